From an optimization exercise on the open Yosys and OpenROAD flow, aimed at small area, a short achievable clock period and few clock cycles per item; shortcuts taken in it are not production practice.
At most, simulation tests tie the RTL to the original design; equivalence was not proved.
The runs stand in the order in which they began. Some may have run side by side, so a run need not build on the results above it, and the first need not be the original design.
The series may have gaps, and a smaller design here may also do less where the tests do not look.
The RTL of runs 1, 4, 6, 9, 17 and 18 was laid out without a check of its function.
No activity file was given, so power comes from the tool's default toggle rates.

==> flow/design.v <==
module top(
    input clk,
    input rst_n,
    input start,
    input Clr,
    output [191:0] C,
    output done,
    output [31:0] mem_address,
    output mem_read,
    input [63:0] mem_readdata,
    input mem_readdatavalid,
    input mem_waitrequest
);
    logic       run;        
    logic       rd_q;       
    logic [3:0] addr;       
    logic       have_b;     
    logic       done_q;
    logic       l_full;     
    logic       r_busy;     
    logic [2:0] r_cnt;      
    logic [2:0] rotcnt;     
    logic       a_v, a_last;   
    wire accept = rd_q & ~mem_waitrequest;
    wire row_v  = mem_readdatavalid & have_b;
    wire b_v    = mem_readdatavalid & ~have_b;
    wire r_end  = r_busy & (r_cnt == 3'd7);
    wire r_take_l  = r_end & l_full;
    wire r_take_rd = row_v & (~r_busy | (r_end & ~l_full));
    wire l_load    = row_v & ~r_take_rd;
    wire rot    = a_v & a_last;
    logic [3:0] addr_n;
    logic       l_full_n;
    always_comb begin
        addr_n = accept ? addr + 4'd1 : addr;
        l_full_n = l_load | (l_full & ~r_take_l);
    end
    always_ff @(posedge clk, negedge rst_n) begin
        if (!rst_n) begin
            run <= 1'b0;
            rd_q <= 1'b0;
            addr <= 4'd0;
            have_b <= 1'b0;
            done_q <= 1'b1;
            l_full <= 1'b0;
            r_busy <= 1'b0;
            r_cnt <= 3'd0;
            rotcnt <= 3'd0;
            a_v <= 1'b0;
            a_last <= 1'b0;
        end else begin
            if (start) begin
                run <= 1'b1;
                rd_q <= 1'b1;
                addr <= 4'd0;
                have_b <= 1'b0;
                done_q <= 1'b0;
                rotcnt <= 3'd0;
            end else begin
                addr <= addr_n;
                rd_q <= run & (addr_n != 4'd9) & ~l_full_n;
                if (b_v) have_b <= 1'b1;
                if (rot) begin
                    rotcnt <= rotcnt + 3'd1;
                    if (rotcnt == 3'd7) begin
                        done_q <= 1'b1;
                        run <= 1'b0;
                    end
                end
            end
            l_full <= l_full_n;
            if (r_take_rd | r_take_l) begin
                r_busy <= 1'b1;
                r_cnt <= 3'd0;
            end else if (r_busy) begin
                r_cnt <= r_cnt + 3'd1;
                if (r_cnt == 3'd7) r_busy <= 1'b0;
            end
            a_v <= r_busy;
            a_last <= r_end;
        end
    end
    assign mem_read = rd_q;
    assign mem_address = {28'd0, addr};
    assign done = done_q;
    logic [63:0] L, R, bv;
    logic [15:0] P;
    always_ff @(posedge clk) begin
        if (l_load) L <= mem_readdata;
        if (r_take_rd) R <= mem_readdata;
        else if (r_take_l) R <= L;
        else R <= {8'd0, R[63:8]};
        if (b_v) bv <= mem_readdata;
        else if (r_busy) bv <= {bv[7:0], bv[63:8]};
        P <= R[7:0] * bv[7:0];
    end
    logic [23:0] acc [0:7];
    wire clr = Clr | ~rst_n;
    wire [23:0] sum = acc[0] + {8'd0, P};
    always_ff @(posedge clk) begin
        if (clr) begin
            for (int i = 0; i < 8; i++) acc[i] <= 24'd0;
        end else if (rot) begin
            for (int i = 0; i < 7; i++) acc[i] <= acc[i+1];
            acc[7] <= sum;
        end else if (a_v) begin
            acc[0] <= sum;
        end
    end
    genvar gi;
    generate
        for (gi = 0; gi < 8; gi = gi + 1) begin : g_c
            assign C[24*gi +: 24] = acc[gi];
        end
    endgenerate
endmodule
==> flow/run.sh <==
#!/bin/bash
# synth_recipe.tcl (not shown) runs the flow's synth.tcl, then flattens the netlist and writes it again
# the make line also repeats each setting of config.mk as NAME=value (left out here)
make -C /OpenROAD-flow-scripts/flow DESIGN_CONFIG=/design/flow/config.mk WORK_HOME=/design/flow/orfs CLKGATE_MAP_FILE= SYNTH_SCRIPT=/design/flow/synth_recipe.tcl finish
==> flow/config.mk <==
export PLATFORM = sky130hd
export DESIGN_NAME = top
export DESIGN_NICKNAME = top
export VERILOG_FILES = /design/flow/design.v
export SDC_FILE = /design/flow/constraint.sdc
export NUM_CORES = 4
export LEC_CHECK = 0
export CAP_MARGIN = 20
export CORE_MARGIN = 2
export CORE_UTILIZATION = 40
export SLEW_MARGIN = 20
==> flow/constraint.sdc <==
create_clock -name core_clock -period 6.0 [get_ports {clk}]
set_input_delay 1.2000 -clock core_clock [delete_from_list [all_inputs] [get_ports {clk}]]
set_output_delay 1.2000 -clock core_clock [all_outputs]
set_load 0.01 [all_outputs]
==> out/qor.csv, run 1 <==
stage,metric,value,unit
floorplanning,CORE AREA,45300,um^2
layout,"most common cell after layout, fill and taps aside",nand2_1,
grt,initial antenna violation count,1,
clock_network,root buf cell,clkbuf_16,
critical_path,cell family with most CP delay,adder cells,
detailed_routing,vias per inst,5.09,
layout,final-layout fill cell count,4178,
timing,RSZ-0062 raised after global routing,false,
yosys,YS warnings,2,
timing,setup TNS,0,ps
clock_network,"Clk pin slew, worst setup/hold paths",60,ps
clock_network,Hold Buf Count CTS,0,
timing,Tcrit/Tclk final,75.6,%
floorplanning,I/O pins,296,
critical_path,Worst Path Required,6460,ps
clock_network,Bufs on Longest Clock Path,3,
timing,Setup Viol. Count Final,0,
layout,fraction of layout instances using a drive strength above 1,7.72,%
layout,area delta synth->final,24.8,%
floorplanning,Rows,78,
critical_path,critical path type,reg -> reg,
layout,fin nets,2225,
detailed_routing,wire length per cell,18.6,um
timing,Tightest Pin Transition,1090,ps
pwr,Cell Pwr Density,430,nW/um^2
floorplanning,die span in y,218,um
floorplanning,die area,47600,um^2
critical_path,Critical-path top delay cell,fa_1,
yosys,share of flip-flops with an asynchronous set or reset,4.31,%
yosys,Syn Area/Cell,9.99,um^2
placed_design,I/O Buffers,267,
timing,Fmax achieved,220,MHz
run_status,outcome,"complete, no violations",
detailed_routing,initial drt markers,1023,
layout,Storage cell area,9740,um^2
clock_network,Max H-tree Level,2,
critical_path,critical path's largest stage delay,570,ps
yosys,"EDFF count, synth",128,
placed_design,placed cells,2613,
layout,n_diodes,0,
detailed_routing,Final Routed Wirelength,50300,um
yosys,Syn Inst Count,1836,
layout,most frequent cells in the layout,"423 x nand2_1, 272 x dfxtp_1, 267 x clkdlybuf4s50_1",
clock_network,CTS sink cnt,418,
run,number of max-cap violations,0,
critical_path,worst-path maximum fanout,9,
critical_path,critical path data arrival time,4990,ps
layout,area of the multi-input gates,7920,um^2
grt,first-pass GRT wire length,76600,um
detailed_routing,"antenna viol nets, final",0,
yosys,library cells used by synthesis,61,
critical_path,critical path cell sequence,and2_1 -> fa_1 -> fa_1 -> fa_1 -> inv_1 -> fa_1 -> inv_1 -> ha_1 -> or3_1 -> o21ai_0 -> a21oi_1 -> a211oi_1 -> a21oi_1 -> xnor2_1,
pwr,worst vdd ir,355,uV
yosys,sequential-to-total area share from yosys stat,53.1,%
critical_path,kind of end point of the critical path,register,
timing,final hold viol count,0,
timing,Final Max Slew Viols,0,
placed_design,hpwl dp,36000,um
grt,largest net degree at the start of global routing,108,
timing,Slew HR,27.5,%
placed_design,GP Congestion,0.869,
grt,vias in the first global route,13092,
critical_path,Worst path most repeated cell,fa_1,
timing,hold slack,456,ps
timing,minimum clock period,4540,ps
worst_hold_path,Hold Crit Class,reg -> reg,
detailed_routing,1st-pass router iterations,5,
clock_network,post_cts resized,0,
grt,GRT Overall Usage,20.7,%
layout,Post-Layout Cell Count,2698,
timing,Final Skew,12.0,ps
grt,GR Overflow Total,0,
floorplanning,Starting Density,40.5,%
critical_path,startpoint types,register,
critical_path,WP buf/inv,2,
detailed_routing,DRC Markers,0,
detailed_routing,DR vias,13728,
floorplanning,Die Span X,218,um
yosys,mapped cell area,18300,um^2
pwr,LEAKAGE,8.21,nW
clock_network,Clock Latency Late Sink,570,ps
yosys,"Primary FF master, synth",dfxtp_1,
clock_network,Setup Buffers After CTS,0,
yosys,#FFs+latches synth,418,
clock_network,number of CTS-inserted buffers,45,
clock_network,CTS tree,built,
==> through the flow <==
stage          cell area [um^2]  setup WS (ps)  total power, mW  util (%)
5_1_grt                   22900           1260             10.6      50.6
2_1_floorplan             18400           1410             6.29         -
6_report                  22900           1460             9.84      50.6
4_1_cts                   22900           1430             9.96      50.5
3_3_place_gp              21400           1490             7.17      47.3
3_5_place_dp              21400           1460             7.23      47.3
==> final timing paths <==
check | endpoint | cells after the start | slack (ps) | startpoint
setup reg to reg | P[15] | 14 | 1460 | bv[4]
setup / recovery | P[15] | 14 | 1460 | bv[4]
min in group asynchronous | addr[3] | 2 | 980 | rst_n
hold / removal | R[61] | 1 | 460 | L[61]
max in group asynchronous | done_q | 2 | 4740 | rst_n
hold reg to reg | R[61] | 1 | 460 | L[61]
==> power breakdown <==
part | total [mW] | leakage [nW] | switching, mW | internal [mW]
logic | 3.31 | 3.82 | 1.87 | 1.44
clock network | 2.69 | 0.706 | 1.15 | 1.55
registers | 3.84 | 3.68 | 0.317 | 3.52
total | 9.84 | 8.21 | 3.34 | 6.51
==> cells in the mapped netlist (all sizes together), types with 3 or more instances <==
library cell,count,area (um^2)
a21oi,200,1000
nor2b,10,62.6
nor2,40,150
a21o,8,60.1
a21boi,4,30.0
clkbuf,90,338
mux2,65,732
and3,10,68.8
nand3,11,55.1
nand4,3,18.8
mux2i,64,641
o211ai,8,60.1
ha,57,713
buf,42,268
o311a,3,30.0
o31ai,4,30.0
fa,37,741
edfxtp,128,3840
dfrtp,17,425
a211oi,7,52.6
o21ai,91,455
nand2b,9,56.3
and2,60,375
nand2,424,1590
xor2,9,78.8
a22o,8,70.1
inv,61,229
o21a,8,60.1
a31oi,12,75.1
or3,8,50.1
xnor2,23,201
nor3,13,65.1
dfxtp,272,5450
==> registers in the layout, indices dropped and copies added, names as in the netlist, 3 cells and up <==
| name | flops |
|---|---|
| L | 64 |
| P | 16 |
| R | 64 |
| acc | 192 |
| addr | 4 |
| bv | 64 |
| r_cnt | 3 |
| rotcnt | 3 |
==> layer usage <==
metal / track usage [%] / wire [um]
met4: 5.26 / 1070
met1: 28.1 / 22600
met2: 34.2 / 23800
met5: 0 / 0
met3: 3.59 / 2880
==> area by class of cell <==
cell class                      count  area share, %
Clock buffer                       63           5.43
Clock inverter                     21          0.809
Sequential cell                   418           42.5
Inverter                           61           1.00
Multi-Input combinational cell   1252           34.6
Tap cell                          600           3.28
Timing Repair Buffer              283           12.3
==> logic make-up (layout without fill, tap and decap cells) <==
group	count (synthesis)	count (layout)	share of synthesized area (%)
AO/OA/AOI/OAI	373	373	11.5
other	1	28	0.0204
AND/OR/NAND/NOR	596	596	13.9
flip-flops	418	418	53.1
multiplexers	129	129	7.48
buffers and inverters	193	428	4.55
adder cells (fa/ha/maj)	94	94	7.93
XOR/XNOR	32	32	1.53
==> run 2: changes to the inputs <==
--- a/flow/design.v
+++ b/flow/design.v
@@ -84,7 +84,8 @@
     assign mem_address = {28'd0, addr};
     assign done = done_q;
     logic [63:0] L, R, bv;
-    logic [15:0] P;
+    logic [9:0]  t3;            
+    logic [15:0] ps, pc;        
     always_ff @(posedge clk) begin
         if (l_load) L <= mem_readdata;
         if (r_take_rd) R <= mem_readdata;
@@ -92,11 +93,37 @@
         else R <= {8'd0, R[63:8]};
         if (b_v) bv <= mem_readdata;
         else if (r_busy) bv <= {bv[7:0], bv[63:8]};
-        P <= R[7:0] * bv[7:0];
     end
-    logic [23:0] acc [0:7];
+    wire [7:0] b_next = r_busy ? bv[15:8] : bv[7:0];
+    always_ff @(posedge clk) t3 <= {2'b00, b_next} + {1'b0, b_next, 1'b0};
+    wire [7:0] a = R[7:0];
+    wire [7:0] b = bv[7:0];
+    function automatic [9:0] pick(input [1:0] d, input [7:0] bb, input [9:0] bb3);
+        case (d)
+            2'd0: pick = 10'd0;
+            2'd1: pick = {2'b00, bb};
+            2'd2: pick = {1'b0, bb, 1'b0};
+            default: pick = bb3;
+        endcase
+    endfunction
+    wire [15:0] pr0 = {6'd0, pick(a[1:0], b, t3)};
+    wire [15:0] pr1 = {4'd0, pick(a[3:2], b, t3), 2'd0};
+    wire [15:0] pr2 = {2'd0, pick(a[5:4], b, t3), 4'd0};
+    wire [15:0] pr3 = {pick(a[7:6], b, t3), 6'd0};
+    wire [15:0] s1 = pr0 ^ pr1 ^ pr2;
+    wire [15:0] c1 = {(pr0[14:0] & pr1[14:0]) | (pr0[14:0] & pr2[14:0]) | (pr1[14:0] & pr2[14:0]), 1'b0};
+    wire [15:0] s2 = s1 ^ c1 ^ pr3;
+    wire [15:0] c2 = {(s1[14:0] & c1[14:0]) | (s1[14:0] & pr3[14:0]) | (c1[14:0] & pr3[14:0]), 1'b0};
+    always_ff @(posedge clk) begin
+        ps <= s2;
+        pc <= c2;
+    end
+    logic [7:0][23:0] acc;
     wire clr = Clr | ~rst_n;
-    wire [23:0] sum = acc[0] + {8'd0, P};
+    wire [23:0] hd  = acc[0];
+    wire [23:0] xs = hd ^ {8'd0, ps} ^ {8'd0, pc};
+    wire [23:0] yc = {(hd[22:0] & {7'd0, ps}) | (hd[22:0] & {7'd0, pc}) | ({7'd0, ps} & {7'd0, pc}), 1'b0};
+    wire [23:0] sum = xs + yc;
     always_ff @(posedge clk) begin
         if (clr) begin
             for (int i = 0; i < 8; i++) acc[i] <= 24'd0;
@@ -107,10 +134,5 @@
             acc[0] <= sum;
         end
     end
-    genvar gi;
-    generate
-        for (gi = 0; gi < 8; gi = gi + 1) begin : g_c
-            assign C[24*gi +: 24] = acc[gi];
-        end
-    endgenerate
+    assign C = acc;
 endmodule
==> run 2 against run 1 <==
  * Still clean
  * Total power grew 2.5%
  * Worst setup slack improved by 1400 ps
  * Sequential power up about 10%
  * Critical endpoint is now acc[178]
==> out/qor.csv, run 2 <==
stage,metric,value,unit,change
critical_path,R2R Path Start,acc[5],,
floorplanning,Starting Density,40.4,%,-0.078 points
detailed_routing,wire length per cell,19.9,um,+6.6%
floorplanning,CORE AREA,46400,um^2,+2.4%
worst_hold_path,Hold Crit Class,reg -> reg,,
placed_design,dpl ws,2510,ps,+1060 ps
worst_hold_path,worst hold path stage count,1,,unchanged
worst_hold_path,worst hold endpoint,R[56],,
critical_path,critical path type,reg -> reg,,
yosys,#FFs+latches synth,439,,+5.0%
critical_path,Worst Path Required,6520,ps,+60 ps
timing,Slew HR,25.7,%,-1.8 points
grt,vias in the first global route,13036,,-0.43%
timing,Final Max Slew Viols,0,,unchanged
run,number of max-cap violations,0,,unchanged
detailed_routing,"antenna viol nets, final",0,,unchanged
clock_network,number of CTS-inserted buffers,47,,+4.4%
yosys,Post-synth top cells,"409 x nand2_1, 293 x dfxtp_1, 186 x a21oi_1",,
yosys,Synth top area share,31.3,%,+1.6 points
clock_network,root buf cell,clkbuf_16,,
layout,max reg flops,192,,unchanged
yosys,YS warnings,1,,-1
critical_path,critical path's largest stage delay,920,ps,+350 ps
detailed_routing,DRC Markers,0,,unchanged
layout,final instance area,23100,um^2,+0.98%
floorplanning,die area,48600,um^2,+2.1%
clock_network,Bufs on Longest Clock Path,3,,unchanged
layout,fin nets,2144,,-3.6%
clock_network,Setup Buffers After CTS,0,,unchanged
timing,Fmax achieved,316,MHz,+43%
critical_path,cell family with most CP delay,compound AO/OA/AOI/OAI gates,,
timing,setup TNS,0,ps,unchanged
timing,Tcrit/Tclk final,52.7,%,-23 points
yosys,"EDFF count, synth",128,,unchanged
layout,area delta synth->final,23.4,%,
critical_path,RR Endpoint,acc[178],,
placed_design,GP Congestion,0.872,,+0.30%
yosys,"Primary FF master, synth",dfxtp_1,,
yosys,share of flip-flops with an asynchronous set or reset,4.10,%,-0.21 points
clock_network,post_cts resized,0,,unchanged
detailed_routing,DR vias,13705,,-0.17%
critical_path,r2r setup slk,2840,ps,+1380 ps
yosys,mapped cell area,18700,um^2,+2.2%
floorplanning,I/O pins,296,,unchanged
layout,fraction of layout instances using a drive strength above 1,10.3,%,+2.6 points
critical_path,critical path cell sequence,fa_1 -> ha_1 -> a21o_1 -> a31o_2 -> o211a_1 -> a2111oi_0 -> a21oi_1 -> nor2_1,,
placed_design,DP Area,21700,um^2,+1.1%
grt,first-pass GRT wire length,79100,um,+3.2%
pwr,Cell Pwr Density,437,nW/um^2,+1.5%
critical_path,Critical-path top delay cell,a2111oi_0,,
worst_hold_path,Hold Startpoint,L[56],,
clock_network,Clock Latency Late Sink,590,ps,+20 ps
critical_path,R2R depth,8,,-6
detailed_routing,Final Routed Wirelength,52700,um,+4.7%
pwr,worst vdd ir,244,uV,-31%
timing,Tightest Pin Transition,1090,ps,-1.04 ps
run_status,outcome,"complete, no violations",,
timing,RSZ-0062 raised after global routing,false,,
layout,fin util,49.9,%,-0.69 points
critical_path,WP buf/inv,0,,-2
detailed_routing,vias per inst,5.17,,+1.6%
yosys,"count leader, synth",nand2_1,,
yosys,leading post-synthesis cells by cell area,"dfxtp_1 31%, edfxtp_1 21%, nand2_1 8.2%",,
grt,GRT Overall Usage,21.4,%,+0.69 points
timing,setup slack after layout,2840,ps,+1380 ps
yosys,Syn Inst Count,1797,,-2.1%
clock_network,CTS tree,built,,
yosys,"area leader, netlist",dfxtp_1,,
grt,GR Overflow Total,0,,unchanged
layout,most frequent cells in the layout,"408 x nand2_1, 293 x dfxtp_1, 267 x clkdlybuf4s50_1",,
detailed_routing,initial drt markers,852,,-17%
yosys,library cells used by synthesis,75,,+23%
grt,initial antenna violation count,0,,-1
layout,"most common cell after layout, fill and taps aside",nand2_1,,
layout,final-layout fill cell count,4365,,+4.5%
timing,final hold viol count,0,,unchanged
yosys,Syn Area/Cell,10.4,um^2,+4.4%
critical_path,kind of end point of the critical path,register,,
floorplanning,Die Span X,220,um,+1.1%
floorplanning,die span in y,220,um,+1.1%
critical_path,startpoint types,register,,
layout,Storage cell area,10200,um^2,+4.3%
layout,area of the multi-input gates,7860,um^2,-0.76%
placed_design,I/O Buffers,267,,unchanged
critical_path,critical path data arrival time,3680,ps,-1310 ps
timing,minimum clock period,3160,ps,-1380 ps
layout,"Most flops, register",acc,,
critical_path,worst-path maximum fanout,6,,-3
placed_design,hpwl dp,38100,um,+5.8%
pwr,LEAKAGE,8.15,nW,-0.74%
grt,largest net degree at the start of global routing,124,,+15%
detailed_routing,1st-pass router iterations,5,,unchanged
clock_network,"Clk pin slew, worst setup/hold paths",60,ps,about the same
clock_network,Hold Buf Count CTS,0,,unchanged
clock_network,CTS sink cnt,439,,+5.0%
yosys,sequential-to-total area share from yosys stat,54.2,%,+1.1 points
timing,Setup Viol. Count Final,0,,unchanged
clock_network,Max H-tree Level,2,,unchanged
floorplanning,Rows,79,,+1.3%
timing,Final Skew,11.4,ps,-0.504 ps
==> run 2: final cells by class <==
type	instances	area share (%)
Antenna cell	1	0.0108
Clock buffer	70	5.72
Clock inverter	16	0.552
Inverter	24	0.390
Multi-Input combinational cell	1210	34.0
Sequential cell	439	43.9
Tap cell	607	3.28
Timing Repair Buffer	283	12.1
==> run 2: power by group <==
group / total (mW) / switching [mW] / leakage [nW] / internal [mW]
Combinational: 3.11 / 1.75 / 3.58 / 1.36
Clock: 2.75 / 1.21 / 0.707 / 1.54
Sequential: 4.23 / 0.514 / 3.86 / 3.72
==> run 2: worst max-delay path by stage <==
stage          cells after the start  endpoint               from
2_1_floorplan                      4      rd_q  mem_readdatavalid
3_3_place_gp                       7    acc[8]              rst_n
3_5_place_dp                       4    bv[15]  mem_readdatavalid
4_1_cts                            8  acc[178]             acc[5]
5_1_grt                            6  acc[187]             a_last
6_report                           8  acc[178]             acc[5]
==> run 2: per-stage QoR <==
step	power (mW)	instances	hold slack, ps
3_3_place_gp	7.37	2563	440
3_5_place_dp	7.41	2563	443
6_report	10.1	2650	460
4_1_cts	10.2	2649	457
5_1_grt	10.7	2649	477
2_1_floorplan	6.42	1824	436
==> run 2: kinds of logic after synthesis <==
logic type	count (synthesis)	synth area share [%]
AOI/OAI and AO/OA	385	12.6
buffers and inverters	175	4.64
adders and majority gates	69	5.65
other	1	0.0200
muxes	175	10.0
xor gates and xnor gates	24	1.12
and+or+nand+nor	529	11.7
DFF	439	54.2
==> run 2: per-layer routing <==
metal | global-route usage [%] | part of all wire (%)
met1 | 27.1 | 42
met2 | 35.9 | 48
met3 | 3.59 | 6.3
met4 | 9.40 | 4.1
met5 | 0 | 0
Testbench counts for the RTL of run 2, summed over its fixed seeds: cycles 14,956, items 192.
==> run 3: changes to the inputs <==
--- a/flow/config.mk
+++ b/flow/config.mk
@@ -8,4 +8,5 @@
 export CAP_MARGIN = 20
 export CORE_MARGIN = 2
 export CORE_UTILIZATION = 40
+export SETUP_SLACK_MARGIN = 3.5
 export SLEW_MARGIN = 20
==> run 3 against run 2 <==
  * Count of clock-buffer cells in the layout rose by 3
  * Cell area rose by 6.3%
  * Worst hold slack worse by 6.7 ps
  * Sequential cell count unchanged
  * Global-route usage is 1.4 points higher
  * Worst setup slack gained 520 ps
  * Wire length rose by 7.4%
  * Register-to-register slack improved by 520 ps
  * Area after synthesis did not move
==> out/qor.csv, run 3 <==
stage,metric,value,unit,change
run_status,outcome,"complete, no violations",,
yosys,#FFs+latches synth,439,,unchanged
pwr,final total power,11.4,mW,+13%
layout,max reg flops,192,,unchanged
floorplanning,die area,48600,um^2,unchanged
critical_path,critical path type,reg -> reg,,
layout,"most common cell after layout, fill and taps aside",nand2_1,,
detailed_routing,DR WL met3,3750,um,+13%
critical_path,Critical-path top delay cell,fa_1,,
clock_network,number of CTS-inserted buffers,48,,+2.1%
timing,Tightest Pin Transition,852,ps,-235 ps
clock_network,root buf cell,clkbuf_16,,
yosys,Syn Inst Count,1797,,unchanged
layout,area delta synth->final,31.2,%,
pwr,Int Power,7.45,mW,+13%
grt,initial antenna violation count,0,,unchanged
layout,fin util,53.0,%,+3.2 points
clock_network,"Clk pin slew, worst setup/hold paths",60,ps,about the same
clock_network,Bufs on Longest Clock Path,3,,unchanged
placed_design,hpwl dp,38700,um,+1.5%
floorplanning,I/O pins,296,,unchanged
yosys,Post-synth top cells,"409 x nand2_1, 293 x dfxtp_1, 186 x a21oi_1",,
timing,Final Max Slew Viols,0,,unchanged
pwr,clock share of power,26.2,%,-1.0 points
placed_design,placed cells,2561,,-0.078%
worst_hold_path,worst hold path stage count,1,,unchanged
floorplanning,Starting Density,40.4,%,unchanged
pwr,worst vdd ir,259,uV,+6.2%
grt,GR Overflow Total,0,,unchanged
pwr,LEAKAGE,9.24,nW,+13%
timing,final hold viol count,0,,unchanged
timing,Slew HR,43.2,%,+18 points
detailed_routing,top sig layer,met4,,
critical_path,R2R depth,9,,+1
floorplanning,CORE AREA,46400,um^2,unchanged
layout,Post-Layout Cell Count,2724,,+2.8%
timing,RSZ-0062 raised after global routing,true,,
layout,fraction of layout instances using a drive strength above 1,23.0,%,+13 points
clock_network,Hold Buf Count CTS,0,,unchanged
detailed_routing,initial drt markers,1144,,+34%
yosys,YS warnings,1,,unchanged
detailed_routing,"antenna viol nets, final",0,,unchanged
grt,GRT Overall Usage,22.8,%,+1.4 points
pwr,Seq pwr share,37.3,%,-4.6 points
yosys,"EDFF count, synth",128,,unchanged
pwr,Cell Pwr Density,462,nW/um^2,+5.8%
clock_network,CTS sink cnt,439,,unchanged
yosys,"count leader, synth",nand2_1,,
yosys,share of flip-flops with an asynchronous set or reset,4.10,%,unchanged
critical_path,worst-path maximum fanout,5,,-1
yosys,library cells used by synthesis,75,,unchanged
grt,vias in the first global route,13938,,+6.9%
yosys,leading post-synthesis cells by cell area,"dfxtp_1 31%, edfxtp_1 21%, nand2_1 8.2%",,
yosys,mapped cell area,18700,um^2,unchanged
timing,hold slack,454,ps,-6.70 ps
yosys,Syn Area/Cell,10.4,um^2,unchanged
critical_path,startpoint types,register,,
grt,largest net degree at the start of global routing,99,,-20%
worst_hold_path,Hold Crit Class,reg -> reg,,
critical_path,WP buf/inv,1,,+1
critical_path,critical path data arrival time,3100,ps,-580 ps
yosys,sequential-to-total area share from yosys stat,54.2,%,unchanged
critical_path,Worst Path Required,6460,ps,-60 ps
layout,final-layout fill cell count,4106,,-5.9%
critical_path,cell family with most CP delay,adder cells,,
critical_path,critical path cell sequence,fa_1 -> ha_4 -> and4_4 -> nand3_4 -> o22ai_4 -> buf_6 -> and2b_1 -> o211ai_1 -> a21oi_1,,
pwr,switching power share of the total,34.4,%,-0.074 points
yosys,Synth top area share,31.3,%,unchanged
layout,Storage cell area,10300,um^2,+1.5%
floorplanning,die span in y,220,um,unchanged
floorplanning,Die Span X,220,um,unchanged
detailed_routing,WL met1,22900,um,+4.6%
detailed_routing,1st-pass router iterations,5,,unchanged
layout,"Most flops, register",acc,,
layout,fin nets,2216,,+3.4%
critical_path,critical path's largest stage delay,500,ps,-420 ps
clock_network,Clock Latency Late Sink,600,ps,about the same
timing,Final Skew,17.3,ps,+5.85 ps
yosys,"Primary FF master, synth",dfxtp_1,,
floorplanning,Rows,79,,unchanged
placed_design,GP Congestion,0.884,,+1.4%
detailed_routing,Final Routed Wirelength,56500,um,+7.4%
yosys,"area leader, netlist",dfxtp_1,,
timing,Setup Viol. Count Final,0,,unchanged
detailed_routing,wire length per cell,20.8,um,+4.4%
run,number of max-cap violations,0,,unchanged
clock_network,CTS tree,built,,
detailed_routing,vias per inst,5.25,,+1.5%
layout,most frequent cells in the layout,"404 x nand2_1, 207 x dfxtp_1, 174 x a21oi_1",,
pwr,Net Switching,3.90,mW,+12%
critical_path,Worst path depth,9,,+1
detailed_routing,metal2 WL,27400,um,+8.3%
detailed_routing,DR vias,14294,,+4.3%
grt,first-pass GRT wire length,83900,um,+6.1%
clock_network,Max H-tree Level,2,,unchanged
critical_path,kind of end point of the critical path,register,,
timing,minimum clock period,2640,ps,-517 ps
timing,setup TNS,0,ps,unchanged
detailed_routing,DRC Markers,0,,unchanged
timing,Fmax achieved,378,MHz,+20%
layout,area of the multi-input gates,8600,um^2,+9.4%
timing,Tcrit/Tclk final,44.1,%,-8.6 points
placed_design,I/O Buffers,267,,unchanged
pwr,Comb pwr share,36.6,%,+5.8 points
[run 3: cell counts after synthesis]
No cell type changed its count.
[run 3: logic make-up (layout without fill, tap and decap cells)]
group	count (synthesis)	in the layout	synth area share (%)
simple gates	529	538	11.7
flops	439	439	54.2
compound gates	385	385	12.6
mux	175	175	10.0
buf+inv	175	458	4.64
fa+ha+maj	69	69	5.65
xor+xnor	24	24	1.12
other cells	1	29	0.0200
[run 3: metal layers]
metal / GRT usage, % / up-vias
met4: 10.6 / 0
met3: 4.51 / 99
met1: 27.8 / 6973
li1: - / 6765
met5: 0 / -
met2: 38.9 / 457
[run 3: layout make-up]
| class | count | share of cell area [%] |
|---|---|---|
| clock buffer | 73 | 5.59 |
| inverter | 24 | 0.382 |
| sequential | 439 | 42.0 |
| tap | 607 | 3.09 |
| antenna | 1 | 0.0102 |
| timing repair buffer | 345 | 13.1 |
| clock inverter | 16 | 0.881 |
| multi-input combinational | 1219 | 35.0 |
[run 3: worst register-to-register path, stage by stage (launching register included)]
cell and delay [ps]:
dfxtp_4 370, fa_1 510, ha_4 320, and4_4 240, nand3_4 90, o22ai_4 200, buf_6 140, and2b_1 180
o211ai_1 350, a21oi_1 110
[run 3: power groups by stage]
stage | sequential (mW) | clock (mW) | combinational, mW
2_1_floorplan | 3.97 | 0 | 2.46
6_report | 4.23 | 2.97 | 4.15
3_5_place_dp | 4.32 | 0 | 3.14
4_1_cts | 4.25 | 3.03 | 3.90
3_3_place_gp | 4.31 | 0 | 3.09
5_1_grt | 4.29 | 3.15 | 4.54
[run 3: timing repair]
action / 4_1_cts / 5_1_grt
resized for setup: 475 / 113
setup buffers: 45 / 19
pin swaps: 61 / 38
setup endpoints to repair: 656 / 254
cloned: 9 / 0
[run 3: final timing paths]
| path | from | end | slack, ps |
|---|---|---|---|
| worst max register to register | acc[8] | acc[183] | 3360 |
| worst min register to register | L[58] | R[58] | 450 |
| worst max-delay path | acc[8] | acc[183] | 3360 |
| worst min-delay path | L[58] | R[58] | 450 |
| max in group asynchronous | rst_n | done_q | 4740 |
| min in group asynchronous | rst_n | have_b | 990 |
[run 3: through the flow]
step / setup WS [ps] / instance area, um^2
2_1_floorplan: 3350 / 18900
3_3_place_gp: 2180 / 21700
3_5_place_dp: 2140 / 21700
4_1_cts: 3300 / 24200
5_1_grt: 3280 / 24600
6_report: 3360 / 24600
==> run 4: changes to the inputs <==
--- a/flow/design.v
+++ b/flow/design.v
@@ -18,13 +18,13 @@
     logic       done_q;
     logic       l_full;     
     logic       r_busy;     
-    logic [2:0] r_cnt;      
+    logic [1:0] r_cnt;      
     logic [2:0] rotcnt;     
     logic       a_v, a_last;   
     wire accept = rd_q & ~mem_waitrequest;
     wire row_v  = mem_readdatavalid & have_b;
     wire b_v    = mem_readdatavalid & ~have_b;
-    wire r_end  = r_busy & (r_cnt == 3'd7);
+    wire r_end  = r_busy & (r_cnt == 2'd3);
     wire r_take_l  = r_end & l_full;
     wire r_take_rd = row_v & (~r_busy | (r_end & ~l_full));
     wire l_load    = row_v & ~r_take_rd;
@@ -44,7 +44,7 @@
             done_q <= 1'b1;
             l_full <= 1'b0;
             r_busy <= 1'b0;
-            r_cnt <= 3'd0;
+            r_cnt <= 2'd0;
             rotcnt <= 3'd0;
             a_v <= 1'b0;
             a_last <= 1'b0;
@@ -71,10 +71,10 @@
             l_full <= l_full_n;
             if (r_take_rd | r_take_l) begin
                 r_busy <= 1'b1;
-                r_cnt <= 3'd0;
+                r_cnt <= 2'd0;
             end else if (r_busy) begin
-                r_cnt <= r_cnt + 3'd1;
-                if (r_cnt == 3'd7) r_busy <= 1'b0;
+                r_cnt <= r_cnt + 2'd1;
+                if (r_cnt == 2'd3) r_busy <= 1'b0;
             end
             a_v <= r_busy;
             a_last <= r_end;
@@ -84,20 +84,21 @@
     assign mem_address = {28'd0, addr};
     assign done = done_q;
     logic [63:0] L, R, bv;
-    logic [9:0]  t3;            
-    logic [15:0] ps, pc;        
+    logic [9:0]  t3a, t3b;      
+    logic [16:0] ps, pc;        
     always_ff @(posedge clk) begin
         if (l_load) L <= mem_readdata;
         if (r_take_rd) R <= mem_readdata;
         else if (r_take_l) R <= L;
-        else R <= {8'd0, R[63:8]};
+        else R <= {16'd0, R[63:16]};
         if (b_v) bv <= mem_readdata;
-        else if (r_busy) bv <= {bv[7:0], bv[63:8]};
+        else if (r_busy) bv <= {bv[15:0], bv[63:16]};
     end
-    wire [7:0] b_next = r_busy ? bv[15:8] : bv[7:0];
-    always_ff @(posedge clk) t3 <= {2'b00, b_next} + {1'b0, b_next, 1'b0};
-    wire [7:0] a = R[7:0];
-    wire [7:0] b = bv[7:0];
+    wire [15:0] b_next = r_busy ? bv[31:16] : bv[15:0];
+    always_ff @(posedge clk) begin
+        t3a <= {2'b00, b_next[7:0]} + {1'b0, b_next[7:0], 1'b0};
+        t3b <= {2'b00, b_next[15:8]} + {1'b0, b_next[15:8], 1'b0};
+    end
     function automatic [9:0] pick(input [1:0] d, input [7:0] bb, input [9:0] bb3);
         case (d)
             2'd0: pick = 10'd0;
@@ -106,23 +107,33 @@
             default: pick = bb3;
         endcase
     endfunction
-    wire [15:0] pr0 = {6'd0, pick(a[1:0], b, t3)};
-    wire [15:0] pr1 = {4'd0, pick(a[3:2], b, t3), 2'd0};
-    wire [15:0] pr2 = {2'd0, pick(a[5:4], b, t3), 4'd0};
-    wire [15:0] pr3 = {pick(a[7:6], b, t3), 6'd0};
-    wire [15:0] s1 = pr0 ^ pr1 ^ pr2;
-    wire [15:0] c1 = {(pr0[14:0] & pr1[14:0]) | (pr0[14:0] & pr2[14:0]) | (pr1[14:0] & pr2[14:0]), 1'b0};
-    wire [15:0] s2 = s1 ^ c1 ^ pr3;
-    wire [15:0] c2 = {(s1[14:0] & c1[14:0]) | (s1[14:0] & pr3[14:0]) | (c1[14:0] & pr3[14:0]), 1'b0};
+    wire [16:0] r0 = {7'd0, pick(R[1:0],   bv[7:0],  t3a)};
+    wire [16:0] r1 = {5'd0, pick(R[3:2],   bv[7:0],  t3a), 2'd0};
+    wire [16:0] r2 = {3'd0, pick(R[5:4],   bv[7:0],  t3a), 4'd0};
+    wire [16:0] r3 = {1'd0, pick(R[7:6],   bv[7:0],  t3a), 6'd0};
+    wire [16:0] r4 = {7'd0, pick(R[9:8],   bv[15:8], t3b)};
+    wire [16:0] r5 = {5'd0, pick(R[11:10], bv[15:8], t3b), 2'd0};
+    wire [16:0] r6 = {3'd0, pick(R[13:12], bv[15:8], t3b), 4'd0};
+    wire [16:0] r7 = {1'd0, pick(R[15:14], bv[15:8], t3b), 6'd0};
+    function automatic [33:0] csa(input [16:0] x, input [16:0] y, input [16:0] z);
+        csa = {x ^ y ^ z, (x[15:0] & y[15:0]) | (x[15:0] & z[15:0]) | (y[15:0] & z[15:0]), 1'b0};
+    endfunction
+    wire [16:0] s1, c1, s2, c2, s3, c3, s4, c4, s5, c5, s6, c6;
+    assign {s1, c1} = csa(r0, r1, r2);
+    assign {s2, c2} = csa(r4, r5, r6);
+    assign {s3, c3} = csa(s1, c1, s2);
+    assign {s4, c4} = csa(c2, r3, r7);
+    assign {s5, c5} = csa(s3, c3, s4);
+    assign {s6, c6} = csa(s5, c5, c4);
     always_ff @(posedge clk) begin
-        ps <= s2;
-        pc <= c2;
+        ps <= s6;
+        pc <= c6;
     end
     logic [7:0][23:0] acc;
     wire clr = Clr | ~rst_n;
     wire [23:0] hd  = acc[0];
-    wire [23:0] xs = hd ^ {8'd0, ps} ^ {8'd0, pc};
-    wire [23:0] yc = {(hd[22:0] & {7'd0, ps}) | (hd[22:0] & {7'd0, pc}) | ({7'd0, ps} & {7'd0, pc}), 1'b0};
+    wire [23:0] xs = hd ^ {7'd0, ps} ^ {7'd0, pc};
+    wire [23:0] yc = {(hd[22:0] & {6'd0, ps}) | (hd[22:0] & {6'd0, pc}) | ({6'd0, ps} & {6'd0, pc}), 1'b0};
     wire [23:0] sum = xs + yc;
     always_ff @(posedge clk) begin
         if (clr) begin
==> run 4 against run 3 <==
  * Still clean on timing, DRC and antenna
  * Total power grew 20%
  * Sequential cell count rose by 13
  * Synthesized cell count is 12% higher
  * Worst setup slack got worse by 520 ps
  * Combinational power rose by about 50%
  * Core utilization increased by 0.44 points
  * Register-to-register slack worse by 520 ps
  * Largest cell class is now multi-input combinational cells
  * Highest routed layer unchanged
==> out/qor.csv, run 4 <==
stage,metric,value,unit,change
run_status,outcome,"complete, no violations",,
yosys,"EDFF count, synth",128,,unchanged
detailed_routing,DRC Markers,0,,unchanged
timing,Setup Viol. Count Final,0,,unchanged
placed_design,GP Congestion,0.922,,+4.3%
detailed_routing,DR vias,15981,,+12%
run,number of max-cap violations,0,,unchanged
pwr,final total power,13.6,mW,+20%
yosys,largest family of logic cells by synthesized area,compound AO/OA/AOI/OAI gates,,
detailed_routing,wire length per cell,19.9,um,-4.2%
layout,final-layout fill cell count,4591,,+12%
yosys,Syn Inst Count,2020,,+12%
timing,Fmax achieved,316,MHz,-16%
floorplanning,die span in y,233,um,+5.5%
critical_path,Critical-path top delay cell,fa_1,,
layout,fin nets,2530,,+14%
yosys,sequential-to-total area share from yosys stat,49.8,%,-4.4 points
yosys,Syn Area/Cell,10.3,um^2,-0.75%
clock_network,CTS sink cnt,452,,+3.0%
critical_path,critical path cell sequence,mux2_4 -> a22o_1 -> fa_1 -> inv_1 -> fa_1 -> fa_1 -> inv_1 -> fa_2,,
grt,initial antenna violation count,0,,unchanged
yosys,Post-synth top cells,"414 x nand2_1, 307 x dfxtp_1, 183 x a21oi_1",,
grt,GRT Overall Usage,21.4,%,-1.4 points
yosys,Post-Synth Simple-Gate Area,10.4,%,-1.3 points
grt,vias in the first global route,15478,,+11%
critical_path,critical path data arrival time,3700,ps,+600 ps
layout,Post-Layout Cell Count,3047,,+12%
critical_path,WP buf/inv,2,,+1
placed_design,DP Area,24300,um^2,+12%
critical_path,cell family with most CP delay,adder cells,,
timing,minimum clock period,3160,ps,+518 ps
worst_hold_path,Hold Crit Class,reg -> reg,,
yosys,library cells used by synthesis,61,,-19%
layout,area delta synth->final,31.7,%,
clock_network,Max H-tree Level,2,,unchanged
yosys,"count leader, synth",nand2_1,,
yosys,fraction of the mapped netlist area in compound gates,12.5,%,-0.16 points
layout,"Most flops, register",acc,,
layout,n_diodes,0,,-1
timing,Tcrit/Tclk final,52.7,%,+8.6 points
clock_network,number of CTS-inserted buffers,48,,unchanged
detailed_routing,1st-pass router iterations,6,,+1
clock_network,Bufs on Longest Clock Path,3,,unchanged
detailed_routing,vias per inst,5.24,,about the same
placed_design,I/O Buffers,267,,unchanged
timing,hold slack,454,ps,+0.788 ps
layout,Storage cell area,10600,um^2,+2.7%
critical_path,Worst Path Required,6530,ps,+70 ps
timing,Final Skew,28.2,ps,+10.9 ps
yosys,YS warnings,1,,unchanged
pwr,LEAKAGE,10.8,nW,+16%
floorplanning,CORE AREA,51500,um^2,+11%
layout,area of the multi-input gates,10600,um^2,+24%
pwr,worst vdd ir,277,uV,+6.9%
detailed_routing,Final Routed Wirelength,60600,um,+7.2%
timing,Tightest Pin Transition,830,ps,-21.4 ps
pwr,Cell Pwr Density,494,nW/um^2,+6.9%
critical_path,Critical path origin,bv[5],,
grt,GR Overflow Total,0,,unchanged
yosys,leading post-synthesis cells by cell area,"dfxtp_1 29%, edfxtp_1 18%, nand2_1 7.4%",,
timing,RSZ-0062 raised after global routing,true,,
critical_path,startpoint types,register,,
yosys,Synth Area in Adders,10.2,%,+4.6 points
clock_network,root buf cell,clkbuf_16,,
layout,final instance area,27500,um^2,+12%
floorplanning,Rows,83,,+5.1%
floorplanning,Die Span X,233,um,+5.5%
floorplanning,Starting Density,40.6,%,+0.16 points
critical_path,Worst path most repeated cell,fa_1,,
yosys,#FFs+latches synth,452,,+3.0%
layout,max reg flops,192,,unchanged
detailed_routing,"antenna viol nets, final",0,,unchanged
timing,Final Max Slew Viols,0,,unchanged
floorplanning,die area,54100,um^2,+11%
clock_network,Clock Latency Late Sink,600,ps,about the same
timing,setup TNS,0,ps,unchanged
yosys,"Primary FF master, synth",dfxtp_1,,
clock_network,CTS tree,built,,
yosys,mux cell area share after synthesis,10.7,%,+0.65 points
yosys,"area leader, netlist",dfxtp_1,,
timing,Slew HR,44.6,%,+1.4 points
clock_network,"Clk pin slew, worst setup/hold paths",60,ps,about the same
placed_design,hpwl dp,41000,um,+6.1%
yosys,mapped cell area,20900,um^2,+12%
layout,most frequent cells in the layout,"408 x nand2_1, 205 x dfxtp_1, 167 x a21oi_1",,
yosys,share of flip-flops with an asynchronous set or reset,3.76,%,-0.34 points
grt,largest net degree at the start of global routing,97,,-2.0%
placed_design,placed cells,2839,,+11%
yosys,Synth top area share,29.4,%,-1.9 points
detailed_routing,initial drt markers,1296,,+13%
timing,final hold viol count,0,,unchanged
critical_path,kind of end point of the critical path,register,,
grt,first-pass GRT wire length,89600,um,+6.8%
critical_path,R2R Path Start,bv[5],,
worst_hold_path,Hold Startpoint,L[62],,
floorplanning,I/O pins,296,,unchanged
critical_path,critical path's largest stage delay,500,ps,about the same
clock_network,Hold Buf Count CTS,0,,unchanged
critical_path,critical path type,reg -> reg,,
critical_path,worst-path maximum fanout,3,,-2
layout,"most common cell after layout, fill and taps aside",nand2_1,,
layout,fraction of layout instances using a drive strength above 1,27.2,%,+4.3 points
yosys,XOR/XNOR Fraction of Synth Area,1.38,%,+0.26 points
[run 4: path summary, 6_finish.rpt]
path / end / slack, ps / cells after the start
worst max-delay path: ps[8] / 2840 / 8
worst min-delay path: R[62] / 450 / 1
worst max register to register: ps[8] / 2840 / 8
worst min register to register: R[62] / 450 / 1
max in group asynchronous: done_q / 4670 / 2
min in group asynchronous: a_last / 1020 / 2
[run 4: final cells by class]
cell class / count / area share (%)
timing repair buffer: 396 / 13.2
inverter: 82 / 1.12
clock buffer: 73 / 5.00
sequential: 452 / 38.5
multi-input combinational: 1349 / 38.6
tap: 680 / 3.09
clock inverter: 15 / 0.577
[run 4: repair_timing]
| action | CTS | global route |
|---|---|---|
| gates cloned | 3 | 5 |
| pin swaps | 62 | 54 |
| endpoints found under the setup margin | 583 | 329 |
| resized for setup | 512 | 138 |
| setup buffers | 69 | 43 |
[run 4: logic make-up after synthesis]
group,count (synthesis)
AND/OR/NAND/NOR,526
flip-flops,452
AO/OA/AOI/OAI,420
buffers and inverters,251
multiplexers,206
adder cells (fa/ha/maj),131
XOR/XNOR,33
other,1
[run 4: worst register-to-register path: stages (launching register included)]
cell and delay (ps):
edfxtp_1 490, mux2_4 320, a22o_1 200, fa_1 500
inv_1 60, fa_1 490, fa_1 490, inv_1 50
fa_2 510
[run 4: metal layers]
metal	vias up	global-route usage, %	wire, um	share of wire, %
met3	130	2.97	3150	5.2
met5	-	0	0	0
met4	0	10.8	2910	4.8
met2	497	36.4	29500	49
met1	7835	26.6	25000	41
li1	7519	-	-	-
[run 4: per-stage QoR]
stage	util [%]	worst slack [ps]
CTS	52.2	2870
finish	53.5	2840
global route	53.5	2770
floorplan	-	2920
detailed placement	47.1	2170
global placement	47.1	2270
[run 4: report_power, final]
| group | total (mW) | internal [mW] | switching [mW] | leakage, nW |
|---|---|---|---|---|
| combinational | 6.24 | 3.00 | 3.24 | 6.01 |
| clock | 2.90 | 1.68 | 1.22 | 0.751 |
| sequential | 4.45 | 3.90 | 0.550 | 3.99 |
==> run 5: changes to the inputs <==
==> flow/design.v: back to that of run 2 <==
==> flow/flow/run.sh (new file) <==
#!/bin/bash
# The standard layout (standard.sh), with sky130_fd_sc_hd__buf_1 as
# the buffer that buffer_ports puts on every input and output port.
set -o pipefail
export BUFFER_PORTS_ARGS="-buffer_cell sky130_fd_sc_hd__buf_1"
bash standard.sh 2>&1 | tee standard.log
==> flow/standard.sh (new file) <==
#!/bin/bash
# synth_recipe.tcl (not shown) runs the flow's synth.tcl, then flattens the netlist and writes it again
# the make line also repeats each setting of config.mk as NAME=value (left out here)
make -C /OpenROAD-flow-scripts/flow DESIGN_CONFIG=/design/flow/config.mk WORK_HOME=/design/flow/orfs CLKGATE_MAP_FILE= SYNTH_SCRIPT=/design/flow/synth_recipe.tcl "${@:-finish}"
--- a/flow/config.mk
+++ b/flow/config.mk
@@ -8,5 +8,6 @@
 export CAP_MARGIN = 20
 export CORE_MARGIN = 2
 export CORE_UTILIZATION = 40
+export CTS_BUF_LIST = sky130_fd_sc_hd__clkbuf_4
 export SETUP_SLACK_MARGIN = 3.5
 export SLEW_MARGIN = 20
removed: flow/run.sh
==> run 5 against run 4 <==
  * Worst setup slack better by 400 ps
  * Wire length grew 4.1%
  * Sequential cell count is 13 lower
  * Sequential share of layout area grew 1.9 points
  * Clock power is 8.3% lower
  * Via count decreased by 0.68%
  * Register-to-register slack gained 460 ps
  * Largest power group is now registers
==> out/qor.csv, run 5 <==
stage,metric,value,unit,change
clock_network,Max H-tree Level,3,,+1
run,number of max-cap violations,0,,unchanged
detailed_routing,vias per inst,5.24,,-0.18%
timing,setup TNS,0,ps,unchanged
critical_path,Worst path depth,1,,-7
grt,vias in the first global route,15422,,-0.36%
detailed_routing,wire length per cell,20.8,um,+4.6%
detailed_routing,1st-pass router iterations,5,,-1
critical_path,kind of end point of the critical path,output port,,
clock_network,root buf cell,clkbuf_4,,
floorplanning,Rows,79,,-4.8%
layout,"Most flops, register",acc,,
timing,Setup Viol. Count Final,0,,unchanged
placed_design,GP Congestion,0.872,,-5.4%
yosys,mapped cell area,18700,um^2,-10%
placed_design,I/O Buffers,267,,unchanged
detailed_routing,DRC Markers,0,,unchanged
yosys,"count leader, synth",nand2_1,,
worst_hold_path,Hold Crit Class,in -> async,,
critical_path,critical path cell sequence,buf_6,,
timing,minimum clock period,2770,ps,-397 ps
floorplanning,CORE AREA,46400,um^2,-10%
critical_path,Critical-path top delay cell,dfstp_2,,
critical_path,cell family with most CP delay,flip-flops,,
layout,most frequent cells in the layout,"404 x nand2_1, 257 x buf_4, 210 x buf_6",,
timing,Tcrit/Tclk final,46.1,%,-6.6 points
clock_network,Bufs on Longest Clock Path,3,,unchanged
floorplanning,I/O pins,296,,unchanged
critical_path,worst-path maximum fanout,2,,-1
clock_network,CTS sink cnt,439,,-2.9%
timing,Final Skew,79.2,ps,+50.9 ps
yosys,Syn Area/Cell,10.4,um^2,+0.76%
clock_network,CTS tree,built,,
layout,area of the multi-input gates,8560,um^2,-19%
detailed_routing,"antenna viol nets, final",0,,unchanged
yosys,Synth top area share,31.3,%,+1.9 points
pwr,LEAKAGE,10.3,nW,-4.5%
layout,max reg flops,192,,unchanged
floorplanning,Die Span X,220,um,-5.2%
detailed_routing,initial drt markers,1295,,-0.077%
yosys,"EDFF count, synth",128,,unchanged
pwr,Cell Pwr Density,427,nW/um^2,-13%
clock_network,Clock Latency Late Sink,900,ps,+300 ps
floorplanning,die span in y,220,um,-5.2%
timing,Tightest Pin Transition,992,ps,+162 ps
pwr,worst vdd ir,258,uV,-7.1%
timing,Fmax achieved,362,MHz,+14%
detailed_routing,DR vias,15873,,-0.68%
yosys,share of flip-flops with an asynchronous set or reset,4.10,%,+0.34 points
critical_path,critical path's largest stage delay,590,ps,+90 ps
layout,Storage cell area,10600,um^2,-0.26%
clock_network,"Clk pin slew, worst setup/hold paths",70,ps,about the same
critical_path,R2R depth,9,,+1
timing,Final Max Slew Viols,0,,unchanged
critical_path,Worst Path Required,4800,ps,-1730 ps
placed_design,hpwl dp,37700,um,-8.0%
layout,final-layout fill cell count,3798,,-17%
critical_path,WP buf/inv,1,,-1
yosys,"Primary FF master, synth",dfxtp_1,,
timing,Slew HR,33.8,%,-11 points
yosys,Syn Inst Count,1797,,-11%
yosys,leading post-synthesis cells by cell area,"dfxtp_1 31%, edfxtp_1 21%, nand2_1 8.2%",,
pwr,final total power,11.2,mW,-18%
detailed_routing,Final Routed Wirelength,63100,um,+4.1%
yosys,"area leader, netlist",dfxtp_1,,
layout,area delta synth->final,39.6,%,
timing,RSZ-0062 raised after global routing,true,,
yosys,YS warnings,1,,unchanged
timing,final hold viol count,0,,unchanged
layout,"most common cell after layout, fill and taps aside",nand2_1,,
critical_path,critical path type,reg -> out,,
grt,initial antenna violation count,10,,+10
yosys,library cells used by synthesis,75,,+23%
yosys,Post-synth top cells,"409 x nand2_1, 293 x dfxtp_1, 186 x a21oi_1",,
clock_network,number of CTS-inserted buffers,112,,+130%
critical_path,critical path data arrival time,1570,ps,-2130 ps
run_status,outcome,"complete, no violations",,
grt,first-pass GRT wire length,89800,um,+0.27%
grt,GR Overflow Total,0,,unchanged
layout,fraction of layout instances using a drive strength above 1,43.9,%,+17 points
yosys,sequential-to-total area share from yosys stat,54.2,%,+4.4 points
grt,largest net degree at the start of global routing,116,,+20%
floorplanning,Starting Density,40.4,%,-0.16 points
grt,GRT Overall Usage,24.7,%,+3.2 points
critical_path,startpoint types,register,,
floorplanning,die area,48600,um^2,-10%
layout,fin nets,2471,,-2.3%
yosys,#FFs+latches synth,439,,-2.9%
run 5: worst paths after layout:
kind	from	end	slack (ps)
max in group asynchronous	rst_n	done_q	5340
worst max-delay path	done_q	done	3230
worst min-delay path	rst_n	addr[3]	340
worst max register to register	acc[5]	acc[191]	3300
worst min register to register	L[56]	R[56]	430
min in group core_clock	L[56]	R[56]	430
run 5: logic make-up (layout without fill, tap and decap cells):
group,after synthesis,in the layout,share of synthesized area [%]
and+or+nand+nor,529,531,11.7
muxes,175,175,10.0
adders and majority gates,69,69,5.65
DFF,439,439,54.2
buffers and inverters,175,768,4.64
xor gates and xnor gates,24,24,1.12
AOI/OAI and AO/OA,385,385,12.6
other,1,34,0.0200
run 5: layout make-up:
| cell class | instances | share of cell area [%] |
|---|---|---|
| Inverter | 24 | 0.349 |
| Multi-Input combinational cell | 1212 | 32.7 |
| Timing Repair Buffer | 543 | 17.9 |
| Antenna cell | 6 | 0.0574 |
| Sequential cell | 439 | 40.4 |
| Clock buffer | 168 | 4.82 |
| Clock inverter | 33 | 0.856 |
| Tap cell | 607 | 2.90 |
run 5: routing by layer:
metal / vias to the layer above / GRT usage (%) / part of all wire [%]
met3: 191 / 7.62 / 8.3
met2: 684 / 43.1 / 49
met4: 12 / 14.5 / 5.7
met1: 7633 / 26.3 / 37
met5: - / 0 / 0.13
li1: 7353 / - / -
run 5: through the flow:
step	instance area [um^2]	cells	utilization (%)	hold WS, ps	worst slack [ps]
after global placement	20000	2561	43.2	443	2620
after CTS	25500	2970	54.9	268	3110
after detailed placement	20000	2561	43.2	447	2580
after global routing	26200	3029	56.4	274	3120
after floorplan	18900	1824	-	436	3350
final	26200	3032	56.4	343	3230
run 5: worst register-to-register path: cells and delay by family, from the launching register on:
family	cells	cell delay [ps]
adders and majority gates	2	740
AOI/OAI and AO/OA	5	1070
buffers and inverters	1	160
xor gates and xnor gates	1	220
DFF	1	360
run 5: what timing repair did:
item	in CTS	in global routing
gates resized for setup	771	52
hold buffers	0	0
gates cloned	2	1
setup buffers	206	55
setup endpoints to repair	478	247
pin swaps	54	42
run 5: report_power, final:
| part | switching (mW) | leakage [nW] | internal (mW) |
|---|---|---|---|
| registers | 0.539 | 3.97 | 3.73 |
| clock network | 1.25 | 0.885 | 1.41 |
| logic | 2.18 | 5.42 | 2.07 |
| total | 3.97 | 10.3 | 7.20 |
Testbench counts for the RTL of run 5, summed over its fixed seeds: cycles 14,956, items 192.
==> run 6: changes to the inputs <==
==> flow/design.v (replaced) <==
module top(
    input clk,
    input rst_n,
    input start,
    input Clr,
    output [191:0] C,
    output done,
    output [31:0] mem_address,
    output mem_read,
    input [63:0] mem_readdata,
    input mem_readdatavalid,
    input mem_waitrequest
);
    logic       run;        
    logic       rd_q;       
    logic [3:0] addr;       
    logic       have_b;     
    logic       done_q;
    logic       l_full;     
    logic       r_busy;     
    logic [1:0] r_cnt;      
    logic [2:0] rotcnt;     
    logic       a_v, a_first, a_last;   
    logic       b_last;     
    wire accept = rd_q & ~mem_waitrequest;
    wire row_v  = mem_readdatavalid & have_b;
    wire b_v    = mem_readdatavalid & ~have_b;
    wire r_end  = r_busy & (r_cnt == 2'd3);
    wire r_take_l  = r_end & l_full;
    wire r_take_rd = row_v & (~r_busy | (r_end & ~l_full));
    wire l_load    = row_v & ~r_take_rd;
    wire rot    = b_last;
    logic [3:0] addr_n;
    logic       l_full_n;
    always_comb begin
        addr_n = accept ? addr + 4'd1 : addr;
        l_full_n = l_load | (l_full & ~r_take_l);
    end
    always_ff @(posedge clk, negedge rst_n) begin
        if (!rst_n) begin
            run <= 1'b0;
            rd_q <= 1'b0;
            addr <= 4'd0;
            have_b <= 1'b0;
            done_q <= 1'b1;
            l_full <= 1'b0;
            r_busy <= 1'b0;
            r_cnt <= 2'd0;
            rotcnt <= 3'd0;
            a_v <= 1'b0;
            a_first <= 1'b0;
            a_last <= 1'b0;
            b_last <= 1'b0;
        end else begin
            if (start) begin
                run <= 1'b1;
                rd_q <= 1'b1;
                addr <= 4'd0;
                have_b <= 1'b0;
                done_q <= 1'b0;
                rotcnt <= 3'd0;
            end else begin
                addr <= addr_n;
                rd_q <= run & (addr_n != 4'd9) & ~l_full_n;
                if (b_v) have_b <= 1'b1;
                if (rot) begin
                    rotcnt <= rotcnt + 3'd1;
                    if (rotcnt == 3'd7) begin
                        done_q <= 1'b1;
                        run <= 1'b0;
                    end
                end
            end
            l_full <= l_full_n;
            if (r_take_rd | r_take_l) begin
                r_busy <= 1'b1;
                r_cnt <= 2'd0;
            end else if (r_busy) begin
                r_cnt <= r_cnt + 2'd1;
                if (r_cnt == 2'd3) r_busy <= 1'b0;
            end
            a_v <= r_busy;
            a_first <= r_busy & (r_cnt == 2'd0);
            a_last <= r_end;
            b_last <= a_v & a_last;
        end
    end
    assign mem_read = rd_q;
    assign mem_address = {28'd0, addr};
    assign done = done_q;
    logic [63:0] L, R, bv;
    logic [9:0]  t3a, t3b;      
    always_ff @(posedge clk) begin
        if (l_load) L <= mem_readdata;
        if (r_take_rd) R <= mem_readdata;
        else if (r_take_l) R <= L;
        else R <= {16'd0, R[63:16]};
        if (b_v) bv <= mem_readdata;
        else if (r_busy) bv <= {bv[15:0], bv[63:16]};
    end
    wire [15:0] b_next = r_busy ? bv[31:16] : bv[15:0];
    always_ff @(posedge clk) begin
        t3a <= {2'b00, b_next[7:0]} + {1'b0, b_next[7:0], 1'b0};
        t3b <= {2'b00, b_next[15:8]} + {1'b0, b_next[15:8], 1'b0};
    end
    function automatic [9:0] pick(input [1:0] d, input [7:0] bb, input [9:0] bb3);
        case (d)
            2'd0: pick = 10'd0;
            2'd1: pick = {2'b00, bb};
            2'd2: pick = {1'b0, bb, 1'b0};
            default: pick = bb3;
        endcase
    endfunction
    wire [16:0] r0 = {7'd0, pick(R[1:0],   bv[7:0],  t3a)};
    wire [16:0] r1 = {5'd0, pick(R[3:2],   bv[7:0],  t3a), 2'd0};
    wire [16:0] r2 = {3'd0, pick(R[5:4],   bv[7:0],  t3a), 4'd0};
    wire [16:0] r3 = {1'd0, pick(R[7:6],   bv[7:0],  t3a), 6'd0};
    wire [16:0] r4 = {7'd0, pick(R[9:8],   bv[15:8], t3b)};
    wire [16:0] r5 = {5'd0, pick(R[11:10], bv[15:8], t3b), 2'd0};
    wire [16:0] r6 = {3'd0, pick(R[13:12], bv[15:8], t3b), 4'd0};
    wire [16:0] r7 = {1'd0, pick(R[15:14], bv[15:8], t3b), 6'd0};
    function automatic [37:0] csa(input [18:0] x, input [18:0] y, input [18:0] z);
        csa = {x ^ y ^ z, (x[17:0] & y[17:0]) | (x[17:0] & z[17:0]) | (y[17:0] & z[17:0]), 1'b0};
    endfunction
    logic [18:0] q0, q1, q2, q3;
    wire  [18:0] s1, c1, s2, c2;
    assign {s1, c1} = csa({2'd0, r0}, {2'd0, r1}, {2'd0, r2});
    assign {s2, c2} = csa({2'd0, r4}, {2'd0, r5}, {2'd0, r6});
    always_ff @(posedge clk) begin
        {q0, q1} <= csa(s1, c1, {2'd0, r3});
        {q2, q3} <= csa(s2, c2, {2'd0, r7});
    end
    logic [18:0] rs_s, rs_c;
    wire  [18:0] u_s = a_first ? 19'd0 : rs_s;
    wire  [18:0] u_c = a_first ? 19'd0 : rs_c;
    wire  [18:0] s3, c3, s4, c4, s5, c5;
    assign {s3, c3} = csa(q0, q1, q2);
    assign {s4, c4} = csa(q3, u_s, u_c);
    assign {s5, c5} = csa(s3, c3, s4);
    always_ff @(posedge clk) {rs_s, rs_c} <= csa(s5, c5, c4);
    logic [7:0][23:0] acc;
    wire clr = Clr | ~rst_n;
    wire [23:0] hd = acc[0];
    wire [23:0] xs = hd ^ {5'd0, rs_s} ^ {5'd0, rs_c};
    wire [23:0] yc = {(hd[22:0] & {4'd0, rs_s}) | (hd[22:0] & {4'd0, rs_c}) | ({4'd0, rs_s} & {4'd0, rs_c}), 1'b0};
    wire [23:0] sum = xs + yc;
    always_ff @(posedge clk) begin
        if (clr) begin
            for (int i = 0; i < 8; i++) acc[i] <= 24'd0;
        end else if (rot) begin
            for (int i = 0; i < 7; i++) acc[i] <= acc[i+1];
            acc[7] <= sum;
        end
    end
    assign C = acc;
endmodule
--- a/flow/config.mk
+++ b/flow/config.mk
@@ -8,6 +8,5 @@
 export CAP_MARGIN = 20
 export CORE_MARGIN = 2
 export CORE_UTILIZATION = 40
-export CTS_BUF_LIST = sky130_fd_sc_hd__clkbuf_4
 export SETUP_SLACK_MARGIN = 3.5
 export SLEW_MARGIN = 20
==> run 6 against run 5 <==
  * Still clean
  * Die area up 23%
  * Wire length down 13%
  * Core utilization down 8.7 points
  * Total power up 19%
  * Count of clock-buffer cells in the layout down 95
  * Cell area up 4.7%
  * Worst hold slack better by 110 ps
  * Cell count down 0.63%
  * Critical path type is now reg -> reg
==> out/qor.csv, run 6 <==
stage,metric,value,unit,change
grt,GRT Overall Usage,17.4,%,-7.3 points
layout,Storage cell area,11700,um^2,+11%
detailed_routing,vias per inst,5.00,,-4.5%
placed_design,DP Area,24800,um^2,+24%
critical_path,critical path data arrival time,3260,ps,+1690 ps
timing,Final Max Slew Viols,0,,unchanged
layout,area of the multi-input gates,11200,um^2,+31%
floorplanning,Starting Density,40.3,%,-0.16 points
layout,fraction of layout instances using a drive strength above 1,17.4,%,-26 points
timing,Final Skew,28.6,ps,-50.5 ps
yosys,"Primary FF master, synth",dfxtp_1,,
layout,n_diodes,0,,-6
layout,final-layout fill cell count,5243,,+38%
layout,area delta synth->final,18.7,%,
run_status,outcome,"complete, no violations",,
timing,final hold viol count,0,,unchanged
yosys,share of flip-flops with an asynchronous set or reset,3.70,%,-0.40 points
critical_path,critical path type,reg -> reg,,
critical_path,WP buf/inv,0,,-1
pwr,switching power share of the total,34.0,%,-1.5 points
placed_design,I/O Buffers,267,,unchanged
clock_network,Clock Latency Late Sink,610,ps,-290 ps
pwr,Comb pwr share,37.0,%,-1.0 points
detailed_routing,initial drt markers,900,,-31%
detailed_routing,DRC Markers,0,,unchanged
timing,Tcrit/Tclk final,45.1,%,-0.99 points
clock_network,Max H-tree Level,2,,-1
yosys,library cells used by synthesis,64,,-15%
clock_network,CTS sink cnt,513,,+17%
timing,minimum clock period,2710,ps,-59.5 ps
layout,fin nets,2447,,-0.97%
clock_network,CTS tree,built,,
worst_hold_path,Hold Crit Class,reg -> reg,,
grt,GR Overflow Total,0,,unchanged
placed_design,GP Congestion,0.841,,-3.5%
layout,max reg flops,192,,unchanged
floorplanning,I/O pins,296,,unchanged
clock_network,number of CTS-inserted buffers,54,,-52%
layout,final instance area,27400,um^2,+4.7%
yosys,mapped cell area,23100,um^2,+23%
grt,initial antenna violation count,0,,-10
yosys,Syn Inst Count,1947,,+8.3%
timing,Tightest Pin Transition,1010,ps,+21.0 ps
grt,first-pass GRT wire length,83400,um,-7.2%
grt,largest net degree at the start of global routing,134,,+16%
pwr,clock share of power,25.2,%,+1.4 points
floorplanning,die span in y,244,um,+11%
yosys,leading post-synthesis cells by cell area,"dfxtp_1 32%, edfxtp_1 17%, mux2i_1 11%",,
pwr,Cell Pwr Density,487,nW/um^2,+14%
detailed_routing,Final Routed Wirelength,54700,um,-13%
detailed_routing,1st-pass router iterations,5,,unchanged
yosys,"count leader, synth",dfxtp_1,,
layout,most frequent cells in the layout,"342 x dfxtp_1, 263 x buf_1, 239 x mux2i_1",,
detailed_routing,"antenna viol nets, final",0,,unchanged
floorplanning,Die Span X,244,um,+11%
clock_network,"Clk pin slew, worst setup/hold paths",60,ps,about the same
critical_path,cell family with most CP delay,compound AO/OA/AOI/OAI gates,,
floorplanning,die area,59700,um^2,+23%
yosys,#FFs+latches synth,513,,+17%
critical_path,Critical-path top delay cell,fa_1,,
timing,setup TNS,0,ps,unchanged
clock_network,Hold Buf Count CTS,0,,unchanged
timing,Slew HR,32.4,%,-1.4 points
detailed_routing,wire length per cell,18.2,um,-13%
placed_design,hpwl dp,37000,um,-2.0%
pwr,Seq pwr share,37.8,%,-0.4 points
critical_path,critical path's largest stage delay,500,ps,-90 ps
critical_path,Worst Path Required,6560,ps,+1760 ps
detailed_routing,DR vias,15071,,-5.1%
critical_path,worst-path maximum fanout,5,,+3
timing,RSZ-0062 raised after global routing,true,,
clock_network,root buf cell,clkbuf_16,,
critical_path,startpoint types,register,,
pwr,worst vdd ir,268,uV,+4.1%
layout,"most common cell after layout, fill and taps aside",dfxtp_1,,
run,number of max-cap violations,0,,unchanged
pwr,Net Switching,4.54,mW,+14%
yosys,Syn Area/Cell,11.9,um^2,+14%
yosys,Post-synth top cells,"366 x dfxtp_1, 243 x mux2i_1, 202 x nor2_1",,
critical_path,kind of end point of the critical path,register,,
yosys,"EDFF count, synth",128,,unchanged
floorplanning,Rows,88,,+11%
clock_network,Bufs on Longest Clock Path,3,,unchanged
pwr,Int Power,8.80,mW,+22%
yosys,YS warnings,1,,unchanged
timing,Fmax achieved,370,MHz,+2.2%
yosys,sequential-to-total area share from yosys stat,50.4,%,-3.8 points
floorplanning,CORE AREA,57400,um^2,+24%
pwr,LEAKAGE,10.2,nW,-0.46%
yosys,Synth top area share,31.7,%,+0.42 points
layout,"Most flops, register",acc,,
timing,Setup Viol. Count Final,0,,unchanged
critical_path,critical path cell sequence,fa_1 -> ha_4 -> and4_4 -> nand2_2 -> a31o_4 -> a2111o_1 -> a2111oi_2 -> a311o_2,,
yosys,"area leader, netlist",dfxtp_1,,
grt,vias in the first global route,14607,,-5.3%
[run 6: layout make-up]
class	instances	share of cell area, %
Sequential cell	513	42.7
Multi-Input combinational cell	1256	40.9
Clock buffer	73	5.56
Timing Repair Buffer	322	5.56
Tap cell	765	3.49
Clock inverter	26	1.02
Inverter	58	0.794
[run 6: repair_timing]
item,4_1_cts,5_1_grt
buffers inserted,16,25
pin swaps,32,21
endpoints found under the setup margin,261,62
resized for setup,53,38
gates cloned,4,4
[run 6: layer usage]
| layer | vias up | wire [um] | track usage (%) |
|---|---|---|---|
| met2 | 381 | 25400 | 27.4 |
| met5 | - | 0 | 0 |
| met3 | 73 | 2540 | 2.67 |
| met1 | 7349 | 25700 | 25.0 |
| met4 | 0 | 1100 | 4.50 |
| li1 | 7268 | - | - |
[run 6: kinds of logic (layout without fill, tap and decap cells)]
logic type / Yosys count / after routing / share of synthesized area [%]
adders and majority gates: 172 / 172 / 12.5
xor gates and xnor gates: 24 / 24 / 0.910
DFF: 513 / 513 / 50.4
other: 1 / 28 / 0.0162
buffers and inverters: 211 / 479 / 3.92
and+or+nand+nor: 409 / 415 / 7.95
AOI/OAI and AO/OA: 240 / 240 / 7.21
muxes: 377 / 377 / 17.1
[run 6: worst paths after layout]
| path | start | to | slack (ps) | cells past startpoint |
|---|---|---|---|---|
| hold reg to reg | r_busy | a_v | 450 | 0 |
| hold / removal | r_busy | a_v | 450 | 0 |
| setup reg to reg | acc[11] | acc[188] | 3290 | 8 |
| max in group asynchronous | rst_n | a_first | 5040 | 2 |
| setup / recovery | acc[11] | acc[188] | 3290 | 8 |
| min in group asynchronous | rst_n | addr[2] | 620 | 2 |
[run 6: power by group through the flow]
stage | registers [mW] | clock network (mW) | logic, mW
after floorplan | 4.72 | 0 | 3.72
after global placement | 5.13 | 0 | 4.27
after detailed placement | 5.16 | 0 | 4.38
after CTS | 5.10 | 3.45 | 4.59
after global routing | 5.12 | 3.61 | 5.57
final | 5.04 | 3.37 | 4.94
[run 6: worst reg2reg max path, cell delays in order (launching register included)]
cell,delay [ps]
dfxtp_4,360
fa_1,500
ha_4,320
and4_4,250
nand2_2,90
a31o_4,300
a2111o_1,340
a2111oi_2,330
a311o_2,160
[run 6: stage by stage]
stage               instances  worst slack, ps  hold slack [ps]  total power [mW]  util (%)
floorplan                1974             3350              428              8.44         -
global placement         2865             2580              362              9.41      43.3
detailed placement       2865             2510              376              9.53      43.3
CTS                      2984             3240              445              13.1      47.0
global route             3013             3250              464              14.3      47.8
finish                   3013             3290              448              13.3      47.8
==> run 7: changes to the inputs <==
==> flow/design.v: back to that of run 2 <==
==> run 7 against run 6 <==
  * Critical endpoint is now acc[183]
  * Total power is 18% lower
  * Via count is 5.8% lower
  * Still clean on timing, DRC and antenna
  * Area after synthesis is 19% lower
  * Worst hold slack better by 14 ps
==> out/qor.csv, run 7 <==
stage,metric,value,unit,change
critical_path,startpoint types,register,,
detailed_routing,DRC Markers,0,,unchanged
grt,GRT Overall Usage,21.5,%,+4.1 points
placed_design,hpwl dp,37700,um,+2.0%
grt,grt met2 use,37.6,%,+10 points
grt,M3 GR Usage,4.58,%,+1.9 points
grt,met1 global-route usage,25.5,%,+0.55 points
timing,setup slack after layout,3360,ps,+69.8 ps
detailed_routing,initial drt markers,1051,,+17%
floorplanning,CORE AREA,46400,um^2,-19%
critical_path,critical path data arrival time,3080,ps,-180 ps
layout,fin util,48.5,%,+0.73 points
layout,Storage cell area,10200,um^2,-13%
yosys,Syn Area/Cell,10.4,um^2,-12%
layout,fraction of layout instances using a drive strength above 1,16.6,%,-0.75 points
timing,minimum clock period,2640,ps,-69.8 ps
layout,area of the multi-input gates,8360,um^2,-25%
timing,Tightest Pin Transition,1030,ps,+19.2 ps
layout,final instance area,22500,um^2,-18%
clock_network,"Clk pin slew, worst setup/hold paths",60,ps,about the same
detailed_routing,wire length per cell,20.1,um,+11%
run,number of max-cap violations,0,,unchanged
placed_design,GP Congestion,0.872,,+3.6%
yosys,Synth top area share,31.3,%,-0.42 points
grt,first-pass GRT wire length,79500,um,-4.7%
detailed_routing,Final Routed Wirelength,54000,um,-1.3%
critical_path,worst-path maximum fanout,3,,-2
yosys,sequential-to-total area share from yosys stat,54.2,%,+3.8 points
clock_network,Max H-tree Level,2,,unchanged
placed_design,I/O Buffers,267,,unchanged
clock_network,number of CTS-inserted buffers,48,,-11%
detailed_routing,DR vias,14193,,-5.8%
layout,max reg flops,192,,unchanged
floorplanning,Starting Density,40.4,%,+0.16 points
critical_path,R2R Path Start,pc[5],,
floorplanning,Rows,79,,-10%
yosys,#FFs+latches synth,439,,-14%
clock_network,root buf cell,clkbuf_16,,
critical_path,Critical path origin,pc[5],,
clock_network,Clock Latency Late Sink,590,ps,-20 ps
clock_network,Hold Buf Count CTS,0,,unchanged
detailed_routing,"antenna viol nets, final",0,,unchanged
yosys,Post-Synth Simple-Gate Area,11.7,%,+3.7 points
detailed_routing,1st-pass router iterations,5,,unchanged
yosys,fraction of the mapped netlist area in compound gates,12.6,%,+5.4 points
yosys,Post-synth top cells,"409 x nand2_1, 293 x dfxtp_1, 186 x a21oi_1",,
yosys,Syn Inst Count,1797,,-7.7%
timing,Final Max Slew Viols,0,,unchanged
run_status,outcome,"complete, no violations",,
yosys,mapped cell area,18700,um^2,-19%
yosys,leading post-synthesis cells by cell area,"dfxtp_1 31%, edfxtp_1 21%, nand2_1 8.2%",,
placed_design,dpl ws,2580,ps,+67.4 ps
timing,Slew HR,31.1,%,-1.4 points
timing,Tcrit/Tclk final,43.9,%,-1.2 points
clock_network,CTS sink cnt,439,,-14%
timing,final hold viol count,0,,unchanged
yosys,"count leader, synth",nand2_1,,
yosys,library cells used by synthesis,75,,+17%
timing,Fmax achieved,379,MHz,+2.6%
yosys,"EDFF count, synth",128,,unchanged
layout,fin nets,2180,,-11%
yosys,"Primary FF master, synth",dfxtp_1,,
floorplanning,Die Span X,220,um,-9.8%
placed_design,DP Area,20000,um^2,-19%
grt,largest net degree at the start of global routing,116,,-13%
placed_design,placed cells,2561,,-11%
timing,Final Skew,22.9,ps,-5.77 ps
grt,initial antenna violation count,8,,+8
pwr,Cell Pwr Density,489,nW/um^2,+0.46%
yosys,XOR/XNOR Fraction of Synth Area,1.12,%,+0.21 points
yosys,Synth Area in Adders,5.65,%,-6.9 points
layout,"most common cell after layout, fill and taps aside",nand2_1,,
grt,vias in the first global route,13250,,-9.3%
layout,Post-Layout Cell Count,2690,,-11%
floorplanning,I/O pins,296,,unchanged
critical_path,kind of end point of the critical path,register,,
worst_hold_path,Hold Crit Class,reg -> reg,,
timing,Setup Viol. Count Final,0,,unchanged
critical_path,Worst Path Required,6450,ps,-110 ps
worst_hold_path,Hold Startpoint,L[59],,
yosys,largest family of logic cells by synthesized area,compound AO/OA/AOI/OAI gates,,
grt,GR Overflow Total,0,,unchanged
layout,most frequent cells in the layout,"406 x nand2_1, 269 x dfxtp_1, 257 x buf_1",,
yosys,share of flip-flops with an asynchronous set or reset,4.10,%,+0.40 points
clock_network,Bufs on Longest Clock Path,3,,unchanged
floorplanning,die area,48600,um^2,-19%
grt,most used routing layer,met2,,
yosys,YS warnings,1,,unchanged
yosys,mux cell area share after synthesis,10.0,%,-7.1 points
clock_network,CTS tree,built,,
timing,RSZ-0062 raised after global routing,true,,
layout,"Most flops, register",acc,,
floorplanning,die span in y,220,um,-9.8%
pwr,LEAKAGE,7.87,nW,-23%
layout,final-layout fill cell count,4367,,-17%
timing,setup TNS,0,ps,unchanged
detailed_routing,vias per inst,5.28,,+5.5%
critical_path,critical path type,reg -> reg,,
layout,area delta synth->final,20.0,%,
yosys,"area leader, netlist",dfxtp_1,,
pwr,worst vdd ir,320,uV,+19%
[run 7: final cells by class]
type                            count  area share, %
Clock buffer                       68           6.27
Sequential cell                   439           45.4
Tap cell                          607           3.38
Timing Repair Buffer              315           6.33
Clock inverter                     20          0.974
Inverter                           24          0.406
Multi-Input combinational cell   1213           37.2
Antenna cell                        4         0.0445
[run 7: power breakdown]
part	internal [mW]	switching, mW	leakage, nW
clock network	1.78	1.23	0.798
logic	1.71	2.00	3.21
registers	3.74	0.536	3.87
[run 7: timing repair]
item,in CTS,in global routing
cloned,2,1
setup endpoints to repair,362,120
buffers inserted,20,14
gates resized for setup,108,26
pin swaps,48,17
[run 7: metrics by stage]
stage	hold slack [ps]	power [mW]
after floorplan	436	6.43
after global placement	443	7.29
after detailed placement	447	7.35
after CTS	462	10.9
after global routing	468	11.6
final	462	11.0
[run 7: critical path, stage by stage (launching register included)]
cell and delay, ps:
dfxtp_2 320, fa_1 570, ha_4 220, a21o_4 220
a221o_1 360, a21bo_2 240, a31o_1 250, o211ai_1 190
a21oi_1 110
[run 7: routing by layer]
layer | vias up | routed length, um
li1 | 6719 | -
met1 | 6920 | 21600
met2 | 446 | 26600
met3 | 98 | 3670
met4 | 10 | 2050
met5 | - | 69
[run 7: final timing paths]
kind	end	slack, ps	cells past startpoint
max reg2reg	acc[183]	3360	8
max	acc[183]	3360	8
min	R[59]	460	1
min reg2reg	R[59]	460	1
min in group asynchronous	r_cnt[1]	660	2
max in group asynchronous	done_q	5040	2
[run 7: cell families (layout without fill, tap and decap cells)]
group,count (synthesis),count (layout)
AO/OA/AOI/OAI,385,385
XOR/XNOR,24,24
adder cells (fa/ha/maj),69,69
buffers and inverters,175,427
flip-flops,439,439
multiplexers,175,175
other,1,32
AND/OR/NAND/NOR,529,532
Testbench counts for the RTL of run 7, summed over its fixed seeds: cycles 14,956, items 192.
==> run 8: changes to the inputs <==
==> flow/design.v (replaced) <==
module top(
    input clk,
    input rst_n,
    input start,
    input Clr,
    output [191:0] C,
    output done,
    output [31:0] mem_address,
    output mem_read,
    input [63:0] mem_readdata,
    input mem_readdatavalid,
    input mem_waitrequest
);
    logic       run;        
    logic       rd_q;       
    logic [3:0] addr;       
    logic       have_b;     
    logic       done_q;
    logic       l_full;     
    logic       r_busy;     
    logic [1:0] r_cnt;      
    logic [2:0] rotcnt;     
    logic       a_v, a_first, a_last;   
    logic       b_last;     
    wire accept = rd_q & ~mem_waitrequest;
    wire row_v  = mem_readdatavalid & have_b;
    wire b_v    = mem_readdatavalid & ~have_b;
    wire r_end  = r_busy & (r_cnt == 2'd3);
    wire r_take_l  = r_end & l_full;
    wire r_take_rd = row_v & (~r_busy | (r_end & ~l_full));
    wire l_load    = row_v & ~r_take_rd;
    wire rot    = b_last;
    logic [3:0] addr_n;
    logic       l_full_n;
    always_comb begin
        addr_n = accept ? addr + 4'd1 : addr;
        l_full_n = l_load | (l_full & ~r_take_l);
    end
    always_ff @(posedge clk, negedge rst_n) begin
        if (!rst_n) begin
            run <= 1'b0;
            rd_q <= 1'b0;
            addr <= 4'd0;
            have_b <= 1'b0;
            done_q <= 1'b1;
            l_full <= 1'b0;
            r_busy <= 1'b0;
            r_cnt <= 2'd0;
            rotcnt <= 3'd0;
            a_v <= 1'b0;
            a_first <= 1'b0;
            a_last <= 1'b0;
            b_last <= 1'b0;
        end else begin
            if (start) begin
                run <= 1'b1;
                rd_q <= 1'b1;
                addr <= 4'd0;
                have_b <= 1'b0;
                done_q <= 1'b0;
                rotcnt <= 3'd0;
            end else begin
                addr <= addr_n;
                rd_q <= run & (addr_n != 4'd9)
                      & (~l_full_n | (r_busy & (r_cnt == 2'd2) & ~r_take_rd));
                if (b_v) have_b <= 1'b1;
                if (rot) begin
                    rotcnt <= rotcnt + 3'd1;
                    if (rotcnt == 3'd7) begin
                        done_q <= 1'b1;
                        run <= 1'b0;
                    end
                end
            end
            l_full <= l_full_n;
            if (r_take_rd | r_take_l) begin
                r_busy <= 1'b1;
                r_cnt <= 2'd0;
            end else if (r_busy) begin
                r_cnt <= r_cnt + 2'd1;
                if (r_cnt == 2'd3) r_busy <= 1'b0;
            end
            a_v <= r_busy;
            a_first <= r_busy & (r_cnt == 2'd0);
            a_last <= r_end;
            b_last <= a_v & a_last;
        end
    end
    assign mem_read = rd_q;
    assign mem_address = {28'd0, addr};
    assign done = done_q;
    logic [63:0] L, R, bv;
    logic [9:0]  t3a, t3b;      
    always_ff @(posedge clk) begin
        if (l_load) L <= mem_readdata;
        if (r_take_rd) R <= mem_readdata;
        else if (r_take_l) R <= L;
        else R <= {16'd0, R[63:16]};
        if (b_v) bv <= mem_readdata;
        else if (r_busy) bv <= {bv[15:0], bv[63:16]};
    end
    wire [15:0] b_next = r_busy ? bv[31:16] : bv[15:0];
    always_ff @(posedge clk) begin
        t3a <= {2'b00, b_next[7:0]} + {1'b0, b_next[7:0], 1'b0};
        t3b <= {2'b00, b_next[15:8]} + {1'b0, b_next[15:8], 1'b0};
    end
    function automatic [9:0] pick(input [1:0] d, input [7:0] bb, input [9:0] bb3);
        case (d)
            2'd0: pick = 10'd0;
            2'd1: pick = {2'b00, bb};
            2'd2: pick = {1'b0, bb, 1'b0};
            default: pick = bb3;
        endcase
    endfunction
    wire [16:0] r0 = {7'd0, pick(R[1:0],   bv[7:0],  t3a)};
    wire [16:0] r1 = {5'd0, pick(R[3:2],   bv[7:0],  t3a), 2'd0};
    wire [16:0] r2 = {3'd0, pick(R[5:4],   bv[7:0],  t3a), 4'd0};
    wire [16:0] r3 = {1'd0, pick(R[7:6],   bv[7:0],  t3a), 6'd0};
    wire [16:0] r4 = {7'd0, pick(R[9:8],   bv[15:8], t3b)};
    wire [16:0] r5 = {5'd0, pick(R[11:10], bv[15:8], t3b), 2'd0};
    wire [16:0] r6 = {3'd0, pick(R[13:12], bv[15:8], t3b), 4'd0};
    wire [16:0] r7 = {1'd0, pick(R[15:14], bv[15:8], t3b), 6'd0};
    function automatic [47:0] csa(input [23:0] x, input [23:0] y, input [23:0] z);
        csa = {x ^ y ^ z, (x[22:0] & y[22:0]) | (x[22:0] & z[22:0]) | (y[22:0] & z[22:0]), 1'b0};
    endfunction
    logic [23:0] q0, q1, q2, q3;
    wire  [23:0] s1, c1, s2, c2;
    assign {s1, c1} = csa({7'd0, r0}, {7'd0, r1}, {7'd0, r2});
    assign {s2, c2} = csa({7'd0, r4}, {7'd0, r5}, {7'd0, r6});
    always_ff @(posedge clk) begin
        {q0, q1} <= csa(s1, c1, {7'd0, r3});
        {q2, q3} <= csa(s2, c2, {7'd0, r7});
    end
    logic [7:0][23:0] acc;
    logic [23:0] rs_s, rs_c;
    wire  [23:0] init = rot ? acc[1] : acc[0];
    wire  [23:0] u_s = a_first ? init : rs_s;
    wire  [23:0] u_c = a_first ? 24'd0 : rs_c;
    wire  [23:0] s3, c3, s4, c4, s5, c5;
    assign {s3, c3} = csa(q0, q1, q2);
    assign {s4, c4} = csa(q3, u_s, u_c);
    assign {s5, c5} = csa(s3, c3, s4);
    always_ff @(posedge clk) {rs_s, rs_c} <= csa(s5, c5, c4);
    wire clr = Clr | ~rst_n;
    wire [23:0] sum = rs_s + rs_c;
    always_ff @(posedge clk) begin
        if (clr) begin
            for (int i = 0; i < 8; i++) acc[i] <= 24'd0;
        end else if (rot) begin
            for (int i = 0; i < 7; i++) acc[i] <= acc[i+1];
            acc[7] <= sum;
        end
    end
    assign C = acc;
endmodule
==> run 8 against run 7 <==
  * Still clean
  * Sequential power increased by about 20%
  * Sequential share of layout area decreased by 2.6 points
  * Synthesized cell count increased by 12%
  * Global-route usage decreased by 3.7 points
  * Sequential cell count increased by 84
  * Cell area increased by 23%
  * Worst setup slack got worse by 3.7 ps
  * Critical endpoint is now rs_s[14]
  * Largest power group unchanged
  * Highest routed layer unchanged
==> out/qor.csv, run 8 <==
stage,metric,value,unit,change
run_status,outcome,"complete, no violations",,
worst_hold_path,worst hold endpoint,R[58],,
detailed_routing,"antenna viol nets, final",0,,unchanged
layout,final-layout fill cell count,5322,,+22%
clock_network,number of CTS-inserted buffers,56,,+17%
timing,Fmax achieved,379,MHz,-0.14%
critical_path,R2R Path Start,b_last,,
layout,Post-Layout Cell Count,3078,,+14%
timing,Tightest Pin Transition,1030,ps,-3.37 ps
critical_path,Worst Path Required,6500,ps,+50 ps
grt,GR Overflow Total,0,,unchanged
grt,first-pass GRT wire length,86100,um,+8.4%
yosys,Synth top area share,32.0,%,+0.71 points
clock_network,"Clk pin slew, worst setup/hold paths",60,ps,about the same
worst_hold_path,Hold Crit Class,reg -> reg,,
layout,"Most flops, register",acc,,
grt,M3 GR Usage,3.31,%,-1.3 points
yosys,"count leader, synth",dfxtp_1,,
floorplanning,I/O pins,296,,unchanged
yosys,library cells used by synthesis,63,,-16%
floorplanning,CORE AREA,57900,um^2,+25%
placed_design,I/O Buffers,267,,unchanged
yosys,Syn Area/Cell,11.6,um^2,+12%
critical_path,Worst path most repeated cell,fa_2,,
worst_hold_path,Hold Startpoint,L[58],,
grt,GRT Overall Usage,17.7,%,-3.7 points
layout,max reg flops,192,,unchanged
timing,Slew HR,31.4,%,+0.30 points
floorplanning,Rows,88,,+11%
layout,"most common cell after layout, fill and taps aside",dfxtp_1,,
critical_path,worst-path maximum fanout,7,,+4
placed_design,placed cells,2933,,+15%
detailed_routing,Final Routed Wirelength,54800,um,+1.4%
layout,most frequent cells in the layout,"375 x dfxtp_1, 258 x buf_1, 232 x mux2i_1",,
yosys,#FFs+latches synth,523,,+19%
floorplanning,die area,60700,um^2,+25%
critical_path,startpoint types,register,,
layout,fin nets,2500,,+15%
yosys,mapped cell area,23500,um^2,+25%
clock_network,root buf cell,clkbuf_16,,
yosys,YS warnings,1,,unchanged
detailed_routing,DRC Markers,0,,unchanged
timing,Final Max Slew Viols,0,,unchanged
critical_path,critical path type,reg -> reg,,
yosys,leading post-synthesis cells by cell area,"dfxtp_1 32%, edfxtp_1 16%, mux2i_1 11%",,
critical_path,Critical-path top delay cell,fa_2,,
pwr,worst vdd ir,259,uV,-19%
worst_hold_path,worst hold path stage count,1,,unchanged
critical_path,critical path's largest stage delay,530,ps,-40 ps
clock_network,CTS tree,built,,
layout,area delta synth->final,17.6,%,
clock_network,Hold Buf Count CTS,0,,unchanged
timing,minimum clock period,2640,ps,+3.70 ps
timing,RSZ-0062 raised after global routing,true,,
placed_design,GP Congestion,0.850,,-2.5%
critical_path,RR Endpoint,rs_s[14],,
clock_network,Bufs on Longest Clock Path,3,,unchanged
critical_path,kind of end point of the critical path,register,,
detailed_routing,vias per inst,5.01,,-5.1%
yosys,share of flip-flops with an asynchronous set or reset,3.63,%,-0.47 points
grt,largest net degree at the start of global routing,115,,-0.86%
timing,setup TNS,0,ps,unchanged
floorplanning,Starting Density,40.6,%,+0.18 points
pwr,Cell Pwr Density,496,nW/um^2,+1.4%
pwr,final total power,13.7,mW,+25%
grt,grt met2 use,28.6,%,-9.1 points
placed_design,hpwl dp,37800,um,+0.23%
pwr,LEAKAGE,10.3,nW,+31%
timing,Setup Viol. Count Final,0,,unchanged
floorplanning,die span in y,246,um,+12%
yosys,Post-synth top cells,"376 x dfxtp_1, 247 x mux2i_1, 219 x nor2_1",,
grt,initial antenna violation count,4,,-4
floorplanning,Die Span X,246,um,+12%
yosys,Syn Inst Count,2021,,+12%
critical_path,r2r setup slk,3360,ps,about the same
critical_path,Critical path origin,b_last,,
clock_network,CTS sink cnt,523,,+19%
detailed_routing,initial drt markers,808,,-23%
detailed_routing,wire length per cell,17.8,um,-11%
run,number of max-cap violations,0,,unchanged
critical_path,cell family with most CP delay,adder cells,,
layout,fraction of layout instances using a drive strength above 1,15.7,%,-0.94 points
grt,met1 global-route usage,24.4,%,-1.1 points
clock_network,Clock Latency Late Sink,620,ps,+30 ps
detailed_routing,1st-pass router iterations,4,,-1
grt,vias in the first global route,15404,,+16%
critical_path,R2R depth,8,,unchanged
timing,Tcrit/Tclk final,44.0,%,+0.062 points
yosys,"EDFF count, synth",128,,unchanged
yosys,"Primary FF master, synth",dfxtp_1,,
critical_path,WP buf/inv,2,,+2
yosys,sequential-to-total area share from yosys stat,50.4,%,-3.8 points
clock_network,Max H-tree Level,2,,unchanged
layout,fin util,47.8,%,-0.74 points
timing,Final Skew,46.3,ps,+23.4 ps
critical_path,critical path data arrival time,3140,ps,+60 ps
grt,most used routing layer,met2,,
timing,final hold viol count,0,,unchanged
critical_path,critical path cell sequence,buf_12 -> mux2i_4 -> nand2_1 -> o21ai_2 -> fa_1 -> inv_1 -> fa_2 -> fa_2,,
detailed_routing,DR vias,15418,,+8.6%
yosys,"area leader, netlist",dfxtp_1,,
==> run 8: cell types whose count changed in the layout (fill, tap and decap cells not counted), sizes merged, moves of 51 or more <==
| cell | change |
|---|---|
| inv | +51 |
| nor2 | +178 |
| dfxtp | +83 |
| fa | +55 |
| a21oi | -144 |
| mux2i | +171 |
| nand2 | -311 |
==> run 8: metal layers <==
layer	share of wire, %	vias up
li1	-	7478
met1	46	7416
met2	46	431
met3	5.7	87
met4	2.2	6
met5	0.071	-
==> run 8: worst register-to-register path, stage by stage, from the launching register on <==
cell and delay, ps:
dfrtp_4 500, buf_12 170, mux2i_4 210, nand2_1 100, o21ai_2 60, fa_1 490
inv_1 50, fa_2 530, fa_2 420
==> run 8: worst max path at each step <==
stage	endpoint	cells after the start	slack [ps]
2_1_floorplan	L[0]	2	3390
3_3_place_gp	acc[120]	4	2270
3_5_place_dp	acc[28]	4	2210
4_1_cts	rs_s[14]	8	3350
5_1_grt	rs_s[14]	8	3290
6_report	rs_s[14]	8	3360
==> run 8: through the flow <==
step / hold slack (ps) / worst slack (ps) / instance area (um^2)
global placement: 440 / 2270 / 25000
global route: 468 / 3290 / 27700
finish: 456 / 3360 / 27700
CTS: 459 / 3350 / 27400
detailed placement: 446 / 2210 / 25000
floorplan: 349 / 3390 / 23700
==> run 8: power breakdown <==
group	switching (mW)	total [mW]	internal, mW	leakage, nW
Sequential	0.618	5.14	4.53	4.54
Clock	1.43	3.45	2.02	0.917
Combinational	2.67	5.12	2.45	4.86
==> run 8: cell type report <==
class                      count  area (um^2)  area share (%)
timing repair buffer         310         1530            5.55
sequential                   523        11900            42.9
multi-input combinational   1298        11200            40.4
inverter                      75          282            1.02
clock inverter                27          288            1.04
clock buffer                  79         1580            5.71
antenna                        1         2.50         0.00905
tap                          765          957            3.46
==> run 8: logic make-up after synthesis <==
kind of cell | after synthesis | synth area share (%)
buffers and inverters | 232 | 4.42
AOI/OAI and AO/OA | 249 | 7.42
adders and majority gates | 166 | 11.4
xor gates and xnor gates | 30 | 1.12
DFF | 523 | 50.4
and+or+nand+nor | 437 | 8.20
other | 1 | 0.0159
muxes | 383 | 17.0
==> run 8: timing repair <==
item	in CTS	in global routing
pin swaps	13	15
cloned	6	1
setup endpoints to repair	298	79
gates resized for setup	79	37
setup buffers	17	14
Testbench counts for the RTL of run 8, summed over its fixed seeds: cycles 11,161, items 192.
==> run 9: changes to the inputs <==
--- a/flow/design.v
+++ b/flow/design.v
@@ -22,6 +22,7 @@
     logic [2:0] rotcnt;     
     logic       a_v, a_first, a_last;   
     logic       b_last;     
+    logic       u_acc0, u_acc1, u_rs;   
     wire accept = rd_q & ~mem_waitrequest;
     wire row_v  = mem_readdatavalid & have_b;
     wire b_v    = mem_readdatavalid & ~have_b;
@@ -51,6 +52,9 @@
             a_first <= 1'b0;
             a_last <= 1'b0;
             b_last <= 1'b0;
+            u_acc0 <= 1'b0;
+            u_acc1 <= 1'b0;
+            u_rs <= 1'b1;
         end else begin
             if (start) begin
                 run <= 1'b1;
@@ -84,6 +88,9 @@
             a_first <= r_busy & (r_cnt == 2'd0);
             a_last <= r_end;
             b_last <= a_v & a_last;
+            u_acc0 <= (r_busy & (r_cnt == 2'd0)) & ~(a_v & a_last);
+            u_acc1 <= (r_busy & (r_cnt == 2'd0)) & (a_v & a_last);
+            u_rs <= ~(r_busy & (r_cnt == 2'd0));
         end
     end
     assign mem_read = rd_q;
@@ -133,12 +140,11 @@
     end
     logic [7:0][23:0] acc;
     logic [23:0] rs_s, rs_c;
-    wire  [23:0] init = rot ? acc[1] : acc[0];
-    wire  [23:0] u_s = a_first ? init : rs_s;
-    wire  [23:0] u_c = a_first ? 24'd0 : rs_c;
+    wire  [23:0] u_s = ({24{u_acc0}} & acc[0]) | ({24{u_acc1}} & acc[1]) | ({24{u_rs}} & rs_s);
+    wire  [23:0] u_c = {24{u_rs}} & rs_c;
     wire  [23:0] s3, c3, s4, c4, s5, c5;
     assign {s3, c3} = csa(q0, q1, q2);
-    assign {s4, c4} = csa(q3, u_s, u_c);
+    assign {s4, c4} = csa(q3, u_c, u_s);
     assign {s5, c5} = csa(s3, c3, s4);
     always_ff @(posedge clk) {rs_s, rs_c} <= csa(s5, c5, c4);
     wire clr = Clr | ~rst_n;
==> run 9 against run 8 <==
  * Maximum frequency increased by 0.11%
  * Cell area fell by 1.4%
  * Highest routed layer is now met4
  * Still clean on timing, DRC and antenna
  * Worst hold slack got worse by 2.8 ps
==> out/qor.csv, run 9 <==
stage,metric,value,unit,change
run,number of max-cap violations,0,,unchanged
clock_network,Bufs on Longest Clock Path,3,,unchanged
detailed_routing,initial drt markers,842,,+4.2%
yosys,mapped cell area,23400,um^2,-0.43%
yosys,"area leader, netlist",dfxtp_1,,
clock_network,Clock Latency Late Sink,610,ps,about the same
critical_path,R2R Path Start,u_rs,,
layout,max reg flops,192,,unchanged
clock_network,Max H-tree Level,2,,unchanged
critical_path,Worst Path Required,6540,ps,+40 ps
pwr,worst vdd ir,273,uV,+5.3%
timing,Slew HR,33.2,%,+1.9 points
critical_path,critical path type,reg -> reg,,
clock_network,"Clk pin slew, worst setup/hold paths",60,ps,about the same
yosys,"count leader, synth",dfxtp_1,,
layout,final-layout fill cell count,5277,,-0.85%
placed_design,I/O Buffers,267,,unchanged
clock_network,CTS sink cnt,525,,+0.38%
layout,Storage cell area,11900,um^2,+0.53%
placed_design,dpl ws,2840,ps,+635 ps
detailed_routing,"antenna viol nets, final",0,,unchanged
run_status,outcome,"complete, no violations",,
timing,RSZ-0062 raised after global routing,true,,
yosys,library cells used by synthesis,67,,+6.3%
layout,final instance area,27300,um^2,-1.4%
worst_hold_path,Hold Crit Class,reg -> reg,,
timing,setup slack after layout,3360,ps,+2.89 ps
critical_path,r2r setup slk,3360,ps,about the same
grt,GR Overflow Total,0,,unchanged
detailed_routing,1st-pass router iterations,5,,+1
layout,area of the multi-input gates,10800,um^2,-3.5%
clock_network,number of CTS-inserted buffers,57,,+1.8%
detailed_routing,DR vias,15264,,-1.0%
timing,minimum clock period,2640,ps,-2.89 ps
timing,Setup Viol. Count Final,0,,unchanged
floorplanning,Die Span X,246,um,-0.21%
grt,first-pass GRT wire length,85800,um,-0.34%
yosys,Synth top area share,32.2,%,+0.14 points
yosys,Syn Inst Count,1997,,-1.2%
floorplanning,die span in y,246,um,-0.21%
detailed_routing,wire length per cell,18.3,um,+2.7%
layout,fin util,47.2,%,-0.60 points
pwr,LEAKAGE,10.4,nW,+0.31%
placed_design,DP Area,24900,um^2,-0.17%
floorplanning,Starting Density,40.5,%,-0.098 points
critical_path,CP endpoint,rs_s[13],,
yosys,"EDFF count, synth",128,,unchanged
layout,fraction of layout instances using a drive strength above 1,14.6,%,-1.1 points
layout,n_diodes,0,,-1
critical_path,worst-path maximum fanout,13,,+6
yosys,Syn Area/Cell,11.7,um^2,+0.77%
timing,Fmax achieved,379,MHz,+0.11%
clock_network,root buf cell,clkbuf_16,,
critical_path,startpoint types,register,,
floorplanning,CORE AREA,57800,um^2,-0.19%
timing,Tightest Pin Transition,1000,ps,-28.0 ps
yosys,#FFs+latches synth,525,,+0.38%
clock_network,CTS tree,built,,
layout,most frequent cells in the layout,"370 x dfxtp_1, 262 x buf_1, 242 x mux2i_1",,
grt,vias in the first global route,15286,,-0.77%
detailed_routing,Final Routed Wirelength,55600,um,+1.6%
yosys,YS warnings,1,,unchanged
grt,initial antenna violation count,0,,-4
timing,Final Max Slew Viols,0,,unchanged
timing,setup TNS,0,ps,unchanged
timing,final hold viol count,0,,unchanged
layout,"most common cell after layout, fill and taps aside",dfxtp_1,,
placed_design,GP Congestion,0.852,,+0.29%
placed_design,hpwl dp,38800,um,+2.5%
layout,fin nets,2470,,-1.2%
yosys,share of flip-flops with an asynchronous set or reset,4.00,%,+0.37 points
yosys,"Primary FF master, synth",dfxtp_1,,
critical_path,kind of end point of the critical path,register,,
critical_path,R2R depth,6,,-2
pwr,Cell Pwr Density,492,nW/um^2,-0.79%
layout,area delta synth->final,16.5,%,
timing,Tcrit/Tclk final,43.9,%,-0.048 points
timing,Final Skew,27.8,ps,-18.5 ps
yosys,Post-synth top cells,"376 x dfxtp_1, 242 x mux2i_1, 211 x nor2_1",,
critical_path,Critical path origin,u_rs,,
floorplanning,die area,60500,um^2,-0.43%
detailed_routing,DRC Markers,0,,unchanged
floorplanning,Rows,88,,unchanged
detailed_routing,vias per inst,5.01,,about the same
layout,"Most flops, register",acc,,
yosys,sequential-to-total area share from yosys stat,50.8,%,+0.44 points
clock_network,Hold Buf Count CTS,0,,unchanged
grt,GRT Overall Usage,17.9,%,+0.13 points
critical_path,RR Endpoint,rs_s[13],,
critical_path,critical path data arrival time,3180,ps,+40 ps
grt,largest net degree at the start of global routing,65,,-43%
yosys,leading post-synthesis cells by cell area,"dfxtp_1 32%, edfxtp_1 16%, mux2i_1 10%",,
floorplanning,I/O pins,296,,unchanged
-- run 9: changes by cell type in the layout (fill, tap and decap cells not counted), sizes merged, moves of 5 or more --
cell	delta
nor2b	-9
inv	+15
nor2	-9
nand2b	-12
nand3	+7
o22ai	-6
o21ai	-10
a222oi	+23
clkbuf	-6
nand4	-8
o211ai	-5
and2	+7
mux2i	-5
a21oi	-7
-- run 9: per-layer routing --
| metal | up-vias | track usage, % | routed length [um] |
|---|---|---|---|
| li1 | 7411 | - | - |
| met1 | 7395 | 24.4 | 25900 |
| met2 | 374 | 29.1 | 25800 |
| met3 | 84 | 3.01 | 2750 |
| met4 | 0 | 5.03 | 1230 |
| met5 | - | 0 | 0 |
-- run 9: how the worst min path moves through the flow --
stage	start	endpoint	slack [ps]	cells past startpoint
2_1_floorplan	r_busy	a_v	350	0
3_3_place_gp	L[55]	R[55]	440	1
3_5_place_dp	L[52]	R[52]	440	1
4_1_cts	L[52]	R[52]	450	1
5_1_grt	L[52]	R[52]	470	1
6_report	L[52]	R[52]	450	1
-- run 9: kinds of logic after synthesis --
| kind of cell | Yosys count | synth area share (%) |
|---|---|---|
| AOI/OAI and AO/OA | 250 | 7.80 |
| xor gates and xnor gates | 27 | 1.01 |
| adders and majority gates | 166 | 11.5 |
| buffers and inverters | 244 | 4.50 |
| DFF | 525 | 50.8 |
| muxes | 376 | 16.8 |
| other | 1 | 0.0160 |
| and+or+nand+nor | 408 | 7.59 |
-- run 9: worst max-delay path, cell delays in order, from the launching register on --
cell and delay, ps:
dfstp_4 480, buf_12 150, a222oi_1 420, fa_1 510
inv_2 70, fa_1 410, fa_2 530
-- run 9: repair_timing --
item / in CTS / in global routing
cloned: 1 / 2
gates resized for setup: 39 / 36
setup buffers: 16 / 6
pin swaps: 20 / 31
setup endpoints to repair: 66 / 191
-- run 9: power by group --
part / switching, mW / internal, mW / total (mW)
sequential: 0.638 / 4.51 / 5.15
combinational: 2.46 / 2.25 / 4.70
clock: 1.44 / 2.11 / 3.56
-- run 9: per-stage QoR --
| step | power (mW) | hold WS [ps] | std cells |
|---|---|---|---|
| after detailed placement | 9.63 | 440 | 2915 |
| final | 13.4 | 453 | 3045 |
| after global routing | 14.3 | 472 | 3045 |
| after global placement | 9.46 | 441 | 2915 |
| after CTS | 13.4 | 453 | 3037 |
| after floorplan | 8.43 | 355 | 2024 |
-- run 9: cell type report --
| cell class | count | area share, % |
|---|---|---|
| clock inverters | 27 | 1.10 |
| inverters | 90 | 1.24 |
| clock buffers | 78 | 5.97 |
| multi-input cells | 1258 | 39.5 |
| repair buffers | 302 | 4.95 |
| well taps | 765 | 3.51 |
| flip-flops and latches | 525 | 43.7 |
==> run 10: changes to the inputs <==
--- a/flow/design.v
+++ b/flow/design.v
@@ -22,7 +22,6 @@
     logic [2:0] rotcnt;     
     logic       a_v, a_first, a_last;   
     logic       b_last;     
-    logic       u_acc0, u_acc1, u_rs;   
     wire accept = rd_q & ~mem_waitrequest;
     wire row_v  = mem_readdatavalid & have_b;
     wire b_v    = mem_readdatavalid & ~have_b;
@@ -52,9 +51,6 @@
             a_first <= 1'b0;
             a_last <= 1'b0;
             b_last <= 1'b0;
-            u_acc0 <= 1'b0;
-            u_acc1 <= 1'b0;
-            u_rs <= 1'b1;
         end else begin
             if (start) begin
                 run <= 1'b1;
@@ -88,9 +84,6 @@
             a_first <= r_busy & (r_cnt == 2'd0);
             a_last <= r_end;
             b_last <= a_v & a_last;
-            u_acc0 <= (r_busy & (r_cnt == 2'd0)) & ~(a_v & a_last);
-            u_acc1 <= (r_busy & (r_cnt == 2'd0)) & (a_v & a_last);
-            u_rs <= ~(r_busy & (r_cnt == 2'd0));
         end
     end
     assign mem_read = rd_q;
@@ -140,11 +133,12 @@
     end
     logic [7:0][23:0] acc;
     logic [23:0] rs_s, rs_c;
-    wire  [23:0] u_s = ({24{u_acc0}} & acc[0]) | ({24{u_acc1}} & acc[1]) | ({24{u_rs}} & rs_s);
-    wire  [23:0] u_c = {24{u_rs}} & rs_c;
+    wire  [23:0] init = rot ? acc[1] : acc[0];
+    wire  [23:0] u_s = a_first ? init : rs_s;
+    wire  [23:0] u_c = a_first ? 24'd0 : rs_c;
     wire  [23:0] s3, c3, s4, c4, s5, c5;
     assign {s3, c3} = csa(q0, q1, q2);
-    assign {s4, c4} = csa(q3, u_c, u_s);
+    assign {s4, c4} = csa(q3, u_s, u_c);
     assign {s5, c5} = csa(s3, c3, s4);
     always_ff @(posedge clk) {rs_s, rs_c} <= csa(s5, c5, c4);
     wire clr = Clr | ~rst_n;
--- a/flow/config.mk
+++ b/flow/config.mk
@@ -8,5 +8,7 @@
 export CAP_MARGIN = 20
 export CORE_MARGIN = 2
 export CORE_UTILIZATION = 40
+export CTS_CLUSTER_DIAMETER = 100
+export CTS_CLUSTER_SIZE = 30
 export SETUP_SLACK_MARGIN = 3.5
 export SLEW_MARGIN = 20
==> run 10 against run 9 <==
  * Global-route usage decreased by 0.57 points
  * First-iteration DRC count shrank 1.4%
  * Total power is 8.9% lower
  * Wire length fell by 3.0%
  * Worst setup slack worse by 63 ps
  * Synthesized cell count up 1.2%
  * Critical path depth increased by 6
  * Sequential cell count shrank 2
  * Worst hold slack improved by 6.5 ps
  * Non-clock buffer count increased by 19
  * Cell area is 2.4% lower
  * Highest routed layer is now met5
==> out/qor.csv, run 10 <==
stage,metric,value,unit,change
yosys,Syn Area/Cell,11.6,um^2,-0.76%
yosys,"area leader, netlist",dfxtp_1,,
layout,Post-Layout Cell Count,3022,,-0.76%
clock_network,number of CTS-inserted buffers,23,,-60%
yosys,Post-synth top cells,"376 x dfxtp_1, 247 x mux2i_1, 219 x nor2_1",,
floorplanning,Rows,88,,unchanged
detailed_routing,DR WL met3,2810,um,+2.2%
grt,first-pass GRT wire length,84700,um,-1.3%
critical_path,Worst Path Required,6470,ps,-70 ps
floorplanning,die area,60700,um^2,+0.43%
timing,Fmax achieved,370,MHz,-2.3%
placed_design,GP Congestion,0.850,,-0.29%
detailed_routing,wire length per cell,17.9,um,-2.3%
critical_path,RR Endpoint,rs_s[3],,
clock_network,CTS sink cnt,523,,-0.38%
critical_path,critical path data arrival time,3170,ps,about the same
detailed_routing,metal2 WL,24700,um,-4.1%
detailed_routing,DR vias,15174,,-0.59%
pwr,worst vdd ir,285,uV,+4.4%
layout,"most common cell after layout, fill and taps aside",dfxtp_1,,
grt,largest net degree at the start of global routing,115,,+77%
critical_path,Critical-path top delay cell,dfrtp_4,,
critical_path,critical path cell sequence,buf_12 -> buf_4 -> buf_12 -> buf_4 -> buf_8 -> mux2i_4 -> a21oi_2 -> ha_1 -> inv_2 -> fa_2 -> inv_2 -> fa_2,,
clock_network,"Clk pin slew, worst setup/hold paths",110,ps,+50 ps
timing,Final Max Slew Viols,0,,unchanged
worst_hold_path,Hold Startpoint,L[56],,
critical_path,critical path's largest stage delay,520,ps,about the same
yosys,"count leader, synth",dfxtp_1,,
clock_network,Clock Latency Late Sink,580,ps,-30 ps
layout,area delta synth->final,13.2,%,
critical_path,R2R Path Start,b_last,,
detailed_routing,"antenna viol nets, final",0,,unchanged
grt,GRT Overall Usage,17.3,%,-0.57 points
layout,most frequent cells in the layout,"375 x dfxtp_1, 261 x buf_1, 231 x mux2i_1",,
critical_path,worst-path maximum fanout,7,,-6
detailed_routing,Final Routed Wirelength,54000,um,-3.0%
clock_network,Bufs on Longest Clock Path,3,,unchanged
floorplanning,die span in y,246,um,+0.21%
clock_network,Hold Buf Count CTS,0,,unchanged
pwr,final total power,12.2,mW,-8.9%
yosys,"EDFF count, synth",128,,unchanged
layout,fin util,46.0,%,-1.2 points
yosys,share of flip-flops with an asynchronous set or reset,3.63,%,-0.37 points
grt,vias in the first global route,15031,,-1.7%
timing,hold slack,460,ps,+6.51 ps
floorplanning,Die Span X,246,um,+0.21%
yosys,#FFs+latches synth,523,,-0.38%
yosys,Syn Inst Count,2021,,+1.2%
pwr,Cell Pwr Density,459,nW/um^2,-6.7%
timing,setup TNS,0,ps,unchanged
yosys,"Primary FF master, synth",dfxtp_1,,
pwr,LEAKAGE,9.78,nW,-5.5%
timing,Slew HR,33.2,%,-0.068 points
layout,final instance area,26600,um^2,-2.4%
critical_path,critical path type,reg -> reg,,
timing,Setup Viol. Count Final,0,,unchanged
detailed_routing,vias per inst,5.02,,+0.17%
yosys,mapped cell area,23500,um^2,+0.43%
worst_hold_path,worst hold path stage count,1,,unchanged
floorplanning,Starting Density,40.6,%,+0.098 points
run,number of max-cap violations,0,,unchanged
placed_design,I/O Buffers,267,,unchanged
timing,Tcrit/Tclk final,45.0,%,+1.0 points
run_status,outcome,"complete, no violations",,
detailed_routing,DRC Markers,0,,unchanged
placed_design,dpl ws,2210,ps,-635 ps
timing,minimum clock period,2700,ps,+62.8 ps
critical_path,startpoint types,register,,
floorplanning,CORE AREA,57900,um^2,+0.19%
layout,Storage cell area,11900,um^2,-0.52%
clock_network,root buf cell,clkbuf_16,,
critical_path,kind of end point of the critical path,register,,
yosys,Synth top area share,32.0,%,-0.14 points
yosys,sequential-to-total area share from yosys stat,50.4,%,-0.44 points
floorplanning,I/O pins,296,,unchanged
grt,initial antenna violation count,4,,+4
layout,area of the multi-input gates,11200,um^2,+3.7%
layout,fin nets,2478,,+0.32%
clock_network,Max H-tree Level,1,,-1
timing,final hold viol count,0,,unchanged
critical_path,R2R depth,12,,+6
detailed_routing,1st-pass router iterations,5,,unchanged
detailed_routing,top sig layer,met5,,
worst_hold_path,worst hold endpoint,R[56],,
critical_path,r2r setup slk,3300,ps,-60 ps
placed_design,hpwl dp,37800,um,-2.4%
layout,fraction of layout instances using a drive strength above 1,14.1,%,-0.51 points
grt,GR Overflow Total,0,,unchanged
layout,final-layout fill cell count,5412,,+2.6%
clock_network,CTS tree,built,,
detailed_routing,initial drt markers,830,,-1.4%
detailed_routing,WL met1,25300,um,-2.1%
placed_design,placed cells,2933,,+0.62%
timing,setup slack after layout,3300,ps,-62.8 ps
worst_hold_path,Hold Crit Class,reg -> reg,,
timing,Final Skew,19.9,ps,-7.89 ps
timing,RSZ-0062 raised after global routing,true,,
placed_design,DP Area,25000,um^2,+0.17%
timing,Tightest Pin Transition,1000,ps,+1.02 ps
yosys,leading post-synthesis cells by cell area,"dfxtp_1 32%, edfxtp_1 16%, mux2i_1 11%",,
yosys,YS warnings,1,,unchanged
layout,"Most flops, register",acc,,
layout,max reg flops,192,,unchanged
yosys,library cells used by synthesis,63,,-6.0%
## run 10: cell types whose count changed after synthesis, moves of 9 or more
cell | before | now
inv_1 | 90 | 75
buf_2 | 26 | 38
nand2b_1 | 4 | 15
nor2b_1 | 32 | 41
o21ai_0 | 60 | 74
a222oi_1 | 23 | 0
## run 10: worst max-delay path by stage
stage                     cells past startpoint       end              start  slack (ps)
after floorplan                               2      L[0]  mem_readdatavalid        3390
after CTS                                     9   rs_s[8]             b_last        3280
after global placement                        4  acc[120]              rst_n        2270
after detailed placement                      4   acc[28]              rst_n        2210
after global routing                         12   rs_s[3]             b_last        3200
final                                        12   rs_s[3]             b_last        3300
## run 10: what timing repair did
action,in CTS,in global routing
cloned,6,1
buffers inserted,14,28
resized for setup,77,41
pin swaps,8,14
endpoints found under the setup margin,289,129
## run 10: layout make-up
| cell class | count | area share, % |
|---|---|---|
| Sequential cell | 523 | 44.5 |
| Clock buffer | 30 | 2.30 |
| Timing Repair Buffer | 321 | 6.15 |
| Inverter | 75 | 1.06 |
| Clock inverter | 9 | 0.353 |
| Multi-Input combinational cell | 1298 | 42.0 |
| Antenna cell | 1 | 0.00940 |
| Tap cell | 765 | 3.60 |
## run 10: worst max-delay path: cells and delay by family, from the launching register on
kind / cells / cell delay, ps
compound gates: 1 / 80
fa+ha+maj: 3 / 1010
buf+inv: 7 / 800
flops: 1 / 520
mux: 1 / 190
## run 10: kinds of logic after synthesis
| kind of cell | count (synthesis) | synth area share, % |
|---|---|---|
| AOI/OAI and AO/OA | 249 | 7.42 |
| xor gates and xnor gates | 30 | 1.12 |
| adders and majority gates | 166 | 11.4 |
| buffers and inverters | 232 | 4.42 |
| DFF | 523 | 50.4 |
| muxes | 383 | 17.0 |
| other | 1 | 0.0159 |
| and+or+nand+nor | 437 | 8.20 |
## run 10: layer usage
layer | track usage, % | up-vias
met3 | 2.67 | 61
met5 | 0 | -
met2 | 28.2 | 359
met4 | 3.47 | 6
li1 | - | 7399
met1 | 24.4 | 7349
## run 10: power by group
group	leakage, nW	switching, mW	total [mW]	internal (mW)
Combinational	4.91	2.69	5.18	2.49
Sequential	4.54	0.609	5.12	4.51
Clock	0.336	1.15	1.91	0.759
Testbench counts for the RTL of run 10, summed over its fixed seeds: cycles 11,161, items 192.
==> run 11: changes to the inputs <==
--- a/flow/design.v
+++ b/flow/design.v
@@ -22,6 +22,7 @@
     logic [2:0] rotcnt;     
     logic       a_v, a_first, a_last;   
     logic       b_last;     
+    logic       u_acc0, u_acc1, u_rs;   
     wire accept = rd_q & ~mem_waitrequest;
     wire row_v  = mem_readdatavalid & have_b;
     wire b_v    = mem_readdatavalid & ~have_b;
@@ -42,7 +43,7 @@
             rd_q <= 1'b0;
             addr <= 4'd0;
             have_b <= 1'b0;
-            done_q <= 1'b1;
+            done_q <= 1'b0;
             l_full <= 1'b0;
             r_busy <= 1'b0;
             r_cnt <= 2'd0;
@@ -51,6 +52,9 @@
             a_first <= 1'b0;
             a_last <= 1'b0;
             b_last <= 1'b0;
+            u_acc0 <= 1'b0;
+            u_acc1 <= 1'b0;
+            u_rs <= 1'b0;
         end else begin
             if (start) begin
                 run <= 1'b1;
@@ -61,6 +65,7 @@
                 rotcnt <= 3'd0;
             end else begin
                 addr <= addr_n;
+                if (!run) done_q <= 1'b1;
                 rd_q <= run & (addr_n != 4'd9)
                       & (~l_full_n | (r_busy & (r_cnt == 2'd2) & ~r_take_rd));
                 if (b_v) have_b <= 1'b1;
@@ -84,6 +89,9 @@
             a_first <= r_busy & (r_cnt == 2'd0);
             a_last <= r_end;
             b_last <= a_v & a_last;
+            u_acc0 <= (r_busy & (r_cnt == 2'd0)) & ~(a_v & a_last);
+            u_acc1 <= (r_busy & (r_cnt == 2'd0)) & (a_v & a_last);
+            u_rs <= ~(r_busy & (r_cnt == 2'd0));
         end
     end
     assign mem_read = rd_q;
@@ -133,14 +141,13 @@
     end
     logic [7:0][23:0] acc;
     logic [23:0] rs_s, rs_c;
-    wire  [23:0] init = rot ? acc[1] : acc[0];
-    wire  [23:0] u_s = a_first ? init : rs_s;
-    wire  [23:0] u_c = a_first ? 24'd0 : rs_c;
+    wire  [23:0] u_s = ({24{u_acc0}} & acc[0]) | ({24{u_acc1}} & acc[1]) | ({24{u_rs}} & rs_s);
+    wire  [23:0] u_c = {24{u_rs}} & rs_c;
     wire  [23:0] s3, c3, s4, c4, s5, c5;
     assign {s3, c3} = csa(q0, q1, q2);
-    assign {s4, c4} = csa(q3, u_s, u_c);
-    assign {s5, c5} = csa(s3, c3, s4);
-    always_ff @(posedge clk) {rs_s, rs_c} <= csa(s5, c5, c4);
+    assign {s4, c4} = csa(s3, c3, q3);
+    assign {s5, c5} = csa(s4, c4, u_c);
+    always_ff @(posedge clk) {rs_s, rs_c} <= csa(s5, c5, u_s);
     wire clr = Clr | ~rst_n;
     wire [23:0] sum = rs_s + rs_c;
     always_ff @(posedge clk) begin
--- a/flow/config.mk
+++ b/flow/config.mk
@@ -7,7 +7,7 @@
 export LEC_CHECK = 0
 export CAP_MARGIN = 20
 export CORE_MARGIN = 2
-export CORE_UTILIZATION = 40
+export CORE_UTILIZATION = 60
 export CTS_CLUSTER_DIAMETER = 100
 export CTS_CLUSTER_SIZE = 30
 export SETUP_SLACK_MARGIN = 3.5
==> run 11 against run 10 <==
  * Sequential power increased by 3%
  * Synthesized cell count decreased by 0.45%
  * First-iteration DRC count increased by 0.96%
  * Clock skew increased by 5.2 ps
  * Area after synthesis about the same
  * Non-clock buffer count decreased by 28
  * Maximum frequency increased by 5.8%
  * Core utilization increased by 20 points
  * Register-to-register slack improved by 150 ps
  * Critical path type unchanged
  * Critical endpoint is now acc[191]
==> out/qor.csv, run 11 <==
stage,metric,value,unit,change
run_status,outcome,"complete, no violations",,
yosys,share of flip-flops with an asynchronous set or reset,3.99,%,+0.36 points
pwr,worst vdd ir,378,uV,+33%
grt,first-pass GRT wire length,86800,um,+2.5%
layout,area delta synth->final,9.07,%,
yosys,fraction of the mapped netlist area in compound gates,7.65,%,+0.23 points
yosys,leading post-synthesis cells by cell area,"dfxtp_1 32%, edfxtp_1 16%, mux2i_1 10%",,
critical_path,Critical-path top delay cell,a2111o_1,,
clock_network,CTS sink cnt,526,,+0.57%
timing,final hold viol count,0,,unchanged
layout,"Most flops, register",acc,,
detailed_routing,DR vias,15325,,+1.0%
yosys,sequential-to-total area share from yosys stat,50.7,%,+0.33 points
floorplanning,Starting Density,60.8,%,+20 points
timing,Tightest Pin Transition,1240,ps,+236 ps
yosys,mux cell area share after synthesis,17.0,%,-0.024 points
grt,GR Overflow Total,0,,unchanged
yosys,"count leader, synth",dfxtp_1,,
layout,area of the multi-input gates,10800,um^2,-3.7%
layout,final-layout fill cell count,3117,,-42%
clock_network,Bufs on Longest Clock Path,3,,unchanged
floorplanning,I/O pins,296,,unchanged
pwr,LEAKAGE,9.74,nW,-0.42%
timing,Setup Viol. Count Final,0,,unchanged
timing,Final Skew,25.1,ps,+5.22 ps
floorplanning,CORE AREA,38600,um^2,-33%
timing,setup TNS,0,ps,unchanged
detailed_routing,1st-pass router iterations,7,,+2
clock_network,CTS tree,built,,
yosys,Post-synth top cells,"377 x dfxtp_1, 245 x mux2i_1, 208 x nor2_1",,
timing,Slew HR,17.4,%,-16 points
worst_hold_path,Hold Crit Class,reg -> reg,,
clock_network,"Clk pin slew, worst setup/hold paths",120,ps,about the same
timing,RSZ-0062 raised after global routing,true,,
floorplanning,die area,40800,um^2,-33%
yosys,YS warnings,1,,unchanged
critical_path,worst-path maximum fanout,3,,-4
timing,Final Max Slew Viols,0,,unchanged
detailed_routing,vias per inst,5.61,,+12%
pwr,Comb pwr share,40.5,%,-1.9 points
grt,largest net degree at the start of global routing,158,,+37%
yosys,mapped cell area,23500,um^2,about the same
layout,max reg flops,192,,unchanged
critical_path,Worst Path Required,6450,ps,-20 ps
layout,"most common cell after layout, fill and taps aside",dfxtp_1,,
pwr,Cell Pwr Density,459,nW/um^2,+0.12%
layout,Storage cell area,11900,um^2,+0.63%
layout,most frequent cells in the layout,"370 x dfxtp_1, 265 x buf_1, 245 x mux2i_1",,
grt,GRT Overall Usage,27.2,%,+9.9 points
timing,Tcrit/Tclk final,42.5,%,-2.5 points
detailed_routing,Final Routed Wirelength,56800,um,+5.2%
placed_design,hpwl dp,41100,um,+8.7%
detailed_routing,initial drt markers,838,,+0.96%
floorplanning,Rows,72,,-18%
pwr,Seq pwr share,44.7,%,+2.7 points
placed_design,GP Congestion,0.892,,+4.9%
detailed_routing,"antenna viol nets, final",0,,unchanged
pwr,final total power,11.8,mW,-3.6%
yosys,"Primary FF master, synth",dfxtp_1,,
clock_network,Hold Buf Count CTS,0,,unchanged
layout,fin util,66.3,%,+20 points
detailed_routing,DRC Markers,0,,unchanged
critical_path,critical path cell sequence,ha_1 -> inv_1 -> fa_2 -> nor2b_2 -> o31a_1 -> o311ai_4 -> a2111o_1 -> a31oi_4 -> nor4_1 -> a221o_1,,
clock_network,root buf cell,clkbuf_16,,
yosys,library cells used by synthesis,64,,+1.6%
critical_path,startpoint types,register,,
yosys,Synth Area in Adders,11.3,%,-0.14 points
critical_path,critical path type,reg -> reg,,
yosys,#FFs+latches synth,526,,+0.57%
placed_design,I/O Buffers,267,,unchanged
clock_network,number of CTS-inserted buffers,21,,-8.7%
yosys,"EDFF count, synth",128,,unchanged
run,number of max-cap violations,0,,unchanged
yosys,"area leader, netlist",dfxtp_1,,
yosys,Syn Inst Count,2012,,-0.45%
pwr,clock share of power,14.8,%,-0.9 points
floorplanning,Die Span X,202,um,-18%
critical_path,kind of end point of the critical path,register,,
timing,hold slack,455,ps,-5.10 ps
layout,fin nets,2434,,-1.8%
pwr,switching power share of the total,36.6,%,+0.17 points
yosys,XOR/XNOR Fraction of Synth Area,1.19,%,+0.075 points
yosys,largest family of logic cells by synthesized area,multiplexers,,
grt,vias in the first global route,15263,,+1.5%
grt,initial antenna violation count,1,,-3
pwr,Net Switching,4.31,mW,-3.1%
clock_network,Clock Latency Late Sink,570,ps,about the same
floorplanning,die span in y,202,um,-18%
detailed_routing,wire length per cell,20.8,um,+16%
layout,fraction of layout instances using a drive strength above 1,10.7,%,-3.4 points
critical_path,critical path's largest stage delay,440,ps,-80 ps
clock_network,Max H-tree Level,1,,unchanged
yosys,Syn Area/Cell,11.7,um^2,+0.37%
timing,minimum clock period,2550,ps,-148 ps
yosys,Synth top area share,32.1,%,+0.11 points
timing,Fmax achieved,392,MHz,+5.8%
critical_path,critical path data arrival time,3010,ps,-160 ps
pwr,Int Power,7.46,mW,-3.9%
yosys,Post-Synth Simple-Gate Area,7.45,%,-0.75 points
-- run 11: layer usage --
metal | global-route usage (%) | routed length [um]
met1 | 33.7 | 23100
met2 | 49.5 | 29000
met3 | 3.21 | 2800
met4 | 8.61 | 1850
met5 | 0 | 0
-- run 11: area by class of cell --
cell class / instances / share of cell area, %
antenna: 1 / 0.00977
clock buffer: 32 / 2.21
clock inverter: 2 / 0.0977
inverter: 103 / 1.51
multi-input combinational: 1257 / 42.0
sequential: 526 / 46.6
tap: 518 / 2.53
timing repair buffer: 293 / 5.09
-- run 11: kinds of logic after synthesis --
kind of cell / Yosys count
buffers and inverters: 258
AOI/OAI and AO/OA: 252
DFF: 526
other: 1
adders and majority gates: 162
xor gates and xnor gates: 32
and+or+nand+nor: 399
muxes: 382
-- run 11: power groups by stage --
stage               sequential, mW  clock (mW)  combinational (mW)
CTS                           5.26        1.79                4.65
floorplan                     4.81           0                3.81
detailed placement            5.37           0                4.51
finish                        5.26        1.74                4.77
global placement              5.36           0                4.32
global route                  5.34        1.89                5.39
-- run 11: timing repair --
item,4_1_cts,5_1_grt
setup endpoints to repair,46,240
gates resized for setup,10,30
pin swaps,4,13
cloned,2,2
setup buffers,7,7
-- run 11: worst max-delay path, delay by kind of cell, from the launching register on --
family / cells / cell delay, ps
simple gates: 2 / 210
flops: 1 / 370
fa+ha+maj: 2 / 540
buf+inv: 1 / 60
compound gates: 5 / 1250
-- run 11: final timing paths --
kind                       startpoint       end  slack (ps)  cells after the start
min                             L[57]     R[57]         450                      1
min in group asynchronous       rst_n       a_v         640                      2
min reg2reg                     L[57]     R[57]         450                      1
max                           rs_s[1]  acc[191]        3450                     10
max in group asynchronous       rst_n    b_last        5060                      2
max reg2reg                   rs_s[1]  acc[191]        3450                     10
-- run 11: per-stage QoR --
step	setup WS (ps)	instance area, um^2	instances
after floorplan	3380	23700	2039
after global placement	2760	24700	2679
after detailed placement	2720	24700	2679
after CTS	3320	25400	2722
after global routing	3340	25600	2732
final	3450	25600	2732
Testbench counts for the RTL of run 11, summed over its fixed seeds: cycles 11,161, items 192.
==> run 12: changes to the inputs <==
--- a/flow/config.mk
+++ b/flow/config.mk
@@ -7,8 +7,8 @@
 export LEC_CHECK = 0
 export CAP_MARGIN = 20
 export CORE_MARGIN = 2
-export CORE_UTILIZATION = 60
+export CORE_UTILIZATION = 40
 export CTS_CLUSTER_DIAMETER = 100
 export CTS_CLUSTER_SIZE = 30
-export SETUP_SLACK_MARGIN = 3.5
+export SETUP_SLACK_MARGIN = 3.3
 export SLEW_MARGIN = 20
==> run 12 against run 11 <==
  * Worst setup slack worse by 31 ps
  * Still clean on timing, DRC and antenna
  * Die area is 49% higher
  * Clock power is 6% higher
  * Register-to-register slack worse by 30 ps
  * Critical endpoint is now q2[8]
  * Synthesized cell count stayed put
  * Clock skew is 6.6 ps lower
  * Maximum frequency is 1.2% lower
  * Critical path type unchanged
  * Sequential cell count stayed put
==> out/qor.csv, run 12 <==
stage,metric,value,unit,change
timing,minimum clock period,2580,ps,+31.0 ps
pwr,worst vdd ir,252,uV,-33%
layout,fin nets,2438,,+0.16%
layout,Storage cell area,11900,um^2,about the same
detailed_routing,"antenna viol nets, final",0,,unchanged
yosys,sequential-to-total area share from yosys stat,50.7,%,unchanged
layout,"Most flops, register",acc,,
floorplanning,Starting Density,40.6,%,-20 points
critical_path,r2r setup slk,3420,ps,-30 ps
grt,initial antenna violation count,1,,unchanged
layout,final instance area,25900,um^2,+0.92%
yosys,Post-synth top cells,"377 x dfxtp_1, 245 x mux2i_1, 208 x nor2_1",,
yosys,Syn Inst Count,2012,,unchanged
yosys,library cells used by synthesis,64,,unchanged
timing,final hold viol count,0,,unchanged
critical_path,Critical path origin,R[12],,
clock_network,Max H-tree Level,1,,unchanged
placed_design,hpwl dp,38100,um,-7.3%
critical_path,Worst Path Required,6450,ps,about the same
clock_network,CTS sink cnt,526,,unchanged
yosys,Synth top area share,32.1,%,unchanged
layout,most frequent cells in the layout,"377 x dfxtp_1, 267 x buf_1, 245 x mux2i_1",,
critical_path,RR Endpoint,q2[8],,
layout,area of the multi-input gates,10700,um^2,-0.70%
critical_path,critical path type,reg -> reg,,
floorplanning,die area,60700,um^2,+49%
clock_network,"Clk pin slew, worst setup/hold paths",120,ps,about the same
floorplanning,I/O pins,296,,unchanged
timing,Setup Viol. Count Final,0,,unchanged
clock_network,number of CTS-inserted buffers,22,,+4.8%
timing,Tcrit/Tclk final,43.0,%,+0.52 points
critical_path,kind of end point of the critical path,register,,
floorplanning,Rows,88,,+22%
yosys,Syn Area/Cell,11.7,um^2,unchanged
clock_network,Clock Latency Late Sink,590,ps,+20 ps
grt,GRT Overall Usage,16.8,%,-10 points
detailed_routing,Final Routed Wirelength,53600,um,-5.6%
timing,Fmax achieved,387,MHz,-1.2%
detailed_routing,DRC Markers,0,,unchanged
placed_design,I/O Buffers,267,,unchanged
timing,setup TNS,0,ps,unchanged
timing,Slew HR,32.9,%,+15 points
pwr,LEAKAGE,9.75,nW,about the same
timing,RSZ-0062 raised after global routing,false,,
layout,fin util,44.7,%,-22 points
critical_path,worst-path maximum fanout,11,,+8
critical_path,CP endpoint,q2[8],,
timing,Final Skew,18.5,ps,-6.58 ps
run_status,outcome,"complete, no violations",,
layout,fraction of layout instances using a drive strength above 1,10.2,%,-0.47 points
clock_network,root buf cell,clkbuf_16,,
pwr,final total power,11.6,mW,-1.3%
grt,vias in the first global route,14693,,-3.7%
pwr,Cell Pwr Density,449,nW/um^2,-2.2%
yosys,"EDFF count, synth",128,,unchanged
detailed_routing,1st-pass router iterations,5,,-2
yosys,share of flip-flops with an asynchronous set or reset,3.99,%,unchanged
layout,max reg flops,192,,unchanged
layout,area delta synth->final,10.1,%,
timing,Final Max Slew Viols,0,,unchanged
clock_network,Hold Buf Count CTS,0,,unchanged
timing,setup slack after layout,3420,ps,-31.0 ps
critical_path,critical path data arrival time,3040,ps,+30 ps
grt,largest net degree at the start of global routing,107,,-32%
clock_network,Bufs on Longest Clock Path,3,,unchanged
layout,"most common cell after layout, fill and taps aside",dfxtp_1,,
clock_network,CTS tree,built,,
critical_path,R2R depth,4,,-6
placed_design,DP Area,25000,um^2,+1.1%
placed_design,dpl ws,2420,ps,-302 ps
floorplanning,Die Span X,246,um,+22%
run,number of max-cap violations,0,,unchanged
layout,final-layout fill cell count,5472,,+76%
worst_hold_path,Hold Crit Class,reg -> reg,,
detailed_routing,initial drt markers,877,,+4.7%
floorplanning,CORE AREA,57900,um^2,+50%
floorplanning,die span in y,246,um,+22%
layout,n_diodes,0,,-1
grt,GR Overflow Total,0,,unchanged
detailed_routing,wire length per cell,18.0,um,-13%
placed_design,GP Congestion,0.849,,-4.8%
yosys,YS warnings,1,,unchanged
grt,first-pass GRT wire length,82700,um,-4.8%
yosys,"Primary FF master, synth",dfxtp_1,,
yosys,#FFs+latches synth,526,,unchanged
detailed_routing,vias per inst,5.05,,-9.9%
yosys,mapped cell area,23500,um^2,unchanged
timing,Tightest Pin Transition,1010,ps,-232 ps
critical_path,R2R Path Start,R[12],,
yosys,leading post-synthesis cells by cell area,"dfxtp_1 32%, edfxtp_1 16%, mux2i_1 10%",,
critical_path,startpoint types,register,,
detailed_routing,DR vias,15071,,-1.7%
yosys,"area leader, netlist",dfxtp_1,,
yosys,"count leader, synth",dfxtp_1,,
==> run 12: cell counts after synthesis <==
No cell type changed its count.
==> run 12: layout make-up <==
class	count	area share [%]
flip-flops and latches	526	46.1
clock inverters	6	0.203
well taps	765	3.70
multi-input cells	1257	41.3
inverters	103	1.49
repair buffers	296	4.83
clock buffers	29	2.35
==> run 12: cell families after synthesis <==
group	Yosys count	share of synthesized area [%]
xor+xnor	32	1.19
buf+inv	258	4.69
flops	526	50.7
compound gates	252	7.65
fa+ha+maj	162	11.3
mux	382	17.0
other cells	1	0.0160
simple gates	399	7.45
==> run 12: worst min-delay path by stage <==
stage          cells after the start    from  slack, ps  endpoint
2_1_floorplan                      0  r_busy        350       a_v
3_3_place_gp                       1   L[55]        440     R[55]
3_5_place_dp                       1   L[60]        440     R[60]
4_1_cts                            1   L[63]        460     R[63]
5_1_grt                            1   L[63]        480     R[63]
6_report                           1   L[63]        450     R[63]
==> run 12: layer usage <==
metal | vias up | wire length, um | GRT usage, %
met1 | 7322 | 25300 | 23.8
li1 | 7276 | - | -
met3 | 57 | 2550 | 2.05
met2 | 416 | 24900 | 27.8
met4 | 0 | 842 | 3.26
met5 | - | 0 | 0
==> run 12: metrics by stage <==
stage               instances  hold slack (ps)
global route             2982              476
global placement         2928              439
floorplan                2039              353
finish                   2982              449
CTS                      2966              460
detailed placement       2928              441
==> run 12: timing repair <==
item | CTS | global route
resized for setup | 5 | 12
buffers inserted | 3 | 14
cloned | 0 | 2
pin swaps | 2 | 3
setup endpoints to repair | 113 | 158
==> run 12: power by group <==
| part | leakage (nW) | internal (mW) | switching (mW) |
|---|---|---|---|
| logic | 4.85 | 2.15 | 2.47 |
| registers | 4.57 | 4.51 | 0.654 |
| clock network | 0.327 | 0.738 | 1.10 |
| total | 9.75 | 7.40 | 4.23 |
==> run 12: worst max-delay path, stage by stage, from the launching register on <==
cell     delay, ps
dfxtp_1        670
nor2b_1        600
a22o_1         310
fa_1           420
fa_1           460
==> run 13: changes to the inputs <==
--- a/flow/config.mk
+++ b/flow/config.mk
@@ -10,5 +10,5 @@
 export CORE_UTILIZATION = 40
 export CTS_CLUSTER_DIAMETER = 100
 export CTS_CLUSTER_SIZE = 30
-export SETUP_SLACK_MARGIN = 3.3
+export SETUP_SLACK_MARGIN = 3.5
 export SLEW_MARGIN = 20
==> run 13 against run 12 <==
  * Still clean on timing, DRC and antenna
  * Synthesized cell count unchanged
  * Cell area increased by 1.3%
  * Register-to-register slack improved by 90 ps
  * Critical path depth rose by 6
  * Critical path type unchanged
  * Largest cell class unchanged
  * Highest routed layer unchanged
==> out/qor.csv, run 13 <==
stage,metric,value,unit,change
run_status,outcome,"complete, no violations",,
clock_network,number of CTS-inserted buffers,24,,+9.1%
layout,fraction of layout instances using a drive strength above 1,11.9,%,+1.7 points
grt,GRT Overall Usage,17.1,%,+0.30 points
placed_design,DP Area,25000,um^2,+0.11%
layout,"Most flops, register",acc,,
clock_network,root buf cell,clkbuf_16,,
floorplanning,CORE AREA,57900,um^2,unchanged
layout,final-layout fill cell count,5428,,-0.80%
critical_path,critical path cell sequence,ha_2 -> inv_2 -> fa_2 -> nor2b_2 -> o31a_1 -> o311ai_4 -> a2111o_1 -> a31oi_4 -> nor4_1 -> a221o_1,,
clock_network,Clock Latency Late Sink,590,ps,about the same
yosys,leading post-synthesis cells by cell area,"dfxtp_1 32%, edfxtp_1 16%, mux2i_1 10%",,
layout,area delta synth->final,11.5,%,
floorplanning,I/O pins,296,,unchanged
floorplanning,Rows,88,,unchanged
layout,max reg flops,192,,unchanged
detailed_routing,Final Routed Wirelength,53500,um,-0.19%
yosys,library cells used by synthesis,64,,unchanged
yosys,Synth top area share,32.1,%,unchanged
floorplanning,die area,60700,um^2,unchanged
layout,n_diodes,0,,unchanged
yosys,"Primary FF master, synth",dfxtp_1,,
critical_path,Worst Path Required,6490,ps,+40 ps
run,number of max-cap violations,0,,unchanged
grt,initial antenna violation count,0,,-1
yosys,sequential-to-total area share from yosys stat,50.7,%,unchanged
clock_network,"Clk pin slew, worst setup/hold paths",110,ps,about the same
pwr,LEAKAGE,9.88,nW,+1.3%
timing,minimum clock period,2490,ps,-89.3 ps
detailed_routing,wire length per cell,17.9,um,-0.63%
timing,setup TNS,0,ps,unchanged
yosys,mapped cell area,23500,um^2,unchanged
pwr,Cell Pwr Density,459,nW/um^2,+2.0%
grt,largest net degree at the start of global routing,69,,-36%
yosys,"area leader, netlist",dfxtp_1,,
critical_path,critical path data arrival time,2980,ps,-60 ps
timing,Fmax achieved,401,MHz,+3.6%
timing,Final Skew,21.4,ps,+2.91 ps
clock_network,Bufs on Longest Clock Path,3,,unchanged
timing,Setup Viol. Count Final,0,,unchanged
floorplanning,die span in y,246,um,unchanged
yosys,"EDFF count, synth",128,,unchanged
yosys,Syn Inst Count,2012,,unchanged
pwr,worst vdd ir,265,uV,+5.3%
timing,Slew HR,30.1,%,-2.8 points
grt,GR Overflow Total,0,,unchanged
layout,most frequent cells in the layout,"366 x dfxtp_1, 264 x buf_1, 245 x mux2i_1",,
yosys,YS warnings,1,,unchanged
timing,RSZ-0062 raised after global routing,true,,
yosys,Post-synth top cells,"377 x dfxtp_1, 245 x mux2i_1, 208 x nor2_1",,
timing,Tcrit/Tclk final,41.5,%,-1.5 points
critical_path,critical path type,reg -> reg,,
yosys,"count leader, synth",dfxtp_1,,
timing,Tightest Pin Transition,1050,ps,+41.3 ps
yosys,#FFs+latches synth,526,,unchanged
critical_path,Critical-path top delay cell,a2111o_1,,
yosys,Syn Area/Cell,11.7,um^2,unchanged
timing,final hold viol count,0,,unchanged
layout,fin nets,2448,,+0.41%
clock_network,CTS sink cnt,526,,unchanged
detailed_routing,vias per inst,5.02,,-0.67%
timing,Final Max Slew Viols,0,,unchanged
timing,setup slack after layout,3510,ps,+89.3 ps
placed_design,GP Congestion,0.856,,+0.85%
detailed_routing,1st-pass router iterations,6,,+1
worst_hold_path,Hold Crit Class,reg -> reg,,
floorplanning,Die Span X,246,um,unchanged
detailed_routing,initial drt markers,941,,+7.3%
clock_network,CTS tree,built,,
grt,vias in the first global route,14965,,+1.9%
critical_path,worst-path maximum fanout,2,,-9
critical_path,critical path's largest stage delay,460,ps,-210 ps
detailed_routing,DR vias,15036,,-0.23%
placed_design,I/O Buffers,267,,unchanged
placed_design,hpwl dp,38100,um,-0.13%
critical_path,startpoint types,register,,
layout,final instance area,26200,um^2,+1.3%
floorplanning,Starting Density,40.6,%,unchanged
clock_network,Max H-tree Level,1,,unchanged
yosys,share of flip-flops with an asynchronous set or reset,3.99,%,unchanged
detailed_routing,DRC Markers,0,,unchanged
placed_design,dpl ws,2320,ps,-102 ps
grt,first-pass GRT wire length,83600,um,+1.2%
layout,"most common cell after layout, fill and taps aside",dfxtp_1,,
critical_path,kind of end point of the critical path,register,,
detailed_routing,"antenna viol nets, final",0,,unchanged
[run 13: cell counts after synthesis]
No cell type changed its count.
[run 13: repair_timing]
| action | 4_1_cts | 5_1_grt |
|---|---|---|
| setup buffers | 10 | 9 |
| hold buffers | 0 | 0 |
| endpoints found under the setup margin | 253 | 125 |
| gates cloned | 7 | 0 |
| pin swaps | 9 | 8 |
| resized for setup | 21 | 26 |
[run 13: critical path: cells and delay by family (launching register included)]
family          cells  cell delay [ps]
compound gates      5             1270
fa+ha+maj           2              520
buf+inv             1               40
flops               1              350
simple gates        2              220
[run 13: power breakdown]
group / switching [mW] / internal (mW) / leakage (nW)
Combinational: 2.56 / 2.26 / 4.91
Clock: 1.16 / 0.892 / 0.393
Sequential: 0.626 / 4.51 / 4.58
Total: 4.35 / 7.66 / 9.88
[run 13: path summary, 6_finish.rpt]
kind,start,endpoint,slack [ps],depth (start not counted)
setup / recovery,rs_c[1],acc[191],3510,10
hold / removal,L[56],R[56],470,1
setup reg to reg,rs_c[1],acc[191],3510,10
hold reg to reg,L[56],R[56],470,1
max in group asynchronous,rst_n,b_last,4920,2
min in group asynchronous,rst_n,u_acc0,490,1
[run 13: cells by family after synthesis]
| logic type | Yosys count | synth area share (%) |
|---|---|---|
| other | 1 | 0.0160 |
| and+or+nand+nor | 399 | 7.45 |
| adders and majority gates | 162 | 11.3 |
| muxes | 382 | 17.0 |
| DFF | 526 | 50.7 |
| xor gates and xnor gates | 32 | 1.19 |
| AOI/OAI and AO/OA | 252 | 7.65 |
| buffers and inverters | 258 | 4.69 |
[run 13: cell type report]
| class | count | area, um^2 | area share, % |
|---|---|---|---|
| sequential | 526 | 11900 | 45.6 |
| clock buffer | 29 | 641 | 2.45 |
| clock inverter | 11 | 178 | 0.678 |
| timing repair buffer | 300 | 1310 | 4.98 |
| multi-input combinational | 1261 | 10800 | 41.2 |
| tap | 765 | 957 | 3.65 |
| inverter | 103 | 387 | 1.48 |
[run 13: stage by stage]
step | hold slack [ps] | instances | utilization, % | power [mW]
floorplan | 369 | 2039 | - | 8.63
global placement | 440 | 2929 | 43.2 | 9.68
finish | 468 | 2995 | 45.2 | 12.0
detailed placement | 441 | 2929 | 43.2 | 9.82
CTS | 467 | 2986 | 45.0 | 12.0
global route | 476 | 2995 | 45.2 | 12.9
[run 13: per-layer routing]
layer	vias to the layer above	part of all wire (%)	global-route usage (%)
met5	-	0	0
met4	0	1.8	3.53
met3	52	4.5	2.32
met2	343	47	28.8
met1	7326	46	23.5
li1	7315	-	-
==> run 14: changes to the inputs <==
--- a/flow/config.mk
+++ b/flow/config.mk
@@ -10,5 +10,5 @@
 export CORE_UTILIZATION = 40
 export CTS_CLUSTER_DIAMETER = 100
 export CTS_CLUSTER_SIZE = 30
-export SETUP_SLACK_MARGIN = 3.5
+export SETUP_SLACK_MARGIN = 3.8
 export SLEW_MARGIN = 20
==> run 14 against run 13 <==
  * Wire length increased by 12%
  * Area after synthesis unchanged
  * Via count increased by 8.7%
  * Combinational power increased by 19%
  * Sequential cell count unchanged
  * First-iteration DRC count increased by 3.3%
  * Maximum frequency increased by 0.82%
  * Critical path depth unchanged
  * Register-to-register slack improved by 20 ps
  * Clock power decreased by 2%
==> out/qor.csv, run 14 <==
stage,metric,value,unit,change
run_status,outcome,"complete, no violations",,
critical_path,r2r setup slk,3530,ps,+20 ps
clock_network,root buf cell,clkbuf_16,,
detailed_routing,Final Routed Wirelength,60100,um,+12%
grt,largest net degree at the start of global routing,124,,+80%
clock_network,number of CTS-inserted buffers,24,,unchanged
grt,vias in the first global route,16447,,+9.9%
detailed_routing,1st-pass router iterations,6,,unchanged
run,number of max-cap violations,0,,unchanged
timing,Slew HR,34.4,%,+4.3 points
layout,max reg flops,192,,unchanged
layout,"Most flops, register",acc,,
layout,most frequent cells in the layout,"278 x buf_4, 244 x mux2i_1, 206 x nor2_1",,
layout,Storage cell area,12300,um^2,+2.9%
placed_design,I/O Buffers,267,,unchanged
critical_path,R2R depth,10,,unchanged
yosys,"Primary FF master, synth",dfxtp_1,,
detailed_routing,WL met1,26200,um,+5.4%
clock_network,Max H-tree Level,1,,unchanged
floorplanning,CORE AREA,57900,um^2,unchanged
grt,GR Overflow Total,0,,unchanged
timing,setup TNS,0,ps,unchanged
critical_path,Critical path origin,rs_s[1],,
clock_network,"Clk pin slew, worst setup/hold paths",110,ps,about the same
yosys,share of flip-flops with an asynchronous set or reset,3.99,%,unchanged
yosys,Syn Inst Count,2012,,unchanged
layout,n_diodes,0,,unchanged
floorplanning,die area,60700,um^2,unchanged
floorplanning,Starting Density,40.6,%,unchanged
critical_path,kind of end point of the critical path,register,,
layout,area of the multi-input gates,11300,um^2,+4.8%
layout,fin nets,2711,,+11%
yosys,Syn Area/Cell,11.7,um^2,unchanged
timing,Fmax achieved,404,MHz,+0.82%
placed_design,placed cells,2927,,-0.068%
placed_design,hpwl dp,38600,um,+1.3%
worst_hold_path,Hold Startpoint,L[56],,
yosys,Post-synth top cells,"377 x dfxtp_1, 245 x mux2i_1, 208 x nor2_1",,
yosys,Synth top area share,32.1,%,unchanged
timing,Final Skew,31.1,ps,+9.64 ps
layout,Post-Layout Cell Count,3257,,+8.7%
critical_path,startpoint types,register,,
yosys,"count leader, synth",dfxtp_1,,
critical_path,Critical-path top delay cell,a2111o_1,,
critical_path,R2R Path Start,rs_s[1],,
detailed_routing,metal2 WL,29700,um,+17%
placed_design,GP Congestion,0.859,,+0.28%
layout,area delta synth->final,30.3,%,
yosys,sequential-to-total area share from yosys stat,50.7,%,unchanged
clock_network,Clock Latency Late Sink,590,ps,about the same
critical_path,WP buf/inv,1,,unchanged
critical_path,worst-path maximum fanout,2,,unchanged
grt,first-pass GRT wire length,92100,um,+10%
floorplanning,die span in y,246,um,unchanged
detailed_routing,DR vias,16350,,+8.7%
clock_network,Hold Buf Count CTS,0,,unchanged
pwr,LEAKAGE,12.6,nW,+28%
yosys,library cells used by synthesis,64,,unchanged
detailed_routing,initial drt markers,972,,+3.3%
layout,fraction of layout instances using a drive strength above 1,39.8,%,+28 points
yosys,mapped cell area,23500,um^2,unchanged
layout,"most common cell after layout, fill and taps aside",buf_4,,
pwr,worst vdd ir,245,uV,-7.5%
yosys,YS warnings,1,,unchanged
critical_path,cell family with most CP delay,compound AO/OA/AOI/OAI gates,,
yosys,leading post-synthesis cells by cell area,"dfxtp_1 32%, edfxtp_1 16%, mux2i_1 10%",,
critical_path,RR Endpoint,acc[191],,
timing,RSZ-0062 raised after global routing,true,,
detailed_routing,vias per inst,5.02,,about the same
detailed_routing,DR WL met3,2760,um,+15%
critical_path,CP endpoint,acc[191],,
detailed_routing,"antenna viol nets, final",0,,unchanged
yosys,"area leader, netlist",dfxtp_1,,
critical_path,critical path data arrival time,2970,ps,about the same
yosys,"EDFF count, synth",128,,unchanged
floorplanning,Rows,88,,unchanged
critical_path,critical path cell sequence,ha_4 -> inv_2 -> fa_2 -> nor2b_4 -> o31a_1 -> o311ai_4 -> a2111o_1 -> a31oi_4 -> nor4_1 -> a221o_1,,
critical_path,critical path's largest stage delay,470,ps,about the same
detailed_routing,top sig layer,met5,,
floorplanning,I/O pins,296,,unchanged
grt,GRT Overall Usage,19.0,%,+1.9 points
grt,initial antenna violation count,2,,+2
timing,Final Max Slew Viols,0,,unchanged
yosys,#FFs+latches synth,526,,unchanged
critical_path,Worst path depth,10,,unchanged
timing,Tightest Pin Transition,984,ps,-64.3 ps
critical_path,critical path type,reg -> reg,,
detailed_routing,wire length per cell,18.5,um,+3.3%
timing,Tcrit/Tclk final,41.2,%,-0.34 points
pwr,Cell Pwr Density,420,nW/um^2,-8.3%
clock_network,CTS sink cnt,526,,unchanged
critical_path,Worst Path Required,6500,ps,about the same
clock_network,CTS tree,built,,
floorplanning,Die Span X,246,um,unchanged
timing,minimum clock period,2470,ps,-20.2 ps
timing,final hold viol count,0,,unchanged
detailed_routing,DRC Markers,0,,unchanged
timing,Setup Viol. Count Final,0,,unchanged
worst_hold_path,Hold Crit Class,reg -> reg,,
layout,final-layout fill cell count,4923,,-9.3%
clock_network,Bufs on Longest Clock Path,3,,unchanged
[run 14: cell families (layout without fill, tap and decap cells)]
logic type | after synthesis | count (layout) | synth area share, %
AO/OA/AOI/OAI | 252 | 252 | 7.65
XOR/XNOR | 32 | 32 | 1.19
buffers and inverters | 258 | 708 | 4.69
other | 1 | 28 | 0.0160
multiplexers | 382 | 382 | 17.0
AND/OR/NAND/NOR | 399 | 402 | 7.45
flip-flops | 526 | 526 | 50.7
adder cells (fa/ha/maj) | 162 | 162 | 11.3
[run 14: where the power goes]
| part | internal, mW | leakage [nW] | total [mW] | switching [mW] |
|---|---|---|---|---|
| logic | 2.86 | 7.54 | 5.73 | 2.87 |
| registers | 4.52 | 4.68 | 5.13 | 0.609 |
| clock network | 0.830 | 0.380 | 2.01 | 1.18 |
| total | 8.21 | 12.6 | 12.9 | 4.66 |
[run 14: stage by stage]
| step | setup slack, ps | hold slack, ps | util (%) | area, um^2 | total power [mW] |
|---|---|---|---|---|---|
| after floorplan | 3380 | 369 | - | 24100 | 8.83 |
| after global placement | 2410 | 439 | 43.7 | 25300 | 9.85 |
| after detailed placement | 2380 | 444 | 43.7 | 25300 | 10.0 |
| after CTS | 3490 | 471 | 51.8 | 30000 | 12.6 |
| after global routing | 3450 | 485 | 52.9 | 30600 | 13.9 |
| final | 3530 | 467 | 52.9 | 30600 | 12.9 |
[run 14: how the worst min path moves through the flow]
stage	end	slack, ps	cells after the start
after CTS	R[56]	470	1
after global placement	R[57]	440	1
after global routing	R[48]	480	1
after detailed placement	R[56]	440	1
final	R[56]	470	1
after floorplan	a_v	370	0
[run 14: timing repair]
action	in CTS	in global routing
setup endpoints to repair	614	404
pin swaps	29	25
resized for setup	711	81
cloned	5	1
setup buffers	245	40
[run 14: layer usage]
layer  vias to the layer above  GRT usage [%]
li1                       7829              -
met1                      8031           25.2
met2                       410           32.9
met3                        76           2.66
met4                         4           4.45
met5                         -              0
[run 14: cell type report]
cell class,instances,area share [%]
repair buffers,566,16.0
clock inverters,11,0.547
flip-flops and latches,526,40.1
well taps,765,3.13
multi-input cells,1258,36.9
clock buffers,28,2.01
inverters,103,1.26
==> run 15: changes to the inputs <==
--- a/flow/config.mk
+++ b/flow/config.mk
@@ -5,10 +5,11 @@
 export SDC_FILE = /design/flow/constraint.sdc
 export NUM_CORES = 4
 export LEC_CHECK = 0
+export ABC_AREA = 1
 export CAP_MARGIN = 20
 export CORE_MARGIN = 2
 export CORE_UTILIZATION = 40
 export CTS_CLUSTER_DIAMETER = 100
 export CTS_CLUSTER_SIZE = 30
-export SETUP_SLACK_MARGIN = 3.8
+export SETUP_SLACK_MARGIN = 3.5
 export SLEW_MARGIN = 20
==> run 15 against run 14 <==
  * Cell area decreased by 15%
  * Critical endpoint is now C[147]
  * Sequential power down 3%
  * Largest cell class unchanged
  * Sequential cell count unchanged
  * Clock skew fell by 10 ps
  * Cell count is 12% higher
  * Critical path type is now reg -> out
  * Combinational power shrank 17%
  * Sequential share of layout area rose by 5.6 points
  * Non-clock buffer count fell by 279
==> out/qor.csv, run 15 <==
stage,metric,value,unit,change
clock_network,root buf cell,clkbuf_16,,
yosys,Post-Synth Simple-Gate Area,18.3,%,+11 points
pwr,worst vdd ir,238,uV,-3.0%
worst_hold_path,Hold Crit Class,reg -> reg,,
floorplanning,Starting Density,40.3,%,-0.27 points
critical_path,startpoint types,register,,
timing,Final Skew,20.9,ps,-10.2 ps
floorplanning,CORE AREA,58800,um^2,+1.5%
detailed_routing,initial drt markers,1308,,+35%
critical_path,worst-path maximum fanout,3,,+1
critical_path,critical path cell sequence,buf_1,,
grt,largest net degree at the start of global routing,114,,-8.1%
placed_design,dpl ws,2750,ps,+370 ps
yosys,share of flip-flops with an asynchronous set or reset,3.99,%,unchanged
timing,Tcrit/Tclk final,41.0,%,-0.20 points
critical_path,cell family with most CP delay,flip-flops,,
layout,fin util,44.5,%,-8.4 points
timing,Setup Viol. Count Final,0,,unchanged
run,number of max-cap violations,0,,unchanged
placed_design,hpwl dp,49400,um,+28%
yosys,Syn Inst Count,2680,,+33%
timing,Fmax achieved,406,MHz,+0.50%
clock_network,Hold Buf Count CTS,0,,unchanged
grt,initial antenna violation count,0,,-2
timing,Tightest Pin Transition,1130,ps,+148 ps
yosys,library cells used by synthesis,39,,-39%
layout,max reg flops,192,,unchanged
floorplanning,I/O pins,296,,unchanged
yosys,largest family of logic cells by synthesized area,simple AND/OR/NAND/NOR gates,,
layout,area of the multi-input gates,10200,um^2,-9.5%
pwr,Cell Pwr Density,452,nW/um^2,+7.6%
yosys,fraction of the mapped netlist area in compound gates,9.86,%,+2.2 points
timing,Slew HR,24.6,%,-9.8 points
floorplanning,Die Span X,247,um,+0.42%
layout,"Most flops, register",acc,,
timing,minimum clock period,2460,ps,-12.2 ps
yosys,leading post-synthesis cells by cell area,"dfxtp_1 32%, edfxtp_1 16%, nand2_1 12%",,
timing,Final Max Slew Viols,0,,unchanged
clock_network,Clock Latency Late Sink,600,ps,about the same
critical_path,Critical-path top delay cell,dfxtp_1,,
grt,vias in the first global route,17760,,+8.0%
timing,RSZ-0062 raised after global routing,true,,
detailed_routing,DR vias,18458,,+13%
critical_path,critical path type,reg -> out,,
pwr,LEAKAGE,10.6,nW,-16%
layout,most frequent cells in the layout,"746 x nand2_1, 358 x dfxtp_1, 255 x inv_1",,
yosys,"area leader, netlist",dfxtp_1,,
placed_design,I/O Buffers,267,,unchanged
timing,final hold viol count,0,,unchanged
floorplanning,die area,61200,um^2,+0.84%
detailed_routing,"antenna viol nets, final",0,,unchanged
yosys,Synth top area share,31.9,%,-0.27 points
layout,fin nets,3101,,+14%
yosys,Post-synth top cells,"749 x nand2_1, 377 x dfxtp_1, 257 x inv_1",,
timing,setup TNS,0,ps,unchanged
detailed_routing,Final Routed Wirelength,67100,um,+12%
layout,"most common cell after layout, fill and taps aside",nand2_1,,
yosys,"Primary FF master, synth",dfxtp_1,,
yosys,Synth Area in Adders,11.2,%,-0.095 points
clock_network,Max H-tree Level,1,,unchanged
clock_network,"Clk pin slew, worst setup/hold paths",110,ps,about the same
floorplanning,Rows,89,,+1.1%
critical_path,Worst Path Required,4800,ps,-1700 ps
run_status,outcome,"complete, no violations",,
critical_path,WP buf/inv,1,,unchanged
placed_design,GP Congestion,0.888,,+3.4%
detailed_routing,1st-pass router iterations,6,,unchanged
critical_path,kind of end point of the critical path,output port,,
detailed_routing,vias per inst,5.04,,+0.49%
grt,GRT Overall Usage,21.3,%,+2.3 points
clock_network,CTS sink cnt,526,,unchanged
yosys,XOR/XNOR Fraction of Synth Area,0.961,%,-0.23 points
layout,fraction of layout instances using a drive strength above 1,5.61,%,-34 points
grt,first-pass GRT wire length,103000,um,+12%
yosys,"EDFF count, synth",128,,unchanged
yosys,Syn Area/Cell,8.84,um^2,-24%
layout,Post-Layout Cell Count,3659,,+12%
yosys,mux cell area share after synthesis,2.09,%,-15 points
detailed_routing,DRC Markers,0,,unchanged
critical_path,critical path data arrival time,1260,ps,-1710 ps
layout,n_diodes,0,,unchanged
clock_network,CTS tree,built,,
critical_path,critical path's largest stage delay,480,ps,about the same
timing,setup slack after layout,3540,ps,+12.2 ps
placed_design,placed cells,3609,,+23%
yosys,sequential-to-total area share from yosys stat,50.3,%,-0.43 points
grt,GR Overflow Total,0,,unchanged
layout,final-layout fill cell count,5803,,+18%
yosys,YS warnings,1,,unchanged
clock_network,number of CTS-inserted buffers,24,,unchanged
yosys,"count leader, synth",nand2_1,,
detailed_routing,wire length per cell,18.3,um,-0.67%
clock_network,Bufs on Longest Clock Path,3,,unchanged
yosys,mapped cell area,23700,um^2,+0.85%
floorplanning,die span in y,247,um,+0.42%
layout,Storage cell area,11900,um^2,-2.7%
yosys,#FFs+latches synth,526,,unchanged
layout,area delta synth->final,10.4,%,
-- run 15: metal layers --
layer	routed length [um]	track usage, %	vias up
li1	-	-	9036
met1	28800	27.4	8911
met2	34000	38.5	446
met3	3010	2.45	65
met4	1230	4.54	0
met5	0	0	-
-- run 15: final timing paths --
path | from | endpoint | slack [ps] | depth (start not counted)
setup / recovery | acc[147] | C[147] | 3540 | 1
hold / removal | R[43] | R[27] | 460 | 2
setup reg to reg | q0[14] | rs_s[14] | 3540 | 6
hold reg to reg | R[43] | R[27] | 460 | 2
max in group asynchronous | rst_n | b_last | 5130 | 2
min in group asynchronous | rst_n | u_acc1 | 580 | 2
-- run 15: layout make-up --
cell class                 count  area share [%]
sequential                   526            45.7
multi-input combinational   1768            39.1
timing repair buffer         287            4.63
inverter                     262            3.81
tap                          773            3.70
clock buffer                  30            2.46
clock inverter                13           0.593
-- run 15: cells by family after synthesis --
group | count (synthesis)
simple gates | 1091
other cells | 1
buf+inv | 414
flops | 526
fa+ha+maj | 162
mux | 44
xor+xnor | 26
compound gates | 416
-- run 15: worst reg2reg max path, cell delays in order, from the launching register on --
cell     delay [ps]
dfxtp_2         340
fa_2            550
inv_1            50
fa_2            540
fa_1            400
inv_1            70
fa_1            410
-- run 15: power by group --
group          switching [mW]  total, mW  leakage (nW)  internal [mW]
clock                    1.20       2.05         0.381          0.856
combinational            3.08       4.78          5.65           1.71
sequential              0.497       4.99          4.58           4.49
total                    4.77       11.8          10.6           7.06
-- run 15: stage by stage --
step | hold WS (ps) | power (mW) | instance area (um^2)
final | 464 | 11.8 | 26200
after CTS | 471 | 11.9 | 26100
after global placement | 450 | 9.66 | 25200
after global routing | 495 | 12.8 | 26200
after detailed placement | 454 | 9.79 | 25200
after floorplan | 355 | 8.35 | 23800
-- run 15: timing repair --
action / in CTS / in global routing
resized for setup: 29 / 23
pin swaps: 1 / 1
setup buffers: 1 / 5
endpoints found under the setup margin: 184 / 225
cloned: 1 / 0
==> run 16: changes to the inputs <==
==> flow/config.mk (replaced) <==
export PLATFORM = sky130hd
export DESIGN_NAME = top
export DESIGN_NICKNAME = top
export VERILOG_FILES = /design/flow/design.v
export SDC_FILE = /design/flow/constraint.sdc
export NUM_CORES = 4
export LEC_CHECK = 0
export CAP_MARGIN = 20
export CORE_MARGIN = 2
export CORE_UTILIZATION = 40
export CTS_CLUSTER_DIAMETER = 80
export CTS_CLUSTER_SIZE = 25
export SETUP_SLACK_MARGIN = 3.5
export SLEW_MARGIN = 20
==> run 16 against run 15 <==
  * Worst hold slack better by 0.91 ps
  * Critical path depth is 9 higher
  * Still clean
  * Largest cell class unchanged
  * Wire length is 20% lower
==> out/qor.csv, run 16 <==
stage,metric,value,unit,change
run_status,outcome,"complete, no violations",,
layout,n_diodes,0,,unchanged
clock_network,Bufs on Longest Clock Path,3,,unchanged
clock_network,root buf cell,clkbuf_16,,
clock_network,Hold Buf Count CTS,0,,unchanged
floorplanning,die span in y,246,um,-0.42%
timing,final hold viol count,0,,unchanged
layout,area delta synth->final,12.3,%,
layout,fraction of layout instances using a drive strength above 1,12.4,%,+6.8 points
critical_path,Worst Path Required,6500,ps,+1700 ps
layout,"most common cell after layout, fill and taps aside",dfxtp_1,,
yosys,"count leader, synth",dfxtp_1,,
yosys,"EDFF count, synth",128,,unchanged
critical_path,kind of end point of the critical path,register,,
timing,RSZ-0062 raised after global routing,true,,
layout,final-layout fill cell count,5416,,-6.7%
clock_network,CTS sink cnt,526,,unchanged
timing,setup TNS,0,ps,unchanged
layout,Post-Layout Cell Count,3004,,-18%
timing,Final Max Slew Viols,0,,unchanged
yosys,#FFs+latches synth,526,,unchanged
layout,"Most flops, register",acc,,
placed_design,placed cells,2929,,-19%
yosys,XOR/XNOR Fraction of Synth Area,1.19,%,+0.23 points
floorplanning,I/O pins,296,,unchanged
timing,Tcrit/Tclk final,41.8,%,+0.84 points
layout,fin nets,2450,,-21%
floorplanning,CORE AREA,57900,um^2,-1.5%
placed_design,I/O Buffers,267,,unchanged
detailed_routing,vias per inst,5.05,,+0.11%
detailed_routing,Final Routed Wirelength,53500,um,-20%
timing,minimum clock period,2510,ps,+50.5 ps
pwr,Cell Pwr Density,466,nW/um^2,+3.0%
timing,Fmax achieved,398,MHz,-2.0%
yosys,Post-Synth Simple-Gate Area,7.45,%,-11 points
layout,final instance area,26400,um^2,+0.89%
floorplanning,Rows,88,,-1.1%
pwr,LEAKAGE,9.97,nW,-6.0%
detailed_routing,DRC Markers,0,,unchanged
critical_path,critical path data arrival time,3010,ps,+1750 ps
run,number of max-cap violations,0,,unchanged
yosys,"Primary FF master, synth",dfxtp_1,,
placed_design,hpwl dp,38100,um,-23%
yosys,Syn Area/Cell,11.7,um^2,+32%
yosys,YS warnings,1,,unchanged
detailed_routing,top sig layer,met4,,
layout,fin util,45.6,%,+1.1 points
grt,GRT Overall Usage,17.0,%,-4.3 points
timing,Slew HR,30.4,%,+5.8 points
pwr,worst vdd ir,304,uV,+28%
critical_path,worst-path maximum fanout,2,,-1
critical_path,startpoint types,register,,
yosys,sequential-to-total area share from yosys stat,50.7,%,+0.43 points
timing,hold slack,465,ps,+0.912 ps
grt,vias in the first global route,14960,,-16%
critical_path,critical path type,reg -> reg,,
detailed_routing,initial drt markers,876,,-33%
yosys,share of flip-flops with an asynchronous set or reset,3.99,%,unchanged
yosys,Synth Area in Adders,11.3,%,+0.095 points
yosys,Synth top area share,32.1,%,+0.27 points
detailed_routing,1st-pass router iterations,9,,+3
yosys,library cells used by synthesis,64,,+64%
clock_network,Clock Latency Late Sink,610,ps,about the same
timing,Final Skew,19.9,ps,-1.00 ps
grt,largest net degree at the start of global routing,69,,-39%
worst_hold_path,Hold Crit Class,reg -> reg,,
yosys,largest family of logic cells by synthesized area,multiplexers,,
layout,max reg flops,192,,unchanged
layout,Storage cell area,11900,um^2,about the same
yosys,leading post-synthesis cells by cell area,"dfxtp_1 32%, edfxtp_1 16%, mux2i_1 10%",,
timing,Setup Viol. Count Final,0,,unchanged
layout,area of the multi-input gates,10800,um^2,+5.6%
timing,Tightest Pin Transition,1040,ps,-87.4 ps
detailed_routing,DR vias,15170,,-18%
yosys,mapped cell area,23500,um^2,-0.84%
layout,most frequent cells in the layout,"365 x dfxtp_1, 263 x buf_1, 245 x mux2i_1",,
floorplanning,Starting Density,40.6,%,+0.27 points
clock_network,CTS tree,built,,
grt,first-pass GRT wire length,83300,um,-19%
floorplanning,die area,60700,um^2,-0.83%
yosys,Post-synth top cells,"377 x dfxtp_1, 245 x mux2i_1, 208 x nor2_1",,
clock_network,number of CTS-inserted buffers,30,,+25%
detailed_routing,wire length per cell,17.8,um,-2.9%
clock_network,"Clk pin slew, worst setup/hold paths",90,ps,-20 ps
yosys,mux cell area share after synthesis,17.0,%,+15 points
yosys,"area leader, netlist",dfxtp_1,,
grt,initial antenna violation count,0,,unchanged
yosys,fraction of the mapped netlist area in compound gates,7.65,%,-2.2 points
detailed_routing,WL met1,24800,um,-14%
detailed_routing,"antenna viol nets, final",0,,unchanged
clock_network,Max H-tree Level,1,,unchanged
placed_design,DP Area,25000,um^2,-0.63%
detailed_routing,DR WL met3,2730,um,-9.5%
grt,GR Overflow Total,0,,unchanged
detailed_routing,metal2 WL,24800,um,-27%
floorplanning,Die Span X,246,um,-0.42%
placed_design,GP Congestion,0.856,,-3.6%
yosys,Syn Inst Count,2012,,-25%
run 16: logic make-up (layout without fill, tap and decap cells):
kind of cell	count (synthesis)	in the layout
compound gates	252	252
buf+inv	258	452
flops	526	526
simple gates	399	405
xor+xnor	32	32
mux	382	382
fa+ha+maj	162	162
other cells	1	28
run 16: area by class of cell:
type	instances	area share (%)
Inverter	103	1.46
Timing Repair Buffer	296	4.80
Tap cell	765	3.63
Clock inverter	15	0.844
Clock buffer	38	3.08
Multi-Input combinational cell	1261	41.0
Sequential cell	526	45.2
run 16: per-stage QoR:
stage	worst slack [ps]	power (mW)
6_report	3490	12.3
5_1_grt	3430	13.2
4_1_cts	3360	12.3
3_5_place_dp	2320	9.82
3_3_place_gp	2320	9.68
2_1_floorplan	3380	8.63
run 16: layer usage:
metal,track usage [%],up-vias
met2,28.2,390
li1,-,7336
met5,0,-
met1,23.6,7380
met3,2.65,64
met4,3.51,0
run 16: final timing paths:
check	startpoint	cells past startpoint	slack [ps]	to
max in group asynchronous	rst_n	2	4920	b_last
min reg2reg	L[51]	1	460	R[51]
max reg2reg	rs_c[1]	10	3490	acc[191]
max	rs_c[1]	10	3490	acc[191]
min in group asynchronous	rst_n	1	490	u_acc0
min	L[51]	1	460	R[51]
run 16: critical path, cell delays in order (launching register included):
cell and delay (ps):
dfxtp_2 370, ha_4 130, inv_1 50, fa_2 370, nor2b_2 150, o31a_1 220
o311ai_4 140, a2111o_1 460, a31oi_4 200, nor4_2 60, a221o_1 260
run 16: timing repair:
item / 4_1_cts / 5_1_grt
gates cloned: 5 / 2
pin swaps: 9 / 8
endpoints found under the setup margin: 245 / 159
gates resized for setup: 22 / 27
endpoints found under the hold margin: 0 / 0
setup buffers: 9 / 6
run 16: report_power, final:
group | total, mW | internal [mW] | switching, mW
sequential | 5.15 | 4.51 | 0.639
combinational | 4.78 | 2.24 | 2.54
clock | 2.36 | 1.10 | 1.26
==> run 17: changes to the inputs <==
--- a/flow/design.v
+++ b/flow/design.v
@@ -27,15 +27,22 @@
     wire row_v  = mem_readdatavalid & have_b;
     wire b_v    = mem_readdatavalid & ~have_b;
     wire r_end  = r_busy & (r_cnt == 2'd3);
-    wire r_take_l  = r_end & l_full;
-    wire r_take_rd = row_v & (~r_busy | (r_end & ~l_full));
-    wire l_load    = row_v & ~r_take_rd;
+    wire r_take_l  = l_full & (~r_busy | r_end);
+    wire l_load    = row_v;
     wire rot    = b_last;
     logic [3:0] addr_n;
-    logic       l_full_n;
+    logic       l_full_n, r_busy_n;
+    logic [1:0] r_cnt_n;
     always_comb begin
         addr_n = accept ? addr + 4'd1 : addr;
         l_full_n = l_load | (l_full & ~r_take_l);
+        if (r_take_l) begin
+            r_busy_n = 1'b1;
+            r_cnt_n = 2'd0;
+        end else begin
+            r_busy_n = r_busy & ~r_end;
+            r_cnt_n = r_cnt + {1'b0, r_busy};
+        end
     end
     always_ff @(posedge clk, negedge rst_n) begin
         if (!rst_n) begin
@@ -66,8 +73,7 @@
             end else begin
                 addr <= addr_n;
                 if (!run) done_q <= 1'b1;
-                rd_q <= run & (addr_n != 4'd9)
-                      & (~l_full_n | (r_busy & (r_cnt == 2'd2) & ~r_take_rd));
+                rd_q <= run & (addr_n != 4'd9) & (~l_full_n | ~r_busy_n | r_cnt_n[1]);
                 if (b_v) have_b <= 1'b1;
                 if (rot) begin
                     rotcnt <= rotcnt + 3'd1;
@@ -78,13 +84,8 @@
                 end
             end
             l_full <= l_full_n;
-            if (r_take_rd | r_take_l) begin
-                r_busy <= 1'b1;
-                r_cnt <= 2'd0;
-            end else if (r_busy) begin
-                r_cnt <= r_cnt + 2'd1;
-                if (r_cnt == 2'd3) r_busy <= 1'b0;
-            end
+            r_busy <= r_busy_n;
+            r_cnt <= r_cnt_n;
             a_v <= r_busy;
             a_first <= r_busy & (r_cnt == 2'd0);
             a_last <= r_end;
@@ -101,8 +102,7 @@
     logic [9:0]  t3a, t3b;      
     always_ff @(posedge clk) begin
         if (l_load) L <= mem_readdata;
-        if (r_take_rd) R <= mem_readdata;
-        else if (r_take_l) R <= L;
+        if (r_take_l) R <= L;
         else R <= {16'd0, R[63:16]};
         if (b_v) bv <= mem_readdata;
         else if (r_busy) bv <= {bv[15:0], bv[63:16]};
--- a/flow/config.mk
+++ b/flow/config.mk
@@ -8,7 +8,7 @@
 export CAP_MARGIN = 20
 export CORE_MARGIN = 2
 export CORE_UTILIZATION = 40
-export CTS_CLUSTER_DIAMETER = 80
-export CTS_CLUSTER_SIZE = 25
+export CTS_CLUSTER_DIAMETER = 100
+export CTS_CLUSTER_SIZE = 30
 export SETUP_SLACK_MARGIN = 3.5
 export SLEW_MARGIN = 20
==> run 17 against run 16 <==
  * Sequential cell count is the same
  * Clock power is 17% lower
  * First-iteration DRC count decreased by 16%
  * Cell area decreased by 3.2%
  * Global-route usage fell by 0.63 points
  * Critical endpoint is now rs_s[5]
  * Still clean
  * Synthesized cell count is 0.35% lower
  * Core utilization is 0.51 points lower
==> out/qor.csv, run 17 <==
stage,metric,value,unit,change
pwr,Int Power,7.37,mW,-6.1%
layout,final instance area,25600,um^2,-3.2%
grt,GR Overflow Total,0,,unchanged
timing,Fmax achieved,409,MHz,+2.6%
yosys,Synth top area share,32.7,%,+0.62 points
detailed_routing,vias per inst,4.93,,-2.3%
detailed_routing,"antenna viol nets, final",0,,unchanged
timing,setup TNS,0,ps,unchanged
placed_design,I/O Buffers,267,,unchanged
pwr,Net Switching,4.25,mW,-4.3%
grt,largest net degree at the start of global routing,67,,-2.9%
pwr,final total power,11.6,mW,-5.5%
yosys,"area leader, netlist",dfxtp_1,,
clock_network,number of CTS-inserted buffers,24,,-20%
clock_network,root buf cell,clkbuf_16,,
yosys,sequential-to-total area share from yosys stat,51.7,%,+0.99 points
layout,Post-Layout Cell Count,2971,,-1.1%
grt,initial antenna violation count,0,,unchanged
pwr,Comb pwr share,38.9,%,about the same
grt,GRT Overall Usage,16.4,%,-0.63 points
critical_path,kind of end point of the critical path,register,,
critical_path,critical path type,reg -> reg,,
yosys,Post-synth top cells,"377 x dfxtp_1, 209 x nor2_1, 195 x mux2i_1",,
floorplanning,die area,59600,um^2,-1.9%
grt,first-pass GRT wire length,79700,um,-4.4%
grt,vias in the first global route,14408,,-3.7%
placed_design,DP Area,24500,um^2,-1.9%
timing,Final Skew,26.7,ps,+6.84 ps
detailed_routing,1st-pass router iterations,6,,-3
yosys,"Primary FF master, synth",dfxtp_1,,
placed_design,GP Congestion,0.847,,-1.1%
detailed_routing,Final Routed Wirelength,50600,um,-5.4%
floorplanning,CORE AREA,56700,um^2,-2.1%
detailed_routing,DR vias,14661,,-3.4%
pwr,Seq pwr share,44.2,%,+2.3 points
clock_network,Bufs on Longest Clock Path,3,,unchanged
clock_network,Clock Latency Late Sink,600,ps,about the same
yosys,Syn Area/Cell,11.5,um^2,-1.6%
clock_network,CTS sink cnt,526,,unchanged
timing,setup slack after layout,3550,ps,+64.8 ps
timing,Tightest Pin Transition,1080,ps,+34.4 ps
yosys,mapped cell area,23000,um^2,-1.9%
timing,Slew HR,28.1,%,-2.3 points
yosys,Syn Inst Count,2005,,-0.35%
layout,"most common cell after layout, fill and taps aside",dfxtp_1,,
run_status,outcome,"complete, no violations",,
worst_hold_path,Hold Crit Class,reg -> reg,,
timing,final hold viol count,0,,unchanged
timing,RSZ-0062 raised after global routing,true,,
layout,fin util,45.1,%,-0.51 points
pwr,clock share of power,17.0,%,-2.2 points
layout,fraction of layout instances using a drive strength above 1,10.0,%,-2.3 points
pwr,switching power share of the total,36.5,%,+0.44 points
yosys,library cells used by synthesis,59,,-7.8%
placed_design,placed cells,2920,,-0.31%
pwr,LEAKAGE,10.0,nW,+0.52%
floorplanning,Die Span X,244,um,-0.94%
yosys,share of flip-flops with an asynchronous set or reset,3.99,%,unchanged
pwr,Cell Pwr Density,455,nW/um^2,-2.4%
floorplanning,I/O pins,296,,unchanged
timing,hold slack,430,ps,-34.9 ps
layout,most frequent cells in the layout,"364 x dfxtp_1, 262 x buf_1, 208 x nor2_1",,
critical_path,startpoint types,register,,
detailed_routing,DRC Markers,0,,unchanged
yosys,#FFs+latches synth,526,,unchanged
yosys,YS warnings,1,,unchanged
detailed_routing,wire length per cell,17.0,um,-4.3%
timing,Tcrit/Tclk final,40.8,%,-1.1 points
critical_path,r2r setup slk,3550,ps,+60 ps
clock_network,Max H-tree Level,1,,unchanged
clock_network,CTS tree,built,,
critical_path,Worst Path Required,6490,ps,about the same
floorplanning,die span in y,244,um,-0.94%
yosys,"EDFF count, synth",128,,unchanged
floorplanning,Rows,87,,-1.1%
pwr,worst vdd ir,219,uV,-28%
critical_path,critical path data arrival time,2930,ps,-80 ps
yosys,"count leader, synth",dfxtp_1,,
run,number of max-cap violations,0,,unchanged
timing,Setup Viol. Count Final,0,,unchanged
critical_path,worst-path maximum fanout,1,,-1
yosys,leading post-synthesis cells by cell area,"dfxtp_1 33%, edfxtp_1 17%, mux2i_1 8.5%",,
layout,area delta synth->final,10.9,%,
timing,Final Max Slew Viols,0,,unchanged
floorplanning,Starting Density,40.6,%,+0.070 points
placed_design,dpl ws,2320,ps,+1.85 ps
layout,"Most flops, register",acc,,
placed_design,hpwl dp,36100,um,-5.2%
clock_network,"Clk pin slew, worst setup/hold paths",110,ps,+20 ps
detailed_routing,initial drt markers,739,,-16%
layout,max reg flops,192,,unchanged
layout,fin nets,2432,,-0.73%
timing,minimum clock period,2450,ps,-64.8 ps
==> run 17: changes by cell type after synthesis, moves of 19 or more <==
cell,previous run,this run
mux2_2,137,112
nand2_1,97,192
mux2_1,0,27
mux2i_1,245,195
and2_1,16,35
o21ai_0,29,9
o21ai_1,49,16
==> run 17: cells by family after synthesis <==
logic type / Yosys count / share of synthesized area, %
other cells: 1 / 0.0163
buf+inv: 249 / 4.65
flops: 526 / 51.7
mux: 334 / 15.3
simple gates: 519 / 9.68
xor+xnor: 30 / 1.14
fa+ha+maj: 160 / 11.4
compound gates: 186 / 6.16
==> run 17: power groups by stage <==
stage                     clock, mW  combinational (mW)  sequential (mW)
after floorplan                   0                3.66             4.79
after global placement            0                4.28             5.22
after detailed placement          0                4.39             5.24
after CTS                      2.05                4.53             5.13
after global routing           2.17                5.18             5.22
final                          1.97                4.52             5.13
==> run 17: critical path, stage by stage (launching register included) <==
cell	delay, ps
dfxtp_2	340
fa_1	530
inv_1	50
fa_1	450
fa_1	490
inv_1	50
fa_1	420
==> run 17: path summary, 6_finish.rpt <==
| path | endpoint | cells past startpoint | startpoint |
|---|---|---|---|
| max in group asynchronous | b_last | 2 | rst_n |
| max | rs_s[5] | 6 | q0[5] |
| min reg2reg | R[18] | 2 | R[34] |
| max reg2reg | rs_s[5] | 6 | q0[5] |
| min in group asynchronous | addr[2] | 2 | rst_n |
| min | R[18] | 2 | R[34] |
==> run 17: cell type report <==
class	count	area [um^2]
well taps	756	946
multi-input cells	1260	10300
flip-flops and latches	526	11900
clock inverters	9	146
inverters	102	387
clock buffers	29	619
fillers	5368	31200
diodes	1	2.50
repair buffers	288	1210
==> run 17: routing by layer <==
metal,up-vias,GRT usage [%],wire (um),part of all wire [%]
met5,-,0,0,0
met4,0,3.62,1030,2.0
met3,54,2.07,2360,4.7
met2,378,26.6,23000,45
met1,7058,23.4,24200,48
li1,7171,-,-,-
==> run 17: timing repair <==
action                     CTS  global route
resized for setup           26            28
buffers inserted             4             4
pin swaps                    3             7
cloned                       2             2
hold buffers                 0             0
setup endpoints to repair   82           154
==> run 18: changes to the inputs <==
--- a/flow/config.mk
+++ b/flow/config.mk
@@ -5,6 +5,7 @@
 export SDC_FILE = /design/flow/constraint.sdc
 export NUM_CORES = 4
 export LEC_CHECK = 0
+export ABC_AREA = 1
 export CAP_MARGIN = 20
 export CORE_MARGIN = 2
 export CORE_UTILIZATION = 40
==> run 18 against run 17 <==
  * Still clean
  * Total power is 1.1% higher
  * Clock power up 9.6%
  * Critical path depth fell by 5
  * Worst hold slack improved by 35 ps
  * Count of clock-buffer cells in the layout increased by 4
==> out/qor.csv, run 18 <==
stage,metric,value,unit,change
run_status,outcome,"complete, no violations",,
floorplanning,die span in y,245,um,+0.33%
grt,initial antenna violation count,0,,unchanged
timing,setup TNS,0,ps,unchanged
layout,fraction of layout instances using a drive strength above 1,8.00,%,-2.0 points
layout,"Most flops, register",acc,,
grt,first-pass GRT wire length,94300,um,+18%
timing,Tightest Pin Transition,1040,ps,-35.1 ps
floorplanning,Die Span X,245,um,+0.33%
critical_path,startpoint types,register,,
layout,most frequent cells in the layout,"665 x nand2_1, 351 x dfxtp_1, 263 x inv_1",,
layout,fin nets,2924,,+20%
yosys,sequential-to-total area share from yosys stat,51.4,%,-0.34 points
clock_network,"Clk pin slew, worst setup/hold paths",110,ps,about the same
timing,Slew HR,30.5,%,+2.3 points
detailed_routing,DR vias,17081,,+17%
yosys,Syn Inst Count,2479,,+24%
grt,vias in the first global route,16702,,+16%
pwr,Net Switching,4.63,mW,+9.0%
floorplanning,Starting Density,40.4,%,-0.27 points
pwr,LEAKAGE,10.7,nW,+6.4%
yosys,"area leader, netlist",dfxtp_1,,
placed_design,dpl ws,2560,ps,+246 ps
pwr,clock share of power,18.4,%,+1.4 points
timing,final hold viol count,0,,unchanged
floorplanning,CORE AREA,57500,um^2,+1.3%
critical_path,critical path cell sequence,buf_1,,
layout,"most common cell after layout, fill and taps aside",nand2_1,,
timing,Final Max Slew Viols,0,,unchanged
yosys,"Primary FF master, synth",dfxtp_1,,
detailed_routing,initial drt markers,1208,,+63%
timing,Fmax achieved,405,MHz,-1.0%
detailed_routing,vias per inst,4.91,,-0.45%
pwr,Int Power,7.12,mW,-3.4%
critical_path,critical path's largest stage delay,490,ps,-40 ps
critical_path,cell family with most CP delay,flip-flops,,
placed_design,I/O Buffers,267,,unchanged
timing,Final Skew,48.5,ps,+21.8 ps
layout,area delta synth->final,11.5,%,
worst_hold_path,Hold Crit Class,reg -> reg,,
pwr,Cell Pwr Density,454,nW/um^2,-0.15%
layout,max reg flops,192,,unchanged
timing,Tcrit/Tclk final,41.2,%,+0.42 points
yosys,library cells used by synthesis,39,,-34%
yosys,leading post-synthesis cells by cell area,"dfxtp_1 33%, edfxtp_1 17%, nand2_1 11%",,
yosys,mapped cell area,23200,um^2,+0.67%
yosys,"count leader, synth",nand2_1,,
layout,final-layout fill cell count,5690,,+6.0%
pwr,switching power share of the total,39.4,%,+2.8 points
timing,hold slack,465,ps,+34.9 ps
critical_path,worst-path maximum fanout,3,,+2
layout,Storage cell area,12000,um^2,+0.22%
detailed_routing,DRC Markers,0,,unchanged
detailed_routing,"antenna viol nets, final",0,,unchanged
clock_network,CTS sink cnt,526,,unchanged
placed_design,hpwl dp,45600,um,+26%
floorplanning,die area,59900,um^2,+0.66%
clock_network,CTS tree,built,,
critical_path,critical path data arrival time,1270,ps,-1660 ps
yosys,YS warnings,1,,unchanged
clock_network,number of CTS-inserted buffers,26,,+8.3%
yosys,Synth top area share,32.5,%,-0.22 points
yosys,Post-synth top cells,"668 x nand2_1, 377 x dfxtp_1, 269 x inv_1",,
detailed_routing,Final Routed Wirelength,61300,um,+21%
grt,GRT Overall Usage,20.0,%,+3.5 points
clock_network,Bufs on Longest Clock Path,3,,unchanged
detailed_routing,1st-pass router iterations,5,,-1
pwr,Comb pwr share,39.6,%,+0.7 points
placed_design,GP Congestion,0.940,,+11%
run,number of max-cap violations,0,,unchanged
critical_path,critical path type,reg -> out,,
grt,GR Overflow Total,0,,unchanged
pwr,worst vdd ir,239,uV,+9.0%
floorplanning,I/O pins,296,,unchanged
timing,minimum clock period,2470,ps,+25.3 ps
placed_design,DP Area,24800,um^2,+0.85%
floorplanning,Rows,88,,+1.1%
critical_path,Critical-path top delay cell,dfxtp_1,,
yosys,share of flip-flops with an asynchronous set or reset,3.99,%,unchanged
critical_path,WP buf/inv,1,,-1
yosys,Syn Area/Cell,9.36,um^2,-19%
layout,final instance area,25900,um^2,+1.3%
critical_path,kind of end point of the critical path,output port,,
critical_path,Worst Path Required,4800,ps,-1690 ps
pwr,Seq pwr share,42.1,%,-2.1 points
clock_network,Max H-tree Level,1,,unchanged
pwr,final total power,11.7,mW,+1.1%
clock_network,Clock Latency Late Sink,600,ps,about the same
clock_network,root buf cell,clkbuf_16,,
grt,largest net degree at the start of global routing,147,,+120%
timing,RSZ-0062 raised after global routing,true,,
timing,Setup Viol. Count Final,0,,unchanged
detailed_routing,wire length per cell,17.6,um,+3.6%
yosys,#FFs+latches synth,526,,unchanged
layout,area of the multi-input gates,9770,um^2,-5.1%
yosys,"EDFF count, synth",128,,unchanged
timing,setup slack after layout,3530,ps,-25.3 ps
layout,n_diodes,0,,-1
[run 18: cell types whose count changed after synthesis, moves of 61 or more]
cell / previous run / this run
nand2_1: 192 / 668
a21oi_1: 23 / 250
mux2i_1: 195 / 0
inv_1: 102 / 269
nor2_1: 209 / 143
nand3_1: 9 / 70
[run 18: worst paths after layout]
kind	from	to	slack, ps	cells past startpoint
worst max-delay path	acc[102]	C[102]	3530	1
worst min-delay path	R[47]	R[31]	460	1
worst max register to register	q0[13]	rs_s[13]	3530	6
worst min register to register	R[47]	R[31]	460	1
max in group asynchronous	rst_n	rotcnt[1]	5190	2
min in group asynchronous	rst_n	run	540	2
[run 18: per-stage QoR]
stage / utilization (%) / std cells
floorplan: - / 2506
CTS: 44.8 / 3469
finish: 45.0 / 3477
detailed placement: 43.1 / 3422
global placement: 43.1 / 3422
global route: 45.0 / 3477
[run 18: kinds of logic after synthesis]
group,share of synthesized area [%]
multiplexers,5.23
flip-flops,51.4
AO/OA/AOI/OAI,8.70
adder cells (fa/ha/maj),11.3
XOR/XNOR,1.06
other,0.0162
AND/OR/NAND/NOR,15.1
buffers and inverters,7.22
[run 18: power groups by stage]
stage | clock (mW) | sequential (mW) | combinational [mW]
4_1_cts | 2.23 | 4.96 | 4.62
3_3_place_gp | 0 | 5.03 | 4.47
5_1_grt | 2.34 | 5.02 | 5.36
3_5_place_dp | 0 | 5.03 | 4.57
6_report | 2.16 | 4.94 | 4.65
2_1_floorplan | 0 | 4.80 | 3.43
[run 18: final cells by class]
| type | count | share of cell area [%] |
|---|---|---|
| Sequential cell | 526 | 46.2 |
| Multi-Input combinational cell | 1580 | 37.8 |
| Timing Repair Buffer | 287 | 4.67 |
| Inverter | 273 | 4.13 |
| Tap cell | 765 | 3.70 |
| Clock buffer | 33 | 2.70 |
| Clock inverter | 13 | 0.788 |
[run 18: what timing repair did]
action	in CTS	in global routing
buffers inserted	1	8
endpoints found under the hold margin	0	0
hold buffers	0	0
endpoints found under the setup margin	149	149
gates resized for setup	38	28
[run 18: metal layers]
layer	vias to the layer above	share of wire [%]	GRT usage [%]
met5	-	0	0
met4	0	3.1	5.92
met3	89	4.3	2.03
met2	412	49	34.2
met1	8202	44	26.7
li1	8378	-	-
==> run 19: changes to the inputs <==
--- a/flow/design.v
+++ b/flow/design.v
@@ -16,6 +16,7 @@
     logic [3:0] addr;       
     logic       have_b;     
     logic       done_q;
+    logic       spec;       
     logic       l_full;     
     logic       r_busy;     
     logic [1:0] r_cnt;      
@@ -24,8 +25,8 @@
     logic       b_last;     
     logic       u_acc0, u_acc1, u_rs;   
     wire accept = rd_q & ~mem_waitrequest;
-    wire row_v  = mem_readdatavalid & have_b;
-    wire b_v    = mem_readdatavalid & ~have_b;
+    wire row_v  = mem_readdatavalid & have_b & ~spec;
+    wire b_v    = mem_readdatavalid & ~have_b & ~spec;
     wire r_end  = r_busy & (r_cnt == 2'd3);
     wire r_take_l  = l_full & (~r_busy | r_end);
     wire l_load    = row_v;
@@ -51,6 +52,7 @@
             addr <= 4'd0;
             have_b <= 1'b0;
             done_q <= 1'b0;
+            spec <= 1'b0;
             l_full <= 1'b0;
             r_busy <= 1'b0;
             r_cnt <= 2'd0;
@@ -66,23 +68,34 @@
             if (start) begin
                 run <= 1'b1;
                 rd_q <= 1'b1;
-                addr <= 4'd0;
+                addr <= accept ? 4'd1 : 4'd0;
                 have_b <= 1'b0;
                 done_q <= 1'b0;
                 rotcnt <= 3'd0;
+            end else if (!run) begin
+                if (!done_q) begin
+                    done_q <= 1'b1;
+                    rd_q <= 1'b1;
+                    addr <= 4'd0;
+                end else if (accept) begin
+                    rd_q <= 1'b0;
+                end
             end else begin
                 addr <= addr_n;
-                if (!run) done_q <= 1'b1;
-                rd_q <= run & (addr_n != 4'd9) & (~l_full_n | ~r_busy_n | r_cnt_n[1]);
+                rd_q <= (addr_n != 4'd9) & (~l_full_n | ~r_busy_n | r_cnt_n[1]);
                 if (b_v) have_b <= 1'b1;
                 if (rot) begin
                     rotcnt <= rotcnt + 3'd1;
                     if (rotcnt == 3'd7) begin
                         done_q <= 1'b1;
                         run <= 1'b0;
+                        rd_q <= 1'b1;
+                        addr <= 4'd0;
                     end
                 end
             end
+            if (accept & ~run & ~start) spec <= 1'b1;
+            else if (mem_readdatavalid) spec <= 1'b0;
             l_full <= l_full_n;
             r_busy <= r_busy_n;
             r_cnt <= r_cnt_n;
--- a/flow/config.mk
+++ b/flow/config.mk
@@ -5,7 +5,6 @@
 export SDC_FILE = /design/flow/constraint.sdc
 export NUM_CORES = 4
 export LEC_CHECK = 0
-export ABC_AREA = 1
 export CAP_MARGIN = 20
 export CORE_MARGIN = 2
 export CORE_UTILIZATION = 40
==> run 19 against run 18 <==
  * Still clean on timing, DRC and antenna
  * Register-to-register slack lost 30 ps
  * Total power grew 1.0%
  * Area after synthesis shrank 0.27%
  * Global-route usage down 3.0 points
  * Synthesized cell count decreased by 19%
  * Combinational power increased by 1%
  * Sequential cell count increased by 1
  * Clock skew decreased by 23 ps
  * Die area is 0.27% lower
  * Sequential power grew 4.7%
  * Via count down 13%
  * Highest routed layer unchanged
==> out/qor.csv, run 19 <==
stage,metric,value,unit,change
yosys,"EDFF count, synth",128,,unchanged
yosys,"area leader, netlist",dfxtp_1,,
layout,area delta synth->final,11.6,%,about the same
layout,"Most flops, register",acc,,
detailed_routing,vias per inst,4.95,,+0.68%
critical_path,RR Endpoint,rs_s[14],,
timing,setup TNS,0,ps,unchanged
detailed_routing,DRC Markers,0,,unchanged
critical_path,R2R Path Start,q0[14],,
pwr,LEAKAGE,10.1,nW,-5.7%
floorplanning,die area,59800,um^2,-0.27%
critical_path,R2R depth,6,,unchanged
yosys,#FFs+latches synth,527,,+0.19%
detailed_routing,DR vias,14794,,-13%
grt,GRT Overall Usage,16.9,%,-3.0 points
critical_path,Critical-path top delay cell,fa_2,,
detailed_routing,1st-pass router iterations,8,,+3
grt,first-pass GRT wire length,81800,um,-13%
layout,final instance area,25800,um^2,-0.23%
clock_network,"Clk pin slew, worst setup/hold paths",110,ps,about the same
layout,max reg flops,192,,unchanged
yosys,library cells used by synthesis,61,,+56%
grt,largest net degree at the start of global routing,75,,-49%
critical_path,critical path's largest stage delay,550,ps,+60 ps
timing,Final Max Slew Viols,0,,unchanged
floorplanning,Rows,88,,unchanged
floorplanning,Starting Density,40.3,%,-0.11 points
pwr,worst vdd ir,268,uV,+12%
layout,most frequent cells in the layout,"361 x dfxtp_1, 266 x buf_1, 206 x nor2_1",,
grt,GR Overflow Total,0,,unchanged
timing,Slew HR,33.7,%,+3.2 points
clock_network,Hold Buf Count CTS,0,,unchanged
yosys,mapped cell area,23100,um^2,-0.27%
critical_path,cell family with most CP delay,adder cells,,
critical_path,worst-path maximum fanout,1,,-2
layout,fraction of layout instances using a drive strength above 1,12.1,%,+4.1 points
yosys,"count leader, synth",dfxtp_1,,
critical_path,Worst path depth,6,,+5
timing,Tightest Pin Transition,995,ps,-47.9 ps
critical_path,Critical path origin,q0[14],,
detailed_routing,"antenna viol nets, final",0,,unchanged
critical_path,kind of end point of the critical path,register,,
placed_design,dpl ws,2820,ps,+252 ps
yosys,"Primary FF master, synth",dfxtp_1,,
layout,n_diodes,0,,unchanged
run_status,outcome,"complete, no violations",,
timing,Setup Viol. Count Final,0,,unchanged
yosys,Post-synth top cells,"377 x dfxtp_1, 207 x nor2_1, 195 x mux2i_1",,
yosys,Syn Area/Cell,11.5,um^2,+23%
timing,minimum clock period,2500,ps,+28.6 ps
grt,vias in the first global route,14486,,-13%
pwr,Cell Pwr Density,460,nW/um^2,+1.3%
grt,initial antenna violation count,0,,unchanged
worst_hold_path,Hold Startpoint,R[61],,
placed_design,GP Congestion,0.857,,-8.9%
timing,Fmax achieved,400,MHz,-1.1%
critical_path,r2r setup slk,3500,ps,-30 ps
yosys,Synth top area share,32.6,%,+0.088 points
critical_path,critical path cell sequence,fa_2 -> inv_1 -> fa_2 -> fa_1 -> inv_1 -> fa_1,,
layout,fin util,44.9,%,-0.10 points
detailed_routing,wire length per cell,17.3,um,-1.7%
timing,Tcrit/Tclk final,41.7,%,+0.48 points
yosys,sequential-to-total area share from yosys stat,51.6,%,+0.25 points
yosys,share of flip-flops with an asynchronous set or reset,4.17,%,+0.18 points
floorplanning,CORE AREA,57500,um^2,unchanged
yosys,YS warnings,1,,unchanged
critical_path,critical path type,reg -> reg,,
timing,Final Skew,26.0,ps,-22.5 ps
placed_design,hpwl dp,36800,um,-19%
critical_path,critical path data arrival time,2970,ps,+1700 ps
clock_network,CTS tree,built,,
floorplanning,Die Span X,245,um,-0.13%
placed_design,I/O Buffers,267,,unchanged
run,number of max-cap violations,0,,unchanged
detailed_routing,initial drt markers,1015,,-16%
placed_design,DP Area,24600,um^2,-0.44%
floorplanning,I/O pins,296,,unchanged
floorplanning,die span in y,245,um,-0.13%
clock_network,CTS sink cnt,527,,+0.19%
worst_hold_path,worst hold endpoint,R[45],,
critical_path,startpoint types,register,,
layout,fin nets,2442,,-16%
timing,setup slack after layout,3500,ps,-28.6 ps
clock_network,Bufs on Longest Clock Path,3,,unchanged
layout,"most common cell after layout, fill and taps aside",dfxtp_1,,
critical_path,Worst Path Required,6470,ps,+1670 ps
yosys,leading post-synthesis cells by cell area,"dfxtp_1 33%, edfxtp_1 17%, mux2i_1 8.4%",,
clock_network,Clock Latency Late Sink,580,ps,-20 ps
timing,final hold viol count,0,,unchanged
critical_path,WP buf/inv,2,,+1
timing,RSZ-0062 raised after global routing,true,,
clock_network,Max H-tree Level,1,,unchanged
clock_network,root buf cell,clkbuf_16,,
detailed_routing,Final Routed Wirelength,51900,um,-15%
worst_hold_path,Hold Crit Class,reg -> reg,,
yosys,Syn Inst Count,2008,,-19%
clock_network,number of CTS-inserted buffers,24,,-7.7%
worst_hold_path,worst hold path stage count,2,,+1
## run 19: cell types whose count changed in the layout (fill, tap and decap cells not counted), sizes merged, moves of 30 or more
cell	before	now
inv	273	97
nand3	70	7
mux2	97	137
nor2b	0	30
a22o	0	52
a21oi	250	32
mux2i	0	195
and2	0	32
nor2	144	207
nand2	669	192
## run 19: stage by stage
stage / hold WS [ps] / total power [mW] / cells
5_1_grt: 421 / 12.9 / 2991
3_3_place_gp: 404 / 9.56 / 2929
6_report: 408 / 11.9 / 2991
3_5_place_dp: 404 / 9.71 / 2929
4_1_cts: 406 / 11.8 / 2974
2_1_floorplan: 399 / 8.54 / 2035
## run 19: tightest hold or removal path, cell delays in order (launching register included)
cell	delay (ps)
dfxtp_1	310
nand2_1	50
nand2_1	40
## run 19: layer usage
metal | up-vias | part of all wire [%] | track usage (%)
li1 | 7184 | - | -
met1 | 7204 | 48 | 24.5
met2 | 352 | 46 | 27.3
met3 | 54 | 4.2 | 2.03
met4 | 0 | 1.8 | 3.60
met5 | - | 0 | 0
## run 19: layout make-up
type,instances,area (um^2)
clock buffers,33,676
clock inverters,7,123
fillers,5444,31700
inverters,95,360
multi-input cells,1264,10400
flip-flops and latches,527,12000
well taps,765,957
repair buffers,300,1310
## run 19: power breakdown
part           internal (mW)  leakage, nW  switching, mW
registers               4.50         4.60          0.661
clock network          0.836        0.382           1.17
logic                   2.21         5.07           2.49
## run 19: worst max-delay path by stage
stage	to
2_1_floorplan	L[0]
3_3_place_gp	acc[170]
3_5_place_dp	acc[170]
4_1_cts	t3b[9]
5_1_grt	t3b[9]
6_report	rs_s[14]
## run 19: logic make-up after synthesis
group / count (synthesis) / synth area share, %
AOI/OAI and AO/OA: 195 / 6.42
xor gates and xnor gates: 33 / 1.25
adders and majority gates: 160 / 11.3
buffers and inverters: 245 / 4.57
DFF: 527 / 51.6
muxes: 332 / 15.1
other: 1 / 0.0162
and+or+nand+nor: 515 / 9.68
## run 19: timing repair
item	4_1_cts	5_1_grt
endpoints found under the setup margin	70	37
pin swaps	1	11
buffers inserted	3	16
gates cloned	2	0
resized for setup	16	36
Testbench counts for the RTL of run 19, summed over its fixed seeds: cycles 11,161, items 192.
==> run 20: changes to the inputs <==
--- a/flow/config.mk
+++ b/flow/config.mk
@@ -10,5 +10,5 @@
 export CORE_UTILIZATION = 40
 export CTS_CLUSTER_DIAMETER = 100
 export CTS_CLUSTER_SIZE = 30
-export SETUP_SLACK_MARGIN = 3.5
+export SETUP_SLACK_MARGIN = 3.6
 export SLEW_MARGIN = 20
==> run 20 against run 19 <==
  * Worst hold slack better by 4.6 ps
  * Largest cell class unchanged
  * Area after synthesis unchanged
  * Non-clock buffer count up 4
  * Still clean on timing, DRC and antenna
  * Core utilization up 0.43 points
  * Synthesized cell count unchanged
  * Total power up 0.16%
  * Cell area up 0.96%
  * Sequential cell count unchanged
  * Combinational power up 3%
  * Largest power group unchanged
  * Wire length up 1.6%
  * Die area unchanged
  * Count of clock-buffer cells in the layout down 4
==> out/qor.csv, run 20 <==
stage,metric,value,unit,change
run_status,outcome,"complete, no violations",,
clock_network,CTS sink cnt,527,,unchanged
timing,Setup Viol. Count Final,0,,unchanged
timing,final hold viol count,0,,unchanged
placed_design,hpwl dp,36100,um,-1.8%
critical_path,critical path's largest stage delay,550,ps,about the same
timing,Tightest Pin Transition,1010,ps,+15.0 ps
floorplanning,Rows,88,,unchanged
placed_design,dpl ws,2750,ps,-70.9 ps
grt,GRT Overall Usage,16.9,%,-0.054 points
layout,max reg flops,192,,unchanged
detailed_routing,top sig layer,met4,,
clock_network,Hold Buf Count CTS,0,,unchanged
yosys,library cells used by synthesis,61,,unchanged
yosys,#FFs+latches synth,527,,unchanged
detailed_routing,vias per inst,4.95,,about the same
critical_path,R2R depth,6,,unchanged
yosys,Synth Area in Adders,11.3,%,unchanged
detailed_routing,WL met1,25200,um,+0.86%
yosys,"Primary FF master, synth",dfxtp_1,,
placed_design,DP Area,24700,um^2,about the same
run,number of max-cap violations,0,,unchanged
pwr,Net Switching,4.34,mW,+0.48%
layout,n_diodes,0,,unchanged
pwr,Seq pwr share,43.8,%,+0.3 points
timing,minimum clock period,2460,ps,-37.7 ps
timing,Final Skew,37.6,ps,+11.6 ps
pwr,Cell Pwr Density,456,nW/um^2,-0.80%
layout,final-layout fill cell count,5414,,-0.55%
critical_path,critical path type,reg -> reg,,
critical_path,critical path cell sequence,fa_1 -> inv_2 -> fa_2 -> fa_1 -> inv_1 -> fa_1,,
yosys,fraction of the mapped netlist area in compound gates,6.42,%,unchanged
floorplanning,I/O pins,296,,unchanged
timing,setup slack after layout,3540,ps,+37.7 ps
placed_design,GP Congestion,0.855,,-0.18%
layout,"Most flops, register",acc,,
layout,fraction of layout instances using a drive strength above 1,18.6,%,+6.5 points
yosys,"EDFF count, synth",128,,unchanged
pwr,switching power share of the total,36.5,%,+0.12 points
timing,Final Max Slew Viols,0,,unchanged
critical_path,Worst path most repeated cell,fa_1,,
critical_path,r2r setup slk,3540,ps,+40 ps
layout,final instance area,26100,um^2,+0.96%
critical_path,worst-path maximum fanout,1,,unchanged
yosys,YS warnings,1,,unchanged
yosys,Syn Inst Count,2008,,unchanged
yosys,leading post-synthesis cells by cell area,"dfxtp_1 33%, edfxtp_1 17%, mux2i_1 8.4%",,
clock_network,CTS tree,built,,
floorplanning,Die Span X,245,um,unchanged
timing,setup TNS,0,ps,unchanged
worst_hold_path,Hold Startpoint,R[60],,
detailed_routing,Final Routed Wirelength,52700,um,+1.6%
yosys,sequential-to-total area share from yosys stat,51.6,%,unchanged
detailed_routing,DR WL met3,2590,um,+18%
yosys,largest family of logic cells by synthesized area,multiplexers,,
clock_network,Max H-tree Level,1,,unchanged
layout,area delta synth->final,12.6,%,
grt,largest net degree at the start of global routing,78,,+4.0%
critical_path,R2R Path Start,q0[14],,
clock_network,Bufs on Longest Clock Path,3,,unchanged
clock_network,Clock Latency Late Sink,580,ps,about the same
floorplanning,Starting Density,40.3,%,unchanged
worst_hold_path,worst hold endpoint,R[44],,
yosys,"count leader, synth",dfxtp_1,,
pwr,Comb pwr share,40.7,%,+1.1 points
worst_hold_path,Hold Crit Class,reg -> reg,,
floorplanning,die area,59800,um^2,unchanged
grt,GR Overflow Total,0,,unchanged
yosys,Post-Synth Simple-Gate Area,9.68,%,unchanged
yosys,mapped cell area,23100,um^2,unchanged
layout,"most common cell after layout, fill and taps aside",dfxtp_1,,
detailed_routing,initial drt markers,890,,-12%
critical_path,critical path data arrival time,2920,ps,-50 ps
worst_hold_path,worst hold path stage count,2,,unchanged
layout,most frequent cells in the layout,"292 x dfxtp_1, 208 x buf_1, 206 x nor2_1",,
grt,initial antenna violation count,0,,unchanged
timing,Slew HR,32.7,%,-1.0 points
pwr,LEAKAGE,10.3,nW,+2.7%
detailed_routing,wire length per cell,17.6,um,+1.6%
timing,Tcrit/Tclk final,41.0,%,-0.63 points
pwr,final total power,11.9,mW,+0.16%
yosys,Post-synth top cells,"377 x dfxtp_1, 207 x nor2_1, 195 x mux2i_1",,
detailed_routing,1st-pass router iterations,6,,-2
critical_path,Critical-path top delay cell,fa_1,,
critical_path,Worst Path Required,6460,ps,about the same
layout,Post-Layout Cell Count,2992,,+0.033%
yosys,XOR/XNOR Fraction of Synth Area,1.25,%,unchanged
critical_path,RR Endpoint,rs_s[14],,
yosys,"area leader, netlist",dfxtp_1,,
floorplanning,die span in y,245,um,unchanged
floorplanning,CORE AREA,57500,um^2,unchanged
pwr,Int Power,7.54,mW,about the same
grt,vias in the first global route,14298,,-1.3%
pwr,worst vdd ir,269,uV,+0.36%
timing,Fmax achieved,406,MHz,+1.5%
yosys,share of flip-flops with an asynchronous set or reset,4.17,%,unchanged
timing,RSZ-0062 raised after global routing,true,,
detailed_routing,"antenna viol nets, final",0,,unchanged
yosys,Synth top area share,32.6,%,unchanged
layout,fin nets,2447,,+0.20%
detailed_routing,metal2 WL,23600,um,-0.60%
pwr,clock share of power,15.5,%,-1.4 points
yosys,mux cell area share after synthesis,15.1,%,unchanged
detailed_routing,DR vias,14797,,+0.020%
placed_design,placed cells,2927,,-0.068%
critical_path,startpoint types,register,,
grt,first-pass GRT wire length,81300,um,-0.61%
clock_network,"Clk pin slew, worst setup/hold paths",110,ps,about the same
yosys,Syn Area/Cell,11.5,um^2,unchanged
critical_path,kind of end point of the critical path,register,,
detailed_routing,DRC Markers,0,,unchanged
placed_design,I/O Buffers,267,,unchanged
clock_network,number of CTS-inserted buffers,23,,-4.2%
clock_network,root buf cell,clkbuf_16,,
run 20: timing repair:
| item | in CTS | in global routing |
|---|---|---|
| gates resized for setup | 96 | 113 |
| endpoints found under the setup margin | 273 | 243 |
| pin swaps | 8 | 23 |
| gates cloned | 3 | 3 |
| buffers inserted | 15 | 9 |
run 20: logic make-up (layout without fill, tap and decap cells):
family	Yosys count	after routing
DFF	527	527
and+or+nand+nor	515	518
muxes	332	332
buffers and inverters	245	434
AOI/OAI and AO/OA	195	195
adders and majority gates	160	160
xor gates and xnor gates	33	33
other	1	28
run 20: worst max-delay path by stage:
stage,start,to,slack (ps),cells past startpoint
detailed placement,rst_n,acc[170],2750,5
floorplan,mem_readdatavalid,L[0],3270,3
CTS,q0[14],rs_s[14],3540,6
global placement,rst_n,acc[170],2780,5
finish,q0[14],rs_s[14],3540,6
global route,q0[10],rs_s[10],3470,6
run 20: power groups by stage:
stage                     logic (mW)  clock network [mW]  registers (mW)
after floorplan                 3.76                   0            4.81
after global placement          4.33                   0            5.27
after detailed placement        4.45                   0            5.29
after CTS                       4.65                1.92            5.19
after global routing            5.50                2.04            5.30
final                           4.83                1.84            5.21
run 20: area by class of cell:
cell class	count	area, um^2	share of cell area [%]
inverter	95	360	1.38
timing repair buffer	304	1470	5.65
tap	765	957	3.67
multi-input combinational	1266	10500	40.4
clock buffer	29	598	2.29
clock inverter	6	85.1	0.326
sequential	527	12100	46.3
run 20: critical path: cells and delay by family (launching register included):
| family | cells | cell delay [ps] |
|---|---|---|
| adder cells (fa/ha/maj) | 4 | 1890 |
| buffers and inverters | 2 | 120 |
| flip-flops | 1 | 360 |
run 20: metal layers:
| metal | GRT usage (%) | up-vias |
|---|---|---|
| met1 | 24.3 | 7124 |
| li1 | - | 7193 |
| met3 | 2.15 | 67 |
| met2 | 27.0 | 413 |
| met5 | 0 | - |
| met4 | 4.05 | 0 |
run 20: stage by stage:
step                hold slack, ps  utilization, %
floorplan                      399               -
global placement               405            42.9
detailed placement             405            42.9
CTS                            408            44.7
global route                   438            45.4
finish                         413            45.4
==> run 21: changes to the inputs <==
--- a/flow/config.mk
+++ b/flow/config.mk
@@ -5,10 +5,11 @@
 export SDC_FILE = /design/flow/constraint.sdc
 export NUM_CORES = 4
 export LEC_CHECK = 0
+export ABC_AREA = 1
 export CAP_MARGIN = 20
 export CORE_MARGIN = 2
 export CORE_UTILIZATION = 40
 export CTS_CLUSTER_DIAMETER = 100
 export CTS_CLUSTER_SIZE = 30
-export SETUP_SLACK_MARGIN = 3.6
+export SETUP_SLACK_MARGIN = 3.5
 export SLEW_MARGIN = 20
==> run 21 against run 20 <==
  * Total power fell by 1.0%
  * Sequential share of layout area rose by 0.10 points
  * Clock power rose by 9%
  * Critical path type is now reg -> out
  * Cell count rose by 17%
  * Area after synthesis rose by 0.76%
  * Core utilization fell by 0.67 points
  * Highest routed layer unchanged
  * Critical path depth fell by 5
  * Sequential power fell by 4%
  * Maximum frequency fell by 0.44%
==> out/qor.csv, run 21 <==
stage,metric,value,unit,change
placed_design,I/O Buffers,267,,unchanged
floorplanning,CORE AREA,57700,um^2,+0.38%
worst_hold_path,Hold Crit Class,reg -> reg,,
layout,"most common cell after layout, fill and taps aside",nand2_1,,
pwr,Net Switching,4.66,mW,+7.2%
critical_path,cell family with most CP delay,flip-flops,,
timing,Final Skew,23.3,ps,-14.3 ps
floorplanning,die area,60200,um^2,+0.75%
layout,fin util,44.7,%,-0.67 points
yosys,"count leader, synth",nand2_1,,
timing,Setup Viol. Count Final,0,,unchanged
yosys,YS warnings,1,,unchanged
critical_path,Critical-path top delay cell,dfxtp_1,,
pwr,switching power share of the total,39.6,%,+3.0 points
yosys,"Primary FF master, synth",dfxtp_1,,
yosys,"area leader, netlist",dfxtp_1,,
detailed_routing,"antenna viol nets, final",0,,unchanged
layout,max reg flops,192,,unchanged
yosys,library cells used by synthesis,37,,-39%
timing,RSZ-0062 raised after global routing,true,,
critical_path,WP buf/inv,1,,-1
yosys,share of flip-flops with an asynchronous set or reset,4.17,%,unchanged
timing,Slew HR,31.4,%,-1.2 points
yosys,"EDFF count, synth",128,,unchanged
yosys,Syn Inst Count,2512,,+25%
detailed_routing,initial drt markers,1056,,+19%
timing,setup TNS,0,ps,unchanged
clock_network,Max H-tree Level,1,,unchanged
yosys,Synth top area share,32.4,%,-0.25 points
run,number of max-cap violations,0,,unchanged
yosys,mapped cell area,23300,um^2,+0.76%
critical_path,critical path's largest stage delay,500,ps,-50 ps
layout,area delta synth->final,10.6,%,
layout,final-layout fill cell count,5682,,+5.0%
grt,first-pass GRT wire length,95900,um,+18%
yosys,#FFs+latches synth,527,,unchanged
grt,vias in the first global route,16694,,+17%
grt,GR Overflow Total,0,,unchanged
layout,n_diodes,0,,unchanged
critical_path,Worst path depth,1,,-5
layout,Storage cell area,12000,um^2,-0.88%
clock_network,Clock Latency Late Sink,590,ps,about the same
critical_path,critical path data arrival time,1270,ps,-1650 ps
timing,Tcrit/Tclk final,41.2,%,+0.18 points
timing,Tightest Pin Transition,1030,ps,+18.6 ps
detailed_routing,DR vias,17076,,+15%
pwr,Cell Pwr Density,456,nW/um^2,about the same
grt,GRT Overall Usage,20.2,%,+3.3 points
pwr,Int Power,7.11,mW,-5.8%
critical_path,R2R depth,6,,unchanged
floorplanning,I/O pins,296,,unchanged
critical_path,R2R Path Start,q0[5],,
timing,minimum clock period,2470,ps,+11.0 ps
clock_network,Hold Buf Count CTS,0,,unchanged
placed_design,GP Congestion,0.919,,+7.4%
critical_path,RR Endpoint,rs_s[5],,
critical_path,CP endpoint,C[33],,
grt,largest net degree at the start of global routing,148,,+90%
detailed_routing,DRC Markers,0,,unchanged
yosys,leading post-synthesis cells by cell area,"dfxtp_1 32%, edfxtp_1 16%, nand2_1 11%",,
clock_network,Bufs on Longest Clock Path,3,,unchanged
yosys,Syn Area/Cell,9.28,um^2,-19%
critical_path,critical path cell sequence,buf_1,,
placed_design,hpwl dp,46600,um,+29%
clock_network,CTS tree,built,,
pwr,clock share of power,17.1,%,+1.6 points
timing,hold slack,450,ps,+37.1 ps
critical_path,worst-path maximum fanout,4,,+3
pwr,LEAKAGE,10.7,nW,+3.3%
floorplanning,Starting Density,40.4,%,+0.15 points
timing,final hold viol count,0,,unchanged
floorplanning,die span in y,245,um,+0.37%
clock_network,CTS sink cnt,527,,unchanged
layout,"Most flops, register",acc,,
yosys,Post-synth top cells,"670 x nand2_1, 377 x dfxtp_1, 282 x inv_1",,
timing,Fmax achieved,404,MHz,-0.44%
detailed_routing,wire length per cell,17.7,um,+0.53%
timing,Final Max Slew Viols,0,,unchanged
detailed_routing,1st-pass router iterations,5,,-1
layout,fin nets,2946,,+20%
clock_network,number of CTS-inserted buffers,24,,+4.3%
clock_network,root buf cell,clkbuf_16,,
critical_path,critical path type,reg -> out,,
yosys,sequential-to-total area share from yosys stat,51.2,%,-0.39 points
critical_path,Critical path origin,acc[33],,
pwr,Seq pwr share,42.7,%,-1.1 points
critical_path,startpoint types,register,,
critical_path,Worst Path Required,4800,ps,-1660 ps
detailed_routing,vias per inst,4.88,,-1.2%
grt,initial antenna violation count,0,,unchanged
pwr,Comb pwr share,40.2,%,-0.5 points
floorplanning,Rows,88,,unchanged
layout,most frequent cells in the layout,"668 x nand2_1, 363 x dfxtp_1, 279 x inv_1",,
floorplanning,Die Span X,245,um,+0.37%
layout,fraction of layout instances using a drive strength above 1,6.44,%,-12 points
layout,area of the multi-input gates,9810,um^2,-6.8%
critical_path,r2r setup slk,3550,ps,about the same
run_status,outcome,"complete, no violations",,
critical_path,kind of end point of the critical path,output port,,
detailed_routing,Final Routed Wirelength,61900,um,+17%
clock_network,"Clk pin slew, worst setup/hold paths",110,ps,about the same
pwr,worst vdd ir,270,uV,+0.35%
-- run 21: cell types whose count changed in the layout (fill, tap and decap cells not counted), moves of 52 or more --
cell,before,now
nand2_1,191,668
a21oi_1,25,251
buf_1,208,261
inv_1,91,279
a22o_1,52,0
dfxtp_1,292,363
nor2_1,206,154
mux2i_1,195,0
mux2_2,133,59
dfxtp_2,79,14
nand3_1,5,68
-- run 21: logic make-up after synthesis --
logic type	Yosys count	synth area share [%]
and+or+nand+nor	910	15.2
DFF	527	51.2
buffers and inverters	415	7.41
AOI/OAI and AO/OA	381	8.98
adders and majority gates	160	11.3
muxes	92	4.98
xor gates and xnor gates	26	0.977
other	1	0.0161
-- run 21: per-layer routing --
layer  track usage, %  share of wire (%)
met1             26.6                 44
met2             35.2                 49
met5                0                  0
met3             2.17                4.1
met4             5.60                3.0
-- run 21: worst min path at each step --
stage            from     to  slack [ps]  cells after the start
2_1_floorplan  r_busy    a_v         370                      0
3_3_place_gp    R[51]  R[35]         440                      1
3_5_place_dp    R[23]   R[7]         440                      1
4_1_cts         R[16]   R[0]         460                      1
5_1_grt         R[45]  R[29]         470                      1
6_report        R[16]   R[0]         450                      1
-- run 21: repair_timing --
| item | CTS | global route |
|---|---|---|
| gates resized for setup | 16 | 25 |
| hold endpoints to repair | 0 | 0 |
| setup endpoints to repair | 139 | 145 |
| setup buffers | 0 | 2 |
-- run 21: layout make-up --
type / count / share of cell area (%)
Sequential cell: 527 / 46.4
Multi-Input combinational cell: 1597 / 38.0
Timing Repair Buffer: 280 / 4.51
Inverter: 286 / 4.29
Tap cell: 765 / 3.71
Clock buffer: 32 / 2.53
Clock inverter: 9 / 0.510
-- run 21: per-stage QoR --
step | total power [mW] | area, um^2 | worst slack (ps) | instances
after global placement | 9.67 | 24900 | 2610 | 3452
after floorplan | 8.39 | 23400 | 3380 | 2539
after CTS | 11.9 | 25700 | 3500 | 3494
after global routing | 12.8 | 25800 | 3450 | 3496
after detailed placement | 9.84 | 24900 | 2540 | 3453
final | 11.8 | 25800 | 3530 | 3496
-- run 21: power groups by stage --
stage,clock (mW),combinational (mW),sequential (mW)
after floorplan,0,3.55,4.84
after global placement,0,4.58,5.09
after detailed placement,0,4.73,5.11
after CTS,2.08,4.76,5.03
after global routing,2.18,5.48,5.11
final,2.01,4.73,5.02
==> run 22: changes to the inputs <==
--- a/flow/config.mk
+++ b/flow/config.mk
@@ -5,10 +5,10 @@
 export SDC_FILE = /design/flow/constraint.sdc
 export NUM_CORES = 4
 export LEC_CHECK = 0
-export ABC_AREA = 1
 export CAP_MARGIN = 20
 export CORE_MARGIN = 2
-export CORE_UTILIZATION = 40
+export CORE_UTILIZATION = 50
+export CTS_BUF_LIST = sky130_fd_sc_hd__clkbuf_8 sky130_fd_sc_hd__clkbuf_16
 export CTS_CLUSTER_DIAMETER = 100
 export CTS_CLUSTER_SIZE = 30
 export SETUP_SLACK_MARGIN = 3.5
==> run 22 against run 21 <==
  * Via count shrank 14%
  * Largest cell class unchanged
  * Critical endpoint is now rs_s[14]
  * Combinational power shrank 2%
  * Largest power group unchanged
  * Total power shrank 1.5%
  * Clock skew shrank 3.4 ps
  * Critical path depth grew 5
  * Core utilization grew 11 points
==> out/qor.csv, run 22 <==
stage,metric,value,unit,change
timing,Final Max Slew Viols,0,,unchanged
floorplanning,Starting Density,50.8,%,+10 points
critical_path,startpoint types,register,,
yosys,"area leader, netlist",dfxtp_1,,
yosys,"EDFF count, synth",128,,unchanged
critical_path,worst-path maximum fanout,1,,-3
floorplanning,Rows,78,,-11%
worst_hold_path,Hold Startpoint,R[39],,
detailed_routing,initial drt markers,906,,-14%
layout,fin util,55.8,%,+11 points
clock_network,Max H-tree Level,1,,unchanged
layout,fin nets,2441,,-17%
layout,most frequent cells in the layout,"364 x dfxtp_1, 266 x buf_1, 205 x nor2_1",,
clock_network,root buf cell,clkbuf_16,,
detailed_routing,Final Routed Wirelength,50400,um,-19%
floorplanning,I/O pins,296,,unchanged
clock_network,CTS sink cnt,527,,unchanged
clock_network,CTS tree,built,,
timing,minimum clock period,2500,ps,+25.5 ps
run,number of max-cap violations,0,,unchanged
pwr,Cell Pwr Density,455,nW/um^2,-0.26%
critical_path,kind of end point of the critical path,register,,
grt,largest net degree at the start of global routing,127,,-14%
yosys,library cells used by synthesis,61,,+65%
placed_design,GP Congestion,0.837,,-8.9%
placed_design,hpwl dp,35800,um,-23%
yosys,share of flip-flops with an asynchronous set or reset,4.17,%,unchanged
grt,initial antenna violation count,0,,unchanged
run_status,outcome,"complete, no violations",,
clock_network,"Clk pin slew, worst setup/hold paths",110,ps,about the same
layout,max reg flops,192,,unchanged
timing,Tcrit/Tclk final,41.6,%,+0.43 points
detailed_routing,vias per inst,5.20,,+6.4%
yosys,Synth top area share,32.6,%,+0.25 points
timing,Setup Viol. Count Final,0,,unchanged
critical_path,critical path data arrival time,2960,ps,+1690 ps
timing,Tightest Pin Transition,882,ps,-147 ps
grt,vias in the first global route,14298,,-14%
detailed_routing,DR vias,14664,,-14%
layout,fraction of layout instances using a drive strength above 1,11.6,%,+5.2 points
layout,"Most flops, register",acc,,
floorplanning,Die Span X,219,um,-11%
yosys,#FFs+latches synth,527,,unchanged
layout,area delta synth->final,9.99,%,
detailed_routing,DRC Markers,0,,unchanged
clock_network,Clock Latency Late Sink,570,ps,-20 ps
worst_hold_path,Hold Crit Class,reg -> reg,,
critical_path,R2R Path Start,q0[14],,
pwr,worst vdd ir,243,uV,-9.9%
critical_path,Critical path origin,q0[14],,
detailed_routing,wire length per cell,17.9,um,+0.95%
yosys,mapped cell area,23100,um^2,-0.75%
detailed_routing,"antenna viol nets, final",0,,unchanged
layout,n_diodes,0,,unchanged
yosys,Post-synth top cells,"377 x dfxtp_1, 207 x nor2_1, 195 x mux2i_1",,
grt,first-pass GRT wire length,79500,um,-17%
yosys,YS warnings,1,,unchanged
critical_path,Worst Path Required,6460,ps,+1660 ps
floorplanning,CORE AREA,45600,um^2,-21%
yosys,Syn Inst Count,2008,,-20%
yosys,sequential-to-total area share from yosys stat,51.6,%,+0.39 points
yosys,"count leader, synth",dfxtp_1,,
clock_network,number of CTS-inserted buffers,22,,-8.3%
timing,Final Skew,19.9,ps,-3.43 ps
yosys,"Primary FF master, synth",dfxtp_1,,
yosys,Syn Area/Cell,11.5,um^2,+24%
clock_network,Hold Buf Count CTS,0,,unchanged
detailed_routing,1st-pass router iterations,7,,+2
clock_network,Bufs on Longest Clock Path,3,,unchanged
critical_path,critical path type,reg -> reg,,
timing,Fmax achieved,400,MHz,-1.0%
yosys,leading post-synthesis cells by cell area,"dfxtp_1 33%, edfxtp_1 17%, mux2i_1 8.4%",,
pwr,LEAKAGE,10.0,nW,-6.0%
floorplanning,die span in y,219,um,-11%
grt,GRT Overall Usage,20.8,%,+0.59 points
timing,Slew HR,41.2,%,+9.8 points
grt,GR Overflow Total,0,,unchanged
timing,final hold viol count,0,,unchanged
timing,setup TNS,0,ps,unchanged
floorplanning,die area,48000,um^2,-20%
timing,RSZ-0062 raised after global routing,true,,
placed_design,placed cells,2765,,-20%
placed_design,I/O Buffers,267,,unchanged
layout,Post-Layout Cell Count,2822,,-19%
layout,"most common cell after layout, fill and taps aside",dfxtp_1,,
-- run 22: critical path, cell delays in order (launching register included) --
cell,delay [ps]
dfxtp_4,380
fa_1,540
inv_1,50
fa_2,520
fa_1,410
inv_1,80
fa_1,400
-- run 22: cell families after synthesis --
| family | Yosys count | synth area share (%) |
|---|---|---|
| adders and majority gates | 160 | 11.3 |
| buffers and inverters | 245 | 4.57 |
| AOI/OAI and AO/OA | 195 | 6.42 |
| other | 1 | 0.0162 |
| and+or+nand+nor | 515 | 9.68 |
| DFF | 527 | 51.6 |
| muxes | 332 | 15.1 |
| xor gates and xnor gates | 33 | 1.25 |
-- run 22: cell type report --
type | instances | area [um^2]
timing repair buffer | 300 | 1320
clock buffer | 23 | 576
tap | 600 | 751
multi-input combinational | 1265 | 10400
clock inverter | 12 | 78.8
sequential | 527 | 12000
fill | 3970 | 20100
inverter | 95 | 360
-- run 22: final timing paths --
kind	end	slack [ps]	cells past startpoint
max in group asynchronous	b_last	5090	2
min in group asynchronous	rd_q	610	2
max reg2reg	rs_s[14]	3500	6
max	rs_s[14]	3500	6
min	R[23]	420	2
min reg2reg	R[23]	420	2
-- run 22: layer usage --
metal	GRT usage (%)	part of all wire, %
met5	0	0
met4	3.99	1.8
met3	2.25	3.6
met2	35.8	48
met1	28.6	47
-- run 22: per-stage QoR --
| step | hold WS [ps] | worst slack, ps | instance area (um^2) | total power [mW] |
|---|---|---|---|---|
| global route | 428 | 3450 | 25400 | 12.6 |
| detailed placement | 407 | 2800 | 24500 | 9.62 |
| finish | 418 | 3500 | 25400 | 11.6 |
| floorplan | 399 | 3270 | 23300 | 8.54 |
| global placement | 401 | 2840 | 24500 | 9.51 |
| CTS | 421 | 3450 | 25200 | 11.6 |
-- run 22: report_power, final --
part | switching, mW | internal (mW) | leakage, nW
Sequential | 0.620 | 4.51 | 4.60
Clock | 1.11 | 0.721 | 0.349
Combinational | 2.46 | 2.17 | 5.08
-- run 22: timing repair --
item | in CTS | in global routing
resized for setup | 16 | 31
cloned | 2 | 1
pin swaps | 1 | 16
setup endpoints to repair | 147 | 71
setup buffers | 3 | 16
==> run 23: changes to the inputs <==
--- a/flow/design.v
+++ b/flow/design.v
@@ -115,8 +115,9 @@
     logic [9:0]  t3a, t3b;      
     always_ff @(posedge clk) begin
         if (l_load) L <= mem_readdata;
-        if (r_take_l) R <= L;
-        else R <= {16'd0, R[63:16]};
+        R[63:48] <= L[63:48];
+        if (r_take_l) R[47:0] <= L[47:0];
+        else R[47:0] <= R[63:16];
         if (b_v) bv <= mem_readdata;
         else if (r_busy) bv <= {bv[15:0], bv[63:16]};
     end
--- a/flow/config.mk
+++ b/flow/config.mk
@@ -7,8 +7,7 @@
 export LEC_CHECK = 0
 export CAP_MARGIN = 20
 export CORE_MARGIN = 2
-export CORE_UTILIZATION = 50
-export CTS_BUF_LIST = sky130_fd_sc_hd__clkbuf_8 sky130_fd_sc_hd__clkbuf_16
+export CORE_UTILIZATION = 40
 export CTS_CLUSTER_DIAMETER = 100
 export CTS_CLUSTER_SIZE = 30
 export SETUP_SLACK_MARGIN = 3.5
==> run 23 against run 22 <==
  * Register-to-register slack better by 20 ps
  * Total power up 16%
  * Non-clock buffer count fell by 9
  * Clock power up 8%
  * Critical endpoint is now rs_s[13]
  * Sequential power is 4% higher
==> out/qor.csv, run 23 <==
stage,metric,value,unit,change
run_status,outcome,"complete, no violations",,
yosys,YS warnings,1,,unchanged
detailed_routing,1st-pass router iterations,8,,+1
yosys,"count leader, synth",dfxtp_1,,
critical_path,startpoint types,register,,
pwr,switching power share of the total,37.3,%,+1.2 points
floorplanning,Rows,87,,+12%
critical_path,r2r setup slk,3520,ps,+20 ps
critical_path,kind of end point of the critical path,register,,
critical_path,R2R Path Start,q0[13],,
floorplanning,die span in y,244,um,+11%
placed_design,DP Area,24500,um^2,+0.20%
pwr,LEAKAGE,9.80,nW,-2.2%
grt,first-pass GRT wire length,78700,um,-1.1%
clock_network,Bufs on Longest Clock Path,3,,unchanged
placed_design,GP Congestion,0.875,,+4.6%
timing,minimum clock period,2480,ps,-18.2 ps
worst_hold_path,worst hold path stage count,0,,-2
grt,grt met2 use,26.2,%,-9.6 points
clock_network,"Clk pin slew, worst setup/hold paths",100,ps,about the same
critical_path,R2R depth,6,,unchanged
placed_design,hpwl dp,35800,um,about the same
clock_network,root buf cell,clkbuf_16,,
floorplanning,I/O pins,296,,unchanged
critical_path,critical path data arrival time,2930,ps,-30 ps
critical_path,Critical-path top delay cell,fa_1,,
pwr,Comb pwr share,45.6,%,+5.6 points
critical_path,critical path type,reg -> reg,,
grt,M3 GR Usage,2.40,%,+0.16 points
timing,Final Skew,34.9,ps,+15.1 ps
grt,GRT Overall Usage,16.3,%,-4.5 points
run,number of max-cap violations,0,,unchanged
critical_path,CP endpoint,rs_s[13],,
floorplanning,Die Span X,244,um,+11%
detailed_routing,Final Routed Wirelength,49900,um,-0.97%
clock_network,number of CTS-inserted buffers,23,,+4.5%
timing,Final Max Slew Viols,0,,unchanged
clock_network,Max H-tree Level,1,,unchanged
timing,setup slack after layout,3520,ps,+18.2 ps
layout,"Most flops, register",acc,,
clock_network,CTS tree,built,,
timing,RSZ-0062 raised after global routing,true,,
clock_network,Clock Latency Late Sink,590,ps,+20 ps
yosys,leading post-synthesis cells by cell area,"dfxtp_1 33%, edfxtp_1 17%, mux2_2 9.0%",,
detailed_routing,vias per inst,4.97,,-4.3%
pwr,Seq pwr share,39.7,%,-4.6 points
detailed_routing,initial drt markers,765,,-16%
critical_path,Critical path origin,q0[13],,
timing,Setup Viol. Count Final,0,,unchanged
yosys,"area leader, netlist",dfxtp_1,,
timing,Slew HR,31.7,%,-9.5 points
clock_network,CTS sink cnt,527,,unchanged
pwr,Cell Pwr Density,526,nW/um^2,+16%
detailed_routing,DR vias,14220,,-3.0%
pwr,clock share of power,14.7,%,-1.1 points
grt,GR Overflow Total,0,,unchanged
floorplanning,Starting Density,40.6,%,-10 points
layout,n_diodes,0,,unchanged
pwr,Int Power,8.41,mW,+14%
timing,Tightest Pin Transition,1020,ps,+143 ps
grt,met1 global-route usage,23.1,%,-5.5 points
yosys,Synth top area share,32.9,%,+0.26 points
timing,hold slack,347,ps,-71.0 ps
critical_path,worst-path maximum fanout,1,,unchanged
timing,setup TNS,0,ps,unchanged
yosys,library cells used by synthesis,65,,+6.6%
timing,final hold viol count,0,,unchanged
layout,fin nets,2320,,-5.0%
layout,max reg flops,192,,unchanged
yosys,share of flip-flops with an asynchronous set or reset,4.17,%,unchanged
grt,initial antenna violation count,0,,unchanged
yosys,sequential-to-total area share from yosys stat,52.0,%,+0.41 points
critical_path,critical path cell sequence,fa_1 -> inv_1 -> fa_1 -> fa_1 -> inv_1 -> fa_1,,
pwr,Net Switching,5.01,mW,+20%
grt,vias in the first global route,13958,,-2.4%
detailed_routing,DRC Markers,0,,unchanged
floorplanning,CORE AREA,56600,um^2,+24%
yosys,Syn Area/Cell,12.2,um^2,+5.5%
layout,most frequent cells in the layout,"365 x dfxtp_1, 265 x buf_1, 200 x nor2_1",,
yosys,"Primary FF master, synth",dfxtp_1,,
worst_hold_path,Hold Crit Class,reg -> reg,,
clock_network,Hold Buf Count CTS,0,,unchanged
timing,Tcrit/Tclk final,41.3,%,-0.30 points
critical_path,critical path's largest stage delay,530,ps,about the same
yosys,Syn Inst Count,1889,,-5.9%
critical_path,RR Endpoint,rs_s[13],,
floorplanning,die area,59300,um^2,+24%
placed_design,dpl ws,2900,ps,+102 ps
yosys,#FFs+latches synth,527,,unchanged
layout,final-layout fill cell count,5335,,+34%
grt,largest net degree at the start of global routing,123,,-3.1%
placed_design,I/O Buffers,267,,unchanged
yosys,mapped cell area,23000,um^2,-0.78%
detailed_routing,wire length per cell,17.5,um,-2.3%
yosys,"EDFF count, synth",128,,unchanged
pwr,worst vdd ir,323,uV,+33%
layout,"most common cell after layout, fill and taps aside",dfxtp_1,,
timing,Fmax achieved,403,MHz,+0.73%
yosys,Post-synth top cells,"377 x dfxtp_1, 200 x nor2_1, 192 x mux2i_1",,
grt,most used routing layer,met2,,
layout,area delta synth->final,11.2,%,
worst_hold_path,Hold Startpoint,L[57],,
critical_path,Worst path most repeated cell,fa_1,,
critical_path,Worst Path Required,6450,ps,about the same
layout,fraction of layout instances using a drive strength above 1,14.2,%,+2.6 points
detailed_routing,"antenna viol nets, final",0,,unchanged
layout,final instance area,25500,um^2,+0.29%
==> run 23: changes by cell type after synthesis, sizes merged, moves of 3 or more <==
cell | previous run | this run
xor2 | 13 | 10
clkbuf | 94 | 84
o21bai | 6 | 3
and2 | 32 | 16
mux2i | 195 | 192
nor2b | 30 | 34
nand2 | 192 | 55
a211oi | 8 | 3
nor2 | 207 | 200
a21oi | 32 | 35
a21o | 12 | 9
mux2 | 137 | 184
==> run 23: cells by family after synthesis <==
| logic type | after synthesis | synth area share [%] |
|---|---|---|
| flops | 527 | 52.0 |
| mux | 376 | 17.4 |
| simple gates | 364 | 7.19 |
| buf+inv | 239 | 4.51 |
| compound gates | 191 | 6.26 |
| fa+ha+maj | 160 | 11.4 |
| xor+xnor | 31 | 1.18 |
| other cells | 1 | 0.0163 |
==> run 23: metal layers <==
metal  routed length [um]  share of wire [%]  vias up
li1                     -                  -     6880
met1                23700                 48     6922
met2                22700                 45      356
met3                 2340                4.7       62
met4                 1150                2.3        0
met5                    0                  0        -
==> run 23: repair_timing <==
action                     4_1_cts  5_1_grt
pin swaps                        1        6
setup buffers                    7        6
cloned                           1        0
resized for setup               13       30
setup endpoints to repair       61      139
==> run 23: worst min path at each step <==
stage	endpoint	slack, ps
finish	R[57]	350
global route	R[57]	360
CTS	R[57]	350
detailed placement	R[51]	330
global placement	R[54]	320
floorplan	R[48]	320
==> run 23: power groups by stage <==
stage | registers, mW | clock network [mW] | logic, mW
after floorplan | 4.92 | 0 | 4.83
after global placement | 5.45 | 0 | 5.78
after detailed placement | 5.47 | 0 | 5.94
after CTS | 5.36 | 2.05 | 6.10
after global routing | 5.44 | 2.18 | 7.07
final | 5.33 | 1.97 | 6.12
==> run 23: final cells by class <==
class | instances | area [um^2] | area share (%)
multi-input cells | 1150 | 10200 | 40.0
flip-flops and latches | 527 | 12000 | 46.9
inverters | 97 | 368 | 1.44
well taps | 756 | 946 | 3.71
clock inverters | 7 | 110 | 0.431
clock buffers | 31 | 647 | 2.53
repair buffers | 291 | 1270 | 4.97
==> run 23: per-stage QoR <==
| stage | total power [mW] | utilization (%) | instances |
|---|---|---|---|
| floorplan | 9.75 | - | 1916 |
| global placement | 11.2 | 43.3 | 2807 |
| detailed placement | 11.4 | 43.3 | 2807 |
| CTS | 13.5 | 44.9 | 2853 |
| global route | 14.7 | 45.1 | 2859 |
| finish | 13.4 | 45.1 | 2859 |
==> run 23: worst max-delay path, delay by kind of cell, from the launching register on <==
family                   cells  cell delay [ps]
buffers and inverters        2              100
flip-flops                   1              340
adder cells (fa/ha/maj)      4             1900
Testbench counts for the RTL of run 23, summed over its fixed seeds: cycles 11,161, items 192.
==> run 24: changes to the inputs <==
--- a/flow/config.mk
+++ b/flow/config.mk
@@ -5,6 +5,7 @@
 export SDC_FILE = /design/flow/constraint.sdc
 export NUM_CORES = 4
 export LEC_CHECK = 0
+export ABC_AREA = 1
 export CAP_MARGIN = 20
 export CORE_MARGIN = 2
 export CORE_UTILIZATION = 40
==> run 24 against run 23 <==
  * Critical path type is now reg -> out
  * Cell area is 0.58% higher
  * Combinational power grew 0.7%
  * Worst setup slack better by 7.9 ps
  * Cell count rose by 21%
  * Sequential share of layout area shrank 0.25 points
  * Sequential cell count unchanged
  * Critical path depth fell by 5
  * Area after synthesis is 0.51% higher
  * Count of clock-buffer cells in the layout decreased by 2
  * Total power rose by 0.46%
  * Largest power group unchanged
  * Sequential power fell by 3%
  * Maximum frequency is 0.32% higher
==> out/qor.csv, run 24 <==
stage,metric,value,unit,change
pwr,switching power share of the total,41.8,%,+4.5 points
timing,Setup Viol. Count Final,0,,unchanged
timing,Final Max Slew Viols,0,,unchanged
floorplanning,I/O pins,296,,unchanged
yosys,"EDFF count, synth",128,,unchanged
grt,initial antenna violation count,0,,unchanged
floorplanning,die area,59600,um^2,+0.50%
yosys,Post-synth top cells,"669 x nand2_1, 377 x dfxtp_1, 270 x inv_1",,
pwr,Seq pwr share,38.3,%,-1.4 points
layout,"Most flops, register",acc,,
detailed_routing,"antenna viol nets, final",0,,unchanged
critical_path,R2R depth,6,,unchanged
grt,first-pass GRT wire length,95600,um,+21%
placed_design,hpwl dp,46200,um,+29%
layout,area delta synth->final,11.3,%,about the same
clock_network,Max H-tree Level,1,,unchanged
yosys,Syn Inst Count,2474,,+31%
yosys,Synth top area share,32.7,%,-0.17 points
clock_network,CTS sink cnt,527,,unchanged
layout,n_diodes,0,,unchanged
pwr,Cell Pwr Density,525,nW/um^2,-0.13%
yosys,"Primary FF master, synth",dfxtp_1,,
critical_path,worst-path maximum fanout,3,,+2
critical_path,r2r setup slk,3540,ps,+20 ps
timing,Tightest Pin Transition,1010,ps,-17.8 ps
pwr,Net Switching,5.64,mW,+13%
critical_path,critical path's largest stage delay,490,ps,-40 ps
clock_network,Clock Latency Late Sink,600,ps,about the same
worst_hold_path,Hold Crit Class,reg -> reg,,
pwr,LEAKAGE,10.5,nW,+6.9%
yosys,#FFs+latches synth,527,,unchanged
critical_path,Worst path depth,1,,-5
floorplanning,die span in y,244,um,+0.25%
yosys,library cells used by synthesis,37,,-43%
detailed_routing,initial drt markers,1164,,+52%
timing,Final Skew,26.5,ps,-8.48 ps
grt,vias in the first global route,16634,,+19%
floorplanning,Starting Density,40.2,%,-0.34 points
yosys,"area leader, netlist",dfxtp_1,,
placed_design,GP Congestion,0.898,,+2.6%
timing,Fmax achieved,404,MHz,+0.32%
yosys,"count leader, synth",nand2_1,,
detailed_routing,wire length per cell,17.9,um,+2.4%
timing,RSZ-0062 raised after global routing,true,,
critical_path,Worst Path Required,4800,ps,-1650 ps
layout,Post-Layout Cell Count,3464,,+21%
critical_path,cell family with most CP delay,flip-flops,,
grt,largest net degree at the start of global routing,118,,-4.1%
run_status,outcome,"complete, no violations",,
critical_path,critical path data arrival time,1270,ps,-1660 ps
placed_design,placed cells,3417,,+22%
layout,final-layout fill cell count,5656,,+6.0%
layout,max reg flops,192,,unchanged
run,number of max-cap violations,0,,unchanged
yosys,YS warnings,1,,unchanged
timing,minimum clock period,2470,ps,-7.93 ps
layout,"most common cell after layout, fill and taps aside",nand2_1,,
critical_path,Critical-path top delay cell,dfxtp_1,,
clock_network,Bufs on Longest Clock Path,3,,unchanged
yosys,leading post-synthesis cells by cell area,"dfxtp_1 33%, edfxtp_1 17%, nand2_1 11%",,
pwr,final total power,13.5,mW,+0.46%
yosys,sequential-to-total area share from yosys stat,51.8,%,-0.26 points
timing,setup TNS,0,ps,unchanged
detailed_routing,DR vias,17080,,+20%
grt,GR Overflow Total,0,,unchanged
clock_network,number of CTS-inserted buffers,25,,+8.7%
layout,fraction of layout instances using a drive strength above 1,7.08,%,-7.1 points
detailed_routing,Final Routed Wirelength,62000,um,+24%
detailed_routing,1st-pass router iterations,5,,-3
placed_design,I/O Buffers,267,,unchanged
timing,Tcrit/Tclk final,41.2,%,-0.13 points
pwr,Int Power,7.84,mW,-6.7%
pwr,worst vdd ir,254,uV,-21%
floorplanning,Die Span X,244,um,+0.25%
timing,Slew HR,32.9,%,+1.2 points
pwr,clock share of power,16.0,%,+1.3 points
yosys,share of flip-flops with an asynchronous set or reset,4.17,%,unchanged
critical_path,critical path type,reg -> out,,
layout,fin nets,2913,,+26%
detailed_routing,DRC Markers,0,,unchanged
yosys,mapped cell area,23100,um^2,+0.51%
clock_network,"Clk pin slew, worst setup/hold paths",120,ps,+20 ps
critical_path,kind of end point of the critical path,output port,,
critical_path,WP buf/inv,1,,-1
detailed_routing,vias per inst,4.93,,-0.87%
layout,most frequent cells in the layout,"667 x nand2_1, 358 x dfxtp_1, 265 x inv_1",,
critical_path,critical path cell sequence,buf_1,,
layout,final instance area,25700,um^2,+0.58%
floorplanning,CORE AREA,57400,um^2,+1.3%
pwr,Comb pwr share,45.7,%,about the same
grt,GRT Overall Usage,20.2,%,+3.9 points
clock_network,CTS tree,built,,
clock_network,root buf cell,clkbuf_16,,
critical_path,startpoint types,register,,
yosys,Syn Area/Cell,9.33,um^2,-23%
floorplanning,Rows,88,,+1.1%
placed_design,DP Area,24700,um^2,+0.59%
worst_hold_path,worst hold path stage count,0,,unchanged
timing,final hold viol count,0,,unchanged
## run 24: worst paths after layout
check / startpoint / to
worst min register to register: L[55] / R[55]
worst max-delay path: acc[157] / C[157]
max in group asynchronous: rst_n / b_last
worst max register to register: q0[14] / rs_s[14]
min in group asynchronous: rst_n / rotcnt[2]
worst min-delay path: L[55] / R[55]
## run 24: area by class of cell
| type | count | area (um^2) | area share [%] |
|---|---|---|---|
| sequential | 527 | 12000 | 46.6 |
| timing repair buffer | 282 | 1180 | 4.61 |
| clock inverter | 14 | 219 | 0.853 |
| tap | 765 | 957 | 3.73 |
| clock buffer | 29 | 641 | 2.50 |
| multi-input combinational | 1574 | 9650 | 37.6 |
| inverter | 273 | 1050 | 4.08 |
## run 24: kinds of logic (layout without fill, tap and decap cells)
| kind of cell | count (synthesis) | count (layout) | synth area share [%] |
|---|---|---|---|
| DFF | 527 | 527 | 51.8 |
| adders and majority gates | 160 | 160 | 11.4 |
| buffers and inverters | 400 | 598 | 7.14 |
| and+or+nand+nor | 888 | 888 | 15.0 |
| AOI/OAI and AO/OA | 381 | 381 | 9.15 |
| xor gates and xnor gates | 25 | 25 | 0.949 |
| muxes | 92 | 92 | 4.65 |
| other | 1 | 28 | 0.0163 |
## run 24: power groups by stage
stage,logic [mW],clock network [mW],registers (mW)
CTS,6.24,2.22,5.16
floorplan,4.48,0,4.96
global route,7.17,2.34,5.27
finish,6.16,2.15,5.17
global placement,6.04,0,5.24
detailed placement,6.21,0,5.24
## run 24: through the flow
step | setup slack (ps) | utilization, % | hold slack (ps)
floorplan | 3380 | - | 323
CTS | 3510 | 44.5 | 353
finish | 3530 | 44.8 | 348
global placement | 2420 | 43.0 | 324
global route | 3450 | 44.8 | 362
detailed placement | 2330 | 43.0 | 327
## run 24: metal layers
layer | up-vias | share of wire, % | GRT usage, %
met3 | 81 | 5.2 | 2.34
met2 | 481 | 48 | 33.9
met4 | 0 | 3.5 | 6.46
met5 | - | 0 | 0
li1 | 8349 | - | -
met1 | 8169 | 44 | 27.2
## run 24: repair_timing
| action | 4_1_cts | 5_1_grt |
|---|---|---|
| cloned | 0 | 1 |
| endpoints found under the setup margin | 130 | 162 |
| hold buffers | 0 | 0 |
| resized for setup | 16 | 34 |
| buffers inserted | 0 | 3 |
==> run 25: changes to the inputs <==
--- a/flow/config.mk
+++ b/flow/config.mk
@@ -5,11 +5,10 @@
 export SDC_FILE = /design/flow/constraint.sdc
 export NUM_CORES = 4
 export LEC_CHECK = 0
-export ABC_AREA = 1
 export CAP_MARGIN = 20
 export CORE_MARGIN = 2
 export CORE_UTILIZATION = 40
 export CTS_CLUSTER_DIAMETER = 100
 export CTS_CLUSTER_SIZE = 30
-export SETUP_SLACK_MARGIN = 3.5
+export SETUP_SLACK_MARGIN = 3.6
 export SLEW_MARGIN = 20
==> run 25 against run 24 <==
  * Maximum frequency fell by 1.1%
  * Area after synthesis decreased by 0.50%
  * Via count decreased by 16%
  * Combinational power grew 3%
  * Synthesized cell count fell by 24%
  * Count of clock-buffer cells in the layout decreased by 1
  * Sequential share of layout area about the same
  * Largest power group unchanged
==> out/qor.csv, run 25 <==
stage,metric,value,unit,change
timing,Final Skew,25.3,ps,-1.20 ps
yosys,mapped cell area,23000,um^2,-0.50%
yosys,mux cell area share after synthesis,17.4,%,+13 points
timing,Tcrit/Tclk final,41.7,%,+0.46 points
detailed_routing,Final Routed Wirelength,51900,um,-16%
layout,"most common cell after layout, fill and taps aside",dfxtp_1,,
yosys,library cells used by synthesis,65,,+76%
yosys,Syn Area/Cell,12.2,um^2,+30%
clock_network,CTS tree,built,,
detailed_routing,DRC Markers,0,,unchanged
placed_design,dpl ws,2770,ps,+437 ps
timing,minimum clock period,2500,ps,+27.8 ps
yosys,#FFs+latches synth,527,,unchanged
grt,largest net degree at the start of global routing,105,,-11%
yosys,"area leader, netlist",dfxtp_1,,
yosys,largest family of logic cells by synthesized area,multiplexers,,
clock_network,number of CTS-inserted buffers,23,,-8.0%
layout,most frequent cells in the layout,"310 x dfxtp_1, 203 x buf_1, 200 x nor2_1",,
detailed_routing,"antenna viol nets, final",0,,unchanged
clock_network,Max H-tree Level,1,,unchanged
yosys,Synth top area share,32.9,%,+0.17 points
grt,initial antenna violation count,0,,unchanged
floorplanning,Starting Density,40.6,%,+0.34 points
timing,hold slack,352,ps,+3.97 ps
timing,RSZ-0062 raised after global routing,true,,
critical_path,worst-path maximum fanout,1,,-2
timing,Slew HR,29.8,%,-3.1 points
run,number of max-cap violations,0,,unchanged
detailed_routing,initial drt markers,844,,-27%
yosys,leading post-synthesis cells by cell area,"dfxtp_1 33%, edfxtp_1 17%, mux2_2 9.0%",,
timing,Tightest Pin Transition,1050,ps,+46.1 ps
floorplanning,CORE AREA,56600,um^2,-1.3%
clock_network,Clock Latency Late Sink,580,ps,-20 ps
floorplanning,die area,59300,um^2,-0.49%
clock_network,Bufs on Longest Clock Path,3,,unchanged
placed_design,GP Congestion,0.859,,-4.3%
layout,fin nets,2335,,-20%
timing,Final Max Slew Viols,0,,unchanged
yosys,YS warnings,1,,unchanged
clock_network,"Clk pin slew, worst setup/hold paths",120,ps,about the same
yosys,"Primary FF master, synth",dfxtp_1,,
critical_path,startpoint types,register,,
layout,area delta synth->final,12.5,%,
floorplanning,I/O pins,296,,unchanged
yosys,Post-synth top cells,"377 x dfxtp_1, 200 x nor2_1, 192 x mux2i_1",,
pwr,final total power,13.6,mW,+0.98%
yosys,"count leader, synth",dfxtp_1,,
layout,n_diodes,0,,unchanged
placed_design,hpwl dp,36500,um,-21%
critical_path,critical path type,reg -> reg,,
worst_hold_path,Hold Crit Class,reg -> reg,,
run_status,outcome,"complete, no violations",,
detailed_routing,wire length per cell,18.1,um,+0.96%
floorplanning,Rows,87,,-1.1%
timing,Setup Viol. Count Final,0,,unchanged
pwr,worst vdd ir,255,uV,+0.36%
clock_network,root buf cell,clkbuf_16,,
pwr,Cell Pwr Density,527,nW/um^2,+0.36%
yosys,sequential-to-total area share from yosys stat,52.0,%,+0.26 points
yosys,Post-Synth Simple-Gate Area,7.19,%,-7.8 points
critical_path,critical path data arrival time,3030,ps,+1760 ps
layout,Post-Layout Cell Count,2873,,-17%
yosys,XOR/XNOR Fraction of Synth Area,1.18,%,+0.23 points
grt,GRT Overall Usage,16.6,%,-3.6 points
clock_network,Hold Buf Count CTS,0,,unchanged
grt,vias in the first global route,14110,,-15%
timing,final hold viol count,0,,unchanged
placed_design,placed cells,2808,,-18%
yosys,fraction of the mapped netlist area in compound gates,6.26,%,-2.9 points
layout,fraction of layout instances using a drive strength above 1,21.3,%,+14 points
timing,setup slack after layout,3500,ps,-27.8 ps
yosys,Syn Inst Count,1889,,-24%
timing,Fmax achieved,400,MHz,-1.1%
grt,first-pass GRT wire length,80000,um,-16%
floorplanning,Die Span X,244,um,-0.25%
yosys,share of flip-flops with an asynchronous set or reset,4.17,%,unchanged
placed_design,I/O Buffers,267,,unchanged
detailed_routing,vias per inst,4.98,,+1.1%
critical_path,Worst Path Required,6530,ps,+1730 ps
layout,max reg flops,192,,unchanged
layout,"Most flops, register",acc,,
floorplanning,die span in y,244,um,-0.25%
detailed_routing,DR vias,14321,,-16%
grt,GR Overflow Total,0,,unchanged
yosys,Synth Area in Adders,11.4,%,+0.058 points
critical_path,kind of end point of the critical path,register,,
yosys,"EDFF count, synth",128,,unchanged
clock_network,CTS sink cnt,527,,unchanged
timing,setup TNS,0,ps,unchanged
detailed_routing,1st-pass router iterations,8,,+3
pwr,LEAKAGE,10.1,nW,-3.6%
## run 25: changes by cell type in the layout (fill, tap and decap cells not counted), moves of 48 or more
cell     before  now
a21oi_1     250   29
a22o_1        0   52
buf_1       262  203
dfxtp_1     358  310
inv_1       265   93
mux2_2       82  180
mux2i_1       0  192
nand2_1     667   54
nand3_1      68    6
nor2_1      132  200
## run 25: cell type report
cell class                      count  area [um^2]
Clock buffer                       28          594
Clock inverter                      9          118
Inverter                           97          368
Timing Repair inverter              1         7.51
Multi-Input combinational cell   1152        10300
Tap cell                          756          946
Timing Repair Buffer              303         1420
Fill cell                        5280        30800
Sequential cell                   527        12000
## run 25: logic make-up after synthesis
logic type	Yosys count
flops	527
fa+ha+maj	160
mux	376
simple gates	364
other cells	1
compound gates	191
xor+xnor	31
buf+inv	239
## run 25: through the flow
step	instance area, um^2	util, %
4_1_cts	25500	45.0
5_1_grt	25800	45.6
3_5_place_dp	24500	43.3
2_1_floorplan	23200	-
3_3_place_gp	24500	43.3
6_report	25800	45.6
## run 25: worst paths after layout
path / start / to / slack, ps / cells past startpoint
worst min-delay path: L[63] / R[63] / 350 / 0
worst max register to register: q0[7] / rs_s[7] / 3500 / 6
worst max-delay path: q0[7] / rs_s[7] / 3500 / 6
worst min register to register: L[63] / R[63] / 350 / 0
max in group asynchronous: rst_n / b_last / 5100 / 2
min in group asynchronous: rst_n / addr[1] / 590 / 2
## run 25: timing repair
action	CTS	global route
setup endpoints to repair	292	143
endpoints found under the hold margin	0	0
gates resized for setup	84	105
pin swaps	3	11
gates cloned	3	1
setup buffers	6	18
## run 25: layer usage
layer	GRT usage (%)	vias up	routed length (um)
li1	-	6910	-
met1	23.6	7001	24600
met2	27.2	357	24100
met3	2.08	53	2310
met4	3.48	0	916
met5	0	-	0
## run 25: critical path, cell delays in order, from the launching register on
cell and delay (ps):
dfxtp_2 340, fa_1 530, inv_1 50, fa_1 470
fa_1 510, inv_2 40, fa_2 510
## run 25: power by group
group / leakage [nW] / total [mW] / switching [mW] / internal [mW]
sequential: 4.64 / 5.35 / 0.740 / 4.61
combinational: 5.11 / 6.34 / 3.27 / 3.07
clock: 0.339 / 1.93 / 1.14 / 0.784
total: 10.1 / 13.6 / 5.15 / 8.46

afterwards: timing with drivers on the ports:
The results above use ideal ports. As a check the final layouts listed here were re-extracted and re-timed, cells and wires unchanged.
Step 1 assumes that a clkbuf_16 drives the clock port and a buf_2 every other input.
Step 2 adds t to the input delays and takes it off the output delays; t is the mean of the earliest and latest rising clock arrival at the registers after step 1. Input paths then give back, and output paths get back, about the clock's delay inside the block.
a / b / c = ideal ports / drivers / drivers and shift; a / b = the first two.
| run | t (ns) | setup slack, ns | hold slack, ns | pins driven straight from the clock port |
|---|---|---|---|---|
| run 1 | 0.622 | 1.463 / 1.463 / 1.463 | 0.456 / 0.456 / 0.456 | 1 |
| run 2 | 0.633 | 2.838 / 2.838 / 2.539 | 0.460 / 0.460 / 0.460 | 1 |
| run 3 | 0.643 | 3.356 / 3.356 / 2.902 | 0.454 / 0.454 / 0.454 | 1 |
| run 4 | 0.635 | 2.837 / 2.837 / 2.672 | 0.454 / 0.454 / 0.454 | 1 |
| run 5 | 0.918 | 3.235 / 3.185 / 2.684 | 0.343 / 0.316 / 0.432 | 1 |
| run 6 | 0.657 | 3.294 / 3.294 / 2.967 | 0.448 / 0.448 / 0.448 | 1 |
| run 7 | 0.633 | 3.364 / 3.364 / 3.003 | 0.462 / 0.462 / 0.462 | 1 |
| run 8 | 0.651 | 3.360 / 3.360 / 2.929 | 0.456 / 0.456 / 0.456 | 1 |
| run 9 | 0.651 | 3.363 / 3.363 / 3.035 | 0.453 / 0.453 / 0.453 | 1 |
| run 10 | 0.629 | 3.300 / 3.300 / 2.944 | 0.460 / 0.460 / 0.460 | 1 |
| run 11 | 0.615 | 3.449 / 3.449 / 3.020 | 0.455 / 0.455 / 0.455 | 1 |
| run 12 | 0.631 | 3.418 / 3.418 / 2.915 | 0.449 / 0.449 / 0.449 | 1 |
| run 13 | 0.637 | 3.507 / 3.494 / 3.021 | 0.468 / 0.449 / 0.468 | 1 |
| run 14 | 0.644 | 3.527 / 3.527 / 3.292 | 0.467 / 0.467 / 0.467 | 1 |
| run 15 | 0.646 | 3.540 / 3.481 / 3.080 | 0.464 / 0.464 / 0.464 | 1 |
| run 16 | 0.655 | 3.489 / 3.489 / 2.938 | 0.465 / 0.454 / 0.465 | 1 |
| run 17 | 0.640 | 3.554 / 3.506 / 3.029 | 0.430 / 0.430 / 0.430 | 1 |
| run 18 | 0.644 | 3.529 / 3.464 / 3.035 | 0.465 / 0.465 / 0.465 | 1 |
| run 19 | 0.628 | 3.500 / 3.499 / 3.058 | 0.408 / 0.408 / 0.408 | 1 |
| run 20 | 0.611 | 3.538 / 3.538 / 3.128 | 0.413 / 0.413 / 0.413 | 1 |
| run 21 | 0.641 | 3.527 / 3.466 / 3.078 | 0.450 / 0.450 / 0.450 | 1 |
| run 22 | 0.613 | 3.501 / 3.495 / 2.983 | 0.418 / 0.418 / 0.418 | 1 |
| run 23 | 0.629 | 3.519 / 3.480 / 3.029 | 0.347 / 0.347 / 0.347 | 1 |
| run 24 | 0.650 | 3.527 / 3.463 / 3.049 | 0.348 / 0.348 / 0.348 | 1 |
| run 25 | 0.629 | 3.500 / 3.500 / 3.089 | 0.352 / 0.352 / 0.352 | 1 |
After both steps every run listed still meets setup and hold.
